From an optimization exercise on the open Yosys and OpenROAD flow, aimed at small area; shortcuts taken in it are not production practice.
At most, simulation tests tie the RTL to the original design; equivalence was not proved.
Order is by start time. A run may have started before the one above it ended, and the first run may already hold edits.
Not every run is shown, and edits may drop behaviour that the tests do not exercise.
For runs 3 and 4, only the layout was checked, not whether the RTL still works.

==> flow/config.mk <==
export PLATFORM = sky130hd
export DESIGN_NAME = top_module
export DESIGN_NICKNAME = top_module
export VERILOG_FILES = /design/flow/design.v
export SDC_FILE = /design/flow/constraint.sdc
export NUM_CORES = 4
export LEC_CHECK = 0
export CAP_MARGIN = 20
export CORE_MARGIN = 2
export CORE_UTILIZATION = 40
export PLACE_DENSITY = 0.6
export SLEW_MARGIN = 20
==> flow/constraint.sdc <==
create_clock -name core_clock -period 8.0 [get_ports {clk}]
set_input_delay 1.6000 -clock core_clock [delete_from_list [all_inputs] [get_ports {clk}]]
set_output_delay 1.6000 -clock core_clock [all_outputs]
set_load 0.01 [all_outputs]
==> flow/design.v <==
`timescale 1ns / 1ps
module iteration_rot #(parameter N = 31,M=31) (
input signed [N:0] a,
input signed [N:0] b,
input  [3:0]shift,
input [M:0] inangle,
input [M:0] microangle,
input [M:0] dec_angle ,
input clk,
output  reg signed [N:0] ox,
output  reg signed [N:0] oy,
output reg [M:0] outangle
) ;
always @ (posedge clk)
 begin
  if (dec_angle < inangle)
   begin
    ox <= a + (b >>> shift);
    oy <= b - (a >>> shift);
    outangle <= dec_angle + microangle;
  end 
  else begin
    ox <= a - (b >>> shift);
    oy <= b + (a >>> shift);
    outangle <= dec_angle - microangle;
  end
end
endmodule
`timescale 1ns / 1ps
module iteration_vector #(parameter N = 31,M=31) (
input signed [N:0] a,
input signed [N:0] b,
input  [3:0]shift,
input [M:0] microangle,
input [M:0] dec_angle ,
input clk,
output  reg signed [N:0] ox,
output  reg signed [N:0] oy,
output reg [M:0] outangle
) ;
always @ (posedge clk)
 begin
  if ( b  >= 0  )
   begin
    ox <= a + (b >>> shift);
    oy <= b - (a >>> shift);
    outangle <= dec_angle + microangle;
  end 
  else begin
    ox <= a - (b >>> shift);
    oy <= b + (a >>> shift);
    outangle <= dec_angle - microangle;
  end
end
endmodule
`timescale 1ns / 1ps
module Rotation #(parameter N = 31,cos=26'b000000010_0110_1101_1101_0100,M=31) (
        input signed [N:0] x0,
        input signed [N:0] y0,
        input [M:0] inangle,
        input clk,
        input rst,
        output  signed  [N:0] xf,
        output  signed  [N:0] yf,
        output   [M:0]  output_angle
    );
    reg signed [N:0] xfr,yfr;
    wire  [3:0] shift;
    wire  [M:0] microangle;
    wire  signed [N:0] ox0,ox1,ox2,ox3,ox4,ox5,ox6,ox7,ox8,ox9,ox10,ox11,ox12,ox13,ox14,ox15 ;
    wire  signed [N:0] oy0,oy1,oy2,oy3,oy4,oy5,oy6,oy7,oy8,oy9,oy10,oy11,oy12,oy13,oy14,oy15 ;
    wire  [M:0] outangle0 ,outangle1 ,outangle2 ,outangle3 ,outangle4 ,outangle5 ,outangle6 ,outangle7, outangle8,outangle9,outangle10,outangle11;
    wire  [M:0] outangle12,outangle13,outangle14,outangle15 ;
    wire  [M:0] dec_angle;
    reg  [M:0] output_angle_it;
    reg signed  [N:0] xf1;
    reg signed  [N:0] yf1;
    reg [M:0]  output_angle1;
    iteration_rot Rot0( .a(x0) , .b(y0) , .shift(4'd0), .inangle(inangle), .dec_angle(32'h0), .microangle(32'h02D_00000), .clk(clk), .ox(ox0),.oy(oy0), .outangle(outangle0) );
    iteration_rot Rot1( .a(ox0), .b(oy0), .shift(4'd1), .inangle(inangle), .dec_angle(outangle0) , .microangle( 32'h01A_90A30 ), .clk(clk), .ox(ox1),.oy(oy1), .outangle(outangle1));
    iteration_rot Rot2( .a(ox1), .b(oy1), .shift(4'd2), .inangle(inangle), .dec_angle(outangle1) , .microangle( 32'h00E_09470 ), .clk(clk), .ox(ox2),.oy(oy2), .outangle(outangle2));
    iteration_rot Rot3( .a(ox2) ,.b(oy2), .shift(4'd3), .inangle(inangle), .dec_angle(outangle2) , .microangle( 32'h007_2000A ), .clk(clk), .ox(ox3),.oy(oy3), .outangle(outangle3));
    iteration_rot Rot4( .a(ox3), .b(oy3), .shift(4'd4), .inangle(inangle), .dec_angle(outangle3) , .microangle( 32'h003_938AA ), .clk(clk), .ox(ox4),.oy(oy4), .outangle(outangle4));
    iteration_rot Rot5( .a(ox4), .b(oy4), .shift(4'd5), .inangle(inangle), .dec_angle(outangle4) , .microangle( 32'h001_CA379 ), .clk(clk), .ox(ox5),.oy(oy5), .outangle(outangle5));
    iteration_rot Rot6( .a(ox5), .b(oy5), .shift(4'd6), .inangle(inangle), .dec_angle(outangle5) , .microangle( 32'h000_E52A1 ), .clk(clk), .ox(ox6),.oy(oy6), .outangle(outangle6));
    iteration_rot Rot7( .a(ox6), .b(oy6), .shift(4'd7), .inangle(inangle), .dec_angle(outangle6) , .microangle( 32'h000_7296D ), .clk(clk), .ox(ox7),.oy(oy7), .outangle(outangle7));
    iteration_rot Rot8 ( .a(ox7),  .b(oy7),   .shift(4'd8),  .inangle(inangle), .dec_angle(outangle7)  , .microangle( 32'h000_394BA ), .clk(clk), .ox(ox8), .oy(oy8),   .outangle(outangle8));
    iteration_rot Rot9 ( .a(ox8),  .b(oy8),   .shift(4'd9),  .inangle(inangle), .dec_angle(outangle8)  , .microangle( 32'h000_1CA5D ), .clk(clk), .ox(ox9), .oy(oy9),   .outangle(outangle9));
    iteration_rot Rot10( .a(ox9),  .b(oy9),   .shift(4'd10), .inangle(inangle), .dec_angle(outangle9)  , .microangle( 32'h000_0E52E ), .clk(clk), .ox(ox10), .oy(oy10), .outangle(outangle10));
   iteration_rot Rot11( .a(ox10), .b(oy10),  .shift(4'd11), .inangle(inangle), .dec_angle(outangle10) , .microangle(  32'h000_07297 ), .clk(clk), .ox(ox11), .oy(oy11), .outangle(outangle11));
   iteration_rot Rot12( .a(ox11), .b(oy11),  .shift(4'd12), .inangle(inangle), .dec_angle(outangle11) , .microangle(  32'h000_0394B ), .clk(clk), .ox(ox12), .oy(oy12), .outangle(outangle12));
    iteration_rot Rot13( .a(ox12), .b(oy12), .shift(4'd13), .inangle(inangle), .dec_angle(outangle12) , .microangle( 32'h000_01CA5 ), .clk(clk), .ox(ox13),.oy(oy13), .outangle(outangle13));
    iteration_rot Rot14( .a(ox13), .b(oy13), .shift(4'd14), .inangle(inangle), .dec_angle(outangle13) , .microangle( 32'h000_00E52 ), .clk(clk), .ox(ox14),.oy(oy14), .outangle(outangle14));
    iteration_rot Rot15( .a(ox14), .b(oy14), .shift(4'd15), .inangle(inangle), .dec_angle(outangle14) , .microangle( 32'h000_00729 ), .clk(clk), .ox(ox15),.oy(oy15), .outangle(outangle15));
always @(posedge clk ) begin
  if ((!rst) ||  ((x0==0)&&(y0==0)) )
     begin  
        xf1 <= 0;
        yf1 <= 0;
        output_angle1 <= 0;
    end 
    else if (inangle==0)
    begin
       xf1 <= x0;
       yf1 <= y0;
   end
    else 
    begin  
        xf1 <= (ox15 >>> 1) + (ox15 >>> 3) + (ox15 >>> 6) - (ox15 >>> 5) - (ox15 >>> 9);
        yf1 <= (oy15 >>>1) +  (oy15 >>>3) +  (oy15 >>>6) -  (oy15 >>> 5) - (oy15 >>>9);
        output_angle1 <= outangle15;
    end
end
assign xf = xf1;
assign yf = yf1;
assign output_angle = output_angle1;
endmodule
`timescale 1ns / 1ps
module vectoring #(parameter N = 31,cos=26'b000000010_0110_1101_1101_0100,M=31) (
        input signed [N:0] x0,
        input signed [N:0] y0,
        input clk,
        input rst,
        output   signed  [N:0] xf,
        output   signed  [N:0] yf,
        output   [M:0]  output_angle
    );
    wire  [3:0] shift;
    wire  [M:0] microangle;
    wire  signed [N:0] ox0,ox1,ox2,ox3,ox4,ox5,ox6,ox7,ox8,ox9,ox10,ox11,ox12,ox13,ox14,ox15 ;
    wire  signed [N:0] oy0,oy1,oy2,oy3,oy4,oy5,oy6,oy7,oy8,oy9,oy10,oy11,oy12,oy13,oy14,oy15 ;
    wire  [M:0] outangle0 ,outangle1 ,outangle2 ,outangle3 ,outangle4 ,outangle5 ,outangle6 ,outangle7, outangle8,outangle9,outangle10,outangle11;
    wire  [M:0] outangle12,outangle13,outangle14,outangle15 ;
    wire  [M:0] dec_angle;
    reg signed  [N:0] xf1;
    reg signed  [N:0] yf1;
    reg [M:0]  output_angle1;
     iteration_vector Vec0( .a(x0) , .b(y0) , .shift(4'd0),  .dec_angle(32'h0)     , .microangle(32'h02D_00000), .clk(clk), .ox(ox0),.oy(oy0), .outangle(outangle0) );
     iteration_vector Vec1( .a(ox0), .b(oy0), .shift(4'd1),  .dec_angle(outangle0) , .microangle(32'h01A_90A30), .clk(clk), .ox(ox1),.oy(oy1), .outangle(outangle1));
     iteration_vector Vec2( .a(ox1), .b(oy1), .shift(4'd2),  .dec_angle(outangle1) , .microangle(32'h00E_09470), .clk(clk), .ox(ox2),.oy(oy2), .outangle(outangle2));
     iteration_vector Vec3( .a(ox2) ,.b(oy2), .shift(4'd3),  .dec_angle(outangle2) ,.microangle( 32'h007_2000A ), .clk(clk), .ox(ox3),.oy(oy3), .outangle(outangle3));
     iteration_vector Vec4( .a(ox3), .b(oy3), .shift(4'd4),  .dec_angle(outangle3) , .microangle( 32'h003_938AA ),.clk(clk), .ox(ox4),.oy(oy4), .outangle(outangle4));
     iteration_vector Vec5( .a(ox4), .b(oy4), .shift(4'd5),  .dec_angle(outangle4) , .microangle( 32'h001_CA379 ),.clk(clk), .ox(ox5),.oy(oy5), .outangle(outangle5));
     iteration_vector Vec6( .a(ox5), .b(oy5), .shift(4'd6),  .dec_angle(outangle5) , .microangle( 32'h000_E52A1 ), .clk(clk), .ox(ox6),.oy(oy6), .outangle(outangle6));
     iteration_vector Vec7( .a(ox6), .b(oy6), .shift(4'd7), .dec_angle(outangle6) , .microangle( 32'h000_7296D ),.clk(clk), .ox(ox7),.oy(oy7), .outangle(outangle7));
     iteration_vector Vec8 ( .a(ox7),  .b(oy7),   .shift(4'd8),  .dec_angle(outangle7)  , .microangle( 32'h000_394BA ), .clk(clk), .ox(ox8), .oy(oy8),   .outangle(outangle8));
     iteration_vector Vec9 ( .a(ox8),  .b(oy8),   .shift(4'd9),  .dec_angle(outangle8)  , .microangle( 32'h000_1CA5D ), .clk(clk), .ox(ox9), .oy(oy9),   .outangle(outangle9));
     iteration_vector Vec10( .a(ox9),  .b(oy9),   .shift(4'd10), .dec_angle(outangle9)  , .microangle( 32'h000_0E52E ), .clk(clk), .ox(ox10), .oy(oy10), .outangle(outangle10));
     iteration_vector Vec11( .a(ox10), .b(oy10),  .shift(4'd11),  .dec_angle(outangle10) , .microangle(  32'h000_07297 ), .clk(clk), .ox(ox11), .oy(oy11), .outangle(outangle11));
     iteration_vector Vec12( .a(ox11), .b(oy11),  .shift(4'd12),  .dec_angle(outangle11) , .microangle(  32'h000_0394B ), .clk(clk), .ox(ox12), .oy(oy12), .outangle(outangle12));
     iteration_vector Vec13( .a(ox12), .b(oy12), .shift(4'd13),  .dec_angle(outangle12) , .microangle( 32'h000_01CA5 ), .clk(clk), .ox(ox13),.oy(oy13), .outangle(outangle13));
     iteration_vector Vec14( .a(ox13), .b(oy13), .shift(4'd14),  .dec_angle(outangle13) , .microangle( 32'h000_00E52 ), .clk(clk), .ox(ox14),.oy(oy14), .outangle(outangle14));
     iteration_vector Vec15( .a(ox14), .b(oy14), .shift(4'd15),  .dec_angle(outangle14) , .microangle( 32'h000_00729 ), .clk(clk), .ox(ox15),.oy(oy15), .outangle(outangle15));
always @(posedge clk) begin
    if ((!rst) ||  ((x0==0)&&(y0==0))   )
     begin  
        xf1 <= 0;
        yf1 <= 0;
        output_angle1 <= 0;
    end 
    else if (y0==0)  
     begin  
        xf1 <= x0;
        yf1 <= 0;
        output_angle1 <= 0;
    end 
    else 
    begin  
        xf1 <= (ox15 >>> 1) + (ox15 >>> 3) + (ox15 >>> 6) - (ox15 >>> 5) - (ox15 >>> 9);
        yf1 <= (oy15 >>> 1) + (oy15 >>>3) +  (oy15 >>>6) -  (oy15 >>> 5) - (oy15 >>>9);
        output_angle1 <= outangle15;
    end
end
   assign xf = xf1;
   assign yf = yf1;
  assign output_angle = output_angle1;
endmodule
`timescale 1ns / 1ps
module top_module #(parameter N = 31,M=31) (
        input signed [N:0] a,
        input signed [N:0] b,
        input signed [N:0] p,
        input signed [N:0] q,
        input clk,
        input rst,rst1,
        output   signed  [N:0] af,
        output   signed  [N:0] bf,
        output   signed  [N:0] pf,
        output   signed  [N:0] qf,
        output  [M:0]  output_angle_vec,
        output  [M:0]  output_angle_rot
    );
    vectoring DUT (  .x0(a),.y0(b), .clk(clk), .rst(rst) , .xf(af), .yf(bf),  .output_angle(output_angle_vec) );
    Rotation  UUT (  .x0(p),.y0(q), .clk(clk), .rst(rst1) , .xf(pf),.yf(qf), .output_angle(output_angle_rot),.inangle(output_angle_vec) );
endmodule
==> flow/run.sh <==
#!/bin/bash
# synth_recipe.tcl (not shown) runs the flow's synth.tcl, then flattens the netlist and writes it again
# the make line also repeats each setting of config.mk as NAME=value (left out here)
make -C /OpenROAD-flow-scripts/flow DESIGN_CONFIG=/design/flow/config.mk WORK_HOME=/design/flow/orfs CLKGATE_MAP_FILE= SYNTH_SCRIPT=/design/flow/synth_recipe.tcl finish
==> results of run 1 <==
[cell usage after synthesis (all sizes together) (198+ instances only)]
cell type,count
or3,316
inv,1957
a31oi,229
nand4,253
clkbuf,368
nor2,2008
o31ai,429
a211oi,223
dfxtp,3116
nor2b,400
nand3,425
xnor2,2615
o21ai,1690
a21oi,2631
fa,421
xor2,1343
nand2b,485
o21bai,390
a21o,1520
o21a,416
nor3,511
nand2,1735
o41ai,198
and3,262
ha,3488
[layout make-up]
class | instances | area, um2 | share of cell area
Multi-Input combinational cell | 24040 | 179800 | 0.6484
Sequential cell | 3116 | 62400 | 0.2250
Tap cell | 8322 | 10410 | 0.03754
Clock buffer | 470 | 10200 | 0.03676
Inverter | 1967 | 7388 | 0.02664
Timing Repair Buffer | 478 | 4414 | 0.01591
Clock inverter | 209 | 2690 | 0.009698
Antenna cell | 16 | 40.04 | 0.0001443
[through the flow]
stage / utilization / worst slack, ns / cells
finish: 0.4445 / 0.8486 / 38620
global route: 0.4444 / 0.4403 / 38610
global placement: 0.4237 / 1.027 / 37920
floorplan: - / 1.651 / 29560
CTS: 0.4444 / 1.038 / 38600
detailed placement: 0.4237 / 1.062 / 37920
[critical path, delay by kind of cell (launching register included)]
kind / cells / cell delay (ns)
AO/OA/AOI/OAI: 14 / 4.10
buffers and inverters: 3 / 1.29
AND/OR/NAND/NOR: 2 / 0.61
adder cells (fa/ha/maj): 2 / 0.47
flip-flops: 1 / 0.33
XOR/XNOR: 2 / 0.19
[how the worst max path moves through the flow]
stage	start	slack, ns	endpoint	depth (start not counted)
after floorplan	DUT.output_angle1[2]	1.65	UUT.Rot13.oy[31]	25
after global placement	DUT.output_angle1[6]	1.03	UUT.Rot11.oy[31]	23
after detailed placement	DUT.output_angle1[6]	1.06	UUT.Rot11.oy[31]	23
after CTS	DUT.output_angle1[6]	1.04	UUT.Rot11.oy[31]	23
after global routing	DUT.output_angle1[6]	0.44	UUT.Rot11.oy[31]	23
final	DUT.output_angle1[6]	0.85	UUT.Rot11.oy[31]	23
[per-layer routing]
layer / vias to the layer above / wire length [um] / global-route usage / part of all wire
met3: 1129 / 34700 / 0.02457 / 0.046
li1: 106300 / - / - / -
met2: 4854 / 356600 / 0.3958 / 0.47
met4: 10 / 27120 / 0.07513 / 0.036
met1: 100700 / 334000 / 0.2920 / 0.44
met5: - / 66 / 0 / 0.000088
[kinds of logic (layout without fill, tap and decap cells)]
logic type / count (synthesis) / after routing / synth area share
compound gates: 8749 / 8749 / 0.2233
simple gates: 7134 / 7134 / 0.1385
xor+xnor: 3958 / 3958 / 0.1382
fa+ha+maj: 3909 / 3909 / 0.2076
flops: 3116 / 3116 / 0.2488
buf+inv: 2403 / 3124 / 0.03602
mux: 181 / 181 / 0.007489
other cells: 1 / 123 / 0.00001495
==> results.sh, run 1 <==
export IMPL_timing_rr_start="DUT.output_angle1[6]"
export IMPL_ys_warn_count=4
export IMPL_fin_crit_ns=7.151
export IMPL_grt_max_degree=124
export IMPL_path_clk_slew_ns=0.06
export IMPL_final_area_um2=277400
export IMPL_reg2regPathDepth=23
export IMPL_clockRootBuffer="clkbuf_16"
export IMPL_final_layout_size_suffix_gt1_frac=0.03735
export IMPL_cts_buffers=364
export IMPL_cp_max_fo=12
export IMPL_place_gp_congestion=0.9407
export IMPL_cts_sinks=3116
export IMPL_drc=0
export IMPL_mostFrequentLayoutCell="ha_1"
export IMPL_placeableCoreArea_um2=624100
export IMPL_hold_viol=0
export IMPL_synth_edff_count=0
export IMPL_area_growth_pct=10.62
export IMPL_drt_wl_total_um=752500
export IMPL_start_util=0.4018
export IMPL_postCtsHoldBufs=0
export IMPL_grt_pass1_vias=205100
export IMPL_cap_violations=0
export IMPL_wl_per_cell_um=19.49
export IMPL_setup_worst_path_start_class="flip-flop"
export IMPL_hold_start="DUT.Vec7.outangle[1]"
export IMPL_netlist_instances=29450
export IMPL_slew_headroom=0.2407
export IMPL_crit_type="reg2reg"
export IMPL_fin_setup_tns_ns=0
export IMPL_ys_flop_type="dfxtp_1"
export IMPL_synthDistinctLibCells=89
export IMPL_grt_ovfl_total=0
export IMPL_grt_pass1_wl_um=1165000
export IMPL_r2r_slack_ns=0.85
export IMPL_row_count=290
export IMPL_yosys_area_top_type_share=0.2488
export IMPL_fin_skew_ns=0.05193
export IMPL_status="finished clean"
export IMPL_timing_fmax_mhz=139.8
export IMPL_fillers=61710
export IMPL_worstSkewPairLatency_ns=1.03
export IMPL_tritoncts="done"
export IMPL_cp_slowest_cell="a2111oi_0"
export IMPL_maxSlewViolCount=0
export IMPL_r2r_end="UUT.Rot11.oy[31]"
export IMPL_nets=34010
export IMPL_hp_class="reg2reg"
export IMPL_fp_dieW_um=795.8
export IMPL_rsz0062_at_grt="false"
export IMPL_dp_hpwl_um=614700
export IMPL_critPathMaxStageDelay_ns=0.65
export IMPL_crit_arrival_ns=8.04
export IMPL_syn_area_um2=250800
export IMPL_htree_levels=5
export IMPL_post_route_period_util=0.8939
export IMPL_synth_async_reset_ratio=0
export IMPL_grt_usage=0.2271
export IMPL_layout_common_cells="3488 x ha_1, 3101 x dfxtp_1, 2630 x a21oi_1, 2615 x xnor2_1, 2007 x nor2_1"
export IMPL_final_antenna_net_count=0
export IMPL_numPortBuffers=320
export IMPL_synth_seq_cells=3116
export IMPL_first_pass_iters=8
export IMPL_place_area_um2=264500
export IMPL_cts_resized_gates=0
export IMPL_synth_top_area_cell="dfxtp_1"
export IMPL_postCtsSetupBuffers=0
export IMPL_antenna_found_initial=19
export IMPL_synthTopCellsByArea="dfxtp_1 25%, ha_1 17%, xnor2_1 9.1%"
export IMPL_io_pins=323
export IMPL_setup_violations=0
export IMPL_die_h_um=795.8
export IMPL_holdWs_ns=0.4239
export IMPL_floorplan_die_area_um2=633300
export IMPL_worstPathRequired_ns=8.89
export IMPL_post_drt_via_cell_ratio=5.516
export IMPL_min_path_cells=1
export IMPL_crit_chain="inv_1, buf_4, ha_1, a21o_1, a21oi_1, o21ai_0, a31oi_1, o21ai_0, a21oi_1, o21a_2, clkinv_1, nor2_1, xor2_1, ha_1, or3_1, o21ai_0, o21ai_0, a2111oi_0, o31ai_1, a31oi_1, o221ai_1, a21oi_1, xnor2_1"
export IMPL_drtIter0Drc=14800
export IMPL_worst_slew_pin_transition_ns=1.124
export IMPL_clockBufferDepth=4
export IMPL_worst_hold_path_endpoint="DUT.Vec8.outangle[1]"
export IMPL_cpMostUsedCell="o21ai_0"
export IMPL_end_kind="flip-flop"
export IMPL_yosysSeqAreaShare=0.2488
export IMPL_dr_total_vias=213000
export IMPL_synthesis_area_per_instance_um2=8.514
Power of run 1 is left out: the tool's default activity adds up to more than one toggle a clock period on the data nets, which glitch-free logic cannot reach.
## Run 2: large edit since run 1, in outline
flow/design.v: 195 -> 11349 lines; modules unchanged: 0
  fadd: new, 4 lines
  top_module: edited, 17 -> 11343 lines, shown in part
  removed: iteration_rot, iteration_vector, Rotation, vectoring
  code outside the modules changed too, not shown
==> module fadd as of run 2 <==
module fadd (input a, input b, input c, output s, output co);
  assign s = a ^ b ^ c;
  assign co = (a & b) | (a & c) | (b & c);
endmodule
==> module top_module, changes in run 2, first 36 of 11360 lines <==
@@ -1,17 +1,11343 @@
-module top_module #(parameter N = 31,M=31) (
-        input signed [N:0] a,
-        input signed [N:0] b,
-        input signed [N:0] p,
-        input signed [N:0] q,
-        input clk,
-        input rst,rst1,
-        output   signed  [N:0] af,
-        output   signed  [N:0] bf,
-        output   signed  [N:0] pf,
-        output   signed  [N:0] qf,
-        output  [M:0]  output_angle_vec,
-        output  [M:0]  output_angle_rot
-    );
-    vectoring DUT (  .x0(a),.y0(b), .clk(clk), .rst(rst) , .xf(af), .yf(bf),  .output_angle(output_angle_vec) );
-    Rotation  UUT (  .x0(p),.y0(q), .clk(clk), .rst(rst1) , .xf(pf),.yf(qf), .output_angle(output_angle_rot),.inangle(output_angle_vec) );
+module top_module #(parameter N = 31, M = 31) (
+  input signed [N:0] a, input signed [N:0] b, input signed [N:0] p, input signed [N:0] q,
+  input clk, input rst, rst1,
+  output signed [N:0] af, output signed [N:0] bf, output signed [N:0] pf, output signed [N:0] qf,
+  output [M:0] output_angle_vec, output [M:0] output_angle_rot);
+  wire vs0 = b[31];
+  wire vx0s_1, vx0c_1;
+  fadd u_vx0_1 (.a(a[0]), .b((b[0] ^ vs0)), .c(vs0), .s(vx0s_1), .co(vx0c_1));
+  wire vx0s_2, vx0c_2;
+  fadd u_vx0_2 (.a(a[1]), .b((b[1] ^ vs0)), .c(vx0c_1), .s(vx0s_2), .co(vx0c_2));
+  wire vx0s_3, vx0c_3;
+  fadd u_vx0_3 (.a(a[2]), .b((b[2] ^ vs0)), .c(vx0c_2), .s(vx0s_3), .co(vx0c_3));
+  wire vx0s_4, vx0c_4;
+  fadd u_vx0_4 (.a(a[3]), .b((b[3] ^ vs0)), .c(vx0c_3), .s(vx0s_4), .co(vx0c_4));
+  wire vx0s_5, vx0c_5;
+  fadd u_vx0_5 (.a(a[4]), .b((b[4] ^ vs0)), .c(vx0c_4), .s(vx0s_5), .co(vx0c_5));
+  wire vx0s_6, vx0c_6;
+  fadd u_vx0_6 (.a(a[5]), .b((b[5] ^ vs0)), .c(vx0c_5), .s(vx0s_6), .co(vx0c_6));
+  wire vx0s_7, vx0c_7;
--- a/flow/config.mk
+++ b/flow/config.mk
@@ -10,3 +10,4 @@
 export CORE_UTILIZATION = 40
 export PLACE_DENSITY = 0.6
 export SLEW_MARGIN = 20
+export SYNTH_HIERARCHICAL = 1
==> run 2 against run 1 <==
Non-clock buffer count rose by 126. Global-route usage fell by 5.3 points. Largest cell class unchanged. Register-to-register slack got worse by 0.56 ns. First-iteration DRC count fell by 71%. Via count fell by 56%.
==> results.sh, run 2 <==
export IMPL_cts_buffers=304
export IMPL_die_h_um=650.4
export IMPL_drtIter0Drc=4322
export IMPL_worstPathRequired_ns=8.80
export IMPL_tritoncts="done"
export IMPL_synth_top_area_cell="dfxtp_1"
export IMPL_floorplan_die_area_um2=423100
export IMPL_end_kind="flip-flop"
export IMPL_final_layout_size_suffix_gt1_frac=0.06409
export IMPL_synth_seq_cells=2737
export IMPL_crit_chain="fa_1, fa_1, fa_1, fa_1, fa_2, fa_1, fa_1, fa_1, fa_1, fa_1, fa_2, fa_2, fa_1, fa_1, fa_1, and4_1, a41oi_2, inv_1, ha_1, xnor2_1, a211oi_1"
export IMPL_synthesis_area_per_instance_um2=12.45
export IMPL_crit_type="reg2reg"
export IMPL_setup_violations=0
export IMPL_ys_flop_type="dfxtp_1"
export IMPL_dp_cells=19180
export IMPL_area_growth_pct=13.10
export IMPL_clockRootBuffer="clkbuf_16"
export IMPL_first_pass_iters=7
export IMPL_yosysSeqAreaShare=0.3278
export IMPL_fin_skew_ns=0.07955
export IMPL_rsz0062_at_grt="false"
export IMPL_grt_pass1_vias=101700
export IMPL_min_path_cells=0
export IMPL_post_route_period_util=0.9635
export IMPL_io_pins=323
export IMPL_cts_sinks=2737
export IMPL_drt_wl_total_um=360700
export IMPL_post_drt_via_cell_ratio=4.707
export IMPL_worstSkewPairLatency_ns=0.92
export IMPL_ys_warn_count=7
export IMPL_grt_ovfl_total=0
export IMPL_fin_crit_ns=7.708
export IMPL_drc=0
export IMPL_htree_levels=5
export IMPL_netlist_instances=13420
export IMPL_wl_per_cell_um=18.28
export IMPL_yosys_top_cells_count="2737 x dfxtp_1, 2679 x fa_1, 1827 x xnor2_1"
export IMPL_clockBufferDepth=4
export IMPL_crit_arrival_ns=8.51
export IMPL_synth_edff_count=0
export IMPL_reg2regPathDepth=21
export IMPL_synth_async_reset_ratio=0
export IMPL_place_gp_congestion=0.8624
export IMPL_nets=17660
export IMPL_path_clk_slew_ns=0.06
export IMPL_final_cells=19730
export IMPL_postCtsHoldBufs=0
export IMPL_mostFrequentLayoutCell="dfxtp_1"
export IMPL_dr_total_vias=92860
export IMPL_synthDistinctLibCells=74
export IMPL_setup_worst_path_start_class="flip-flop"
export IMPL_worst_slew_pin_transition_ns=1.010
export IMPL_post_synth_top_count_cell="dfxtp_1"
export IMPL_layout_common_cells="2712 x dfxtp_1, 2667 x fa_1, 1816 x xnor2_1, 1256 x xor2_1, 868 x ha_1"
export IMPL_hp_class="reg2reg"
export IMPL_maxSlewViolCount=0
export IMPL_numPortBuffers=320
export IMPL_cpMostUsedCell="fa_1"
export IMPL_dp_hpwl_um=296000
export IMPL_antenna_found_initial=3
export IMPL_row_count=237
export IMPL_timing_fmax_mhz=129.7
export IMPL_final_antenna_net_count=0
export IMPL_syn_area_um2=167100
export IMPL_grt_pass1_wl_um=580700
export IMPL_status="finished clean"
export IMPL_grt_usage=0.1740
export IMPL_critPathMaxStageDelay_ns=0.56
export IMPL_yosys_area_top_type_share=0.3278
export IMPL_cp_max_fo=3
export IMPL_fin_util=0.4541
export IMPL_start_util=0.4015
export IMPL_slew_headroom=0.3230
export IMPL_hold_viol=0
export IMPL_fp_dieW_um=650.4
export IMPL_cap_violations=0
export IMPL_placeableCoreArea_um2=416300
export IMPL_synthTopCellsByArea="dfxtp_1 33%, fa_1 32%, xnor2_1 9.6%"
export IMPL_cp_slowest_cell="fa_1"
export IMPL_grt_max_degree=92
run 2: changes by cell type in the layout (fill, tap and decap cells not counted), moves of 477 or more:
cell / change
ha_1: -2620
a21oi_1: -2459
fa_1: +2246
nor2_1: -1774
o21ai_0: -1590
a21o_1: -1479
inv_1: -1283
nand2_1: -993
xnor2_1: -799
nand2b_1: -477
run 2: cells by family after synthesis:
logic type               Yosys count  synth area share
adder cells (fa/ha/maj)         3548            0.3859
XOR/XNOR                        3086            0.1617
AND/OR/NAND/NOR                 2373           0.07344
flip-flops                      2737            0.3278
multiplexers                      16         0.0009581
buffers and inverters           1034           0.02507
AO/OA/AOI/OAI                    627           0.02508
other                              2        0.00004493
run 2: metrics by stage:
step / worst slack, ns / cell area, um2 / hold WS [ns] / setup TNS (ns)
CTS: 0.004453 / 188900 / 0.2627 / 0
global route: 0.00005418 / 189000 / 0.2483 / 0
detailed placement: -0.08996 / 178400 / 0.3121 / -0.3429
global placement: 0.0006875 / 178300 / 0.3097 / 0
floorplan: 0.08825 / 167200 / 0.3096 / 0
finish: 0.2923 / 189000 / 0.2624 / 0
run 2: worst paths after layout:
| kind | start | endpoint | slack [ns] |
|---|---|---|---|
| min | vec_d8[7] | vec_d9[7] | 0.26 |
| max | rot_x15[3] | pf_r[24] | 0.29 |
| min reg2reg | vec_d8[7] | vec_d9[7] | 0.26 |
| max reg2reg | rot_x15[3] | pf_r[24] | 0.29 |
run 2: modules after synthesis (local to each module, per instance):
module	flops+latches	cell area [um2]	cells	times used
top_module	2737	113500	10740	1
fadd	0	20.02	1	2679
run 2: final cells by class:
| type | count | area (um2) |
|---|---|---|
| Multi-Input combinational cell | 9667 | 108600 |
| Timing Repair Buffer | 604 | 5615 |
| Inverter | 672 | 2527 |
| Tap cell | 5497 | 6878 |
| Fill cell | 38020 | 227300 |
| Clock inverter | 160 | 2061 |
| Sequential cell | 2737 | 54830 |
| Antenna cell | 1 | 2.502 |
| Clock buffer | 391 | 8513 |
run 2: critical path: cells and delay by family (launching register included):
family | cells | cell delay (ns)
flops | 1 | 0.34
fa+ha+maj | 16 | 6.31
xor+xnor | 1 | 0.12
simple gates | 1 | 0.24
buf+inv | 1 | 0.09
compound gates | 2 | 0.49
run 2: what timing repair did:
item / in CTS / in global routing
setup buffers: 0 / 2
endpoints found under the setup margin: 5 / 55
pin swaps: 0 / 7
resized for setup: 2 / 28
run 2: per-layer routing:
layer / up-vias / wire length [um] / track usage / part of all wire
met5: - / 0 / 0 / 0
met4: 0 / 9779 / 0.04497 / 0.027
met3: 463 / 12590 / 0.02171 / 0.035
met2: 1360 / 172300 / 0.2926 / 0.48
met1: 46470 / 166000 / 0.2375 / 0.46
li1: 44560 / - / - / -
Power of run 2 is left out for the same reason.
==> run 3: too many edits to list; what changed since run 2 <==
flow/design.v: 11349 -> 11265 lines; modules unchanged: 1
  top_module: edited, 11343 -> 11259 lines, shown in part
==> module top_module, changes in run 3, first 24 of 14047 lines <==
@@ -3621,161 +3621,151 @@
   wire vsxs_2527, vsxc_2527;
   fadd u_vsx_2527 (.a(vec_x15[25]), .b(vec_x15[27]), .c(vec_x15[30]), .s(vsxs_2527), .co(vsxc_2527));
   wire vsxs_2528, vsxc_2528;
-  fadd u_vsx_2528 (.a(vec_x15[26]), .b(vec_x15[28]), .c(vec_x15[31]), .s(vsxs_2528), .co(vsxc_2528));
+  fadd u_vsx_2528 (.a(vec_x15[26]), .b(vec_x15[28]), .c(~vec_x15[30]), .s(vsxs_2528), .co(vsxc_2528));
   wire vsxs_2529, vsxc_2529;
-  fadd u_vsx_2529 (.a(vec_x15[27]), .b(vec_x15[29]), .c(vec_x15[31]), .s(vsxs_2529), .co(vsxc_2529));
+  fadd u_vsx_2529 (.a(vec_x15[27]), .b(vec_x15[29]), .c(~vec_x15[31]), .s(vsxs_2529), .co(vsxc_2529));
   wire vsxs_2530, vsxc_2530;
-  fadd u_vsx_2530 (.a(vec_x15[28]), .b(vec_x15[30]), .c(vec_x15[31]), .s(vsxs_2530), .co(vsxc_2530));
+  fadd u_vsx_2530 (.a(vec_x15[28]), .b(vec_x15[30]), .c(~vec_x15[31]), .s(vsxs_2530), .co(vsxc_2530));
   wire vsxs_2531, vsxc_2531;
-  fadd u_vsx_2531 (.a(vec_x15[29]), .b(vec_x15[31]), .c(vec_x15[31]), .s(vsxs_2531), .co(vsxc_2531));
+  fadd u_vsx_2531 (.a(vsxs_2501), .b(~vec_x15[5]), .c(~vec_x15[9]), .s(vsxs_2531), .co(vsxc_2531));
   wire vsxs_2532, vsxc_2532;
-  fadd u_vsx_2532 (.a(vec_x15[30]), .b(vec_x15[31]), .c(vec_x15[31]), .s(vsxs_2532), .co(vsxc_2532));
+  fadd u_vsx_2532 (.a(vsxc_2501), .b(vsxs_2502), .c(vsxs_2503), .s(vsxs_2532), .co(vsxc_2532));
   wire vsxs_2533, vsxc_2533;
-  fadd u_vsx_2533 (.a(vec_x15[31]), .b(vec_x15[31]), .c(vec_x15[31]), .s(vsxs_2533), .co(vsxc_2533));
+  fadd u_vsx_2533 (.a(vsxc_2502), .b(vsxc_2504), .c(vsxs_2505), .s(vsxs_2533), .co(vsxc_2533));
   wire vsxs_2534, vsxc_2534;
-  fadd u_vsx_2534 (.a(vec_x15[31]), .b(vec_x15[31]), .c(vec_x15[31]), .s(vsxs_2534), .co(vsxc_2534));
+  fadd u_vsx_2534 (.a(vsxc_2505), .b(vsxs_2506), .c(~vec_x15[8]), .s(vsxs_2534), .co(vsxc_2534));
--- a/flow/config.mk
+++ b/flow/config.mk
@@ -8,6 +8,7 @@
 export CAP_MARGIN = 20
 export CORE_MARGIN = 2
 export CORE_UTILIZATION = 40
+export CTS_BUF_LIST = sky130_fd_sc_hd__clkbuf_8
 export PLACE_DENSITY = 0.6
 export SLEW_MARGIN = 20
 export SYNTH_HIERARCHICAL = 1
==> run 3 against run 2 <==
Still clean. Hold slack got worse by 0.039 ns. Final cell count about the same. Fmax fell by 0.39%. Setup slack lost 0.030 ns. Sequential share of layout area grew 0.34 points. Die area fell by 1.2%. Routed wire length fell by 0.45%. Critical path depth rose by 1. Clock skew increased by 0.030 ns.
==> results.sh, run 3 <==
export IMPL_status="finished clean"
export IMPL_r2r_end="af_r[30]"
export IMPL_synth_async_reset_ratio=0
export IMPL_area_growth_pct=13.15
export IMPL_worstSkewPairLatency_ns=1.12
export IMPL_worstPathRequired_ns=8.98
export IMPL_dp_cells=18900
export IMPL_reg2regPathDepth=22
export IMPL_synthTopCellsByArea="dfxtp_1 33%, fa_1 32%, xnor2_1 9.5%"
export IMPL_timing_fmax_mhz=129.2
export IMPL_clockRootBuffer="clkbuf_8"
export IMPL_netlist_instances=13140
export IMPL_place_area_um2=176600
export IMPL_fillers=37630
export IMPL_fin_setup_tns_ns=0
export IMPL_fp_dieW_um=646.5
export IMPL_cap_violations=0
export IMPL_fin_crit_ns=7.738
export IMPL_grt_pass1_wl_um=574500
export IMPL_grt_pass1_vias=100500
export IMPL_grt_ovfl_total=0
export IMPL_ys_flop_type="dfxtp_1"
export IMPL_grt_usage=0.1755
export IMPL_post_synth_top_count_cell="dfxtp_1"
export IMPL_place_gp_congestion=0.8588
export IMPL_first_pass_iters=5
export IMPL_drtIter0Drc=3951
export IMPL_placeableCoreArea_um2=410500
export IMPL_slew_headroom=0.3080
export IMPL_mostFrequentLayoutCell="dfxtp_1"
export IMPL_path_clk_slew_ns=0.07
export IMPL_cts_sinks=2737
export IMPL_hold_viol=0
export IMPL_rsz0062_at_grt="false"
export IMPL_crit_type="reg2reg"
export IMPL_dr_total_vias=91140
export IMPL_ys_warn_count=7
export IMPL_yosys_top_cells_count="2737 x dfxtp_1, 2603 x fa_1, 1799 x xnor2_1"
export IMPL_grt_max_degree=92
export IMPL_yosys_area_top_type_share=0.3319
export IMPL_io_pins=323
export IMPL_crit_arrival_ns=8.72
export IMPL_antenna_found_initial=3
export IMPL_htree_levels=5
export IMPL_timing_rr_start="vec_x15[3]"
export IMPL_final_antenna_net_count=0
export IMPL_row_count=235
export IMPL_fin_skew_ns=0.1092
export IMPL_final_layout_size_suffix_gt1_frac=0.08099
export IMPL_r2r_slack_ns=0.26
export IMPL_cp_max_fo=3
export IMPL_post_drt_via_cell_ratio=4.623
export IMPL_setup_violations=0
export IMPL_numPortBuffers=320
export IMPL_wl_per_cell_um=18.21
export IMPL_tritoncts="done"
export IMPL_worst_slack_ns=0.2620
export IMPL_drc=0
export IMPL_synth_top_area_cell="dfxtp_1"
export IMPL_maxSlewViolCount=0
export IMPL_synthesis_area_per_instance_um2=12.57
export IMPL_drt_wl_total_um=359100
export IMPL_worst_slew_pin_transition_ns=1.031
export IMPL_setup_worst_path_start_class="flip-flop"
export IMPL_dp_hpwl_um=294000
export IMPL_post_route_period_util=0.9672
export IMPL_synthDistinctLibCells=61
export IMPL_die_h_um=646.5
export IMPL_hold_start="vec_d13[12]"
export IMPL_floorplan_die_area_um2=417900
export IMPL_pre_cts_ws_ns=-0.08634
export IMPL_min_path_cells=0
export IMPL_clockBufferDepth=4
export IMPL_synth_edff_count=0
export IMPL_start_util=0.4022
export IMPL_yosysSeqAreaShare=0.3319
export IMPL_nets=17530
export IMPL_layout_common_cells="2717 x dfxtp_1, 2588 x fa_1, 1786 x xnor2_1, 1296 x xor2_1, 900 x ha_1"
export IMPL_hp_class="reg2reg"
export IMPL_synth_seq_cells=2737
export IMPL_final_cells=19720
export IMPL_end_kind="flip-flop"
export IMPL_syn_area_um2=165100
export IMPL_final_area_um2=186800
export IMPL_worst_hold_path_endpoint="vec_d14[12]"
export IMPL_cts_buffers=448
[run 3: metrics by stage]
stage	util	hold slack [ns]
2_1_floorplan	-	0.3096
3_3_place_gp	0.4303	0.3098
3_5_place_dp	0.4304	0.3121
4_1_cts	0.4548	0.1969
5_1_grt	0.4551	0.2240
6_report	0.4551	0.2236
[run 3: how the worst max path moves through the flow]
stage	start	endpoint	slack, ns	depth (start not counted)
2_1_floorplan	b[31]	vec_x0[31]	0.07	22
3_3_place_gp	rot_y15[3]	qf_r[31]	0.04	22
3_5_place_dp	vec_x15[3]	af_r[30]	-0.09	22
4_1_cts	rot_x15[3]	pf_r[31]	0.01	23
5_1_grt	rot_y15[3]	qf_r[31]	0.0008	22
6_report	vec_x15[3]	af_r[30]	0.26	22
[run 3: repair_timing]
action / in CTS / in global routing
setup buffers: 0 / 0
gates resized for setup: 2 / 28
gates cloned: 0 / 0
pin swaps: 1 / 8
hold buffers: 0 / 0
setup endpoints to repair: 9 / 41
[run 3: layout make-up]
| class | instances | area [um2] | area share |
|---|---|---|---|
| clock buffers | 552 | 7597 | 0.04067 |
| well taps | 5451 | 6820 | 0.03651 |
| multi-input cells | 9347 | 106500 | 0.5701 |
| inverters | 711 | 2670 | 0.01429 |
| flip-flops and latches | 2737 | 54820 | 0.2935 |
| repair buffers | 652 | 5967 | 0.03194 |
| diodes | 5 | 12.51 | 0.00006698 |
| clock inverters | 262 | 2426 | 0.01299 |
[run 3: layer usage]
metal | vias to the layer above | GRT usage | share of wire
met1 | 45520 | 0.2371 | 0.46
met3 | 547 | 0.02290 | 0.036
met4 | 0 | 0.04826 | 0.027
li1 | 43760 | - | -
met2 | 1311 | 0.2960 | 0.48
met5 | - | 0 | 0
[run 3: logic make-up after synthesis]
logic type               synth area share
adder cells (fa/ha/maj)            0.3838
XOR/XNOR                           0.1673
flip-flops                         0.3319
AND/OR/NAND/NOR                   0.06662
buffers and inverters             0.02602
AO/OA/AOI/OAI                     0.02339
multiplexers                    0.0009700
other                          0.00004549
[run 3: per-module statistics from Yosys, one instance, submodules excluded]
module      area [um2]  cells
fadd             20.02      1
top_module      113000  10540
[run 3: worst max-delay path, cell delays in order, from the launching register on]
cell,delay [ns]
dfxtp_1,0.34
fa_1,0.58
fa_1,0.44
fa_1,0.47
fa_1,0.45
fa_1,0.40
fa_2,0.36
fa_1,0.38
fa_1,0.38
fa_1,0.39
fa_1,0.39
fa_1,0.39
fa_1,0.39
fa_1,0.39
fa_1,0.40
fa_2,0.35
and4_4,0.22
a41oi_4,0.24
nor3b_2,0.09
and2_1,0.19
nand2_1,0.09
xor2_1,0.18
a211oi_2,0.09
Power of run 3 is left out for the same reason.
==> run 4: too many edits to list; what changed since run 3 <==
flow/design.v: 11265 -> 11194 lines; modules unchanged: 1
  top_module: edited, 11259 -> 11188 lines, shown in part
==> module top_module as of run 4, first 33 of 11188 lines <==
module top_module #(parameter N = 31, M = 31) (
  input signed [N:0] a, input signed [N:0] b, input signed [N:0] p, input signed [N:0] q,
  input clk, input rst, rst1,
  output signed [N:0] af, output signed [N:0] bf, output signed [N:0] pf, output signed [N:0] qf,
  output [M:0] output_angle_vec, output [M:0] output_angle_rot);
  wire vs0 = b[31];
  wire vx0s_1, vx0c_1;
  fadd u_vx0_1 (.a(a[0]), .b((b[0] ^ vs0)), .c(vs0), .s(vx0s_1), .co(vx0c_1));
  wire vx0s_2, vx0c_2;
  fadd u_vx0_2 (.a(a[1]), .b((b[1] ^ vs0)), .c(vx0c_1), .s(vx0s_2), .co(vx0c_2));
  wire vx0s_3, vx0c_3;
  fadd u_vx0_3 (.a(a[2]), .b((b[2] ^ vs0)), .c(vx0c_2), .s(vx0s_3), .co(vx0c_3));
  wire vx0s_4, vx0c_4;
  fadd u_vx0_4 (.a(a[3]), .b((b[3] ^ vs0)), .c(vx0c_3), .s(vx0s_4), .co(vx0c_4));
  wire vx0s_5, vx0c_5;
  fadd u_vx0_5 (.a(a[4]), .b((b[4] ^ vs0)), .c(vx0c_4), .s(vx0s_5), .co(vx0c_5));
  wire vx0s_6, vx0c_6;
  fadd u_vx0_6 (.a(a[5]), .b((b[5] ^ vs0)), .c(vx0c_5), .s(vx0s_6), .co(vx0c_6));
  wire vx0s_7, vx0c_7;
  fadd u_vx0_7 (.a(a[6]), .b((b[6] ^ vs0)), .c(vx0c_6), .s(vx0s_7), .co(vx0c_7));
  wire vx0s_8, vx0c_8;
  fadd u_vx0_8 (.a(a[7]), .b((b[7] ^ vs0)), .c(vx0c_7), .s(vx0s_8), .co(vx0c_8));
  wire vx0s_9, vx0c_9;
  fadd u_vx0_9 (.a(a[8]), .b((b[8] ^ vs0)), .c(vx0c_8), .s(vx0s_9), .co(vx0c_9));
  wire vx0s_10, vx0c_10;
  fadd u_vx0_10 (.a(a[9]), .b((b[9] ^ vs0)), .c(vx0c_9), .s(vx0s_10), .co(vx0c_10));
  wire vx0s_11 = a[10] ^ (b[10] ^ vs0);
  wire vx0c_12 = a[10] & (b[10] ^ vs0);
  wire vx0s_13, vx0c_13;
  fadd u_vx0_13 (.a(a[11]), .b((b[11] ^ vs0)), .c(vx0c_12), .s(vx0s_13), .co(vx0c_13));
  wire vx0s_14, vx0c_14;
  fadd u_vx0_14 (.a(a[12]), .b((b[12] ^ vs0)), .c(vx0c_13), .s(vx0s_14), .co(vx0c_14));
  wire vx0s_15, vx0c_15;
removed: flow/run.sh
==> flow/flow/run.sh (new file) <==
#!/bin/bash
# Own flow: the standard layout (standard.sh, unchanged synthesis and steps), with
#  - port buffers made from the smallest buffer cell instead of clkdlybuf4s50_1, and
#  - the clock tree built without dummy loads and with larger leaf clusters.
# Every ORFS step writes its full log under orfs/logs/; this script's own output goes to
# run_flow.log in the work folder.
set -euo pipefail
exec > >(tee -a run_flow.log) 2>&1
export BUFFER_PORTS_ARGS="-buffer_cell sky130_fd_sc_hd__buf_1"
export CTS_ARGS="-sink_clustering_enable -repair_clock_nets -dont_use_dummy_load -buf_list sky130_fd_sc_hd__clkbuf_16 -sink_clustering_size 24 -sink_clustering_max_diameter 80"
bash standard.sh
==> flow/standard.sh (new file) <==
#!/bin/bash
# synth_recipe.tcl (not shown) runs the flow's synth.tcl, then flattens the netlist and writes it again
# the make line also repeats each setting of config.mk as NAME=value (left out here)
make -C /OpenROAD-flow-scripts/flow DESIGN_CONFIG=/design/flow/config.mk WORK_HOME=/design/flow/orfs CLKGATE_MAP_FILE= SYNTH_SCRIPT=/design/flow/synth_recipe.tcl "${@:-finish}"
--- a/flow/config.mk
+++ b/flow/config.mk
@@ -8,7 +8,6 @@
 export CAP_MARGIN = 20
 export CORE_MARGIN = 2
 export CORE_UTILIZATION = 40
-export CTS_BUF_LIST = sky130_fd_sc_hd__clkbuf_8
 export PLACE_DENSITY = 0.6
 export SLEW_MARGIN = 20
 export SYNTH_HIERARCHICAL = 1
==> run 4 against run 3 <==
Via count about the same. Hold slack better by 0.066 ns. Fmax down 0.48%. Non-clock buffer count up 63. Setup slack worse by 0.037 ns. Critical path type unchanged. Highest routed layer unchanged.
==> results.sh, run 4 <==
export IMPL_post_route_period_util=0.9719
export IMPL_antenna_found_initial=3
export IMPL_cts_sinks=2725
export IMPL_crit_type="reg2reg"
export IMPL_first_pass_iters=5
export IMPL_drc=0
export IMPL_io_pins=323
export IMPL_grt_usage=0.1724
export IMPL_synth_top_area_cell="dfxtp_1"
export IMPL_slew_headroom=0.3490
export IMPL_post_synth_top_count_cell="dfxtp_1"
export IMPL_start_util=0.4012
export IMPL_worst_slack_ns=0.2251
export IMPL_maxSlewViolCount=0
export IMPL_drtIter0Drc=4632
export IMPL_synthDistinctLibCells=71
export IMPL_floorplan_die_area_um2=418900
export IMPL_cap_violations=0
export IMPL_globalRouteMet2Util=0.2892
export IMPL_r2r_end="qf_r[30]"
export IMPL_final_cells=19340
export IMPL_fin_skew_ns=0.1058
export IMPL_wl_per_cell_um=18.27
export IMPL_path_clk_slew_ns=0.09
export IMPL_dp_hpwl_um=294200
export IMPL_setup_worst_path_start_class="flip-flop"
export IMPL_timing_rr_start="rot_y15[3]"
export IMPL_grt_pass1_vias=98460
export IMPL_hold_viol=0
export IMPL_ys_flop_type="dfxtp_1"
export IMPL_grt_ovfl_total=0
export IMPL_synth_async_reset_ratio=0
export IMPL_hp_class="reg2reg"
export IMPL_clockRootBuffer="clkbuf_16"
export IMPL_end_kind="flip-flop"
export IMPL_cts_buffers=159
export IMPL_yosysSeqAreaShare=0.3296
export IMPL_numPortBuffers=320
export IMPL_netlist_instances=13360
export IMPL_final_antenna_net_count=0
export IMPL_row_count=236
export IMPL_hold_start="vec_d14[8]"
export IMPL_dp_cells=19170
export IMPL_timing_fmax_mhz=128.6
export IMPL_fillers=38280
export IMPL_worst_slew_pin_transition_ns=0.9765
export IMPL_status="finished clean"
export IMPL_worstPathRequired_ns=8.70
export IMPL_met3_usage=0.02027
export IMPL_final_layout_size_suffix_gt1_frac=0.05193
export IMPL_fin_util=0.4358
export IMPL_nets=17480
export IMPL_place_gp_congestion=0.8909
export IMPL_ys_warn_count=7
export IMPL_clockBufferDepth=4
export IMPL_syn_area_um2=165500
export IMPL_drt_wl_total_um=353400
export IMPL_die_h_um=647.2
export IMPL_r2r_slack_ns=0.23
export IMPL_layout_common_cells="2701 x dfxtp_1, 2559 x fa_1, 1673 x xnor2_1, 1323 x xor2_1, 899 x ha_1"
export IMPL_crit_arrival_ns=8.47
export IMPL_synth_seq_cells=2725
export IMPL_fin_crit_ns=7.775
export IMPL_mostFrequentLayoutCell="dfxtp_1"
export IMPL_yosys_top_cells_count="2725 x dfxtp_1, 2583 x fa_1, 1687 x xnor2_1"
export IMPL_dr_total_vias=91050
export IMPL_htree_levels=4
export IMPL_yosys_area_top_type_share=0.3296
export IMPL_grt_pass1_wl_um=565700
export IMPL_tritoncts="done"
export IMPL_grt_max_degree=92
export IMPL_min_path_cells=0
export IMPL_synthTopCellsByArea="dfxtp_1 33%, fa_1 31%, xnor2_1 8.9%"
export IMPL_synth_edff_count=0
export IMPL_placeableCoreArea_um2=412500
export IMPL_postCtsHoldBufs=0
export IMPL_cp_max_fo=6
export IMPL_pre_cts_ws_ns=-0.1537
export IMPL_setup_violations=0
export IMPL_grt_use_met1=0.2369
export IMPL_grt_busiest_layer="met2"
export IMPL_synthesis_area_per_instance_um2=12.39
export IMPL_area_growth_pct=8.625
export IMPL_worst_hold_path_endpoint="vec_d15[8]"
export IMPL_post_drt_via_cell_ratio=4.707
export IMPL_reg2regPathDepth=22
export IMPL_worstSkewPairLatency_ns=0.89
export IMPL_fp_dieW_um=647.2
## run 4: cell types whose count changed after synthesis, sizes merged, moves of 32 or more
cell / before / now
nor2: 223 / 311
o211ai: 8 / 41
a21o: 152 / 91
nand2: 675 / 774
xnor2: 1799 / 1687
mux2i: 16 / 48
a211oi: 53 / 92
## run 4: worst max-delay path by stage
stage | startpoint | endpoint | slack [ns] | cells after the start
2_1_floorplan | rot_y15[3] | qf_r[30] | 0.004 | 24
3_3_place_gp | rot_y15[3] | qf_r[30] | -0.12 | 22
3_5_place_dp | rot_y15[3] | qf_r[30] | -0.15 | 22
4_1_cts | vec_y15[3] | bf_r[28] | 0.002 | 22
5_1_grt | angv_r[19] | rot_x9[31] | -0.09 | 24
6_report | rot_y15[3] | qf_r[30] | 0.23 | 22
## run 4: what timing repair did
action	4_1_cts	5_1_grt
hold endpoints to repair	0	0
endpoints found under the setup margin	15	74
cloned	0	1
resized for setup	8	33
pin swaps	1	13
setup buffers	0	6
## run 4: area by class of cell
cell class                      instances  area (um2)  share of cell area
Antenna cell                            4       10.01          0.00005568
Clock buffer                          159        3979             0.02213
Inverter                              697        2618             0.01456
Multi-Input combinational cell       9569      107100              0.5959
Sequential cell                      2725       54590              0.3037
Tap cell                             5474        6849             0.03810
Timing Repair Buffer                  715        4604             0.02561
## run 4: cells by family after synthesis
| group | synth area share |
|---|---|
| muxes | 0.004876 |
| adders and majority gates | 0.3804 |
| xor gates and xnor gates | 0.1595 |
| buffers and inverters | 0.02606 |
| AOI/OAI and AO/OA | 0.02947 |
| other | 0.00004538 |
| DFF | 0.3296 |
| and+or+nand+nor | 0.06999 |
## run 4: metal layers
metal / part of all wire / vias to the layer above
li1: - / 44000
met5: 0 / -
met4: 0.028 / 0
met1: 0.46 / 45420
met2: 0.47 / 1239
met3: 0.034 / 390
## run 4: modules after synthesis (local to each module, per instance)
module | copies in the design | cells inside
fadd | 2583 | 1
top_module | 1 | 10770
## run 4: metrics by stage
step | cell area [um2] | hold WS [ns] | TNS, ns
2_1_floorplan | 165600 | 0.3096 | 0
3_3_place_gp | 175500 | 0.3097 | -0.4612
3_5_place_dp | 175600 | 0.3121 | -1.098
4_1_cts | 179600 | 0.2760 | 0
5_1_grt | 179800 | 0.2813 | -0.1146
6_report | 179800 | 0.2897 | 0
## run 4: critical path: stages (launching register included)
cell	delay (ns)
dfxtp_2	0.34
fa_1	0.56
fa_1	0.45
fa_1	0.50
fa_2	0.41
fa_2	0.35
fa_2	0.37
fa_1	0.39
fa_2	0.35
fa_1	0.40
fa_1	0.39
fa_1	0.40
fa_2	0.35
fa_2	0.35
fa_2	0.35
fa_2	0.35
and4_1	0.23
a41o_1	0.25
and4_1	0.22
and2_2	0.24
nand4_1	0.11
xor2_1	0.16
a211oi_1	0.08
Power of run 4 is left out for the same reason.
--- run 5: outline of the changes from run 4 ---
flow/design.v: 11194 -> 11050 lines; modules unchanged: 1
  incb: new, 3 lines
  cgen: new, 3 lines
  top_module: edited, 11188 -> 11038 lines, shown in part
==> module incb as of run 5 <==
module incb (input a, input b, input c, output y);
  assign y = a ^ (b & c);
endmodule
==> module cgen as of run 5 <==
module cgen (input a, input b, input c, output y);
  assign y = a | (b & c);
endmodule
==> module top_module, changes in run 5, first 34 of 21175 lines <==
@@ -248,10 +248,10 @@
   fadd u_vx1_166 (.a(vec_x0[10]), .b((vec_y0[11] ^ vs1)), .c(vx1c_165), .s(vx1s_166), .co(vx1c_166));
   wire vx1s_167, vx1c_167;
   fadd u_vx1_167 (.a(vec_x0[11]), .b((vec_y0[12] ^ vs1)), .c(vx1c_166), .s(vx1s_167), .co(vx1c_167));
-  wire vx1s_168 = vec_x0[12] ^ (vec_y0[13] ^ vs1);
-  wire vx1c_169 = vec_x0[12] & (vec_y0[13] ^ vs1);
-  wire vx1s_170, vx1c_170;
-  fadd u_vx1_170 (.a(vec_x0[13]), .b((vec_y0[14] ^ vs1)), .c(vx1c_169), .s(vx1s_170), .co(vx1c_170));
+  wire vx1s_168, vx1c_168;
+  fadd u_vx1_168 (.a(vec_x0[12]), .b((vec_y0[13] ^ vs1)), .c(vx1c_167), .s(vx1s_168), .co(vx1c_168));
+  wire vx1s_169 = vec_x0[13] ^ (vec_y0[14] ^ vs1);
+  wire vx1c_170 = vec_x0[13] & (vec_y0[14] ^ vs1);
   wire vx1s_171, vx1c_171;
   fadd u_vx1_171 (.a(vec_x0[14]), .b((vec_y0[15] ^ vs1)), .c(vx1c_170), .s(vx1s_171), .co(vx1c_171));
   wire vx1s_172, vx1c_172;
@@ -268,8 +268,9 @@
   fadd u_vx1_177 (.a(vec_x0[20]), .b((vec_y0[21] ^ vs1)), .c(vx1c_176), .s(vx1s_177), .co(vx1c_177));
   wire vx1s_178, vx1c_178;
   fadd u_vx1_178 (.a(vec_x0[21]), .b((vec_y0[22] ^ vs1)), .c(vx1c_177), .s(vx1s_178), .co(vx1c_178));
-  wire vx1t_179 = vx1s_168 & vx1s_170;
-  wire vx1t_180 = vx1t_179 & vx1s_171;
+  wire vx1s_179, vx1c_179;
+  fadd u_vx1_179 (.a(vec_x0[22]), .b((vec_y0[23] ^ vs1)), .c(vx1c_178), .s(vx1s_179), .co(vx1c_179));
+  wire vx1t_180 = vx1s_169 & vx1s_171;
   wire vx1t_181 = vx1t_180 & vx1s_172;
   wire vx1t_182 = vx1t_181 & vx1s_173;
   wire vx1t_183 = vx1t_182 & vx1s_174;
@@ -277,21 +278,20 @@
   wire vx1t_185 = vx1t_184 & vx1s_176;
   wire vx1t_186 = vx1t_185 & vx1s_177;
   wire vx1t_187 = vx1t_186 & vx1s_178;
-  wire vx1o_188 = vx1s_168 ^ vx1c_167;
-  wire vx1o_189 = vx1s_170 ^ (vx1c_167 & vx1s_168);
-  wire vx1o_190 = vx1s_171 ^ (vx1c_167 & vx1t_179);
==> run 5 against run 4 <==
Still clean. Die area shrank 1.3%. Synthesized area shrank 1.3%. Utilization grew 0.078 points. Critical path depth shrank 1. Non-clock buffer count shrank 29. Cell area shrank 1.3%. First-iteration DRC count shrank 5.2%. Final cell count shrank 1.6%. Clock skew is essentially flat. Hold slack lost 0.035 ns. Highest routed layer is now met5.
==> results.sh, run 5 <==
export IMPL_cts_sinks=2725
export IMPL_cp_max_fo=4
export IMPL_hp_class="reg2reg"
export IMPL_path_depth=21
export IMPL_setup_violations=0
export IMPL_htree_levels=4
export IMPL_hold_viol=0
export IMPL_fillers=37770
export IMPL_placeableCoreArea_um2=406400
export IMPL_cpMostUsedCell="fa_1"
export IMPL_synth_edff_count=0
export IMPL_ys_warn_count=7
export IMPL_drtIter0Drc=4389
export IMPL_path_clk_slew_ns=0.09
export IMPL_final_antenna_net_count=0
export IMPL_grt_usage=0.1738
export IMPL_drt_wl_total_um=352300
export IMPL_yosys_top_cells_count="2725 x dfxtp_1, 2585 x fa_1, 1741 x xnor2_1"
export IMPL_die_h_um=642.9
export IMPL_hold_start="vec_d7[7]"
export IMPL_crit_type="reg2reg"
export IMPL_fin_crit_ns=7.732
export IMPL_synthTopCellsByArea="dfxtp_1 33%, fa_1 32%, xnor2_1 9.3%"
export IMPL_tritoncts="done"
export IMPL_worstSkewPairLatency_ns=0.89
export IMPL_netlist_instances=13010
export IMPL_cp_slowest_cell="fa_1"
export IMPL_dp_hpwl_um=292700
export IMPL_area_growth_pct=8.667
export IMPL_place_gp_congestion=0.9278
export IMPL_post_drt_via_cell_ratio=4.686
export IMPL_timing_fmax_mhz=129.3
export IMPL_grt_pass1_vias=97370
export IMPL_register_area_um2=54590
export IMPL_crit_family="adder cells"
export IMPL_clockRootBuffer="clkbuf_16"
export IMPL_postCtsHoldBufs=0
export IMPL_wl_per_cell_um=18.51
export IMPL_synthDistinctLibCells=71
export IMPL_end_kind="flip-flop"
export IMPL_floorplan_die_area_um2=413300
export IMPL_synth_async_reset_ratio=0
export IMPL_crit_arrival_ns=8.50
export IMPL_synth_top_area_cell="dfxtp_1"
export IMPL_pre_cts_ws_ns=-0.04271
export IMPL_cts_buffers=157
export IMPL_maxSlewViolCount=0
export IMPL_synthesis_area_per_instance_um2=12.55
export IMPL_start_util=0.4018
export IMPL_first_pass_iters=6
export IMPL_reg2regPathDepth=21
export IMPL_r2r_end="qf_r[27]"
export IMPL_crit_chain="fa_1, fa_1, fa_1, fa_1, fa_2, fa_2, fa_1, fa_1, fa_2, fa_1, fa_1, fa_1, fa_2, fa_2, fa_2, and4_1, a41oi_1, buf_4, nor3_1, or2_2, a211oi_1"
export IMPL_final_layout_size_suffix_gt1_frac=0.04912
export IMPL_worst_slew_pin_transition_ns=1.078
export IMPL_slew_headroom=0.2753
export IMPL_layout_common_cells="2697 x dfxtp_1, 2572 x fa_1, 1729 x xnor2_1, 1266 x xor2_1, 899 x ha_1"
export IMPL_r2r_slack_ns=0.27
export IMPL_grt_pass1_wl_um=563000
export IMPL_drc=0
export IMPL_worst_slack_ns=0.2677
export IMPL_numPortBuffers=320
export IMPL_grt_max_degree=92
export IMPL_worstPathRequired_ns=8.77
export IMPL_dr_total_vias=89190
export IMPL_status="finished clean"
export IMPL_crit_end="qf_r[27]"
export IMPL_antenna_found_initial=8
export IMPL_cap_violations=0
export IMPL_multi_input_area_um2=105200
export IMPL_fin_skew_ns=0.1053
export IMPL_row_count=234
export IMPL_cp_num_buf_inv=1
export IMPL_syn_area_um2=163300
export IMPL_grt_ovfl_total=0
export IMPL_yosys_area_top_type_share=0.3341
export IMPL_yosysSeqAreaShare=0.3341
export IMPL_fp_dieW_um=642.9
export IMPL_mostFrequentLayoutCell="dfxtp_1"
export IMPL_io_pins=323
export IMPL_timing_rr_start="rot_y15[3]"
export IMPL_nets=17220
export IMPL_post_synth_top_count_cell="dfxtp_1"
export IMPL_crit_path_start="rot_y15[3]"
export IMPL_clockBufferDepth=4
export IMPL_setup_worst_path_start_class="flip-flop"
export IMPL_post_route_period_util=0.9665
export IMPL_critPathMaxStageDelay_ns=0.57
export IMPL_ys_flop_type="dfxtp_1"
export IMPL_synth_seq_cells=2725
[run 5: cell count changes after synthesis, sizes merged, moves of 54 or more]
| cell | before | now |
|---|---|---|
| xor2 | 1327 | 1269 |
| xnor2 | 1687 | 1759 |
| clkbuf | 220 | 109 |
| nand3 | 368 | 430 |
| and4 | 189 | 97 |
| nand2 | 774 | 654 |
| and3 | 215 | 161 |
[run 5: worst min path at each step]
stage | endpoint | cells after the start
6_report | vec_d8[7] | 0
5_1_grt | vec_d8[7] | 0
4_1_cts | vec_d8[7] | 0
3_5_place_dp | vec_d11[1] | 0
3_3_place_gp | vec_d15[3] | 0
2_1_floorplan | vec_d10[0] | 0
[run 5: Yosys stat by module, one instance, submodules excluded]
| module | cells | copies in the design |
|---|---|---|
| fadd | 1 | 2585 |
| top_module | 10430 | 1 |
[run 5: layout make-up]
cell class	count	area share
multi-input cells	9308	0.5928
flip-flops and latches	2725	0.3077
well taps	5428	0.03828
repair buffers	686	0.02362
clock buffers	157	0.02214
inverters	724	0.01535
diodes	5	0.00007052
[run 5: per-layer routing]
layer / track usage / share of wire / vias up
li1: - / - / 42810
met1: 0.2389 / 0.46 / 44620
met2: 0.2908 / 0.47 / 1292
met3: 0.02092 / 0.037 / 462
met4: 0.04564 / 0.030 / 2
met5: 0 / 0.000037 / -
[run 5: what timing repair did]
| action | in CTS | in global routing |
|---|---|---|
| gates resized for setup | 3 | 38 |
| endpoints found under the setup margin | 4 | 104 |
| pin swaps | 0 | 7 |
| cloned | 0 | 0 |
| buffers inserted | 0 | 5 |
[run 5: stage by stage]
step	setup TNS, ns	utilization	area [um2]	hold WS (ns)	instances
after global routing	-0.007057	0.4366	177400	0.2631	19030
after detailed placement	-0.09577	0.4263	173300	0.3121	18860
after floorplan	0	-	163300	0.3096	13030
after global placement	0	0.4263	173300	0.3101	18860
final	0	0.4366	177400	0.2545	19030
after CTS	0	0.4360	177200	0.2305	19020
[run 5: cells by family (layout without fill, tap and decap cells)]
family / Yosys count / in the layout / synth area share
buffers and inverters: 995 / 1567 / 0.02464
muxes: 19 / 19 / 0.001165
DFF: 2725 / 2725 / 0.3341
xor gates and xnor gates: 3028 / 3028 / 0.1633
adders and majority gates: 3484 / 3484 / 0.3859
and+or+nand+nor: 2173 / 2173 / 0.06659
AOI/OAI and AO/OA: 588 / 588 / 0.02430
other: 2 / 21 / 0.00004600
[run 5: worst register-to-register path: stages (launching register included)]
cell      delay (ns)
dfxtp_1         0.35
fa_1            0.57
fa_1            0.43
fa_1            0.47
fa_1            0.45
fa_2            0.37
fa_2            0.35
fa_1            0.39
fa_1            0.39
fa_2            0.36
fa_1            0.38
fa_1            0.39
fa_1            0.40
fa_2            0.36
fa_2            0.35
fa_2            0.38
and4_1          0.24
a41oi_1         0.22
buf_4           0.16
nor3_1          0.08
or2_2           0.30
a211oi_1        0.22
Power of run 5 is left out for the same reason.
## Run 6: large edit since run 5, in outline
flow/design.v: 11050 -> 16088 lines; modules unchanged: 3
  pgp: new, 4 lines
  xnr: new, 3 lines
  nnd: new, 3 lines
  caoi: new, 3 lines
  coai: new, 3 lines
  top_module: edited, 11038 -> 16060 lines, shown in part
==> module pgp as of run 6 <==
module pgp (input a, input b, output p, output g);
  assign p = a ^ b;
  assign g = a & b;
endmodule
==> module xnr as of run 6 <==
module xnr (input a, input b, output y);
  assign y = ~(a ^ b);
endmodule
==> module nnd as of run 6 <==
module nnd (input a, input b, output y);
  assign y = ~(a & b);
endmodule
==> module caoi as of run 6 <==
module caoi (input p, input c, input g, output y);
  assign y = ~(g | (p & c));
endmodule
==> module coai as of run 6 <==
module coai (input pn, input cn, input gn, output y);
  assign y = ~(gn & (pn | cn));
endmodule
==> module top_module as of run 6, first 39 of 16060 lines <==
module top_module #(parameter N = 31, M = 31) (
  input signed [N:0] a, input signed [N:0] b, input signed [N:0] p, input signed [N:0] q,
  input clk, input rst, rst1,
  output signed [N:0] af, output signed [N:0] bf, output signed [N:0] pf, output signed [N:0] qf,
  output [M:0] output_angle_vec, output [M:0] output_angle_rot);
  wire vs0 = b[31];
  wire vx0p_1, vx0g_1;
  pgp u_vx0p_1 (.a(a[0]), .b((b[0] ^ vs0)), .p(vx0p_1), .g(vx0g_1));
  wire vx0o_2 = vx0p_1 ^ vs0;
  wire vx0c_3;
  caoi u_vx0c_3 (.p(vx0p_1), .c(vs0), .g(vx0g_1), .y(vx0c_3));
  wire vx0pn_4, vx0gn_4;
  xnr u_vx0x_4 (.a(a[1]), .b((b[1] ^ vs0)), .y(vx0pn_4));
  nnd u_vx0n_4 (.a(a[1]), .b((b[1] ^ vs0)), .y(vx0gn_4));
  wire vx0o_5 = vx0pn_4 ^ vx0c_3;
  wire vx0c_6;
  coai u_vx0c_6 (.pn(vx0pn_4), .cn(vx0c_3), .gn(vx0gn_4), .y(vx0c_6));
  wire vx0p_7, vx0g_7;
  pgp u_vx0p_7 (.a(a[2]), .b((b[2] ^ vs0)), .p(vx0p_7), .g(vx0g_7));
  wire vx0o_8 = vx0p_7 ^ vx0c_6;
  wire vx0c_9;
  caoi u_vx0c_9 (.p(vx0p_7), .c(vx0c_6), .g(vx0g_7), .y(vx0c_9));
  wire vx0pn_10, vx0gn_10;
  xnr u_vx0x_10 (.a(a[3]), .b((b[3] ^ vs0)), .y(vx0pn_10));
  nnd u_vx0n_10 (.a(a[3]), .b((b[3] ^ vs0)), .y(vx0gn_10));
  wire vx0o_11 = vx0pn_10 ^ vx0c_9;
  wire vx0c_12;
  coai u_vx0c_12 (.pn(vx0pn_10), .cn(vx0c_9), .gn(vx0gn_10), .y(vx0c_12));
  wire vx0p_13, vx0g_13;
  pgp u_vx0p_13 (.a(a[4]), .b((b[4] ^ vs0)), .p(vx0p_13), .g(vx0g_13));
  wire vx0o_14 = vx0p_13 ^ vx0c_12;
  wire vx0c_15;
  caoi u_vx0c_15 (.p(vx0p_13), .c(vx0c_12), .g(vx0g_13), .y(vx0c_15));
  wire vx0pn_16, vx0gn_16;
  xnr u_vx0x_16 (.a(a[5]), .b((b[5] ^ vs0)), .y(vx0pn_16));
  nnd u_vx0n_16 (.a(a[5]), .b((b[5] ^ vs0)), .y(vx0gn_16));
  wire vx0o_17 = vx0pn_16 ^ vx0c_15;
  wire vx0c_18;
  coai u_vx0c_18 (.pn(vx0pn_16), .cn(vx0c_15), .gn(vx0gn_16), .y(vx0c_18));
==> run 6 against run 5 <==
Still clean. Global-route usage is 0.34 points higher. Final cell count is 15% higher. Setup slack better by 0.15 ns. Critical path type unchanged. Largest cell class unchanged.
==> results.sh, run 6 <==
export IMPL_status="finished clean"
export IMPL_cp_slowest_cell="dfxtp_1"
export IMPL_path_clk_slew_ns=0.09
export IMPL_drt_wl_total_um=361300
export IMPL_synth_xor_area_frac=0.2820
export IMPL_netlist_instances=15250
export IMPL_cp_max_fo=5
export IMPL_floorplan_die_area_um2=402000
export IMPL_synthDistinctLibCells=59
export IMPL_synth_seq_cells=2725
export IMPL_ys_flop_type="dfxtp_1"
export IMPL_rsz0062_at_grt="true"
export IMPL_synth_simple_gate_area_frac=0.04134
export IMPL_yosys_top_cells_count="2965 x xor2_1, 2725 x dfxtp_1, 2109 x xnor2_1"
export IMPL_yosys_area_top_type_share=0.3436
export IMPL_crit_type="reg2reg"
export IMPL_setup_violations=0
export IMPL_nets=18910
export IMPL_drc=0
export IMPL_final_area_um2=179900
export IMPL_place_gp_congestion=0.8545
export IMPL_grt_max_degree=92
export IMPL_grt_pass1_vias=102200
export IMPL_slew_headroom=0.3163
export IMPL_syn_area_um2=158800
export IMPL_crit_arrival_ns=8.33
export IMPL_end_kind="flip-flop"
export IMPL_htree_levels=4
export IMPL_final_antenna_net_count=0
export IMPL_setup_worst_path_start_class="flip-flop"
export IMPL_drtIter0Drc=3545
export IMPL_final_layout_size_suffix_gt1_frac=0.1726
export IMPL_hold_viol=0
export IMPL_yosysSeqAreaShare=0.3436
export IMPL_grt_usage=0.1772
export IMPL_clockRootBuffer="clkbuf_16"
export IMPL_place_area_um2=173800
export IMPL_dp_hpwl_um=293500
export IMPL_synth_mux_area_frac=0.0005674
export IMPL_cts_sinks=2725
export IMPL_fin_skew_ns=0.08515
export IMPL_layout_common_cells="2956 x xor2_1, 2689 x dfxtp_1, 2099 x xnor2_1, 1751 x ha_1, 1281 x nand2_1"
export IMPL_worst_slew_pin_transition_ns=1.018
export IMPL_synth_edff_count=0
export IMPL_wl_per_cell_um=16.52
export IMPL_first_pass_iters=5
export IMPL_synthTopCellsByArea="dfxtp_1 34%, xor2_1 16%, ha_1 14%"
export IMPL_post_drt_via_cell_ratio=4.643
export IMPL_grt_pass1_wl_um=563200
export IMPL_cpMostUsedCell="ha_1"
export IMPL_grt_ovfl_total=0
export IMPL_numPortBuffers=320
export IMPL_fin_crit_ns=7.584
export IMPL_io_pins=323
export IMPL_critPathMaxStageDelay_ns=0.54
export IMPL_tritoncts="done"
export IMPL_post_route_period_util=0.9480
export IMPL_synthAdderAreaFrac=0.1914
export IMPL_synth_top_area_cell="dfxtp_1"
export IMPL_clockBufferDepth=4
export IMPL_synth_compound_area_share=0.1179
export IMPL_timing_fmax_mhz=131.9
export IMPL_hp_class="reg2reg"
export IMPL_row_count=231
export IMPL_area_growth_pct=13.34
export IMPL_worstPathRequired_ns=8.74
export IMPL_dr_total_vias=101500
export IMPL_worstSkewPairLatency_ns=0.92
export IMPL_cap_violations=0
export IMPL_die_h_um=634.0
export IMPL_ys_warn_count=7
export IMPL_synth_top_family_by_area="XOR/XNOR gates"
export IMPL_maxSlewViolCount=0
export IMPL_placeableCoreArea_um2=395400
export IMPL_antenna_found_initial=8
export IMPL_mostFrequentLayoutCell="xor2_1"
export IMPL_post_synth_top_count_cell="xor2_1"
export IMPL_fp_dieW_um=634.0
export IMPL_synth_async_reset_ratio=0
export IMPL_synthesis_area_per_instance_um2=10.41
export IMPL_cts_buffers=165
export IMPL_start_util=0.4015
-- run 6: cells by family after synthesis --
| kind of cell | Yosys count |
|---|---|
| AOI/OAI and AO/OA | 2732 |
| xor gates and xnor gates | 5094 |
| adders and majority gates | 2177 |
| buffers and inverters | 884 |
| DFF | 2725 |
| muxes | 9 |
| other | 2 |
| and+or+nand+nor | 1628 |
-- run 6: final timing paths --
path / start / end / slack, ns / depth (start not counted)
worst max register to register: vec_d15[12] / angv_r[26] / 0.42 / 32
worst min-delay path: vec_d6[0] / vec_d7[0] / 0.27 / 0
worst min register to register: vec_d6[0] / vec_d7[0] / 0.27 / 0
worst max-delay path: vec_d15[12] / angv_r[26] / 0.42 / 32
-- run 6: Yosys stat by module (local to each module, per instance) --
module / flip-flops and latches / cells / cell area (um2)
caoi: 0 / 1 / 8.758
coai: 0 / 1 / 5.005
top_module: 2725 / 9038 / 104900
nnd: 0 / 1 / 3.754
xnr: 0 / 1 / 8.758
pgp: 0 / 1 / 12.51
fadd: 0 / 1 / 20.02
-- run 6: repair_timing --
item | CTS | global route
cloned | 0 | 1
resized for setup | 19 | 355
buffers inserted | 1 | 58
hold buffers | 0 | 0
endpoints found under the hold margin | 0 | 0
pin swaps | 1 | 130
endpoints found under the setup margin | 11 | 160
-- run 6: cell type report --
type,count,area (um2)
fill,37360,215500
multi-input combinational,11660,102200
sequential,2725,54610
timing repair buffer,1430,9995
tap,5242,6559
clock buffer,165,4129
inverter,620,2328
antenna,29,72.57
-- run 6: worst max-delay path: cells and delay by family, from the launching register on --
| family | cells | cell delay, ns |
|---|---|---|
| flip-flops | 1 | 0.54 |
| XOR/XNOR | 1 | 0.09 |
| buffers and inverters | 3 | 0.18 |
| adder cells (fa/ha/maj) | 17 | 4.89 |
| AND/OR/NAND/NOR | 1 | 0.31 |
| AO/OA/AOI/OAI | 10 | 1.41 |
-- run 6: metal layers --
layer | routed length (um) | GRT usage | vias up
met4 | 10250 | 0.04856 | 0
met1 | 164900 | 0.2252 | 47200
li1 | - | - | 53000
met3 | 9259 | 0.01624 | 393
met2 | 176900 | 0.3183 | 941
met5 | 0 | 0 | -
-- run 6: stage by stage --
| step | cells | setup slack [ns] | util | TNS [ns] | hold slack, ns |
|---|---|---|---|---|---|
| floorplan | 15270 | 0.03934 | - | 0 | 0.3096 |
| global placement | 21610 | -0.4531 | 0.4395 | -1.303 | 0.3104 |
| detailed placement | 21610 | -0.3739 | 0.4396 | -1.193 | 0.3121 |
| CTS | 21780 | 0.005960 | 0.4502 | 0 | 0.2376 |
| global route | 21860 | -0.1127 | 0.4551 | -0.8637 | 0.2440 |
| finish | 21870 | 0.4159 | 0.4551 | 0 | 0.2683 |
Power of run 6 is left out for the same reason.
==> inputs of run 7 (changes only) <==
--- a/flow/config.mk
+++ b/flow/config.mk
@@ -8,6 +8,7 @@
 export CAP_MARGIN = 20
 export CORE_MARGIN = 2
 export CORE_UTILIZATION = 40
+export GPL_TIMING_DRIVEN = 0
 export PLACE_DENSITY = 0.6
 export SLEW_MARGIN = 20
 export SYNTH_HIERARCHICAL = 1
==> run 7 against run 6 <==
Die area did not move. Clock skew is 0.019 ns higher. Still clean. Synthesized area unchanged. Highest routed layer unchanged. Utilization grew 0.39 points. Synthesized cell count unchanged. Critical path type unchanged.
==> results.sh, run 7 <==
export IMPL_status="finished clean"
export IMPL_fin_crit_ns=7.773
export IMPL_post_drt_via_cell_ratio=4.717
export IMPL_ys_flop_type="dfxtp_1"
export IMPL_slew_headroom=0.2730
export IMPL_netlist_instances=15250
export IMPL_grt_ovfl_total=0
export IMPL_synthDistinctLibCells=59
export IMPL_setup_worst_path_start_class="flip-flop"
export IMPL_fp_dieW_um=634.0
export IMPL_critPathMaxStageDelay_ns=0.53
export IMPL_final_cells=21720
export IMPL_synth_async_reset_ratio=0
export IMPL_cp_slowest_cell="nor3_4"
export IMPL_cap_violations=0
export IMPL_end_kind="flip-flop"
export IMPL_cp_max_fo=6
export IMPL_globalRouteMet2Util=0.3284
export IMPL_place_gp_congestion=0.9371
export IMPL_cts_sinks=2725
export IMPL_io_pins=323
export IMPL_met3_usage=0.01756
export IMPL_crit_arrival_ns=8.61
export IMPL_post_route_period_util=0.9716
export IMPL_syn_area_um2=158800
export IMPL_grt_usage=0.1864
export IMPL_wl_per_cell_um=17.78
export IMPL_path_clk_slew_ns=0.09
export IMPL_final_area_um2=181500
export IMPL_synth_top_area_cell="dfxtp_1"
export IMPL_grt_busiest_layer="met2"
export IMPL_drtIter0Drc=3974
export IMPL_numPortBuffers=320
export IMPL_nets=18780
export IMPL_start_util=0.4015
export IMPL_synthTopCellsByArea="dfxtp_1 34%, xor2_1 16%, ha_1 14%"
export IMPL_area_growth_pct=14.31
export IMPL_final_antenna_net_count=0
export IMPL_yosys_area_top_type_share=0.3436
export IMPL_dp_cells=20850
export IMPL_yosys_top_cells_count="2965 x xor2_1, 2725 x dfxtp_1, 2109 x xnor2_1"
export IMPL_clockRootBuffer="clkbuf_16"
export IMPL_worstPathRequired_ns=8.83
export IMPL_final_layout_size_suffix_gt1_frac=0.1827
export IMPL_crit_type="reg2reg"
export IMPL_place_area_um2=167200
export IMPL_synth_seq_cells=2725
export IMPL_grt_max_degree=32
export IMPL_worst_slew_pin_transition_ns=1.084
export IMPL_antenna_found_initial=15
export IMPL_ys_warn_count=7
export IMPL_floorplan_die_area_um2=402000
export IMPL_fin_skew_ns=0.1043
export IMPL_grt_use_met1=0.2366
export IMPL_postCtsHoldBufs=0
export IMPL_yosysSeqAreaShare=0.3436
export IMPL_synthesis_area_per_instance_um2=10.41
export IMPL_first_pass_iters=7
export IMPL_rsz0062_at_grt="true"
export IMPL_mostFrequentLayoutCell="xor2_1"
export IMPL_worstSkewPairLatency_ns=0.93
export IMPL_cts_buffers=161
export IMPL_setup_violations=0
export IMPL_synth_edff_count=0
export IMPL_timing_fmax_mhz=128.7
export IMPL_htree_levels=4
export IMPL_drt_wl_total_um=386200
export IMPL_die_h_um=634.0
export IMPL_post_synth_top_count_cell="xor2_1"
export IMPL_dp_hpwl_um=294800
export IMPL_dr_total_vias=102400
export IMPL_grt_pass1_wl_um=582000
export IMPL_hold_viol=0
export IMPL_hp_class="reg2reg"
export IMPL_grt_pass1_vias=101400
export IMPL_placeableCoreArea_um2=395400
export IMPL_tritoncts="done"
export IMPL_clockBufferDepth=4
export IMPL_fillers=37070
export IMPL_row_count=231
export IMPL_layout_common_cells="2941 x xor2_1, 2678 x dfxtp_1, 2085 x xnor2_1, 1721 x ha_1, 1281 x nand2_1"
export IMPL_fin_setup_tns_ns=0
export IMPL_maxSlewViolCount=0
export IMPL_drc=0
-- run 7: cell count changes in the layout (fill, tap and decap cells not counted), sizes merged --
cell,previous run,this run
buf,1427,1199
clkbuf,168,250
diode,29,8
bufbuf,0,15
clkinvlp,0,12
inv,619,608
clkinv,1,0
-- run 7: logic make-up (layout without fill, tap and decap cells) --
kind of cell | Yosys count | after routing | synth area share
xor+xnor | 5094 | 5094 | 0.2820
buf+inv | 884 | 2084 | 0.02323
simple gates | 1628 | 1628 | 0.04134
other cells | 2 | 25 | 0.00004730
fa+ha+maj | 2177 | 2177 | 0.1914
compound gates | 2732 | 2732 | 0.1179
mux | 9 | 9 | 0.0005674
flops | 2725 | 2725 | 0.3436
-- run 7: area by class of cell --
| type | instances | area [um2] | share of cell area |
|---|---|---|---|
| inverter | 620 | 2385 | 0.01314 |
| tap | 5242 | 6559 | 0.03614 |
| timing repair buffer | 1050 | 7886 | 0.04346 |
| antenna | 8 | 20.02 | 0.0001103 |
| sequential | 2725 | 54680 | 0.3013 |
| multi-input combinational | 11660 | 103900 | 0.5727 |
| buffer | 253 | 1981 | 0.01091 |
| clock buffer | 161 | 4029 | 0.02220 |
-- run 7: layer usage --
layer  part of all wire  routed length, um  vias up
li1                   -                  -    52720
met1               0.45             174000    48100
met2               0.48             185800     1130
met3              0.028              10750      495
met4              0.040              15570        0
met5                  0                  0        -
-- run 7: what timing repair did --
| action | in CTS | in global routing |
|---|---|---|
| gates cloned | 15 | 2 |
| setup buffers | 227 | 463 |
| pin swaps | 138 | 842 |
| setup endpoints to repair | 445 | 250 |
| resized for setup | 557 | 478 |
-- run 7: per-module statistics from Yosys (local to each module, per instance) --
module	flops+latches	cells	area, um2
top_module	2725	9038	104900
fadd	0	1	20.02
pgp	0	1	12.51
caoi	0	1	8.758
xnr	0	1	8.758
coai	0	1	5.005
nnd	0	1	3.754
-- run 7: worst paths after layout --
kind,from,endpoint,slack [ns],cells past startpoint
hold reg to reg,vec_d11[6],vec_d12[6],0.28,0
hold / removal,vec_d11[6],vec_d12[6],0.28,0
setup reg to reg,rot_d1[0],rot_y2[31],0.23,49
setup / recovery,rot_d1[0],rot_y2[31],0.23,49
-- run 7: worst max-delay path: cells and delay by family, from the launching register on --
kind / cells / cell delay, ns
AOI/OAI and AO/OA: 33 / 4.52
buffers and inverters: 7 / 0.95
and+or+nand+nor: 4 / 0.87
adders and majority gates: 3 / 0.71
DFF: 1 / 0.36
xor gates and xnor gates: 2 / 0.32
-- run 7: through the flow --
step,hold WS [ns],utilization,worst slack [ns]
after CTS,0.2656,0.4445,-0.09245
final,0.2818,0.4590,0.2275
after global placement,0.3099,0.4213,-4.326
after global routing,0.2738,0.4590,-0.2077
after detailed placement,0.3121,0.4228,-2.356
after floorplan,0.3096,-,0.03934
Power of run 7 is left out for the same reason.
==> inputs of run 8 (changes only) <==
==> flow/design.v: back to that of run 5 <==
==> run 8 against run 7 <==
Still clean on timing, DRC and antenna. Setup slack got worse by 0.055 ns. Sequential cell count is the same. Cell area down 1.6%. Critical path depth is 29 lower. Routed wire length fell by 5.8%. First-iteration DRC count up 7.1%. Final cell count fell by 12%. Via count shrank 12%. Register-to-register slack got worse by 0.06 ns. Clock skew is 0.029 ns higher. Critical endpoint is now qf_r[29].
==> results.sh, run 8 <==
export IMPL_final_antenna_net_count=0
export IMPL_drtIter0Drc=4255
export IMPL_post_route_period_util=0.9785
export IMPL_synth_seq_cells=2725
export IMPL_dr_total_vias=89930
export IMPL_rsz0062_at_grt="true"
export IMPL_clockRootBuffer="clkbuf_16"
export IMPL_setup_violations=0
export IMPL_syn_area_um2=163300
export IMPL_worstSkewPairLatency_ns=0.89
export IMPL_crit_arrival_ns=8.60
export IMPL_hp_class="reg2reg"
export IMPL_synthesis_area_per_instance_um2=12.55
export IMPL_yosys_top_cells_count="2725 x dfxtp_1, 2585 x fa_1, 1741 x xnor2_1"
export IMPL_mostFrequentLayoutCell="dfxtp_1"
export IMPL_maxSlewViolCount=0
export IMPL_fin_skew_ns=0.1334
export IMPL_fin_util=0.4394
export IMPL_synth_edff_count=0
export IMPL_worst_slew_pin_transition_ns=1.010
export IMPL_cap_violations=0
export IMPL_htree_levels=4
export IMPL_cp_max_fo=6
export IMPL_cp_slowest_cell="fa_1"
export IMPL_synthDistinctLibCells=71
export IMPL_critPathMaxStageDelay_ns=0.56
export IMPL_row_count=234
export IMPL_fp_dieW_um=642.9
export IMPL_cts_sinks=2725
export IMPL_hold_start="vec_d9[2]"
export IMPL_area_growth_pct=9.375
export IMPL_r2r_end="qf_r[29]"
export IMPL_numPortBuffers=320
export IMPL_hold_viol=0
export IMPL_post_drt_via_cell_ratio=4.717
export IMPL_postCtsHoldBufs=0
export IMPL_dp_hpwl_um=301400
export IMPL_timing_fmax_mhz=127.7
export IMPL_place_gp_congestion=0.9868
export IMPL_yosysSeqAreaShare=0.3341
export IMPL_worst_hold_path_endpoint="vec_d10[2]"
export IMPL_layout_common_cells="2661 x dfxtp_1, 2558 x fa_1, 1715 x xnor2_1, 1261 x xor2_1, 899 x ha_1"
export IMPL_grt_max_degree=32
export IMPL_status="finished clean"
export IMPL_grt_ovfl_total=0
export IMPL_min_path_cells=0
export IMPL_worst_slack_ns=0.1720
export IMPL_placeableCoreArea_um2=406400
export IMPL_final_layout_size_suffix_gt1_frac=0.05421
export IMPL_antenna_found_initial=6
export IMPL_grt_usage=0.1796
export IMPL_timing_rr_start="rot_y15[3]"
export IMPL_grt_pass1_wl_um=575300
export IMPL_first_pass_iters=5
export IMPL_grt_pass1_vias=97940
export IMPL_cpMostUsedCell="fa_2"
export IMPL_yosys_area_top_type_share=0.3341
export IMPL_r2r_slack_ns=0.17
export IMPL_ys_flop_type="dfxtp_1"
export IMPL_synth_async_reset_ratio=0
export IMPL_io_pins=323
export IMPL_netlist_instances=13010
export IMPL_drt_wl_total_um=363800
export IMPL_fillers=37800
export IMPL_drc=0
export IMPL_ys_warn_count=7
export IMPL_slew_headroom=0.3266
export IMPL_die_h_um=642.9
export IMPL_worstPathRequired_ns=8.77
export IMPL_end_kind="flip-flop"
export IMPL_start_util=0.4018
export IMPL_synth_top_area_cell="dfxtp_1"
export IMPL_post_synth_top_count_cell="dfxtp_1"
export IMPL_cts_buffers=157
export IMPL_synthTopCellsByArea="dfxtp_1 33%, fa_1 32%, xnor2_1 9.3%"
export IMPL_floorplan_die_area_um2=413300
export IMPL_path_clk_slew_ns=0.09
export IMPL_fin_crit_ns=7.828
export IMPL_tritoncts="done"
export IMPL_nets=17250
export IMPL_setup_worst_path_start_class="flip-flop"
export IMPL_crit_type="reg2reg"
export IMPL_pre_cts_ws_ns=-2.105
export IMPL_reg2regPathDepth=20
export IMPL_wl_per_cell_um=19.08
export IMPL_clockBufferDepth=4
export IMPL_crit_chain="fa_1, fa_1, fa_1, fa_1, fa_2, fa_1, fa_2, fa_2, fa_1, fa_2, fa_2, fa_1, fa_2, fa_2, fa_2, and4_4, a41oi_4, nor4_2, or2_2, a211oi_4"
==> run 8: layout make-up <==
| cell class | count | area (um2) | share of cell area |
|---|---|---|---|
| Timing Repair inverter | 1 | 5.005 | 0.00002803 |
| Buffer | 262 | 1708 | 0.009564 |
| Inverter | 724 | 2759 | 0.01545 |
| Sequential cell | 2725 | 54710 | 0.3064 |
| Antenna cell | 4 | 10.01 | 0.00005605 |
| Tap cell | 5428 | 6792 | 0.03803 |
| Timing Repair Buffer | 456 | 2790 | 0.01563 |
| Clock buffer | 157 | 3929 | 0.02200 |
| Multi-Input combinational cell | 9308 | 105900 | 0.5929 |
==> run 8: kinds of logic (layout without fill, tap and decap cells) <==
| group | after synthesis | count (layout) | share of synthesized area |
|---|---|---|---|
| flops | 2725 | 2725 | 0.3341 |
| simple gates | 2173 | 2173 | 0.06659 |
| other cells | 2 | 20 | 0.00004600 |
| fa+ha+maj | 3484 | 3484 | 0.3859 |
| mux | 19 | 19 | 0.001165 |
| xor+xnor | 3028 | 3028 | 0.1633 |
| buf+inv | 995 | 1600 | 0.02464 |
| compound gates | 588 | 588 | 0.02430 |
==> run 8: what timing repair did <==
action                     in CTS  in global routing
cloned                          4                  0
pin swaps                      13                 43
setup endpoints to repair     870                456
buffers inserted               40                 59
resized for setup             217                222
==> run 8: critical path, delay by kind of cell (launching register included) <==
kind	cells	cell delay, ns
and+or+nand+nor	3	0.69
DFF	1	0.35
adders and majority gates	15	5.95
AOI/OAI and AO/OA	2	0.69
==> run 8: metal layers <==
metal  wire (um)  vias up  share of wire  global-route usage
met2      172400     1389           0.47              0.2992
met3       13430      453          0.037             0.02165
met5          63        -        0.00017            0.001041
li1            -    42880              -                   -
met4       11620        4          0.032             0.05126
met1      166300    45200           0.46              0.2461
==> run 8: how the worst max path moves through the flow <==
stage	start	endpoint	depth (start not counted)
2_1_floorplan	angv_r[22]	rot_x15[26]	24
3_3_place_gp	angv_r[10]	rot_y8[31]	25
3_5_place_dp	angv_r[25]	rot_y7[23]	24
4_1_cts	angv_r[15]	rot_y9[23]	25
5_1_grt	angv_r[9]	rot_y1[26]	26
6_report	rot_y15[3]	qf_r[29]	20
==> run 8: metrics by stage <==
stage | std cells | hold slack [ns] | TNS, ns | cell area [um2]
after global routing | 19060 | 0.2915 | -0.04995 | 178600
after global placement | 18780 | 0.3099 | -1234.24 | 171300
after detailed placement | 18810 | 0.3121 | -517.56 | 172200
final | 19070 | 0.2932 | 0 | 178600
after floorplan | 13030 | 0.3096 | 0 | 163300
after CTS | 19010 | 0.2874 | -0.003610 | 177400
==> run 8: Yosys stat by module (local to each module, per instance) <==
module      cells  area (um2)  flip-flops and latches  times used
fadd            1       20.02                       0        2585
top_module  10430      111500                    2725           1
Power of run 8 is left out for the same reason.
==> inputs of run 9 (changes only) <==
--- a/flow/flow/run.sh
+++ b/flow/flow/run.sh
@@ -7,5 +7,6 @@
 set -euo pipefail
 exec > >(tee -a run_flow.log) 2>&1
 export BUFFER_PORTS_ARGS="-buffer_cell sky130_fd_sc_hd__buf_1"
-export CTS_ARGS="-sink_clustering_enable -repair_clock_nets -dont_use_dummy_load -buf_list sky130_fd_sc_hd__clkbuf_16 -sink_clustering_size 24 -sink_clustering_max_diameter 80"
+export CTS_ARGS="-sink_clustering_enable -repair_clock_nets -dont_use_dummy_load -buf_list sky130_fd_sc_hd__clkbuf_16 -sink_clustering_size 30 -sink_clustering_max_diameter 100"
+export RECOVER_POWER=100
 bash standard.sh
--- a/flow/config.mk
+++ b/flow/config.mk
@@ -8,7 +8,6 @@
 export CAP_MARGIN = 20
 export CORE_MARGIN = 2
 export CORE_UTILIZATION = 40
-export GPL_TIMING_DRIVEN = 0
 export PLACE_DENSITY = 0.6
 export SLEW_MARGIN = 20
 export SYNTH_HIERARCHICAL = 1
==> run 9 against run 8 <==
Now fails the layout checks on max-capacitance violations, max-slew violations. Sequential cell count did not move. Hold slack got worse by 0.0055 ns. Sequential share of layout area rose by 0.29 points. Largest cell class unchanged.
==> results.sh, run 9 <==
export IMPL_synth_simple_gate_area_frac=0.06659
export IMPL_fin_crit_ns=7.741
export IMPL_ys_warn_count=7
export IMPL_yosysSeqAreaShare=0.3341
export IMPL_slew_headroom=-0.09292
export IMPL_final_layout_size_suffix_gt1_frac=0.04489
export IMPL_worstPathRequired_ns=8.81
export IMPL_crit_type="reg2reg"
export IMPL_htree_levels=3
export IMPL_yosys_top_cells_count="2725 x dfxtp_1, 2585 x fa_1, 1741 x xnor2_1"
export IMPL_fin_skew_ns=0.1707
export IMPL_post_synth_top_count_cell="dfxtp_1"
export IMPL_clockBufferDepth=4
export IMPL_ys_flop_type="dfxtp_1"
export IMPL_path_clk_slew_ns=0.11
export IMPL_grt_busiest_layer="met2"
export IMPL_placeableCoreArea_um2=406400
export IMPL_synth_xor_area_frac=0.1633
export IMPL_cp_max_fo=4
export IMPL_tritoncts="done"
export IMPL_post_route_period_util=0.9676
export IMPL_drt_wl_total_um=350600
export IMPL_synthDistinctLibCells=71
export IMPL_holdWs_ns=0.2877
export IMPL_synth_top_family_by_area="adder cells"
export IMPL_numPortBuffers=320
export IMPL_synth_mux_area_frac=0.001165
export IMPL_synthTopCellsByArea="dfxtp_1 33%, fa_1 32%, xnor2_1 9.3%"
export IMPL_die_h_um=642.9
export IMPL_post_drt_via_cell_ratio=4.676
export IMPL_mostFrequentLayoutCell="dfxtp_1"
export IMPL_floorplan_die_area_um2=413300
export IMPL_cap_violations=2
export IMPL_grt_pass1_wl_um=560300
export IMPL_nets=17180
export IMPL_cts_buffers=121
export IMPL_yosys_area_top_type_share=0.3341
export IMPL_setup_violations=0
export IMPL_drtIter0Drc=4413
export IMPL_synthAdderAreaFrac=0.3859
export IMPL_first_pass_iters=7
export IMPL_grt_max_degree=92
export IMPL_synth_compound_area_share=0.02430
export IMPL_place_gp_congestion=0.9278
export IMPL_io_pins=323
export IMPL_cts_sinks=2725
export IMPL_synth_edff_count=0
export IMPL_status="failed layout checks"
export IMPL_dp_hpwl_um=292700
export IMPL_hp_class="reg2reg"
export IMPL_final_antenna_net_count=0
export IMPL_grt_usage=0.1730
export IMPL_setup_worst_path_start_class="flip-flop"
export IMPL_grt_use_met1=0.2389
export IMPL_layout_common_cells="2707 x dfxtp_1, 2573 x fa_1, 1729 x xnor2_1, 1266 x xor2_1, 899 x ha_1"
export IMPL_syn_area_um2=163300
export IMPL_netlist_instances=13010
export IMPL_hold_viol=0
export IMPL_start_util=0.4018
export IMPL_worst_slew_pin_transition_ns=1.639
export IMPL_globalRouteMet2Util=0.2912
export IMPL_drc=0
export IMPL_end_kind="flip-flop"
export IMPL_grt_pass1_vias=97000
export IMPL_antenna_found_initial=6
export IMPL_fp_dieW_um=642.9
export IMPL_maxSlewViolCount=40
export IMPL_grt_ovfl_total=0
export IMPL_clockRootBuffer="clkbuf_16"
export IMPL_area_growth_pct=8.093
export IMPL_synth_async_reset_ratio=0
export IMPL_synth_seq_cells=2725
export IMPL_reg2regPathDepth=21
export IMPL_met3_usage=0.01839
export IMPL_synthesis_area_per_instance_um2=12.55
export IMPL_worstSkewPairLatency_ns=0.98
export IMPL_crit_arrival_ns=8.55
export IMPL_violations="max-capacitance violations, max-slew violations"
export IMPL_min_path_cells=0
export IMPL_dr_total_vias=88850
export IMPL_wl_per_cell_um=18.45
export IMPL_row_count=234
export IMPL_timing_fmax_mhz=129.2
export IMPL_synth_top_area_cell="dfxtp_1"
==> run 9: per-stage QoR <==
| step | instance area, um2 | utilization | cells | setup slack, ns | TNS (ns) |
|---|---|---|---|---|---|
| floorplan | 163300 | - | 13030 | 0.01483 | 0 |
| global placement | 173300 | 0.4263 | 18860 | 0.009070 | 0 |
| detailed placement | 173300 | 0.4263 | 18860 | -0.04271 | -0.09577 |
| CTS | 176300 | 0.4338 | 18980 | 0.04513 | 0 |
| global route | 176500 | 0.4342 | 19000 | -0.002764 | -0.002764 |
| finish | 176500 | 0.4343 | 19000 | 0.2594 | 0 |
==> run 9: worst paths after layout <==
| path | from | to | slack (ns) |
|---|---|---|---|
| setup / recovery | rot_y15[3] | qf_r[27] | 0.26 |
| hold reg to reg | vec_d10[9] | vec_d11[9] | 0.29 |
| setup reg to reg | rot_y15[3] | qf_r[27] | 0.26 |
| hold / removal | vec_d10[9] | vec_d11[9] | 0.29 |
==> run 9: final cells by class <==
| cell class | instances | area, um2 |
|---|---|---|
| Inverter | 724 | 2723 |
| Tap cell | 5428 | 6792 |
| Timing Repair Buffer | 688 | 4164 |
| Sequential cell | 2725 | 54580 |
| Fill cell | 37890 | 229900 |
| Clock buffer | 121 | 3028 |
| Multi-Input combinational cell | 9308 | 105200 |
| Antenna cell | 8 | 20.02 |
==> run 9: timing repair <==
action / CTS / global route
hold endpoints to repair: 0 / 0
gates resized for setup: 4 / 38
hold buffers: 0 / 0
buffers inserted: 0 / 7
cloned: 0 / 0
pin swaps: 0 / 5
endpoints found under the setup margin: 6 / 84
==> run 9: worst max-delay path: stages (launching register included) <==
cell,delay (ns)
dfxtp_1,0.35
fa_1,0.57
fa_1,0.43
fa_1,0.47
fa_1,0.45
fa_2,0.37
fa_2,0.35
fa_1,0.39
fa_1,0.39
fa_2,0.36
fa_1,0.38
fa_1,0.39
fa_1,0.39
fa_1,0.40
fa_2,0.36
fa_2,0.37
and4_1,0.24
a41oi_1,0.21
buf_4,0.17
nor3_1,0.08
or2_2,0.30
a211oi_1,0.22
==> run 9: routing by layer <==
layer  part of all wire  wire, um  vias to the layer above
met5                  0         0                        -
li1                   -         -                    42730
met2               0.48    166800                     1226
met1               0.46    162900                    44480
met3              0.033     11510                      406
met4              0.027      9435                        0
==> run 9: Yosys stat by module, one instance, submodules excluded <==
module	cells	cell area, um2	flip-flops and latches
top_module	10430	111500	2725
fadd	1	20.02	0
==> run 9: cell families (layout without fill, tap and decap cells) <==
kind of cell    after synthesis  in the layout
fa+ha+maj                  3484           3484
xor+xnor                   3028           3028
flops                      2725           2725
simple gates               2173           2173
buf+inv                     995           1533
compound gates              588            588
mux                          19             19
other cells                   2             24
Power of run 9 is left out for the same reason.
## Run 10: large edit since run 9, in outline
flow/design.v: 11050 -> 11988 lines; modules unchanged: 3
  pgp: new, 4 lines
  xnr: new, 3 lines
  nnd: new, 3 lines
  caoi: new, 3 lines
  coai: new, 3 lines
  top_module: edited, 11038 -> 11960 lines, shown in part
==> module pgp as of run 10 <==
module pgp (input a, input b, output p, output g);
  assign p = a ^ b;
  assign g = a & b;
endmodule
==> module xnr as of run 10 <==
module xnr (input a, input b, output y);
  assign y = ~(a ^ b);
endmodule
==> module nnd as of run 10 <==
module nnd (input a, input b, output y);
  assign y = ~(a & b);
endmodule
==> module caoi as of run 10 <==
module caoi (input p, input c, input g, output y);
  assign y = ~(g | (p & c));
endmodule
==> module coai as of run 10 <==
module coai (input pn, input cn, input gn, output y);
  assign y = ~(gn & (pn | cn));
endmodule
==> module top_module as of run 10, first 33 of 11960 lines <==
module top_module #(parameter N = 31, M = 31) (
  input signed [N:0] a, input signed [N:0] b, input signed [N:0] p, input signed [N:0] q,
  input clk, input rst, rst1,
  output signed [N:0] af, output signed [N:0] bf, output signed [N:0] pf, output signed [N:0] qf,
  output [M:0] output_angle_vec, output [M:0] output_angle_rot);
  wire vs0 = b[31];
  wire vx0s_1, vx0c_1;
  fadd u_vx0_1 (.a(a[0]), .b((b[0] ^ vs0)), .c(vs0), .s(vx0s_1), .co(vx0c_1));
  wire vx0s_2, vx0c_2;
  fadd u_vx0_2 (.a(a[1]), .b((b[1] ^ vs0)), .c(vx0c_1), .s(vx0s_2), .co(vx0c_2));
  wire vx0s_3, vx0c_3;
  fadd u_vx0_3 (.a(a[2]), .b((b[2] ^ vs0)), .c(vx0c_2), .s(vx0s_3), .co(vx0c_3));
  wire vx0s_4, vx0c_4;
  fadd u_vx0_4 (.a(a[3]), .b((b[3] ^ vs0)), .c(vx0c_3), .s(vx0s_4), .co(vx0c_4));
  wire vx0s_5, vx0c_5;
  fadd u_vx0_5 (.a(a[4]), .b((b[4] ^ vs0)), .c(vx0c_4), .s(vx0s_5), .co(vx0c_5));
  wire vx0s_6, vx0c_6;
  fadd u_vx0_6 (.a(a[5]), .b((b[5] ^ vs0)), .c(vx0c_5), .s(vx0s_6), .co(vx0c_6));
  wire vx0s_7, vx0c_7;
  fadd u_vx0_7 (.a(a[6]), .b((b[6] ^ vs0)), .c(vx0c_6), .s(vx0s_7), .co(vx0c_7));
  wire vx0s_8, vx0c_8;
  fadd u_vx0_8 (.a(a[7]), .b((b[7] ^ vs0)), .c(vx0c_7), .s(vx0s_8), .co(vx0c_8));
  wire vx0s_9, vx0c_9;
  fadd u_vx0_9 (.a(a[8]), .b((b[8] ^ vs0)), .c(vx0c_8), .s(vx0s_9), .co(vx0c_9));
  wire vx0s_10, vx0c_10;
  fadd u_vx0_10 (.a(a[9]), .b((b[9] ^ vs0)), .c(vx0c_9), .s(vx0s_10), .co(vx0c_10));
  wire vx0s_11 = a[10] ^ (b[10] ^ vs0);
  wire vx0c_12 = a[10] & (b[10] ^ vs0);
  wire vx0s_13, vx0c_13;
  fadd u_vx0_13 (.a(a[11]), .b((b[11] ^ vs0)), .c(vx0c_12), .s(vx0s_13), .co(vx0c_13));
  wire vx0s_14, vx0c_14;
  fadd u_vx0_14 (.a(a[12]), .b((b[12] ^ vs0)), .c(vx0c_13), .s(vx0s_14), .co(vx0c_14));
  wire vx0s_15, vx0c_15;
--- a/flow/flow/run.sh
+++ b/flow/flow/run.sh
@@ -7,6 +7,5 @@
 set -euo pipefail
 exec > >(tee -a run_flow.log) 2>&1
 export BUFFER_PORTS_ARGS="-buffer_cell sky130_fd_sc_hd__buf_1"
-export CTS_ARGS="-sink_clustering_enable -repair_clock_nets -dont_use_dummy_load -buf_list sky130_fd_sc_hd__clkbuf_16 -sink_clustering_size 30 -sink_clustering_max_diameter 100"
-export RECOVER_POWER=100
+export CTS_ARGS="-sink_clustering_enable -repair_clock_nets -dont_use_dummy_load -buf_list sky130_fd_sc_hd__clkbuf_16 -sink_clustering_size 24 -sink_clustering_max_diameter 80"
 bash standard.sh
==> run 10 against run 9 <==
Now clean on timing, DRC and antenna. Clock-buffer cell count increased by 38. Fmax rose by 1.3%. Via count up 1.4%. Die area shrank 0.70%. Critical path depth is 5 higher. Final cell count is 2.0% higher. First-iteration DRC count decreased by 13%. Sequential cell count stayed put.
==> results.sh, run 10 <==
export IMPL_dp_cells=19210
export IMPL_hold_viol=0
export IMPL_tritoncts="done"
export IMPL_crit_type="reg2reg"
export IMPL_row_count=233
export IMPL_globalRouteMet2Util=0.2929
export IMPL_timing_fmax_mhz=130.9
export IMPL_r2r_slack_ns=0.36
export IMPL_status="finished clean"
export IMPL_worst_slew_pin_transition_ns=0.9732
export IMPL_grt_pass1_wl_um=545800
export IMPL_crit_arrival_ns=8.34
export IMPL_grt_ovfl_total=0
export IMPL_synth_edff_count=0
export IMPL_grt_use_met1=0.2261
export IMPL_cap_violations=0
export IMPL_numPortBuffers=320
export IMPL_slew_headroom=0.3465
export IMPL_worstPathRequired_ns=8.71
export IMPL_fp_dieW_um=640.6
export IMPL_first_pass_iters=7
export IMPL_synth_seq_cells=2725
export IMPL_place_gp_congestion=0.8874
export IMPL_maxSlewViolCount=0
export IMPL_grt_busiest_layer="met2"
export IMPL_mostFrequentLayoutCell="dfxtp_1"
export IMPL_multi_input_area_um2=104000
export IMPL_worst_hold_path_endpoint="vec_d9[0]"
export IMPL_area_growth_pct=8.732
export IMPL_timing_rr_start="angv_r[11]"
export IMPL_reg2regPathDepth=26
export IMPL_post_drt_via_cell_ratio=4.649
export IMPL_htree_levels=4
export IMPL_min_path_cells=0
export IMPL_grt_max_degree=133
export IMPL_drc=0
export IMPL_r2r_end="rot_y9[31]"
export IMPL_synthesis_area_per_instance_um2=12.09
export IMPL_nets=17330
export IMPL_antenna_found_initial=6
export IMPL_start_util=0.4021
export IMPL_layout_common_cells="2706 x dfxtp_1, 2177 x fa_1, 1845 x xnor2_1, 1553 x xor2_1, 1043 x ha_1"
export IMPL_path_clk_slew_ns=0.09
export IMPL_post_route_period_util=0.9548
export IMPL_fin_crit_ns=7.638
export IMPL_synthDistinctLibCells=62
export IMPL_ys_warn_count=7
export IMPL_floorplan_die_area_um2=410400
export IMPL_cp_max_fo=9
export IMPL_cts_sinks=2725
export IMPL_drtIter0Drc=3857
export IMPL_synth_async_reset_ratio=0
export IMPL_drt_wl_total_um=339500
export IMPL_hp_class="reg2reg"
export IMPL_yosys_top_cells_count="2725 x dfxtp_1, 2177 x fa_1, 1857 x xnor2_1"
export IMPL_yosysSeqAreaShare=0.3365
export IMPL_postCtsHoldBufs=0
export IMPL_die_h_um=640.6
export IMPL_synthTopCellsByArea="dfxtp_1 34%, fa_1 27%, xnor2_1 10%"
export IMPL_placeableCoreArea_um2=403200
export IMPL_io_pins=323
export IMPL_synth_top_area_cell="dfxtp_1"
export IMPL_grt_pass1_vias=97230
export IMPL_register_area_um2=54580
export IMPL_met3_usage=0.01790
export IMPL_final_layout_size_suffix_gt1_frac=0.06139
export IMPL_final_cells=19390
export IMPL_fin_skew_ns=0.1196
export IMPL_clockBufferDepth=4
export IMPL_setup_violations=0
export IMPL_cts_buffers=159
export IMPL_hold_start="vec_d8[0]"
export IMPL_clockRootBuffer="clkbuf_16"
export IMPL_fillers=37580
export IMPL_wl_per_cell_um=17.51
export IMPL_ys_flop_type="dfxtp_1"
export IMPL_grt_usage=0.1688
export IMPL_syn_area_um2=162100
export IMPL_post_synth_top_count_cell="dfxtp_1"
export IMPL_yosys_area_top_type_share=0.3365
export IMPL_setup_worst_path_start_class="flip-flop"
export IMPL_worstSkewPairLatency_ns=0.88
export IMPL_netlist_instances=13410
export IMPL_final_antenna_net_count=0
export IMPL_dp_hpwl_um=281900
export IMPL_end_kind="flip-flop"
export IMPL_dr_total_vias=90130
[run 10: cell count changes after synthesis, sizes merged, moves of 42 or more]
cell    delta
xnor2     +98
nand2     +70
ha       +144
and3      -42
fa       -408
nand4     -42
clkbuf    +48
nand3     -89
o21ai    +199
a21oi    +229
xor2     +288
[run 10: worst max path at each step]
stage	start	to	slack, ns	cells past startpoint
floorplan	angv_r[10]	rot_y7[30]	0.13	25
global placement	rot_d1[0]	rot_y2[31]	-0.17	29
detailed placement	rot_d1[0]	rot_y2[31]	-0.18	29
CTS	angv_r[11]	rot_y10[30]	0.04	23
global route	angv_r[7]	rot_y9[31]	-0.03	26
finish	angv_r[11]	rot_y9[31]	0.36	26
[run 10: modules after synthesis (local to each module, per instance)]
module	times used	cells	area, um2
pgp	239	1	12.51
xnr	218	1	8.758
top_module	1	10120	109700
coai	213	1	5.005
nnd	213	1	3.754
fadd	2177	1	20.02
caoi	231	1	8.758
[run 10: metal layers]
layer,vias up,part of all wire
li1,44390,-
met1,44240,0.46
met2,1100,0.49
met3,400,0.031
met4,0,0.025
met5,-,0
[run 10: final cells by class]
| class | instances | area share |
|---|---|---|
| diodes | 8 | 0.0001136 |
| multi-input cells | 9681 | 0.5898 |
| well taps | 5405 | 0.03837 |
| flip-flops and latches | 2725 | 0.3097 |
| repair buffers | 694 | 0.02421 |
| inverters | 717 | 0.01530 |
| clock buffers | 159 | 0.02257 |
[run 10: stage by stage]
| stage | worst slack, ns | TNS (ns) | hold WS [ns] | utilization | area (um2) |
|---|---|---|---|---|---|
| global route | -0.02503 | -0.05908 | 0.3061 | 0.4372 | 176300 |
| floorplan | 0.1332 | 0 | 0.3096 | - | 162200 |
| CTS | 0.03619 | 0 | 0.2974 | 0.4366 | 176000 |
| finish | 0.3620 | 0 | 0.3020 | 0.4372 | 176300 |
| detailed placement | -0.1768 | -0.8919 | 0.3121 | 0.4267 | 172000 |
| global placement | -0.1666 | -0.7274 | 0.3095 | 0.4267 | 172000 |
[run 10: timing repair]
| action | CTS | global route |
|---|---|---|
| pin swaps | 1 | 10 |
| setup endpoints to repair | 9 | 84 |
| buffers inserted | 0 | 11 |
| cloned | 0 | 0 |
| gates resized for setup | 3 | 17 |
[run 10: cells by family (layout without fill, tap and decap cells)]
family / after synthesis / after routing / share of synthesized area
and+or+nand+nor: 2024 / 2024 / 0.06187
AOI/OAI and AO/OA: 997 / 997 / 0.04235
buffers and inverters: 1018 / 1570 / 0.02488
other: 2 / 25 / 0.00004633
adders and majority gates: 3220 / 3220 / 0.3493
xor gates and xnor gates: 3414 / 3414 / 0.1844
DFF: 2725 / 2725 / 0.3365
muxes: 9 / 9 / 0.0005557
[run 10: critical path: stages (launching register included)]
cell,delay [ns]
dfxtp_4,0.38
buf_8,0.16
ha_1,0.30
and3_1,0.20
a221o_1,0.37
a221oi_2,0.26
nand2_1,0.17
a21oi_4,0.36
buf_4,0.17
buf_4,0.16
xnor2_1,0.10
fa_1,0.41
fa_1,0.38
fa_1,0.39
fa_1,0.39
fa_1,0.39
fa_1,0.39
fa_1,0.39
fa_1,0.39
fa_1,0.42
and4_2,0.30
a31oi_1,0.17
buf_4,0.17
nor4b_1,0.06
o211ai_1,0.36
nor3_1,0.11
xor2_1,0.15
Power of run 10 is left out for the same reason.
==> inputs of run 11 (changes only) <==
--- a/flow/config.mk
+++ b/flow/config.mk
@@ -7,7 +7,7 @@
 export LEC_CHECK = 0
 export CAP_MARGIN = 20
 export CORE_MARGIN = 2
-export CORE_UTILIZATION = 40
-export PLACE_DENSITY = 0.6
+export CORE_UTILIZATION = 55
+export PLACE_DENSITY = 0.7
 export SLEW_MARGIN = 20
 export SYNTH_HIERARCHICAL = 1
==> run 11 against run 10 <==
Still clean on timing, DRC and antenna. Synthesized area did not move. Global-route usage rose by 6.4 points. Sequential cell count unchanged. Clock skew fell by 0.018 ns. Routed wire length rose by 0.79%. Die area down 27%. Final cell count fell by 8.1%. Fmax fell by 2.4%. Utilization up 16 points. Sequential share of layout area grew 0.43 points.
==> results.sh, run 11 <==
export IMPL_ys_warn_count=7
export IMPL_final_area_um2=173900
export IMPL_wl_per_cell_um=19.20
export IMPL_final_antenna_net_count=0
export IMPL_nets=17240
export IMPL_post_synth_top_count_cell="dfxtp_1"
export IMPL_tritoncts="done"
export IMPL_place_area_um2=169500
export IMPL_worst_slew_pin_transition_ns=0.9735
export IMPL_setup_worst_path_start_class="flip-flop"
export IMPL_register_area_um2=54580
export IMPL_cts_sinks=2725
export IMPL_io_pins=323
export IMPL_multi_input_area_um2=104100
export IMPL_final_layout_size_suffix_gt1_frac=0.05687
export IMPL_worstPathRequired_ns=8.71
export IMPL_area_growth_pct=7.247
export IMPL_row_count=199
export IMPL_grt_max_degree=92
export IMPL_setup_violations=0
export IMPL_htree_levels=4
export IMPL_mostFrequentLayoutCell="dfxtp_1"
export IMPL_yosys_area_top_type_share=0.3365
export IMPL_post_drt_via_cell_ratio=5.114
export IMPL_clockBufferDepth=4
export IMPL_drc=0
export IMPL_worst_slack_ns=0.1738
export IMPL_post_route_period_util=0.9783
export IMPL_synthDistinctLibCells=62
export IMPL_cp_num_buf_inv=2
export IMPL_timing_fmax_mhz=127.8
export IMPL_synth_top_area_cell="dfxtp_1"
export IMPL_layout_common_cells="2707 x dfxtp_1, 2177 x fa_1, 1845 x xnor2_1, 1552 x xor2_1, 1043 x ha_1"
export IMPL_ys_flop_type="dfxtp_1"
export IMPL_netlist_instances=13410
export IMPL_cp_slowest_cell="fa_1"
export IMPL_r2r_slack_ns=0.17
export IMPL_crit_type="reg2reg"
export IMPL_dp_hpwl_um=281600
export IMPL_crit_arrival_ns=8.53
export IMPL_path_clk_slew_ns=0.10
export IMPL_floorplan_die_area_um2=299100
export IMPL_syn_area_um2=162100
export IMPL_worst_hold_path_endpoint="vec_d9[5]"
export IMPL_synth_async_reset_ratio=0
export IMPL_critPathMaxStageDelay_ns=0.44
export IMPL_grt_usage=0.2330
export IMPL_start_util=0.5522
export IMPL_drt_wl_total_um=342200
export IMPL_fillers=23920
export IMPL_holdWs_ns=0.2995
export IMPL_maxSlewViolCount=0
export IMPL_antenna_found_initial=4
export IMPL_hp_class="reg2reg"
export IMPL_fin_crit_ns=7.826
export IMPL_cts_buffers=158
export IMPL_fin_skew_ns=0.1015
export IMPL_postCtsHoldBufs=0
export IMPL_end_kind="flip-flop"
export IMPL_first_pass_iters=6
export IMPL_fp_dieW_um=546.9
export IMPL_hold_viol=0
export IMPL_hold_start="vec_d8[5]"
export IMPL_die_h_um=546.9
export IMPL_worstSkewPairLatency_ns=0.88
export IMPL_pre_cts_ws_ns=0.009530
export IMPL_min_path_cells=0
export IMPL_drtIter0Drc=4537
export IMPL_synth_seq_cells=2725
export IMPL_synth_edff_count=0
export IMPL_grt_pass1_wl_um=545900
export IMPL_status="finished clean"
export IMPL_grt_ovfl_total=0
export IMPL_cpMostUsedCell="fa_1"
export IMPL_r2r_end="rot_y6[26]"
export IMPL_clockRootBuffer="clkbuf_16"
export IMPL_slew_headroom=0.3478
export IMPL_synthesis_area_per_instance_um2=12.09
export IMPL_timing_rr_start="angv_r[11]"
export IMPL_reg2regPathDepth=24
export IMPL_placeableCoreArea_um2=293600
export IMPL_yosysSeqAreaShare=0.3365
export IMPL_place_gp_congestion=0.9612
export IMPL_numPortBuffers=320
export IMPL_synthTopCellsByArea="dfxtp_1 34%, fa_1 27%, xnor2_1 10%"
export IMPL_grt_pass1_vias=97630
export IMPL_crit_chain="buf_4, ha_1, and3_1, a221o_1, a221oi_1, nand2_1, a21oi_4, buf_4, xnor2_1, fa_1, fa_1, fa_1, fa_1, fa_1, fa_1, fa_1, fa_1, fa_1, and4_1, a31oi_2, nor4b_2, or2_2, ha_1, xor2_1"
export IMPL_cp_max_fo=7
export IMPL_yosys_top_cells_count="2725 x dfxtp_1, 2177 x fa_1, 1857 x xnor2_1"
export IMPL_dr_total_vias=91120
export IMPL_cap_violations=0
export IMPL_crit_family="adder cells"
## run 11: cell counts after synthesis
Identical to the previous run, type by type.
## run 11: modules after synthesis, one instance, submodules excluded
module	area (um2)	copies in the design
top_module	109700	1
fadd	20.02	2177
pgp	12.51	239
caoi	8.758	231
xnr	8.758	218
coai	5.005	213
nnd	3.754	213
## run 11: how the worst max path moves through the flow
stage	startpoint	endpoint	slack, ns	cells past startpoint
after CTS	rot_a7[11]	rot_y8[26]	0.04	23
final	angv_r[11]	rot_y6[26]	0.17	24
after floorplan	angv_r[10]	rot_y7[30]	0.13	25
after detailed placement	angv_r[11]	rot_y10[30]	0.01	23
after global routing	angv_r[11]	rot_x6[31]	-0.03	23
after global placement	rot_d1[1]	rot_y2[31]	-0.12	27
## run 11: what timing repair did
action / 4_1_cts / 5_1_grt
gates resized for setup: 2 / 39
pin swaps: 0 / 7
endpoints found under the setup margin: 7 / 81
buffers inserted: 0 / 17
## run 11: per-layer routing
metal,up-vias,share of wire,GRT usage
li1,44230,-,-
met1,45060,0.43,0.3031
met2,1397,0.50,0.4128
met3,437,0.036,0.02635
met4,0,0.029,0.05938
met5,-,0,0
## run 11: cells by family after synthesis
kind of cell	count (synthesis)	share of synthesized area
AOI/OAI and AO/OA	997	0.04235
xor gates and xnor gates	3414	0.1844
adders and majority gates	3220	0.3493
buffers and inverters	1018	0.02488
DFF	2725	0.3365
muxes	9	0.0005557
other	2	0.00004633
and+or+nand+nor	2024	0.06187
## run 11: worst reg2reg max path, stage by stage (launching register included)
cell and delay (ns):
dfxtp_1 0.41, buf_4 0.25, ha_1 0.28, and3_1 0.20, a221o_1 0.36, a221oi_1 0.28
nand2_1 0.22, a21oi_4 0.43, buf_4 0.21, xnor2_1 0.08, fa_1 0.44, fa_1 0.40
fa_1 0.39, fa_1 0.40, fa_1 0.41, fa_1 0.40, fa_1 0.39, fa_1 0.40
fa_1 0.42, and4_1 0.30, a31oi_2 0.27, nor4b_2 0.11, or2_2 0.29, ha_1 0.19
xor2_1 0.15
## run 11: final cells by class
cell class / count / share of cell area
well taps: 3919 / 0.02820
multi-input cells: 9681 / 0.5985
diodes: 7 / 0.0001008
flip-flops and latches: 2725 / 0.3139
repair buffers: 610 / 0.02105
clock buffers: 158 / 0.02274
inverters: 717 / 0.01550
## run 11: metrics by stage
stage,TNS [ns],instances,utilization
after floorplan,0,13420,-
after global placement,-0.5791,17630,0.5775
after detailed placement,0,17640,0.5775
after CTS,0,17790,0.5910
after global routing,-0.07395,17810,0.5922
final,0,17820,0.5923
Power of run 11 is left out for the same reason.
==> inputs of run 12 (changes only) <==
--- a/flow/flow/run.sh
+++ b/flow/flow/run.sh
@@ -7,5 +7,5 @@
 set -euo pipefail
 exec > >(tee -a run_flow.log) 2>&1
 export BUFFER_PORTS_ARGS="-buffer_cell sky130_fd_sc_hd__buf_1"
-export CTS_ARGS="-sink_clustering_enable -repair_clock_nets -dont_use_dummy_load -buf_list sky130_fd_sc_hd__clkbuf_16 -sink_clustering_size 24 -sink_clustering_max_diameter 80"
+export CTS_ARGS="-sink_clustering_enable -repair_clock_nets -dont_use_dummy_load -buf_list sky130_fd_sc_hd__clkbuf_8 -sink_clustering_size 16 -sink_clustering_max_diameter 60"
 bash standard.sh
--- a/flow/config.mk
+++ b/flow/config.mk
@@ -7,7 +7,7 @@
 export LEC_CHECK = 0
 export CAP_MARGIN = 20
 export CORE_MARGIN = 2
-export CORE_UTILIZATION = 55
-export PLACE_DENSITY = 0.7
+export CORE_UTILIZATION = 40
+export PLACE_DENSITY = 0.6
 export SLEW_MARGIN = 20
 export SYNTH_HIERARCHICAL = 1
==> run 12 against run 11 <==
Routed wire length decreased by 0.59%. Via count decreased by 0.88%. Largest cell class unchanged. Critical endpoint is now rot_y9[29]. Global-route usage decreased by 6.4 points. Register-to-register slack improved by 0.16 ns. Critical path type unchanged.
==> results.sh, run 12 <==
export IMPL_status="finished clean"
export IMPL_numPortBuffers=320
export IMPL_final_area_um2=175600
export IMPL_maxSlewViolCount=0
export IMPL_worstSkewPairLatency_ns=1.12
export IMPL_worstPathRequired_ns=8.86
export IMPL_htree_levels=4
export IMPL_dr_total_vias=90310
export IMPL_synthAdderAreaFrac=0.3493
export IMPL_crit_type="reg2reg"
export IMPL_synth_top_family_by_area="adder cells"
export IMPL_hold_viol=0
export IMPL_area_growth_pct=8.317
export IMPL_holdWs_ns=0.2156
export IMPL_wl_per_cell_um=17.47
export IMPL_tritoncts="done"
export IMPL_post_route_period_util=0.9586
export IMPL_drt_wl_total_um=340100
export IMPL_syn_area_um2=162100
export IMPL_synth_compound_area_share=0.04235
export IMPL_fp_dieW_um=640.6
export IMPL_grt_usage=0.1691
export IMPL_clockBufferDepth=4
export IMPL_layout_common_cells="2708 x dfxtp_1, 2177 x fa_1, 1845 x xnor2_1, 1553 x xor2_1, 1043 x ha_1"
export IMPL_setup_worst_path_start_class="flip-flop"
export IMPL_r2r_slack_ns=0.33
export IMPL_synth_edff_count=0
export IMPL_worst_slew_pin_transition_ns=0.9396
export IMPL_cts_sinks=2725
export IMPL_synth_xor_area_frac=0.1844
export IMPL_cp_num_buf_inv=4
export IMPL_slew_headroom=0.3691
export IMPL_drc=0
export IMPL_io_pins=323
export IMPL_hp_class="reg2reg"
export IMPL_reg2regPathDepth=26
export IMPL_ys_warn_count=7
export IMPL_timing_fmax_mhz=130.4
export IMPL_synth_async_reset_ratio=0
export IMPL_netlist_instances=13410
export IMPL_synth_top_area_cell="dfxtp_1"
export IMPL_crit_arrival_ns=8.53
export IMPL_row_count=233
export IMPL_post_drt_via_cell_ratio=4.639
export IMPL_postCtsHoldBufs=0
export IMPL_grt_pass1_vias=97790
export IMPL_dp_hpwl_um=281900
export IMPL_first_pass_iters=8
export IMPL_drtIter0Drc=3867
export IMPL_post_synth_top_count_cell="dfxtp_1"
export IMPL_start_util=0.4021
export IMPL_cpMostUsedCell="fa_1"
export IMPL_synthTopCellsByArea="dfxtp_1 34%, fa_1 27%, xnor2_1 10%"
export IMPL_final_antenna_net_count=0
export IMPL_synth_seq_cells=2725
export IMPL_fin_crit_ns=7.668
export IMPL_r2r_end="rot_y9[29]"
export IMPL_cp_max_fo=10
export IMPL_clockRootBuffer="clkbuf_8"
export IMPL_antenna_found_initial=7
export IMPL_fin_skew_ns=0.1688
export IMPL_cp_slowest_cell="a2111oi_0"
export IMPL_place_area_um2=172000
export IMPL_min_path_cells=0
export IMPL_final_cells=19470
export IMPL_mostFrequentLayoutCell="dfxtp_1"
export IMPL_placeableCoreArea_um2=403200
export IMPL_floorplan_die_area_um2=410400
export IMPL_setup_violations=0
export IMPL_timing_rr_start="angv_r[17]"
export IMPL_synth_simple_gate_area_frac=0.06187
export IMPL_final_layout_size_suffix_gt1_frac=0.06645
export IMPL_synth_mux_area_frac=0.0005557
export IMPL_hold_start="vec_d14[12]"
export IMPL_synthesis_area_per_instance_um2=12.09
export IMPL_cap_violations=0
export IMPL_crit_family="adder cells"
export IMPL_critPathMaxStageDelay_ns=0.49
export IMPL_grt_pass1_wl_um=547000
export IMPL_end_kind="flip-flop"
export IMPL_yosys_area_top_type_share=0.3365
export IMPL_nets=17410
export IMPL_fillers=37700
export IMPL_grt_ovfl_total=0
export IMPL_grt_max_degree=133
export IMPL_dp_cells=19210
export IMPL_cts_buffers=244
export IMPL_yosys_top_cells_count="2725 x dfxtp_1, 2177 x fa_1, 1857 x xnor2_1"
export IMPL_ys_flop_type="dfxtp_1"
export IMPL_die_h_um=640.6
export IMPL_place_gp_congestion=0.8874
export IMPL_path_clk_slew_ns=0.08
export IMPL_yosysSeqAreaShare=0.3365
export IMPL_worst_hold_path_endpoint="vec_d15[12]"
export IMPL_synthDistinctLibCells=62
run 12: repair_timing:
item	CTS	global route
gates resized for setup	2	13
pin swaps	1	7
buffers inserted	0	6
setup endpoints to repair	9	65
run 12: routing by layer:
metal | track usage | vias to the layer above | share of wire
li1 | - | 44520 | -
met2 | 0.2926 | 1130 | 0.48
met1 | 0.2256 | 44210 | 0.46
met4 | 0.04114 | 2 | 0.026
met5 | 0 | - | 0.000038
met3 | 0.01924 | 459 | 0.033
run 12: final cells by class:
type | instances | area (um2) | area share
tap | 5405 | 6763 | 0.03851
antenna | 8 | 20.02 | 0.0001140
multi-input combinational | 9681 | 104000 | 0.5920
clock buffer | 244 | 3358 | 0.01912
sequential | 2725 | 54580 | 0.3108
timing repair buffer | 689 | 4227 | 0.02407
inverter | 717 | 2696 | 0.01536
run 12: per-stage QoR:
| stage | util | TNS, ns | setup slack, ns |
|---|---|---|---|
| final | 0.4355 | 0 | 0.3316 |
| after floorplan | - | 0 | 0.1332 |
| after global placement | 0.4267 | -0.7274 | -0.1666 |
| after detailed placement | 0.4267 | -0.8919 | -0.1768 |
| after global routing | 0.4355 | -0.02214 | -0.02214 |
| after CTS | 0.4350 | 0 | 0.005864 |
run 12: how the worst max path moves through the flow:
| stage | startpoint | endpoint | slack [ns] | cells past startpoint |
|---|---|---|---|---|
| 6_report | angv_r[17] | rot_y9[29] | 0.33 | 26 |
| 5_1_grt | angv_r[10] | rot_y9[29] | -0.02 | 26 |
| 4_1_cts | rot_a9[11] | rot_y10[30] | 0.006 | 24 |
| 3_5_place_dp | rot_d1[0] | rot_y2[31] | -0.18 | 29 |
| 3_3_place_gp | rot_d1[0] | rot_y2[31] | -0.17 | 29 |
| 2_1_floorplan | angv_r[10] | rot_y7[30] | 0.13 | 25 |
run 12: logic make-up (layout without fill, tap and decap cells):
family          count (synthesis)  in the layout
simple gates                 2024           2024
xor+xnor                     3414           3414
mux                             9              9
fa+ha+maj                    3220           3220
compound gates                997            997
flops                        2725           2725
buf+inv                      1018           1650
other cells                     2             25
run 12: modules after synthesis, one instance, submodules excluded:
module      cells inside  flip-flops and latches  cell area (um2)
top_module         10120                    2725           109700
fadd                   1                       0            20.02
pgp                    1                       0            12.51
caoi                   1                       0            8.758
xnr                    1                       0            8.758
coai                   1                       0            5.005
nnd                    1                       0            3.754
Power of run 12 is left out for the same reason.
==> inputs of run 13 (changes only) <==
--- a/flow/config.mk
+++ b/flow/config.mk
@@ -7,7 +7,7 @@
 export LEC_CHECK = 0
 export CAP_MARGIN = 20
 export CORE_MARGIN = 2
-export CORE_UTILIZATION = 40
-export PLACE_DENSITY = 0.6
+export CORE_UTILIZATION = 55
+export PLACE_DENSITY = 0.7
 export SLEW_MARGIN = 20
 export SYNTH_HIERARCHICAL = 1
==> run 13 against run 12 <==
Clock skew up 0.034 ns. Global-route usage up 6.3 points. Utilization up 15 points. First-iteration DRC count up 20%. Clock-buffer cell count down 13. Via count up 1.3%.
==> results.sh, run 13 <==
export IMPL_status="finished clean"
export IMPL_dr_total_vias=91520
export IMPL_fin_setup_tns_ns=0
export IMPL_crit_family="adder cells"
export IMPL_cpMostUsedCell="fa_1"
export IMPL_grt_pass1_vias=97820
export IMPL_ys_warn_count=7
export IMPL_grt_usage=0.2326
export IMPL_cp_slowest_cell="fa_1"
export IMPL_clockRootBuffer="clkbuf_8"
export IMPL_layout_common_cells="2706 x dfxtp_1, 2177 x fa_1, 1845 x xnor2_1, 1552 x xor2_1, 1043 x ha_1"
export IMPL_clockBufferDepth=4
export IMPL_start_util=0.5522
export IMPL_post_route_period_util=0.9693
export IMPL_post_synth_top_count_cell="dfxtp_1"
export IMPL_critPathMaxStageDelay_ns=0.43
export IMPL_antenna_found_initial=6
export IMPL_crit_type="reg2reg"
export IMPL_crit_arrival_ns=8.65
export IMPL_synth_top_area_cell="dfxtp_1"
export IMPL_multi_input_area_um2=104000
export IMPL_io_pins=323
export IMPL_place_gp_congestion=0.9612
export IMPL_netlist_instances=13410
export IMPL_cap_violations=0
export IMPL_postCtsHoldBufs=0
export IMPL_maxSlewViolCount=0
export IMPL_final_layout_size_suffix_gt1_frac=0.06138
export IMPL_wl_per_cell_um=19.11
export IMPL_synthesis_area_per_instance_um2=12.09
export IMPL_wl_met1_um=147200
export IMPL_fin_skew_ns=0.2026
export IMPL_setup_worst_path_start_class="flip-flop"
export IMPL_dp_hpwl_um=281600
export IMPL_grt_max_degree=92
export IMPL_tritoncts="done"
export IMPL_numPortBuffers=320
export IMPL_syn_area_um2=162100
export IMPL_area_growth_pct=6.748
export IMPL_timing_fmax_mhz=129.0
export IMPL_yosys_top_cells_count="2725 x dfxtp_1, 2177 x fa_1, 1857 x xnor2_1"
export IMPL_ys_flop_type="dfxtp_1"
export IMPL_htree_levels=4
export IMPL_synthDistinctLibCells=62
export IMPL_grt_pass1_wl_um=545600
export IMPL_register_area_um2=54580
export IMPL_grt_ovfl_total=0
export IMPL_first_pass_iters=6
export IMPL_mostFrequentLayoutCell="dfxtp_1"
export IMPL_worstPathRequired_ns=8.90
export IMPL_fin_util=0.5895
export IMPL_top_layer="met4"
export IMPL_holdWs_ns=0.2756
export IMPL_end_kind="flip-flop"
export IMPL_synthTopCellsByArea="dfxtp_1 34%, fa_1 27%, xnor2_1 10%"
export IMPL_hold_viol=0
export IMPL_setup_violations=0
export IMPL_fp_dieW_um=546.9
export IMPL_hp_class="reg2reg"
export IMPL_path_clk_slew_ns=0.09
export IMPL_placeableCoreArea_um2=293600
export IMPL_nets=17320
export IMPL_post_drt_via_cell_ratio=5.116
export IMPL_yosysSeqAreaShare=0.3365
export IMPL_cts_sinks=2725
export IMPL_routed_wl_met3_um=12520
export IMPL_cp_num_buf_inv=3
export IMPL_drc=0
export IMPL_drtIter0Drc=4628
export IMPL_drt_wl_total_um=341800
export IMPL_yosys_area_top_type_share=0.3365
export IMPL_worst_slew_pin_transition_ns=0.9763
export IMPL_slew_headroom=0.3459
export IMPL_cp_max_fo=7
export IMPL_floorplan_die_area_um2=299100
export IMPL_fillers=24060
export IMPL_synth_async_reset_ratio=0
export IMPL_die_h_um=546.9
export IMPL_route_met2_wl_um=171800
export IMPL_synth_seq_cells=2725
export IMPL_synth_edff_count=0
export IMPL_worstSkewPairLatency_ns=1.10
export IMPL_final_antenna_net_count=0
export IMPL_cts_buffers=231
export IMPL_fin_crit_ns=7.754
export IMPL_row_count=199
==> run 13: cell families after synthesis <==
group,after synthesis,share of synthesized area
AND/OR/NAND/NOR,2024,0.06187
buffers and inverters,1018,0.02488
XOR/XNOR,3414,0.1844
AO/OA/AOI/OAI,997,0.04235
flip-flops,2725,0.3365
adder cells (fa/ha/maj),3220,0.3493
other,2,0.00004633
multiplexers,9,0.0005557
==> run 13: area by class of cell <==
type                       count  area share
timing repair buffer         608     0.02106
sequential                  2725      0.3154
clock buffer                 231     0.01837
antenna                        7   0.0001012
tap                         3919     0.02834
inverter                     717     0.01555
multi-input combinational   9681      0.6012
==> run 13: per-module statistics from Yosys, one instance, submodules excluded <==
module      area (um2)  times used
pgp              12.51         239
coai             5.005         213
nnd              3.754         213
top_module      109700           1
xnr              8.758         218
fadd             20.02        2177
caoi             8.758         231
==> run 13: final timing paths <==
kind                             startpoint     endpoint  slack [ns]  cells after the start
worst max-delay path             angv_r[11]   rot_y6[26]        0.25                     25
worst min-delay path            vec_d11[10]  vec_d12[10]        0.28                      0
worst max register to register   angv_r[11]   rot_y6[26]        0.25                     25
worst min register to register  vec_d11[10]  vec_d12[10]        0.28                      0
==> run 13: per-layer routing <==
layer  track usage  vias to the layer above
met5             0                        -
met4       0.06034                        0
met1        0.3022                    45230
li1              -                    44310
met2        0.4110                     1490
met3       0.02784                      483
==> run 13: what timing repair did <==
action                                  4_1_cts  5_1_grt
gates resized for setup                       2       34
buffers inserted                              0       15
pin swaps                                     1        7
endpoints found under the setup margin       13       78
==> run 13: through the flow <==
step,setup WS (ns),instances,cell area [um2]
after floorplan,0.1332,13420,162200
after global placement,-0.1159,17630,169500
after detailed placement,0.009530,17640,169500
after CTS,0.06742,17870,172700
after global routing,-0.04435,17890,173000
final,0.2456,17890,173100
Power of run 13 is left out for the same reason.
==> inputs of run 14 (changes only) <==
--- a/flow/config.mk
+++ b/flow/config.mk
@@ -5,9 +5,9 @@
 export SDC_FILE = /design/flow/constraint.sdc
 export NUM_CORES = 4
 export LEC_CHECK = 0
-export CAP_MARGIN = 20
+export CAP_MARGIN = 10
 export CORE_MARGIN = 2
 export CORE_UTILIZATION = 55
 export PLACE_DENSITY = 0.7
-export SLEW_MARGIN = 20
+export SLEW_MARGIN = 10
 export SYNTH_HIERARCHICAL = 1
==> run 14 against run 13 <==
Hold slack improved by 0.0026 ns. Clock skew is 0.022 ns lower. Still clean on timing, DRC and antenna. Non-clock buffer count down 6. Utilization barely moved. Synthesized cell count unchanged.
==> results.sh, run 14 <==
export IMPL_first_pass_iters=6
export IMPL_tritoncts="done"
export IMPL_crit_arrival_ns=8.59
export IMPL_worstSkewPairLatency_ns=1.07
export IMPL_status="finished clean"
export IMPL_globalRouteMet2Util=0.4116
export IMPL_hold_viol=0
export IMPL_antenna_found_initial=6
export IMPL_nets=17310
export IMPL_hold_start="vec_d4[1]"
export IMPL_placeableCoreArea_um2=293600
export IMPL_wl_per_cell_um=19.16
export IMPL_cp_max_fo=7
export IMPL_crit_path_start="angv_r[11]"
export IMPL_ys_flop_type="dfxtp_1"
export IMPL_io_pins=323
export IMPL_worstPathRequired_ns=8.83
export IMPL_grt_ovfl_total=0
export IMPL_postCtsHoldBufs=0
export IMPL_cp_num_buf_inv=2
export IMPL_fin_setup_tns_ns=0
export IMPL_drc=0
export IMPL_hp_class="reg2reg"
export IMPL_place_gp_congestion=0.9612
export IMPL_crit_chain="buf_4, ha_1, and3_1, a221o_1, a221oi_1, nand2_1, a21oi_4, buf_12, xnor2_1, fa_1, fa_1, fa_1, fa_1, fa_1, fa_1, fa_1, fa_1, fa_1, and4_1, a31oi_1, nor4b_2, o211ai_1, nor3_1, xor2_1"
export IMPL_htree_levels=4
export IMPL_synthesis_area_per_instance_um2=12.09
export IMPL_worst_slack_ns=0.2409
export IMPL_area_growth_pct=6.680
export IMPL_maxSlewViolCount=0
export IMPL_setup_violations=0
export IMPL_drtIter0Drc=4374
export IMPL_grt_use_met1=0.3033
export IMPL_clockBufferDepth=4
export IMPL_post_drt_via_cell_ratio=5.108
export IMPL_grt_max_degree=92
export IMPL_synth_seq_cells=2725
export IMPL_grt_pass1_wl_um=547200
export IMPL_synth_async_reset_ratio=0
export IMPL_cpMostUsedCell="fa_1"
export IMPL_rsz0062_at_grt="true"
export IMPL_critPathMaxStageDelay_ns=0.43
export IMPL_yosys_area_top_type_share=0.3365
export IMPL_grt_usage=0.2334
export IMPL_final_layout_size_suffix_gt1_frac=0.06063
export IMPL_mostFrequentLayoutCell="dfxtp_1"
export IMPL_timing_fmax_mhz=128.9
export IMPL_place_area_um2=169500
export IMPL_cts_sinks=2725
export IMPL_floorplan_die_area_um2=299100
export IMPL_final_area_um2=172900
export IMPL_layout_common_cells="2705 x dfxtp_1, 2177 x fa_1, 1847 x xnor2_1, 1553 x xor2_1, 1043 x ha_1"
export IMPL_path_clk_slew_ns=0.10
export IMPL_start_util=0.5522
export IMPL_timing_rr_start="angv_r[11]"
export IMPL_crit_type="reg2reg"
export IMPL_cap_violations=0
export IMPL_clockRootBuffer="clkbuf_8"
export IMPL_post_route_period_util=0.9699
export IMPL_synth_top_area_cell="dfxtp_1"
export IMPL_post_synth_top_count_cell="dfxtp_1"
export IMPL_cp_slowest_cell="fa_1"
export IMPL_crit_family="adder cells"
export IMPL_yosysSeqAreaShare=0.3365
export IMPL_met3_usage=0.02722
export IMPL_slew_headroom=0.2315
export IMPL_synthDistinctLibCells=62
export IMPL_setup_worst_path_start_class="flip-flop"
export IMPL_die_h_um=546.9
export IMPL_numPortBuffers=320
export IMPL_fp_dieW_um=546.9
export IMPL_dr_total_vias=91310
export IMPL_yosys_top_cells_count="2725 x dfxtp_1, 2177 x fa_1, 1857 x xnor2_1"
export IMPL_dp_hpwl_um=281700
export IMPL_row_count=199
export IMPL_syn_area_um2=162100
export IMPL_netlist_instances=13410
export IMPL_final_antenna_net_count=0
export IMPL_ys_warn_count=7
export IMPL_worst_slew_pin_transition_ns=1.145
export IMPL_synthTopCellsByArea="dfxtp_1 34%, fa_1 27%, xnor2_1 10%"
export IMPL_grt_busiest_layer="met2"
export IMPL_synth_edff_count=0
export IMPL_grt_pass1_vias=97950
export IMPL_pre_cts_ws_ns=-0.1872
export IMPL_fin_crit_ns=7.759
export IMPL_fin_skew_ns=0.1804
export IMPL_drt_wl_total_um=342400
export IMPL_fin_util=0.5891
export IMPL_end_kind="flip-flop"
export IMPL_cts_buffers=228
run 14: cell counts after synthesis:
Identical to the previous run, type by type.
run 14: kinds of logic (layout without fill, tap and decap cells):
logic type,after synthesis,in the layout,share of synthesized area
XOR/XNOR,3414,3414,0.1844
adder cells (fa/ha/maj),3220,3220,0.3493
flip-flops,2725,2725,0.3365
AND/OR/NAND/NOR,2024,2024,0.06187
buffers and inverters,1018,1547,0.02488
AO/OA/AOI/OAI,997,997,0.04235
multiplexers,9,9,0.0005557
other,2,20,0.00004633
run 14: final cells by class:
type | count | area, um2
clock buffer | 228 | 3138
fill | 24060 | 120600
timing repair buffer | 602 | 3602
multi-input combinational | 9681 | 104000
inverter | 717 | 2691
tap | 3919 | 4903
antenna | 3 | 7.507
sequential | 2725 | 54580
run 14: through the flow:
| stage | hold slack (ns) | instances |
|---|---|---|
| after global placement | 0.3096 | 17630 |
| after global routing | 0.2683 | 17880 |
| after CTS | 0.2804 | 17860 |
| after detailed placement | 0.3121 | 17630 |
| final | 0.2782 | 17880 |
| after floorplan | 0.3096 | 13420 |
run 14: path summary, 6_finish.rpt:
path | end | slack [ns] | depth (start not counted)
setup reg to reg | rot_y6[31] | 0.24 | 24
setup / recovery | rot_y6[31] | 0.24 | 24
hold reg to reg | vec_d5[1] | 0.28 | 0
hold / removal | vec_d5[1] | 0.28 | 0
run 14: metal layers:
metal,vias to the layer above,part of all wire
met5,-,0
met4,0,0.031
met3,500,0.037
met2,1474,0.50
met1,45040,0.43
li1,44290,-
run 14: timing repair:
item                                    4_1_cts  5_1_grt
pin swaps                                     1        6
gates resized for setup                       3       34
endpoints found under the setup margin       21       82
buffers inserted                              0       10
run 14: worst register-to-register path, stage by stage (launching register included):
cell	delay, ns
dfxtp_1	0.40
buf_4	0.26
ha_1	0.27
and3_1	0.20
a221o_1	0.36
a221oi_1	0.28
nand2_1	0.22
a21oi_4	0.23
buf_12	0.16
xnor2_1	0.09
fa_1	0.43
fa_1	0.40
fa_1	0.39
fa_1	0.39
fa_1	0.40
fa_1	0.41
fa_1	0.39
fa_1	0.39
fa_1	0.42
and4_1	0.29
a31oi_1	0.34
nor4b_2	0.12
o211ai_1	0.43
nor3_1	0.12
xor2_1	0.16
run 14: per-module statistics from Yosys (local to each module, per instance):
module      cell area (um2)  times used
caoi                  8.758         231
coai                  5.005         213
fadd                  20.02        2177
nnd                   3.754         213
pgp                   12.51         239
top_module           109700           1
xnr                   8.758         218
Power of run 14 is left out for the same reason.
==> run 15: too many edits to list; what changed since run 14 <==
flow/design.v: 11988 -> 11766 lines; modules unchanged: 8
  top_module: edited, 11960 -> 11738 lines, shown in part
==> module top_module as of run 15, first 33 of 11738 lines <==
module top_module #(parameter N = 31, M = 31) (
  input signed [N:0] a, input signed [N:0] b, input signed [N:0] p, input signed [N:0] q,
  input clk, input rst, rst1,
  output signed [N:0] af, output signed [N:0] bf, output signed [N:0] pf, output signed [N:0] qf,
  output [M:0] output_angle_vec, output [M:0] output_angle_rot);
  wire vs0 = b[31];
  wire vx0s_1, vx0c_1;
  fadd u_vx0_1 (.a(a[0]), .b((b[0] ^ vs0)), .c(vs0), .s(vx0s_1), .co(vx0c_1));
  wire vx0s_2, vx0c_2;
  fadd u_vx0_2 (.a(a[1]), .b((b[1] ^ vs0)), .c(vx0c_1), .s(vx0s_2), .co(vx0c_2));
  wire vx0s_3, vx0c_3;
  fadd u_vx0_3 (.a(a[2]), .b((b[2] ^ vs0)), .c(vx0c_2), .s(vx0s_3), .co(vx0c_3));
  wire vx0s_4, vx0c_4;
  fadd u_vx0_4 (.a(a[3]), .b((b[3] ^ vs0)), .c(vx0c_3), .s(vx0s_4), .co(vx0c_4));
  wire vx0s_5, vx0c_5;
  fadd u_vx0_5 (.a(a[4]), .b((b[4] ^ vs0)), .c(vx0c_4), .s(vx0s_5), .co(vx0c_5));
  wire vx0s_6, vx0c_6;
  fadd u_vx0_6 (.a(a[5]), .b((b[5] ^ vs0)), .c(vx0c_5), .s(vx0s_6), .co(vx0c_6));
  wire vx0s_7, vx0c_7;
  fadd u_vx0_7 (.a(a[6]), .b((b[6] ^ vs0)), .c(vx0c_6), .s(vx0s_7), .co(vx0c_7));
  wire vx0s_8, vx0c_8;
  fadd u_vx0_8 (.a(a[7]), .b((b[7] ^ vs0)), .c(vx0c_7), .s(vx0s_8), .co(vx0c_8));
  wire vx0s_9, vx0c_9;
  fadd u_vx0_9 (.a(a[8]), .b((b[8] ^ vs0)), .c(vx0c_8), .s(vx0s_9), .co(vx0c_9));
  wire vx0s_10, vx0c_10;
  fadd u_vx0_10 (.a(a[9]), .b((b[9] ^ vs0)), .c(vx0c_9), .s(vx0s_10), .co(vx0c_10));
  wire vx0s_11 = a[10] ^ (b[10] ^ vs0);
  wire vx0c_12 = a[10] & (b[10] ^ vs0);
  wire vx0s_13, vx0c_13;
  fadd u_vx0_13 (.a(a[11]), .b((b[11] ^ vs0)), .c(vx0c_12), .s(vx0s_13), .co(vx0c_13));
  wire vx0s_14, vx0c_14;
  fadd u_vx0_14 (.a(a[12]), .b((b[12] ^ vs0)), .c(vx0c_13), .s(vx0s_14), .co(vx0c_14));
  wire vx0s_15, vx0c_15;
--- a/flow/config.mk
+++ b/flow/config.mk
@@ -5,9 +5,9 @@
 export SDC_FILE = /design/flow/constraint.sdc
 export NUM_CORES = 4
 export LEC_CHECK = 0
-export CAP_MARGIN = 10
+export CAP_MARGIN = 20
 export CORE_MARGIN = 2
 export CORE_UTILIZATION = 55
 export PLACE_DENSITY = 0.7
-export SLEW_MARGIN = 10
+export SLEW_MARGIN = 20
 export SYNTH_HIERARCHICAL = 1
==> run 15 against run 14 <==
Still clean on timing, DRC and antenna. Final cell count fell by 0.56%. Hold slack better by 0.0049 ns. Non-clock buffer count fell by 20. Clock skew fell by 0.045 ns. Die area shrank 0.46%. Register-to-register slack gained 0.06 ns. Utilization is 0.19 points higher. Critical path type unchanged. Critical endpoint is now rot_y4[31].
==> results.sh, run 15 <==
export IMPL_post_route_period_util=0.9619
export IMPL_synth_edff_count=0
export IMPL_mostFrequentLayoutCell="dfxtp_1"
export IMPL_cts_buffers=237
export IMPL_grt_pass1_vias=99100
export IMPL_drc=0
export IMPL_worstPathRequired_ns=8.97
export IMPL_synth_seq_cells=2715
export IMPL_fin_setup_tns_ns=0
export IMPL_tritoncts="done"
export IMPL_pre_cts_ws_ns=0.06609
export IMPL_grt_ovfl_total=0
export IMPL_cp_max_fo=6
export IMPL_maxSlewViolCount=0
export IMPL_die_h_um=545.7
export IMPL_synth_top_area_cell="dfxtp_1"
export IMPL_fin_util=0.5911
export IMPL_layout_common_cells="2693 x dfxtp_1, 2177 x fa_1, 1847 x xnor2_1, 1450 x xor2_1, 1045 x ha_1"
export IMPL_worst_slew_pin_transition_ns=1.040
export IMPL_fillers=23900
export IMPL_dr_total_vias=91380
export IMPL_yosysSeqAreaShare=0.3368
export IMPL_synthesis_area_per_instance_um2=12.11
export IMPL_worstSkewPairLatency_ns=1.09
export IMPL_final_cells=17780
export IMPL_grt_busiest_layer="met2"
export IMPL_worst_slack_ns=0.3051
export IMPL_area_growth_pct=6.716
export IMPL_placeableCoreArea_um2=291300
export IMPL_fp_dieW_um=545.7
export IMPL_setup_violations=0
export IMPL_synth_async_reset_ratio=0
export IMPL_status="finished clean"
export IMPL_met3_usage=0.03222
export IMPL_fin_crit_ns=7.695
export IMPL_crit_arrival_ns=8.67
export IMPL_netlist_instances=13330
export IMPL_io_pins=323
export IMPL_hold_viol=0
export IMPL_yosys_area_top_type_share=0.3368
export IMPL_nets=17220
export IMPL_dp_cells=17510
export IMPL_start_util=0.5539
export IMPL_clockBufferDepth=4
export IMPL_yosys_top_cells_count="2715 x dfxtp_1, 2177 x fa_1, 1858 x xnor2_1"
export IMPL_clockRootBuffer="clkbuf_8"
export IMPL_end_kind="flip-flop"
export IMPL_grt_pass1_wl_um=565000
export IMPL_row_count=198
export IMPL_ys_flop_type="dfxtp_1"
export IMPL_path_clk_slew_ns=0.09
export IMPL_htree_levels=4
export IMPL_grt_usage=0.2455
export IMPL_final_antenna_net_count=0
export IMPL_floorplan_die_area_um2=297700
export IMPL_globalRouteMet2Util=0.4255
export IMPL_final_layout_size_suffix_gt1_frac=0.06181
export IMPL_wl_per_cell_um=20.12
export IMPL_setup_worst_path_start_class="flip-flop"
export IMPL_place_gp_congestion=0.9326
export IMPL_syn_area_um2=161400
export IMPL_post_drt_via_cell_ratio=5.141
export IMPL_drtIter0Drc=4481
export IMPL_slew_headroom=0.3000
export IMPL_dp_hpwl_um=298000
export IMPL_grt_use_met1=0.3173
export IMPL_first_pass_iters=5
export IMPL_hp_class="reg2reg"
export IMPL_ys_warn_count=7
export IMPL_cap_violations=0
export IMPL_timing_fmax_mhz=130.0
export IMPL_grt_max_degree=159
export IMPL_fin_skew_ns=0.1351
export IMPL_cts_sinks=2715
export IMPL_crit_type="reg2reg"
export IMPL_synthTopCellsByArea="dfxtp_1 34%, fa_1 27%, xnor2_1 10%"
export IMPL_synthDistinctLibCells=77
export IMPL_post_synth_top_count_cell="dfxtp_1"
export IMPL_antenna_found_initial=30
export IMPL_numPortBuffers=320
export IMPL_drt_wl_total_um=357700
## run 15: cell count changes after synthesis, moves of 42 or more
cell / before / now
nand2_1: 724 / 650
xor2_1: 1557 / 1455
a21oi_1: 167 / 232
inv_1: 715 / 779
clkbuf_1: 157 / 115
nand4_1: 232 / 180
## run 15: per-module statistics from Yosys (local to each module, per instance)
module / times used / area, um2 / flops+latches / cells inside
pgp: 213 / 12.51 / 0 / 1
nnd: 189 / 3.754 / 0 / 1
xnr: 192 / 8.758 / 0 / 1
top_module: 1 / 110000 / 2715 / 10160
caoi: 205 / 8.758 / 0 / 1
fadd: 2177 / 20.02 / 0 / 1
coai: 189 / 5.005 / 0 / 1
## run 15: final cells by class
| class | count | area, um2 | area share |
|---|---|---|---|
| Timing Repair Buffer | 582 | 3608 | 0.02096 |
| Sequential cell | 2715 | 54380 | 0.3158 |
| Clock buffer | 237 | 3262 | 0.01894 |
| Inverter | 781 | 2935 | 0.01705 |
| Antenna cell | 11 | 27.53 | 0.0001599 |
| Tap cell | 3900 | 4880 | 0.02834 |
| Multi-Input combinational cell | 9549 | 103100 | 0.5987 |
## run 15: kinds of logic after synthesis
logic type / share of synthesized area
AOI/OAI and AO/OA: 0.04045
other: 0.00004654
xor gates and xnor gates: 0.1800
adders and majority gates: 0.3512
DFF: 0.3368
and+or+nand+nor: 0.06292
buffers and inverters: 0.02705
muxes: 0.001504
## run 15: path summary, 6_finish.rpt
path | startpoint | cells after the start | slack [ns] | end
max | rot_d3[1] | 27 | 0.31 | rot_y4[31]
min | vec_d5[5] | 0 | 0.28 | vec_d6[5]
max reg2reg | rot_d3[1] | 27 | 0.31 | rot_y4[31]
min reg2reg | vec_d5[5] | 0 | 0.28 | vec_d6[5]
## run 15: per-stage QoR
stage / cell area, um2 / hold slack [ns]
after floorplan: 161400 / 0.3096
after global placement: 168600 / 0.3098
after detailed placement: 168600 / 0.3121
after CTS: 171900 / 0.2776
after global routing: 172200 / 0.2745
final: 172200 / 0.2831
## run 15: layer usage
layer,up-vias,part of all wire,wire length [um]
met5,-,0.00025,89
met4,14,0.037,13180
met3,563,0.043,15540
met2,1615,0.49,176300
met1,45400,0.43,152600
li1,43790,-,-
## run 15: timing repair
action	in CTS	in global routing
buffers inserted	0	12
hold buffers	0	0
gates resized for setup	0	38
setup endpoints to repair	0	112
## run 15: critical path: stages (launching register included)
cell and delay, ns:
dfxtp_1 0.38, inv_1 0.17, ha_1 0.34, nand3_1 0.09, a21oi_1 0.26, o311ai_0 0.16
buf_4 0.16, a2111oi_2 0.37, or2_2 0.32, inv_2 0.06, xnor2_1 0.15, fa_1 0.42
fa_1 0.39, fa_1 0.39, fa_1 0.39, fa_1 0.39, fa_1 0.40, fa_1 0.40
fa_1 0.39, fa_1 0.42, and4_1 0.29, a31oi_1 0.22, buf_4 0.16, nor3b_2 0.07
a41o_1 0.27, and4_1 0.25, nand4_1 0.12, xnor2_1 0.15
Power of run 15 is left out for the same reason.

==> separate check: timing with driven ports <==
The flow's constraints put no driver on any port. The routed layouts listed below were extracted and timed again, unchanged, in two steps.
Step 1 (the two cells are an assumption about what drives the block):
set clk [get_ports {clk}]
set_driving_cell -lib_cell sky130_fd_sc_hd__clkbuf_16 $clk
set_driving_cell -lib_cell sky130_fd_sc_hd__buf_2 [delete_from_list [all_inputs] $clk]
Step 2 times the ports against the registers' clock, not the clock port: input delays grow and output delays shrink by t, the midpoint of the rising clock arrivals with the driver on.
Three values: ideal, step 1, step 2; two values: the first two.
run | t (ns) | setup slack, ns | clock arrival spread, ns
run 1 | 1.123 | 0.849 / 0.849 / 0.849 | 0.053 / 0.053
run 2 | 0.988 | 0.292 / 0.292 / 0.156 | 0.085 / 0.086
run 3 | 1.161 | 0.262 / 0.262 / 0.152 | 0.124 / 0.124
run 4 | 0.948 | 0.225 / 0.225 / 0.222 | 0.107 / 0.107
run 5 | 0.957 | 0.268 / 0.268 / 0.268 | 0.122 / 0.122
run 6 | 0.972 | 0.416 / 0.416 / -0.169 | 0.111 / 0.111
run 7 | 0.968 | 0.227 / 0.227 / -0.527 | 0.145 / 0.145
run 8 | 0.941 | 0.172 / 0.172 / -0.383 | 0.146 / 0.146
run 9 | 1.000 | 0.259 / 0.259 / -0.176 | 0.175 / 0.175
run 10 | 0.944 | 0.362 / 0.362 / 0.362 | 0.160 / 0.160
run 11 | 0.923 | 0.174 / 0.174 / 0.174 | 0.108 / 0.107
run 12 | 1.150 | 0.332 / 0.332 / 0.332 | 0.187 / 0.187
run 13 | 1.098 | 0.246 / 0.246 / 0.246 | 0.214 / 0.214
run 14 | 1.081 | 0.241 / 0.241 / 0.241 | 0.198 / 0.198
run 15 | 1.117 | 0.305 / 0.305 / 0.129 | 0.136 / 0.137
For run 7, which loses most, drivers alone change the setup slack by 0.000 ns; drivers and shift together by -0.754 ns.
